This is an optimization exercise on Yosys and OpenROAD, whose aim is small area, not a production implementation.
Where RTL was checked, it was by simulation tests only, not by an equivalence proof against the original.
Runs are listed by start time; runs that overlapped did not see each other's results, and the first one shown may already differ from the original design.
Some runs may be left out. An edit can pass the tests and still lose a function that they never use.
No functional check of the RTL was part of runs 1, 3, 9, 15 and 18.
The flow treats the clock pin as an ideal source, which a real chip does not have.
No activity file was given, so power comes from the tool's default toggle rates.

==> flow/design.v <==
module GoodButFixBallMotion(
		input        CLOCK_50,
		input        resetn,
		input  [3:0] KEY,
		output [7:0] x,
		output [6:0] y,
		output [2:0] colour,
		output       plot
	);
	localparam [2:0] M_UPD   = 3'b000;
	localparam [2:0] M_RESET = 3'b001;
	localparam [2:0] M_PAUSE = 3'b010;
	localparam [2:0] M_D0    = 3'b011;    
	localparam [2:0] M_DRAW  = 3'b101;
	localparam [2:0] M_ERASE = 3'b111;
	reg  [2:0] mode;
	reg  [7:0] X;
	reg  [6:0] Y;
	reg        C;
	reg  [6:0] P1, P2;      
	reg  [6:0] BX;          
	reg  [6:0] BY;          
	reg        VXN;         
	reg  [2:0] VY;          
	assign plot = mode[0];
	wire y120  = (Y == 7'd120);
	wire x160  = (X == 8'd160);
	wire x159  = (X == 8'd159);
	wire dup   = x160 & ~y120;
	wire [7:0] xo = dup ? 8'd159 : X;
	assign x = xo;
	assign y = Y;
	assign colour = {2'b00, C};
	wire [7:0] bx = {BX, 1'b0};
	wire in_p1 = (xo == 8'd3 || xo == 8'd4) && (P1 >= 7'd6) && ({1'b0,Y} + 8'd5 >= {1'b0,P1}) && ({1'b0,Y} <= {1'b0,P1} + 8'd5);
	wire in_p2 = (xo == 8'd155 || xo == 8'd156) && (P2 >= 7'd6) && ({1'b0,Y} + 8'd5 >= {1'b0,P2}) && ({1'b0,Y} <= {1'b0,P2} + 8'd5);
	wire in_b  = (BX != 7'd0) && ({1'b0,xo} + 9'd1 >= {1'b0,bx}) && ({1'b0,xo} <= {1'b0,bx} + 9'd1) &&
	             (BY >= 7'd2) && ({1'b0,Y} + 8'd1 >= {1'b0,BY}) && ({1'b0,Y} <= {1'b0,BY} + 8'd1);
	wire f = in_p1 | in_p2 | in_b;
	wire       rp = BX[6];                   
	wire [6:0] P  = rp ? P2 : P1;
	wire [7:0] D  = {1'b0,BY} - {1'b0,P};   
	wire signed [7:0] Ds = D;
	wire face1 = (bx == 8'd6)   && (P1 >= 7'd6) && (Ds >= -8'sd6) && (Ds <= 8'sd6);
	wire face2 = (bx == 8'd152) && (P2 >= 7'd7) && (Ds >= -8'sd7) && (Ds <= 8'sd7);
	wire side  = ((bx == 8'd4) && (P1 >= 7'd6) || (bx == 8'd154) && (P2 >= 7'd6)) && (Ds >= -8'sd6) && (Ds <= 8'sd6);
	wire wall  = ((BY == 7'd2) || (BY == 7'd117)) && (bx > 8'd2) && (bx < 8'd157);
	wire face  = face1 | face2;
	wire up    = face1 ? (Ds <= -8'sd2) : (Ds <= 8'sd3);
	wire mid   = face1 & (Ds >= -8'sd1) & (Ds <= 8'sd1);
	reg  [2:0] nVY;
	always @(*) begin
		if (wall | side)  nVY = -VY;
		else if (!face)   nVY = VY;
		else if (mid)     nVY = 3'd0;
		else if (up)      nVY = VY - 3'd1;
		else              nVY = VY + 3'd1;
	end
	always @(posedge CLOCK_50) begin
		if (!resetn) begin
			mode <= M_RESET;
			X <= 8'd156;
			Y <= 7'd0;
			C <= 1'b0;
			P1 <= 7'd59;
			P2 <= 7'd59;
			BX <= 7'd40;
			BY <= 7'd59;
			VXN <= 1'b0;
			VY <= 3'd0;
		end else begin
			case (mode)
				M_RESET: mode <= M_UPD;
				M_UPD: begin
					mode <= X[5] ? M_DRAW : M_D0;
					if (!KEY[2] && P1 >= 7'd4) P1 <= P1 - 7'd1;
					else if (!KEY[3] && P1 <= 7'd115) P1 <= P1 + 7'd1;
					if (!KEY[0] && P2 >= 7'd4) P2 <= P2 - 7'd1;
					else if (!KEY[1] && P2 <= 7'd115) P2 <= P2 + 7'd1;
					VXN <= VXN ^ (face & ~wall);
					VY <= nVY;
					BX <= VXN ? BX - 7'd1 : BX + 7'd1;
					BY <= BY + {{4{VY[2]}}, VY};
				end
				default: begin
					if (mode == M_D0 || (x160 && y120 && mode != M_PAUSE)) begin
						X <= 8'd0;
						Y <= 7'd0;
					end else if (x160 && y120) begin
						X <= 8'd28;
						Y <= 7'd82;
					end else if (x160) begin
						X <= 8'd0;
						Y <= Y + 7'd1;
					end else
						X <= X + 8'd1;
					if (x159 && y120) begin
						case (mode)
							M_DRAW:  mode <= M_PAUSE;
							M_PAUSE: mode <= M_ERASE;
							default: mode <= M_UPD;
						endcase
					end else if (mode == M_D0)
						mode <= M_DRAW;
					if (mode == M_ERASE)
						C <= 1'b0;
					else if (mode != M_PAUSE && !(x159 && !y120))
						C <= f;
				end
			endcase
		end
	end
endmodule
==> flow/run.sh <==
#!/bin/bash
# synth_recipe.tcl (not shown) runs the flow's synth.tcl, then flattens the netlist and writes it again
# the make line also repeats each setting of config.mk as NAME=value (left out here)
make -C /OpenROAD-flow-scripts/flow DESIGN_CONFIG=/design/flow/config.mk WORK_HOME=/design/flow/orfs CLKGATE_MAP_FILE= SYNTH_SCRIPT=/design/flow/synth_recipe.tcl finish
==> flow/config.mk <==
export PLATFORM = sky130hd
export DESIGN_NAME = GoodButFixBallMotion
export DESIGN_NICKNAME = GoodButFixBallMotion
export VERILOG_FILES = /design/flow/design.v
export SDC_FILE = /design/flow/constraint.sdc
export NUM_CORES = 4
export LEC_CHECK = 0
export CAP_MARGIN = 20
export CORE_MARGIN = 2
export CORE_UTILIZATION = 40
export SLEW_MARGIN = 20
==> flow/constraint.sdc <==
create_clock -name core_clock -period 10.0 [get_ports {CLOCK_50}]
set_input_delay 2.0000 -clock core_clock [delete_from_list [all_inputs] [get_ports {CLOCK_50}]]
set_output_delay 2.0000 -clock core_clock [all_outputs]
set_load 0.01 [all_outputs]
==> results of run 1 <==
[cell type report]
class	count	share of cell area
multi-input cells	592	0.701
flip-flops and latches	51	0.163
repair buffers	26	0.0400
well taps	180	0.0360
inverters	58	0.0348
clock buffers	6	0.0222
clock inverters	2	0.00260
[synth_stat cells, types with 6 or more instances]
cell       number
a21o_1         12
a21oi_1        63
buf_4           8
clkbuf_1       24
dfxtp_1        51
ha_1           96
inv_1          57
mux2i_1         8
nand2_1        45
nand2b_1        8
nand3_1        23
nand4_1         8
nor2_1         57
nor2b_1        14
nor3_1         14
nor4_1         11
o2111ai_1       8
o211ai_1       16
o21a_1          7
o21ai_0        45
o21bai_1        9
or2_2           6
or3_1           7
xnor2_1        43
xor2_1         14
[state kept, by name, summed over array words and instances (netlist names)]
name and cells:
VY 3, Y 7, mode 3, X 8, C 1, VXN 1, BY 7, P1 7
P2 7, BX 7
[critical path: cells and delay by family (launching register included)]
kind	cells	cell delay [ps]
fa+ha+maj	1	240
buf+inv	2	730
flops	1	550
simple gates	4	910
[worst max path at each step]
stage          endpoint  slack [ps]  cells after the start
2_1_floorplan     P1[6]        6050                     11
3_3_place_gp      P2[6]        5440                     12
3_5_place_dp      P2[6]        5320                     12
4_1_cts            x[4]        5250                      7
5_1_grt            x[2]        5110                      7
6_report           x[4]        5270                      7
[power breakdown]
group	internal [W]	switching (W)
Clock	0.000101	0.0000899
Combinational	0.000300	0.000385
Sequential	0.000236	0.0000828
[cells by family (layout without fill, tap and decap cells)]
logic type                 after synthesis  after routing  synth area share
adders and majority gates              101            101             0.225
other                                    1              2          0.000648
DFF                                     51             51             0.176
AOI/OAI and AO/OA                      205            205             0.236
xor gates and xnor gates                57             57            0.0863
buffers and inverters                   92             92            0.0651
muxes                                    8              8            0.0138
and+or+nand+nor                        219            219             0.197
[through the flow]
step	area, um2	total power [W]	utilization
after global placement	6110	0.000979	0.436
after detailed placement	6110	0.00100	0.436
after global routing	6260	0.00130	0.448
after floorplan	5790	0.000839	-
after CTS	6260	0.00120	0.448
final	6260	0.00119	0.448
[layer usage]
| metal | wire length [um] | up-vias | track usage |
|---|---|---|---|
| met2 | 6970 | 102 | 0.328 |
| met5 | 0 | - | 0 |
| met1 | 7510 | 2479 | 0.268 |
| li1 | - | 2651 | - |
| met3 | 541 | 26 | 0.0322 |
| met4 | 379 | 0 | 0.0720 |
==> qor.yml, run 1 <==
cells_and_area:
  instances_no_fill: 915
  multi_input_area_um2: 4390
  final_net_count: 841
  mostFrequentLayoutCell: "ha_1"
  syn_to_final_growth_pct: 8.22
  seqCellArea_um2: 1020
  n_antenna_cell: 0
  drive_above_1_share: 0.0435
  final_cell_mix: "96 x ha_1, 63 x a21oi_1, 57 x inv_1, 57 x nor2_1, 51 x dfxtp_1"
  fillCellCount: 1431
timing:
  fin_crit_ps: 4730
  hold_violations: 0
  worst_slew_pin_slew_ps: 968
  skew_ps: 7.50
  setup_viol: 0
  setup_tns_ps: 0
  maxSlewViolCount: 0
  rsz0062_at_grt: "no"
  setup_ws_ps: 5270
  fin_hold_ws_ps: 538
  fmax_mhz: 211
  slew-limit-headroom: 0.351
  period_share: 0.473
worst_setup_path:
  cp_cell_sequence: "inv_1 -> ha_1 -> and4b_1 -> nand3_1 -> and2_1 -> or2_2 -> clkdlybuf4s50_1"
  worst_r2r_endpoint: "VY[2]"
  crit_arrival_ps: 2730
  start_kind: "flop"
  crit_start: "Y[0]"
  critPathKind: "flop to output port"
  critPathMaxFanout: 10
  cp-end-kind: "output port"
  slowest_stage: "dfxtp_1"
  reg2reg_depth: 15
  cp.required_ps: 8000
  reg2reg_from: "BX[6]"
  rrSetupSlack_ps: 5850
  slowest_delay_ps: 550
floorplanning:
  initial_core_util: 0.414
  fp.dieArea_um2: 15400
  rows: 43
  pin_count: 25
  floorplan.die.width_um: 124
  core_um2: 14000
  die_h_um: 124
clocking:
  post_cts_buffers: 0
  cts_resized: 0
  cts.clk_slew.worst_paths_ps: 70
  cts-root-buf: "clkbuf_16"
  h-tree-depth: 2
  clock_sinks: 51
  ctsHoldBuffers: 0
  worstSkewPairLatency_ps: 310
  cts_buffers: 5
  cts_buffer_depth: 2
  cts_tree: "built"
route:
  antenna_left: 0
  routed_via_density: 5.75
  drt-wirelength-per-cell_um: 16.8
  drc: 0
  vias: 5258
  routed_wl_mm: 15.4
  drt_iter0_markers: 326
  drt_pass1_iterations: 5
yosys:
  synthTopCellsByArea: "ha_1 21%, dfxtp_1 18%, xnor2_1 6.5%, a21oi_1 5.4%, o21ai_0 3.9%"
  synth_ff_type: "dfxtp_1"
  yosysTopAreaCellShare: 0.208
  yosysSeqAreaShare: 0.176
  synth_cell_types: 68
  syn_avg_cell_area_um2: 7.88
  syn_inst: 734
  synthesis.area_um2: 5790
  synthArstFlopShare: 0
  synth-edff-count: 0
  synth_seq_cells: 51
  yosys_warnings: 1
  yosys.area.top_type: "ha_1"
global_routing:
  grt_pass1_vias: 5224
  grt_max_degree: 28
  antenna_found_initial: 0
  grt_pass1_wl_mm: 25.8
  grt.overflow.total: 0
  grt_use_total: 0.201
min_path:
  hold-path-cell-count: 2
  hp-start: "BY[6]"
  min_path_type: "flop to flop"
  hold_end: "BY[6]"
run_status:
  status: "finished clean"
pwr:
  pwr_density_cell_nw_per_um2: 191
  vdd_drop_max_mv: 0.0895
  power_leakage_nw: 2.67
place:
  routabilityCongestion: 0.878
  dp_slack_ps: 5320
  dpl.cell_count: 907
  dp_hpwl_mm: 11.7
  port_buffers: 22
flow_run:
  cap_violations: 0
==> run 2, diff against run 1 <==
==> flow/design.v (replaced) <==
module GoodButFixBallMotion(
		input        CLOCK_50,
		input        resetn,
		input  [3:0] KEY,
		output [7:0] x,
		output [6:0] y,
		output [2:0] colour,
		output       plot
	);
	localparam [2:0] M_UPD   = 3'b000;
	localparam [2:0] M_RESET = 3'b001;
	localparam [2:0] M_PAUSE = 3'b010;
	localparam [2:0] M_D0    = 3'b011;    
	localparam [2:0] M_DRAW  = 3'b101;
	localparam [2:0] M_ERASE = 3'b111;
	reg  [2:0] mode;
	reg  [7:0] X;
	reg  [6:0] Y;
	reg        C;
	reg  [6:0] P1, P2;      
	reg  [6:0] BX;          
	reg  [6:0] BY;          
	reg        VXN;         
	reg  [2:0] VY;          
	assign plot = mode[0];
	wire y120  = (Y == 7'd120);
	wire x160  = (X == 8'd160);
	wire x159  = (X == 8'd159);
	wire dup   = x160 & ~y120;
	wire [7:0] xo = dup ? 8'd159 : X;
	assign x = xo;
	assign y = Y;
	assign colour = {2'b00, C};
	wire f;
	wire [6:0] nP1, nP2, nBX, nBY;
	wire       nVXN;
	wire [2:0] nVY;
	pong_pix pix(xo, Y, P1, P2, BX, BY, f);
	pong_upd upd(KEY, P1, P2, BX, BY, VXN, VY, nP1, nP2, nBX, nBY, nVXN, nVY);
	always @(posedge CLOCK_50) begin
		if (!resetn) begin
			mode <= M_RESET;
			X <= 8'd156;
			Y <= 7'd0;
			C <= 1'b0;
			P1 <= 7'd59;
			P2 <= 7'd59;
			BX <= 7'd40;
			BY <= 7'd59;
			VXN <= 1'b0;
			VY <= 3'd0;
		end else begin
			case (mode)
				M_RESET: mode <= M_UPD;
				M_UPD: begin
					mode <= X[5] ? M_DRAW : M_D0;
					P1 <= nP1;
					P2 <= nP2;
					BX <= nBX;
					BY <= nBY;
					VXN <= nVXN;
					VY <= nVY;
				end
				default: begin
					if (mode == M_D0 || (x160 && y120 && mode != M_PAUSE)) begin
						X <= 8'd0;
						Y <= 7'd0;
					end else if (x160 && y120) begin
						X <= 8'd28;
						Y <= 7'd82;
					end else if (x160) begin
						X <= 8'd0;
						Y <= Y + 7'd1;
					end else
						X <= X + 8'd1;
					if (x159 && y120) begin
						case (mode)
							M_DRAW:  mode <= M_PAUSE;
							M_PAUSE: mode <= M_ERASE;
							default: mode <= M_UPD;
						endcase
					end else if (mode == M_D0)
						mode <= M_DRAW;
					if (mode == M_ERASE)
						C <= 1'b0;
					else if (mode != M_PAUSE && !(x159 && !y120))
						C <= f;
				end
			endcase
		end
	end
endmodule
module pong_pix(input [7:0] xo, input [6:0] Y, P1, P2, BX, BY, output f);
	wire [7:0] bx = {BX, 1'b0};
	wire in_p1 = (xo == 8'd3 || xo == 8'd4) && (P1 >= 7'd6) && ({1'b0,Y} + 8'd5 >= {1'b0,P1}) && ({1'b0,Y} <= {1'b0,P1} + 8'd5);
	wire in_p2 = (xo == 8'd155 || xo == 8'd156) && (P2 >= 7'd6) && ({1'b0,Y} + 8'd5 >= {1'b0,P2}) && ({1'b0,Y} <= {1'b0,P2} + 8'd5);
	wire in_b  = (BX != 7'd0) && ({1'b0,xo} + 9'd1 >= {1'b0,bx}) && ({1'b0,xo} <= {1'b0,bx} + 9'd1) &&
	             (BY >= 7'd2) && ({1'b0,Y} + 8'd1 >= {1'b0,BY}) && ({1'b0,Y} <= {1'b0,BY} + 8'd1);
	assign f = in_p1 | in_p2 | in_b;
endmodule
module pong_upd(input [3:0] KEY, input [6:0] P1, P2, BX, BY, input VXN, input [2:0] VY,
		output [6:0] nP1, nP2, nBX, nBY, output nVXN, output [2:0] nVY);
	wire [7:0] bx = {BX, 1'b0};
	reg  [2:0] nVY_r;
	wire       rp = BX[6];                   
	wire [6:0] P  = rp ? P2 : P1;
	wire [7:0] D  = {1'b0,BY} - {1'b0,P};   
	wire signed [7:0] Ds = D;
	wire face1 = (bx == 8'd6)   && (P1 >= 7'd6) && (Ds >= -8'sd6) && (Ds <= 8'sd6);
	wire face2 = (bx == 8'd152) && (P2 >= 7'd7) && (Ds >= -8'sd7) && (Ds <= 8'sd7);
	wire side  = ((bx == 8'd4) && (P1 >= 7'd6) || (bx == 8'd154) && (P2 >= 7'd6)) && (Ds >= -8'sd6) && (Ds <= 8'sd6);
	wire wall  = ((BY == 7'd2) || (BY == 7'd117)) && (bx > 8'd2) && (bx < 8'd157);
	wire face  = face1 | face2;
	wire up    = face1 ? (Ds <= -8'sd2) : (Ds <= 8'sd3);
	wire mid   = face1 & (Ds >= -8'sd1) & (Ds <= 8'sd1);
	always @(*) begin
		if (wall | side)  nVY_r = -VY;
		else if (!face)   nVY_r = VY;
		else if (mid)     nVY_r = 3'd0;
		else if (up)      nVY_r = VY - 3'd1;
		else              nVY_r = VY + 3'd1;
	end
	assign nVY  = nVY_r;
	assign nVXN = VXN ^ (face & ~wall);
	assign nBX  = VXN ? BX - 7'd1 : BX + 7'd1;
	assign nBY  = BY + {{4{VY[2]}}, VY};
	assign nP1  = (!KEY[2] && P1 >= 7'd4) ? P1 - 7'd1 : (!KEY[3] && P1 <= 7'd115) ? P1 + 7'd1 : P1;
	assign nP2  = (!KEY[0] && P2 >= 7'd4) ? P2 - 7'd1 : (!KEY[1] && P2 <= 7'd115) ? P2 + 7'd1 : P2;
endmodule
==> run 2 against run 1 <==
Total power is 16% lower. Clock power is essentially flat. Via count grew 2.8%. Global-route usage up 0.17 points. Non-clock buffer count fell by 1. First-iteration DRC count is 18% higher. Critical path depth shrank 2. Flip-flop and latch count did not move. Largest power group unchanged. Maximum frequency decreased by 0.44%. Setup slack worse by 21 ps. Register-to-register slack better by 150 ps. Worst hold slack better by 29 ps.
==> qor.yml, run 2 <==
clocking:
  cts_resized: 0
  cts_buffers: 5
  cts_tree: "built"
  cts_buffer_depth: 2
  ctsHoldBuffers: 0
  cts.clk_slew.worst_paths_ps: 70
  cts-root-buf: "clkbuf_16"
  clock_sinks: 51
  post_cts_buffers: 0
  h-tree-depth: 2
  worstSkewPairLatency_ps: 300
floorplanning:
  core_um2: 14500
  fp.dieArea_um2: 15700
  pin_count: 25
  rows: 44
  floorplan.die.width_um: 125
  die_h_um: 125
  initial_core_util: 0.407
yosys:
  syn_inst: 755
  synthMuxAreaShare: 0.0121
  synthArstFlopShare: 0
  syn_avg_cell_area_um2: 7.80
  yosysTopAreaCellShare: 0.204
  synth_xor_area_frac: 0.0833
  synth-simple-area-share: 0.210
  synth_cell_types: 70
  synthTopCellsByArea: "ha_1 20%, dfxtp_1 17%, xnor2_1 6.2%, a21oi_1 4.7%, nor2_1 3.7%"
  yosys.area.top_type: "ha_1"
  synth_seq_cells: 51
  synth_top_family_by_area: "compound AO/OA/AOI/OAI gates"
  synthesis.area_um2: 5890
  synthTopCellsByCount: "96 x ha_1, 58 x nor2_1, 55 x a21oi_1"
  yosys_warnings: 2
  synth_ff_type: "dfxtp_1"
  synth_compound_area_frac: 0.237
  yosysSeqAreaShare: 0.173
  synth_most_common_cell: "ha_1"
  synth-edff-count: 0
  synthAdderAreaFrac: 0.221
worst_setup_path:
  path_delay_family: "simple AND/OR/NAND/NOR gates"
  cp-end-kind: "output port"
  worst-path-buf-inv: 1
  slowest_stage: "dfxtp_1"
  cp_cell_sequence: "nand4_1 -> or3b_1 -> and2_1 -> or2_2 -> clkdlybuf4s50_1"
  critPathMaxFanout: 13
  critPathKind: "flop to output port"
  crit_arrival_ps: 2750
  cp.required_ps: 8000
  slowest_delay_ps: 600
  start_kind: "flop"
global_routing:
  antenna_found_initial: 0
  grt_max_degree: 30
  grt_use_total: 0.202
  grt_pass1_vias: 5258
  grt.overflow.total: 0
  grt_pass1_wl_mm: 26.6
cells_and_area:
  fin_area_um2: 6350
  n_antenna_cell: 0
  fillCellCount: 1443
  syn_to_final_growth_pct: 7.80
  largest_register_ffs: 8
  final_net_count: 856
  top_register: "X"
  drive_above_1_share: 0.0453
  final_cell_mix: "96 x ha_1, 58 x nor2_1, 55 x a21oi_1"
  mostFrequentLayoutCell: "ha_1"
place:
  placed_area_um2: 6200
  port_buffers: 22
  routabilityCongestion: 0.876
  dp_slack_ps: 5420
  dp_hpwl_mm: 12.1
route:
  drt-wirelength-per-cell_um: 16.9
  routed_wl_mm: 15.8
  drt_pass1_iterations: 5
  drt_iter0_markers: 384
  drc: 0
  antenna_left: 0
  vias: 5407
  routed_via_density: 5.79
run_status:
  status: "finished clean"
timing:
  slew-limit-headroom: 0.461
  fmax_mhz: 210
  skew_ps: 8.27
  fin_crit_ps: 4750
  setup_viol: 0
  rsz0062_at_grt: "no"
  setup_tns_ps: 0
  maxSlewViolCount: 0
  setup_ws_ps: 5250
  hold_violations: 0
  worst_slew_pin_slew_ps: 804
  period_share: 0.475
pwr:
  vdd_drop_max_mv: 0.0854
  finalPower_w: 0.000999
  power_leakage_nw: 2.74
  pwr_density_cell_nw_per_um2: 157
flow_run:
  cap_violations: 0
min_path:
  min_path_type: "flop to flop"
==> run 2: changes by cell type after synthesis, sizes merged, moves of 5 or more <==
cell	change
buf	+5
nor4	-7
nand2b	+8
nand3	-7
a21oi	-5
nand2	+7
==> run 2: worst paths after layout <==
path,depth (start not counted),from,slack (ps),to
max,5,Y[3],5250,x[4]
min,2,C,570,C
max reg2reg,15,BX[6],6000,VY[2]
min reg2reg,2,C,570,C
==> run 2: cells by family after synthesis <==
family,Yosys count
mux,7
xor+xnor,56
buf+inv,92
other cells,1
compound gates,207
flops,51
fa+ha+maj,101
simple gates,240
==> run 2: worst register-to-register path, cell delays in order (launching register included) <==
cell	delay [ps]
dfxtp_1	730
nand2_1	100
o21ai_0	130
ha_1	220
inv_1	80
fa_1	440
xor2_1	270
nor2_1	120
a211oi_1	380
and3_1	240
a22o_1	160
a21oi_2	80
fa_1	420
xnor2_1	150
a221oi_1	290
o21ai_1	80
==> run 2: per-layer routing <==
| layer | wire length, um | GRT usage | part of all wire |
|---|---|---|---|
| met1 | 7640 | 0.272 | 0.48 |
| met2 | 7310 | 0.339 | 0.46 |
| met3 | 540 | 0.0308 | 0.034 |
| met4 | 322 | 0.0536 | 0.020 |
| met5 | 0 | 0 | 0 |
==> run 2: stage by stage <==
stage                     cells  hold WS, ps   util
after floorplan             756          496      -
after global placement      926          549  0.428
after detailed placement    926          556  0.428
after CTS                   934          566  0.439
after global routing        934          599  0.439
final                       934          567  0.439
==> run 2: area by class of cell <==
cell class / instances / area, um2 / share of cell area
Timing Repair Buffer: 25 / 243 / 0.0382
Clock inverter: 2 / 13.8 / 0.00217
Clock buffer: 6 / 139 / 0.0219
Inverter: 53 / 199 / 0.0313
Multi-Input combinational cell: 613 / 4500 / 0.709
Sequential cell: 51 / 1020 / 0.161
Tap cell: 184 / 230 / 0.0363
==> run 2: where the power goes <==
| part | leakage [nW] | internal (W) | switching [W] |
|---|---|---|---|
| registers | 0.416 | 0.000225 | 0.0000525 |
| logic | 2.25 | 0.000233 | 0.000299 |
| clock network | 0.0772 | 0.000101 | 0.0000877 |
| total | 2.74 | 0.000559 | 0.000439 |
==> run 3, diff against run 2 <==
==> flow/design.v (replaced) <==
module GoodButFixBallMotion(
		input        CLOCK_50,
		input        resetn,
		input  [3:0] KEY,
		output [7:0] x,
		output [6:0] y,
		output [2:0] colour,
		output       plot
	);
	reg  [2:0] mode;
	reg  [7:0] X;
	reg  [6:0] Y;
	reg        C;
	reg  [6:0] P1, P2;      
	reg  [6:0] BX;          
	reg  [6:0] BY;          
	reg        VXN;         
	reg  [2:0] VY;          
	wire [2:0] mode_d;
	wire [7:0] X_d;
	wire [6:0] Y_d, P1_d, P2_d, BX_d, BY_d;
	wire       C_d, VXN_d;
	wire [2:0] VY_d;
	pong_next nx(resetn, KEY, mode, X, Y, C, P1, P2, BX, BY, VXN, VY,
		mode_d, X_d, Y_d, C_d, P1_d, P2_d, BX_d, BY_d, VXN_d, VY_d, x, y, colour, plot);
	always @(posedge CLOCK_50) begin
		mode <= mode_d;
		X    <= X_d;
		Y    <= Y_d;
		C    <= C_d;
		P1   <= P1_d;
		P2   <= P2_d;
		BX   <= BX_d;
		BY   <= BY_d;
		VXN  <= VXN_d;
		VY   <= VY_d;
	end
endmodule
module pong_next(
		input            resetn,
		input      [3:0] KEY,
		input      [2:0] mode,
		input      [7:0] X,
		input      [6:0] Y,
		input            C,
		input      [6:0] P1, P2, BX, BY,
		input            VXN,
		input      [2:0] VY,
		output reg [2:0] mode_d,
		output reg [7:0] X_d,
		output reg [6:0] Y_d,
		output reg       C_d,
		output reg [6:0] P1_d, P2_d, BX_d, BY_d,
		output reg       VXN_d,
		output reg [2:0] VY_d,
		output     [7:0] x,
		output     [6:0] y,
		output     [2:0] colour,
		output           plot
	);
	function ge8(input [7:0] a, input [7:0] k);
		integer i;
		begin
			ge8 = 1'b1;
			for (i = 0; i < 8; i = i + 1)
				ge8 = k[i] ? (a[i] & ge8) : (a[i] | ge8);
		end
	endfunction
	function le8(input [7:0] a, input [7:0] k);
		integer i;
		begin
			le8 = 1'b1;
			for (i = 0; i < 8; i = i + 1)
				le8 = k[i] ? (~a[i] | le8) : (~a[i] & le8);
		end
	endfunction
	function [7:0] diff7(input [6:0] a, input [6:0] b);
		integer i;
		reg c;
		begin
			c = 1'b0;
			for (i = 0; i < 7; i = i + 1) begin
				diff7[i] = a[i] ^ ~b[i] ^ c;
				c = (a[i] & ~b[i]) | (c & (a[i] ^ ~b[i]));
			end
			diff7[7] = c;
		end
	endfunction
	function [6:0] incdec7(input [6:0] a, input en, input dn);
		integer i;
		reg t;
		begin
			t = en;
			for (i = 0; i < 7; i = i + 1) begin
				incdec7[i] = a[i] ^ t;
				t = t & (a[i] ^ dn);
			end
		end
	endfunction
	localparam [2:0] M_UPD   = 3'b000;
	localparam [2:0] M_RESET = 3'b001;
	localparam [2:0] M_D0    = 3'b011;    
	localparam [2:0] M_PAUSE = 3'b100;
	localparam [2:0] M_DRAW  = 3'b101;
	localparam [2:0] M_ERASE = 3'b111;
	wire upd   = (mode == M_UPD);
	wire y120  = &Y[6:3];               
	wire x160  = X[7] & X[5];           
	wire x159  = X[7] & (&X[4:0]);
	wire dup   = x160 & ~y120;
	wire [7:0] xo = {X[7:6], X[5] & ~dup, X[4:0] | {5{dup}}};
	assign plot   = mode[0];
	assign x      = xo;
	assign y      = Y;
	assign colour = {2'b00, C};
	wire [7:0] xinc = X + 8'd1;
	wire [6:0] yinc = Y + 7'd1;
	wire       psel = upd ? BX[6] : xo[7];
	wire [6:0] Pm   = psel ? P2 : P1;
	wire [6:0] Am   = upd ? BY : Y;
	wire [7:0] S    = diff7(Am, Pm);        
	wire       pm6  = (Pm[6:3] != 4'd0) | (Pm[2] & Pm[1]);    
	wire       pm7  = (Pm[6:3] != 4'd0) | (&Pm[2:0]);         
	wire [6:0] u    = xo[7:1];
	wire in_bx = (BX != 7'd0) & ((u == BX) | (xo[0] & (xinc[7:1] == BX)));
	wire [7:0] SB   = diff7(Y, BY);         
	wire in_by = (BY[6:1] != 6'd0) & ge8(SB, 8'd126) & le8(SB, 8'd128);
	wire in_p  = pm6 & ge8(S, 8'd122) & le8(S, 8'd132) &
	             (xo == 8'd3 || xo == 8'd4 || xo == 8'd155 || xo == 8'd156);
	wire f = in_p | (in_bx & in_by);
	wire near6 = ge8(S, 8'd121) & le8(S, 8'd133) & pm6;   
	wire face1 = (BX == 7'd3)  & near6;
	wire face2 = (BX == 7'd76) & ge8(S, 8'd120) & le8(S, 8'd134) & pm7;
	wire side  = ((BX == 7'd2) | (BX == 7'd77)) & near6;
	wire wall  = ((BY == 7'd2) | (BY == 7'd117)) & (BX[6:1] != 6'd0) &
	             ~(BX[6] & (BX[5] | BX[4] | (&BX[3:0])));    
	wire face  = face1 | face2;
	wire up    = face1 ? le8(S, 8'd125) : le8(S, 8'd130);
	wire mid   = face1 & ge8(S, 8'd126) & le8(S, 8'd128);
	reg  [2:0] nVY;
	always @(*) begin
		if (wall | side)  nVY = -VY;
		else if (!face)   nVY = VY;
		else if (mid)     nVY = 3'd0;
		else if (up)      nVY = VY - 3'd1;
		else              nVY = VY + 3'd1;
	end
	wire p1dn = ~KEY[2] & (P1[6:2] != 5'd0);                        
	wire p1up = ~KEY[3] & ~(&P1[6:4] & (P1[3] | P1[2]));            
	wire p2dn = ~KEY[0] & (P2[6:2] != 5'd0);
	wire p2up = ~KEY[1] & ~(&P2[6:4] & (P2[3] | P2[2]));
	always @(*) begin
		mode_d = mode; X_d = X; Y_d = Y; C_d = C; P1_d = P1; P2_d = P2;
		BX_d = BX; BY_d = BY; VXN_d = VXN; VY_d = VY;
		if (!resetn) begin
			mode_d = M_RESET;
			X_d = 8'd156;
			Y_d = 7'd0;
			C_d = 1'b0;
			P1_d = 7'd59;
			P2_d = 7'd59;
			BX_d = 7'd40;
			BY_d = 7'd59;
			VXN_d = 1'b0;
			VY_d = 3'd0;
		end else begin
			P1_d = incdec7(P1, upd & (p1dn | p1up), p1dn);
			P2_d = incdec7(P2, upd & (p2dn | p2up), p2dn);
			BX_d = incdec7(BX, upd, VXN);
			VXN_d = VXN ^ (upd & face & ~wall);
			if (upd) begin
				VY_d = nVY;
				BY_d = BY + {{4{VY[2]}}, VY};
			end
			case (mode)
				M_RESET: mode_d = M_UPD;
				M_UPD:   mode_d = X[5] ? M_DRAW : M_D0;
				default: begin
					if (mode == M_D0) begin
						X_d = 8'd0;
						Y_d = 7'd0;
					end else if (x160) begin
						X_d = (y120 && mode == M_PAUSE) ? 8'd28 : 8'd0;
						Y_d = y120 ? ((mode == M_PAUSE) ? 7'd82 : 7'd0) : yinc;
					end else
						X_d = xinc;
					if (x159 && y120) begin
						case (mode)
							M_DRAW:  mode_d = M_PAUSE;
							M_PAUSE: mode_d = M_ERASE;
							default: mode_d = M_UPD;
						endcase
					end else if (mode == M_D0)
						mode_d = M_DRAW;
					if (mode == M_ERASE)
						C_d = 1'b0;
					else if (mode != M_PAUSE && !(x159 && !y120))
						C_d = f;
				end
			endcase
		end
	end
endmodule
==> run 3 against run 2 <==
Non-clock buffer count down 2. Sequential power down 6%. Setup slack worse by 2000 ps. Synthesized cell count down 30%. First-iteration DRC count is 44% lower. Sequential share of layout area up 7.0 points. Worst hold slack got worse by 38 ps.
==> qor.yml, run 3 <==
pwr:
  power_leakage_nw: 1.56
  pwr_density_cell_nw_per_um2: 139
  combPwrFrac: 0.333
  power.switching_w: 0.000233
  swShare: 0.378
  p_seq_frac: 0.424
  finalPower_w: 0.000615
  p_int_w: 0.000383
  vdd_drop_max_mv: 0.0573
  p_clk_frac: 0.243
clocking:
  cts-root-buf: "clkbuf_8"
  cts_resized: 0
  h-tree-depth: 2
  worstSkewPairLatency_ps: 320
  cts.clk_slew.worst_paths_ps: 110
  ctsHoldBuffers: 0
  cts_buffer_depth: 2
  cts_tree: "built"
  cts_buffers: 5
  clock_sinks: 51
  post_cts_buffers: 0
route:
  drc: 0
  antenna_left: 0
  routed-wl-met3_um: 371
  routed_via_density: 5.45
  vias: 3598
  routed_wl_mm: 9.75
  top_layer: "met4"
  drt-wirelength-per-cell_um: 14.8
  drt_iter0_markers: 215
  wl_met1_mm: 4.65
  wl_met2_mm: 4.65
  drt_pass1_iterations: 4
min_path:
  hold_end: "BY[2]"
  hp-start: "BY[2]"
  hold-path-cell-count: 2
  min_path_type: "flop to flop"
global_routing:
  grt.overflow.total: 0
  grt_use_total: 0.185
  grt_pass1_vias: 3545
  grt_max_degree: 29
  grt_pass1_wl_mm: 17.0
  antenna_found_initial: 0
yosys:
  synthArstFlopShare: 0
  synthTopCellsByCount: "66 x nand2_1, 51 x dfxtp_1, 44 x a21oi_1, 44 x nor2_1, 40 x o21ai_0"
  synth_ff_type: "dfxtp_1"
  yosys_warnings: 2
  yosysSeqAreaShare: 0.250
  syn_avg_cell_area_um2: 7.73
  synthTopCellsByArea: "dfxtp_1 25%, fa_1 6.9%, nand2_1 6.1%, a21oi_1 5.4%, xnor2_1 4.9%"
  synth_most_common_cell: "nand2_1"
  yosys.area.top_type: "dfxtp_1"
  synth_cell_types: 67
  synthesis.area_um2: 4080
  yosysTopAreaCellShare: 0.250
  syn_inst: 528
  synth-edff-count: 0
  synth_seq_cells: 51
timing:
  slew-limit-headroom: 0.354
  worst_slew_pin_slew_ps: 963
  maxSlewViolCount: 0
  setup_tns_ps: 0
  hold_violations: 0
  fin_crit_ps: 6770
  setup_viol: 0
  rsz0062_at_grt: "no"
  fmax_mhz: 148
  setup_ws_ps: 3230
  fin_hold_ws_ps: 530
  skew_ps: 13.8
  period_share: 0.677
cells_and_area:
  final_net_count: 558
  largest_register_ffs: 8
  n_antenna_cell: 0
  syn_to_final_growth_pct: 8.58
  final_cell_mix: "66 x nand2_1, 51 x dfxtp_1, 44 x a21oi_1, 44 x nor2_1, 40 x o21ai_0"
  drive_above_1_share: 0.0569
  mostFrequentLayoutCell: "nand2_1"
  top_register: "X"
worst_setup_path:
  slowest_delay_ps: 680
  reg2reg_depth: 23
  rrSetupSlack_ps: 3230
  slowest_stage: "nor3_4"
  crit_arrival_ps: 6990
  critPathKind: "flop to flop"
  start_kind: "flop"
  path_common_cell: "fa_1"
  critPathMaxFanout: 14
  worst_r2r_endpoint: "VY[2]"
  worst-path-buf-inv: 3
  path_delay_family: "adder cells"
  cp.required_ps: 10230
  reg2reg_from: "mode[2]"
  cp_cell_sequence: "nor3_4 -> mux2i_4 -> mux2i_1 -> ha_1 -> fa_1 -> fa_1 -> inv_1 -> fa_1 -> fa_1 -> inv_1 -> fa_1 -> inv_1 -> fa_1 -> nor4b_1 -> nand3_1 -> a211o_1 -> nor3_2 -> nor2_1 -> fa_1 -> xnor2_1 -> nor3b_1 -> o221ai_2 -> a21oi_2"
  cp-end-kind: "flop"
floorplanning:
  fp.dieArea_um2: 11000
  pin_count: 25
  rows: 36
  die_h_um: 105
  floorplan.die.width_um: 105
  initial_core_util: 0.416
  core_um2: 9820
run_status:
  status: "finished clean"
place:
  port_buffers: 22
  dp_hpwl_mm: 7.23
  dp_slack_ps: 3240
  routabilityCongestion: 0.836
flow_run:
  cap_violations: 0
[run 3: cell count changes in the layout (fill, tap and decap cells not counted), sizes merged, moves of 11 or more]
cell / delta
a21oi: -11
nor2: -14
ha: -84
xnor2: -19
o211ai: -11
inv: -28
nor2b: -13
nand2: +14
a21o: -11
[run 3: metrics by stage]
| step | area, um2 | std cells | utilization |
|---|---|---|---|
| 6_report | 4430 | 660 | 0.451 |
| 5_1_grt | 4430 | 660 | 0.451 |
| 4_1_cts | 4430 | 660 | 0.451 |
| 3_5_place_dp | 4320 | 652 | 0.440 |
| 3_3_place_gp | 4320 | 652 | 0.440 |
| 2_1_floorplan | 4090 | 529 | - |
[run 3: layout make-up]
| cell class | count | area (um2) |
|---|---|---|
| tap | 133 | 166 |
| clock buffer | 5 | 68.8 |
| timing repair buffer | 23 | 228 |
| clock inverter | 3 | 43.8 |
| inverter | 27 | 101 |
| multi-input combinational | 418 | 2800 |
| sequential | 51 | 1020 |
| fill | 1037 | 5390 |
[run 3: cells by family (layout without fill, tap and decap cells)]
group	after synthesis	in the layout	share of synthesized area
simple gates	202	202	0.252
compound gates	131	131	0.196
buf+inv	60	58	0.0640
flops	51	51	0.250
xor+xnor	41	41	0.0880
fa+ha+maj	26	26	0.105
mux	16	16	0.0444
other cells	1	2	0.000919
[run 3: tightest hold or removal path: stages (launching register included)]
cell	delay, ps
dfxtp_1	370
nand2_1	70
a21oi_1	50
[run 3: worst max-delay path by stage]
stage          depth (start not counted)  slack (ps)    start     to
4_1_cts                               23        3230  mode[2]  VY[2]
2_1_floorplan                         26        4120  mode[0]  VY[2]
3_5_place_dp                          23        3240  mode[2]  VY[2]
6_report                              23        3230  mode[2]  VY[2]
5_1_grt                               23        2650  mode[2]  VY[2]
3_3_place_gp                          23        3510  mode[2]  VY[2]
[run 3: layer usage]
| layer | vias to the layer above | global-route usage |
|---|---|---|
| li1 | 1842 | - |
| met1 | 1692 | 0.249 |
| met2 | 58 | 0.313 |
| met3 | 6 | 0.0274 |
| met4 | 0 | 0.0438 |
| met5 | - | 0 |
[run 3: power groups by stage]
stage | logic [W] | clock network, W | registers [W]
after global routing | 0.000233 | 0.000162 | 0.000266
after CTS | 0.000205 | 0.000156 | 0.000261
after global placement | 0.000200 | 0 | 0.000264
final | 0.000205 | 0.000150 | 0.000261
after floorplan | 0.000175 | 0 | 0.000242
after detailed placement | 0.000204 | 0 | 0.000266
==> run 4, diff against run 3 <==
--- a/flow/design.v
+++ b/flow/design.v
@@ -86,6 +86,29 @@
 			diff7[7] = c;
 		end
 	endfunction
+	function [6:0] adds7(input [6:0] a, input [2:0] b);
+		integer i;
+		reg c, bi;
+		begin
+			c = 1'b0;
+			for (i = 0; i < 7; i = i + 1) begin
+				bi = b[(i < 2) ? i : 2];
+				adds7[i] = a[i] ^ bi ^ c;
+				c = (a[i] & bi) | (c & (a[i] ^ bi));
+			end
+		end
+	endfunction
+	function [7:0] inc8(input [7:0] a);
+		integer i;
+		reg t;
+		begin
+			t = 1'b1;
+			for (i = 0; i < 8; i = i + 1) begin
+				inc8[i] = a[i] ^ t;
+				t = t & a[i];
+			end
+		end
+	endfunction
 	function [6:0] incdec7(input [6:0] a, input en, input dn);
 		integer i;
 		reg t;
@@ -113,8 +136,9 @@
 	assign x      = xo;
 	assign y      = Y;
 	assign colour = {2'b00, C};
-	wire [7:0] xinc = X + 8'd1;
-	wire [6:0] yinc = Y + 7'd1;
+	wire [7:0] xinc = inc8(X);
+	wire [7:0] yinc8 = inc8({1'b0, Y});
+	wire [6:0] yinc = yinc8[6:0];
 	wire       psel = upd ? BX[6] : xo[7];
 	wire [6:0] Pm   = psel ? P2 : P1;
 	wire [6:0] Am   = upd ? BY : Y;
@@ -137,13 +161,15 @@
 	wire face  = face1 | face2;
 	wire up    = face1 ? le8(S, 8'd125) : le8(S, 8'd130);
 	wire mid   = face1 & ge8(S, 8'd126) & le8(S, 8'd128);
+	wire [2:0] vym = {VY[2] ^ ~(VY[1] | VY[0]), VY[1] ^ ~VY[0], ~VY[0]};   
+	wire [2:0] vyp = {VY[2] ^ (VY[1] & VY[0]), VY[1] ^ VY[0], ~VY[0]};      
 	reg  [2:0] nVY;
 	always @(*) begin
-		if (wall | side)  nVY = -VY;
+		if (wall | side)  nVY = ~vym;           
 		else if (!face)   nVY = VY;
 		else if (mid)     nVY = 3'd0;
-		else if (up)      nVY = VY - 3'd1;
-		else              nVY = VY + 3'd1;
+		else if (up)      nVY = vym;
+		else              nVY = vyp;
 	end
 	wire p1dn = ~KEY[2] & (P1[6:2] != 5'd0);                        
 	wire p1up = ~KEY[3] & ~(&P1[6:4] & (P1[3] | P1[2]));            
@@ -170,7 +196,7 @@
 			VXN_d = VXN ^ (upd & face & ~wall);
 			if (upd) begin
 				VY_d = nVY;
-				BY_d = BY + {{4{VY[2]}}, VY};
+				BY_d = adds7(BY, VY);
 			end
 			case (mode)
 				M_RESET: mode_d = M_UPD;
--- a/flow/config.mk
+++ b/flow/config.mk
@@ -5,6 +5,7 @@
 export SDC_FILE = /design/flow/constraint.sdc
 export NUM_CORES = 4
 export LEC_CHECK = 0
+export ABC_AREA = 1
 export CAP_MARGIN = 20
 export CORE_MARGIN = 2
 export CORE_UTILIZATION = 40
==> run 4 against run 3 <==
First-iteration DRC count down 38%. Sequential share of layout area up 0.60 points. Flip-flop and latch count stayed put. Synthesized cell count increased by 5.3%. Core utilization decreased by 0.53 points. Count of clock-buffer cells in the layout is 2 higher. Routed wire length rose by 0.41%. Largest power group is now combinational logic. Cell area shrank 2.5%. Total power grew 60%. Largest cell class unchanged.
==> qor.yml, run 4 <==
route:
  routed_via_density: 5.13
  routed_wl_mm: 9.79
  drt_pass1_iterations: 4
  drc: 0
  vias: 3594
  drt-wirelength-per-cell_um: 14.0
  drt_iter0_markers: 134
  antenna_left: 0
pwr:
  vdd_drop_max_mv: 0.0872
  pwr_density_cell_nw_per_um2: 228
  power_leakage_nw: 1.89
floorplanning:
  die_h_um: 103
  rows: 36
  pin_count: 25
  core_um2: 9680
  floorplan.die.width_um: 103
  initial_core_util: 0.408
  fp.dieArea_um2: 10700
clocking:
  cts_buffers: 5
  cts_tree: "built"
  worstSkewPairLatency_ps: 300
  cts_buffer_depth: 2
  cts-root-buf: "clkbuf_8"
  cts_resized: 0
  h-tree-depth: 2
  post_cts_buffers: 0
  cts.clk_slew.worst_paths_ps: 100
  clock_sinks: 51
  ctsHoldBuffers: 0
timing:
  setup_tns_ps: 0
  setup_viol: 0
  fin_crit_ps: 5070
  rsz0062_at_grt: "no"
  fin_hold_ws_ps: 500
  fmax_mhz: 197
  skew_ps: 7.40
  slew-limit-headroom: 0.569
  setup_ws_ps: 4930
  maxSlewViolCount: 0
  hold_violations: 0
  period_share: 0.507
  worst_slew_pin_slew_ps: 645
flow_run:
  cap_violations: 0
place:
  dp_slack_ps: 4960
  routabilityCongestion: 0.854
  dp_hpwl_mm: 7.62
  placed_area_um2: 4240
  port_buffers: 22
global_routing:
  grt_pass1_wl_mm: 16.4
  grt_pass1_vias: 3537
  grt.overflow.total: 0
  grt_use_total: 0.196
  antenna_found_initial: 0
  grt_max_degree: 39
yosys:
  yosys.area.top_type: "dfxtp_1"
  syn_avg_cell_area_um2: 7.10
  syn_inst: 556
  synthTopCellsByCount: "101 x nand2_1, 76 x inv_1, 51 x dfxtp_1"
  synthTopCellsByArea: "dfxtp_1 26%, nand2_1 9.6%, fa_1 8.6%, inv_1 7.2%, o21ai_0 6.3%"
  synthArstFlopShare: 0
  yosysTopAreaCellShare: 0.259
  yosys_warnings: 2
  synth-edff-count: 0
  synth_ff_type: "dfxtp_1"
  yosysSeqAreaShare: 0.259
  synth_seq_cells: 51
  synth_most_common_cell: "nand2_1"
  synth_cell_types: 51
  synthesis.area_um2: 3950
worst_setup_path:
  crit_arrival_ps: 5320
  cp.required_ps: 10240
  cp-end-kind: "flop"
  start_kind: "flop"
  critPathKind: "flop to flop"
  critPathMaxFanout: 25
min_path:
  min_path_type: "flop to flop"
cells_and_area:
  final_cell_mix: "101 x nand2_1, 76 x inv_1, 51 x dfxtp_1"
  fillCellCount: 977
  top_register: "X"
  drive_above_1_share: 0.0792
  final_net_count: 606
  n_antenna_cell: 0
  mostFrequentLayoutCell: "nand2_1"
  largest_register_ffs: 8
  fin_area_um2: 4320
  syn_to_final_growth_pct: 9.45
run_status:
  status: "finished clean"
==> run 4: cell types whose count changed after synthesis, moves of 9 or more <==
cell      previous run  this run
a21oi_1             44        35
clkbuf_1            20         9
inv_1               26        76
mux2i_1             10         0
nand2_1             66       101
nand2_2              0        16
nand3_1             17        40
nor2_1              44        33
o21ai_0             40        50
or3_1               13         1
xnor2_1             23         3
==> run 4: power by group <==
| part | internal, W | switching, W |
|---|---|---|
| Combinational | 0.000191 | 0.000376 |
| Sequential | 0.000244 | 0.0000536 |
| Clock | 0.0000495 | 0.0000723 |
==> run 4: final cells by class <==
class                   count  area (um2)  area share
clock buffers               7        76.3      0.0177
clock inverters             1        5.00     0.00116
inverters                  80         300      0.0695
multi-input cells         406        2520       0.584
flip-flops and latches     51        1020       0.236
well taps                 133         166      0.0385
repair buffers             23         228      0.0527
==> run 4: per-stage QoR <==
stage | total power [W] | std cells | util
floorplan | 0.000730 | 557 | -
global placement | 0.000853 | 693 | 0.438
detailed placement | 0.000866 | 693 | 0.438
CTS | 0.000992 | 701 | 0.446
global route | 0.00108 | 701 | 0.446
finish | 0.000986 | 701 | 0.446
==> run 4: routing by layer <==
layer / vias up / global-route usage / part of all wire
met5: - / 0 / 0
met4: 0 / 0.0506 / 0.013
met3: 10 / 0.0276 / 0.038
met2: 68 / 0.341 / 0.48
met1: 1658 / 0.256 / 0.46
li1: 1858 / - / -
==> run 4: path summary, 6_finish.rpt <==
kind	slack, ps	from	cells after the start	endpoint
setup / recovery	4930	mode[2]	21	C
hold / removal	500	P2[0]	2	P2[0]
setup reg to reg	4930	mode[2]	21	C
hold reg to reg	500	P2[0]	2	P2[0]
==> run 4: cells by family (layout without fill, tap and decap cells) <==
| kind of cell | after synthesis | after routing | share of synthesized area |
|---|---|---|---|
| adders and majority gates | 33 | 33 | 0.137 |
| buffers and inverters | 100 | 111 | 0.103 |
| and+or+nand+nor | 230 | 230 | 0.282 |
| other | 1 | 2 | 0.000950 |
| DFF | 51 | 51 | 0.259 |
| xor gates and xnor gates | 20 | 20 | 0.0444 |
| AOI/OAI and AO/OA | 121 | 121 | 0.174 |
==> run 4: worst max-delay path: stages, from the launching register on <==
cell and delay, ps:
dfxtp_1 390, nor2_4 340, nand2_4 240, nand2_2 150
nand2_2 90, o21ai_2 160, ha_1 190, fa_1 180
fa_1 160, inv_1 50, fa_1 380, fa_1 390
fa_1 380, inv_1 80, fa_1 440, nor4_2 450
o21ai_0 150, o21ai_0 310, nand3_1 110, nor2_1 130
a21oi_1 80, a21oi_1 130
==> run 5, diff against run 4 <==
==> flow/flow/run.sh (new file) <==
#!/bin/bash
# Own layout flow: the standard synthesis, then an area re-mapping of its
# combinational logic (flip-flops untouched, checked equivalent with ABC's cec),
# then the standard layout with the port buffers made of buf_1 cells.
set -euo pipefail
WORK=$(pwd)
FLOWDIR=$WORK/flow
R=$WORK/orfs/results/$FLOW_PLATFORM/GoodButFixBallMotion/base
LIB=$FLOW_HOME/platforms/$FLOW_PLATFORM/lib/sky130_fd_sc_hd__tt_025C_1v80.lib

export BUFFER_PORTS_ARGS="-buffer_cell sky130_fd_sc_hd__buf_1"

bash standard.sh synth > $WORK/synth.log 2>&1

cp $R/1_2_yosys.v $WORK/std_netlist.v
DU=""
for c in $(cat $FLOWDIR/dont_use.txt); do DU="$DU -dont_use $c"; done
best=""
for t in 1 2 3; do
  sed -e "s#@LIB@#$LIB#g" -e "s#@IN@#$WORK/std_netlist.v#" -e "s#@TOP@#$FLOW_TOP#g" \
      -e "s#@DONTUSE@#$DU#" -e "s#@OUT@#$WORK/reopt_$t.v#" \
      -e "s#@SCRIPT@#strash;\&get,-n;\&deepsyn,-T,40,-S,$t;\&put;dch;amap;topo#" \
      $FLOWDIR/reopt.ys.in > $WORK/reopt_$t.ys
  yosys -l $WORK/reopt_$t.log -q $WORK/reopt_$t.ys > /dev/null 2>&1 &
done
wait
# equivalence of each candidate with the standard netlist (flip-flops matched by name)
for f in std_netlist reopt_1 reopt_2 reopt_3; do
  [[ -f $WORK/$f.v ]] || continue
  yosys -q -l $WORK/blif_$f.log -p "read_liberty -ignore_miss_func $LIB; read_verilog $WORK/$f.v; hierarchy -top $FLOW_TOP; flatten; opt_clean; techmap; opt_clean; write_blif -gates $WORK/$f.blif" > /dev/null 2>&1 || true
done
for t in 1 2 3; do
  [[ -f $WORK/reopt_$t.blif ]] || continue
  yosys-abc -c "cec -n $WORK/std_netlist.blif $WORK/reopt_$t.blif" > $WORK/cec_$t.log 2>&1 || true
  if grep -q "Networks are equivalent" $WORK/cec_$t.log; then
    a=$(grep "Chip area" $WORK/reopt_$t.log | tail -1 | awk '{print $NF}')
    echo "candidate $t area $a" >> $WORK/reopt_choice.log
    if [[ -z "$best" ]] || awk "BEGIN{exit !($a < $besta)}"; then best=$t; besta=$a; fi
  fi
done
if [[ -n "$best" ]]; then
  echo "using candidate $best" >> $WORK/reopt_choice.log
  cp $WORK/reopt_$best.v $R/1_2_yosys.v
  touch $R/1_2_yosys.v
else
  echo "no equivalent candidate, keeping the standard netlist" >> $WORK/reopt_choice.log
fi

bash standard.sh > $WORK/layout.log 2>&1
==> flow/flow/dont_use.txt (new file) <==
sky130_fd_sc_hd__probe_p_8 sky130_fd_sc_hd__probec_p_8 sky130_fd_sc_hd__lpflow_bleeder_1 sky130_fd_sc_hd__lpflow_clkbufkapwr_1 sky130_fd_sc_hd__lpflow_clkbufkapwr_16 sky130_fd_sc_hd__lpflow_clkbufkapwr_2 sky130_fd_sc_hd__lpflow_clkbufkapwr_4 sky130_fd_sc_hd__lpflow_clkbufkapwr_8 sky130_fd_sc_hd__lpflow_clkinvkapwr_1 sky130_fd_sc_hd__lpflow_clkinvkapwr_16 sky130_fd_sc_hd__lpflow_clkinvkapwr_2 sky130_fd_sc_hd__lpflow_clkinvkapwr_4 sky130_fd_sc_hd__lpflow_clkinvkapwr_8 sky130_fd_sc_hd__lpflow_decapkapwr_12 sky130_fd_sc_hd__lpflow_decapkapwr_3 sky130_fd_sc_hd__lpflow_decapkapwr_4 sky130_fd_sc_hd__lpflow_decapkapwr_6 sky130_fd_sc_hd__lpflow_decapkapwr_8 sky130_fd_sc_hd__lpflow_inputiso0n_1 sky130_fd_sc_hd__lpflow_inputiso0p_1 sky130_fd_sc_hd__lpflow_inputiso1n_1 sky130_fd_sc_hd__lpflow_inputiso1p_1 sky130_fd_sc_hd__lpflow_inputisolatch_1 sky130_fd_sc_hd__lpflow_isobufsrc_1 sky130_fd_sc_hd__lpflow_isobufsrc_16 sky130_fd_sc_hd__lpflow_isobufsrc_2 sky130_fd_sc_hd__lpflow_isobufsrc_4 sky130_fd_sc_hd__lpflow_isobufsrc_8 sky130_fd_sc_hd__lpflow_isobufsrckapwr_16 sky130_fd_sc_hd__lpflow_lsbuf_lh_hl_isowell_tap_1 sky130_fd_sc_hd__lpflow_lsbuf_lh_hl_isowell_tap_2 sky130_fd_sc_hd__lpflow_lsbuf_lh_hl_isowell_tap_4 sky130_fd_sc_hd__lpflow_lsbuf_lh_isowell_4 sky130_fd_sc_hd__lpflow_lsbuf_lh_isowell_tap_1 sky130_fd_sc_hd__lpflow_lsbuf_lh_isowell_tap_2 sky130_fd_sc_hd__lpflow_lsbuf_lh_isowell_tap_4 
==> flow/flow/reopt.ys.in (new file) <==
# Re-map the combinational logic of the standard synthesis netlist for area.
# The flip-flops are kept as they are (same instances, names and cells).
read_liberty -ignore_miss_func @LIB@
read_verilog @IN@
hierarchy -top @TOP@
setattr -mod -set keep_hierarchy 1 sky130_fd_sc_hd__dfxtp_1
flatten
opt_clean -purge
abc -liberty @LIB@ @DONTUSE@ -script +@SCRIPT@
opt_clean -purge
hilomap -singleton -hicell sky130_fd_sc_hd__conb_1 HI -locell sky130_fd_sc_hd__conb_1 LO
splitnets
opt_clean -purge
insbuf -buf sky130_fd_sc_hd__buf_4 A X
stat -liberty @LIB@
select @TOP@
write_verilog -noattr -noexpr -nohex -nodec -selected @OUT@
==> flow/standard.sh (new file) <==
#!/bin/bash
# synth_recipe.tcl (not shown) runs the flow's synth.tcl, then flattens the netlist and writes it again
# the make line also repeats each setting of config.mk as NAME=value (left out here)
make -C /OpenROAD-flow-scripts/flow DESIGN_CONFIG=/design/flow/config.mk WORK_HOME=/design/flow/orfs CLKGATE_MAP_FILE= SYNTH_SCRIPT=/design/flow/synth_recipe.tcl "${@:-finish}"
removed: flow/run.sh
==> run 5 against run 4 <==
Largest cell class unchanged. Combinational power decreased by 16%. Critical endpoint is now VY[2]. Largest power group unchanged. Via count increased by 0.64%. Cell area decreased by 16%. Flip-flop and latch count unchanged. Still clean on timing, DRC and antenna.
==> qor.yml, run 5 <==
timing:
  fmax_mhz: 158
  worst_slew_pin_slew_ps: 680
  skew_ps: 11.1
  rsz0062_at_grt: "no"
  maxSlewViolCount: 0
  setup_ws_ps: 3680
  period_share: 0.632
  fin_crit_ps: 6320
  setup_viol: 0
  hold_violations: 0
  slew-limit-headroom: 0.543
  setup_tns_ps: 0
worst_setup_path:
  critPathMaxFanout: 17
  crit_arrival_ps: 6540
  slowest_delay_ps: 640
  start_kind: "flop"
  rrSetupSlack_ps: 3680
  cp-end-kind: "flop"
  slowest_stage: "o22ai_1"
  path_common_cell: "clkinv_1"
  critPathKind: "flop to flop"
  cp.required_ps: 10220
clocking:
  worstSkewPairLatency_ps: 320
  cts_resized: 0
  post_cts_buffers: 0
  cts-root-buf: "clkbuf_8"
  clock_sinks: 51
  h-tree-depth: 2
  cts_tree: "built"
  cts_buffers: 5
  cts.clk_slew.worst_paths_ps: 100
  cts_buffer_depth: 2
  ctsHoldBuffers: 0
route:
  routed_via_density: 5.66
  routed_wl_mm: 9.28
  drt-wirelength-per-cell_um: 14.5
  antenna_left: 0
  vias: 3617
  drt_iter0_markers: 151
  drc: 0
  drt_pass1_iterations: 5
flow_run:
  cap_violations: 0
cells_and_area:
  drive_above_1_share: 0.0169
  top_register: "X"
  mostFrequentLayoutCell: "clkinv_1"
  largest_register_ffs: 8
  syn_to_final_growth_pct: 7.70
  n_antenna_cell: 0
  final_cell_mix: "92 x clkinv_1, 88 x nor2_1, 51 x dfxtp_1"
  final_net_count: 540
global_routing:
  grt_pass1_wl_mm: 15.1
  grt_use_total: 0.209
  grt.overflow.total: 0
  use_met2: 0.322
  grt_max_degree: 24
  grtUsageMet3: 0.0258
  antenna_found_initial: 0
  top_usage_layer: "met2"
  grt_pass1_vias: 3140
  use_met1: 0.302
yosys:
  syn_avg_cell_area_um2: 6.60
  yosys_warnings: 2
  syn_inst: 512
  synthesis.area_um2: 3380
run_status:
  status: "finished clean"
place:
  dp_slack_ps: 3760
  port_buffers: 22
  routabilityCongestion: 0.863
  dp_hpwl_mm: 7.19
floorplanning:
  rows: 33
  die_h_um: 95.9
  core_um2: 8220
  pin_count: 25
  initial_core_util: 0.411
  fp.dieArea_um2: 9200
  floorplan.die.width_um: 95.9
min_path:
  min_path_type: "flop to flop"
pwr:
  power_leakage_nw: 1.12
  vdd_drop_max_mv: 0.103
  pwr_density_cell_nw_per_um2: 244
==> run 5: final cells by class <==
class | instances | area (um2)
inverters | 92 | 345
clock buffers | 6 | 72.6
flip-flops and latches | 51 | 1020
clock inverters | 1 | 30.0
well taps | 105 | 131
multi-input cells | 359 | 1940
fillers | 872 | 4580
repair buffers | 25 | 105
==> run 5: path summary, 6_finish.rpt <==
path	startpoint	endpoint	depth (start not counted)
min reg2reg	P2[5]	P2[5]	1
min	P2[5]	P2[5]	1
max	mode[1]	VY[2]	29
max reg2reg	mode[1]	VY[2]	29
==> run 5: worst max-delay path: cells and delay by family (launching register included) <==
family | cells | cell delay [ps]
compound gates | 13 | 2600
simple gates | 10 | 1980
buf+inv | 6 | 1290
flops | 1 | 340
==> run 5: power breakdown <==
part / total [W] / switching (W) / internal (W)
logic: 0.000475 / 0.000323 / 0.000153
registers: 0.000264 / 0.0000332 / 0.000230
clock network: 0.000148 / 0.0000741 / 0.0000736
total: 0.000887 / 0.000430 / 0.000456
==> run 5: metrics by stage <==
stage | area [um2] | hold WS (ps) | instances | total power (W) | utilization
global placement | 3540 | 496 | 632 | 0.000731 | 0.431
CTS | 3640 | 518 | 639 | 0.000886 | 0.443
floorplan | 3380 | 446 | 513 | 0.000636 | -
finish | 3640 | 515 | 639 | 0.000887 | 0.443
global route | 3640 | 539 | 639 | 0.000972 | 0.443
detailed placement | 3540 | 480 | 632 | 0.000739 | 0.431
==> run 5: metal layers <==
layer / wire [um] / share of wire
met5: 0 / 0
met4: 141 / 0.015
met3: 381 / 0.041
met2: 4080 / 0.44
met1: 4670 / 0.50
==> run 6, diff against run 5 <==
--- a/flow/design.v
+++ b/flow/design.v
@@ -148,7 +148,7 @@
 	wire [6:0] u    = xo[7:1];
 	wire in_bx = (BX != 7'd0) & ((u == BX) | (xo[0] & (xinc[7:1] == BX)));
 	wire [7:0] SB   = diff7(Y, BY);         
-	wire in_by = (BY[6:1] != 6'd0) & ge8(SB, 8'd126) & le8(SB, 8'd128);
+	wire in_by = (BY[6:1] != 6'd0) & ((Y == BY) | (yinc == BY) | ({1'b0, Y} == {1'b0, BY} + 8'd1));
 	wire in_p  = pm6 & ge8(S, 8'd122) & le8(S, 8'd132) &
 	             (xo == 8'd3 || xo == 8'd4 || xo == 8'd155 || xo == 8'd156);
 	wire f = in_p | (in_bx & in_by);
--- a/flow/flow/run.sh
+++ b/flow/flow/run.sh
@@ -9,6 +9,7 @@
 LIB=$FLOW_HOME/platforms/$FLOW_PLATFORM/lib/sky130_fd_sc_hd__tt_025C_1v80.lib
 
 export BUFFER_PORTS_ARGS="-buffer_cell sky130_fd_sc_hd__buf_1"
+export CTS_ARGS="-sink_clustering_enable -repair_clock_nets -dont_use_dummy_load"
 
 bash standard.sh synth > $WORK/synth.log 2>&1
 
@@ -16,20 +17,20 @@
 DU=""
 for c in $(cat $FLOWDIR/dont_use.txt); do DU="$DU -dont_use $c"; done
 best=""
-for t in 1 2 3; do
+for t in 1 2 3 4; do
   sed -e "s#@LIB@#$LIB#g" -e "s#@IN@#$WORK/std_netlist.v#" -e "s#@TOP@#$FLOW_TOP#g" \
       -e "s#@DONTUSE@#$DU#" -e "s#@OUT@#$WORK/reopt_$t.v#" \
-      -e "s#@SCRIPT@#strash;\&get,-n;\&deepsyn,-T,40,-S,$t;\&put;dch;amap;topo#" \
+      -e "s#@SCRIPT@#strash;\&get,-n;\&deepsyn,-T,40,-S,$t;\&put;dch;amap;strash;dch;amap;topo#" \
       $FLOWDIR/reopt.ys.in > $WORK/reopt_$t.ys
   yosys -l $WORK/reopt_$t.log -q $WORK/reopt_$t.ys > /dev/null 2>&1 &
 done
 wait
 # equivalence of each candidate with the standard netlist (flip-flops matched by name)
-for f in std_netlist reopt_1 reopt_2 reopt_3; do
+for f in std_netlist reopt_1 reopt_2 reopt_3 reopt_4; do
   [[ -f $WORK/$f.v ]] || continue
   yosys -q -l $WORK/blif_$f.log -p "read_liberty -ignore_miss_func $LIB; read_verilog $WORK/$f.v; hierarchy -top $FLOW_TOP; flatten; opt_clean; techmap; opt_clean; write_blif -gates $WORK/$f.blif" > /dev/null 2>&1 || true
 done
-for t in 1 2 3; do
+for t in 1 2 3 4; do
   [[ -f $WORK/reopt_$t.blif ]] || continue
   yosys-abc -c "cec -n $WORK/std_netlist.blif $WORK/reopt_$t.blif" > $WORK/cec_$t.log 2>&1 || true
   if grep -q "Networks are equivalent" $WORK/cec_$t.log; then
--- a/flow/flow/reopt.ys.in
+++ b/flow/flow/reopt.ys.in
@@ -3,7 +3,7 @@
 read_liberty -ignore_miss_func @LIB@
 read_verilog @IN@
 hierarchy -top @TOP@
-setattr -mod -set keep_hierarchy 1 sky130_fd_sc_hd__dfxtp_1
+setattr -mod -set keep_hierarchy 1 sky130_fd_sc_hd__*df* sky130_fd_sc_hd__*dl*
 flatten
 opt_clean -purge
 abc -liberty @LIB@ @DONTUSE@ -script +@SCRIPT@
==> run 6 against run 5 <==
Still clean on timing, DRC and antenna. Non-clock buffer count fell by 2. Combinational power rose by 17%. Count of clock-buffer cells in the layout fell by 1. Largest power group unchanged. Highest routed layer unchanged.
==> qor.yml, run 6 <==
yosys:
  yosys_warnings: 2
  syn_avg_cell_area_um2: 6.50
  syn_inst: 514
  synthesis.area_um2: 3340
route:
  routed_wl_mm: 9.02
  drt_iter0_markers: 194
  antenna_left: 0
  drt-wirelength-per-cell_um: 14.2
  routed_via_density: 5.68
  vias: 3616
  drt_pass1_iterations: 5
  drc: 0
pwr:
  power.switching_w: 0.000479
  swShare: 0.507
  p_clk_frac: 0.118
  p_int_w: 0.000467
  power_leakage_nw: 1.13
  pwr_density_cell_nw_per_um2: 266
  vdd_drop_max_mv: 0.163
  p_seq_frac: 0.297
  combPwrFrac: 0.585
worst_setup_path:
  reg2reg_from: "mode[2]"
  path_common_cell: "nor2_1"
  crit_arrival_ps: 8140
  start_kind: "flop"
  crit_start: "mode[2]"
  rrSetupSlack_ps: 2070
  critPathMaxFanout: 17
  cp.required_ps: 10200
  critPathKind: "flop to flop"
  slowest_delay_ps: 740
  slowest_stage: "nor2_1"
  cp-end-kind: "flop"
place:
  dp_hpwl_mm: 6.96
  port_buffers: 22
  dpl.cell_count: 632
  dp_slack_ps: 2280
  placed_area_um2: 3480
  routabilityCongestion: 0.845
clocking:
  worstSkewPairLatency_ps: 310
  cts_buffer_depth: 2
  cts_tree: "built"
  ctsHoldBuffers: 0
  cts.clk_slew.worst_paths_ps: 90
  cts_resized: 0
  h-tree-depth: 2
  cts_buffers: 5
  post_cts_buffers: 0
  clock_sinks: 51
  cts-root-buf: "clkbuf_8"
floorplanning:
  core_um2: 8180
  fp.dieArea_um2: 9100
  floorplan.die.width_um: 95.4
  pin_count: 25
  initial_core_util: 0.409
  rows: 33
  die_h_um: 95.4
cells_and_area:
  n_antenna_cell: 0
  fin_area_um2: 3550
  top_register: "X"
  instances_no_fill: 637
  largest_register_ffs: 8
  final_net_count: 540
  final_cell_mix: "126 x nor2_1, 72 x clkinv_1, 51 x dfxtp_1"
  fillCellCount: 889
  mostFrequentLayoutCell: "nor2_1"
  syn_to_final_growth_pct: 6.33
  seqCellArea_um2: 1020
  drive_above_1_share: 0.0113
  multi_input_area_um2: 1970
global_routing:
  grt_pass1_vias: 3195
  grt_pass1_wl_mm: 15.1
  grt.overflow.total: 0
  antenna_found_initial: 0
  grt_use_total: 0.209
  grt_max_degree: 26
timing:
  setup_ws_ps: 2070
  rsz0062_at_grt: "no"
  fin_crit_ps: 7930
  slew-limit-headroom: 0.372
  maxSlewViolCount: 0
  setup_tns_ps: 0
  setup_viol: 0
  period_share: 0.793
  hold_violations: 0
  fmax_mhz: 126
  worst_slew_pin_slew_ps: 938
  skew_ps: 22.8
min_path:
  min_path_type: "flop to flop"
  hp-start: "VXN"
run_status:
  status: "finished clean"
flow_run:
  cap_violations: 0
run 6: power groups by stage:
stage	Combinational [W]	Sequential [W]	Clock, W
detailed placement	0.000540	0.000285	0
global placement	0.000527	0.000285	0
finish	0.000554	0.000281	0.000111
CTS	0.000543	0.000280	0.000115
floorplan	0.000431	0.000274	0
global route	0.000624	0.000287	0.000123
run 6: worst max-delay path, delay by kind of cell, from the launching register on:
kind | cells | cell delay [ps]
AND/OR/NAND/NOR | 10 | 2710
AO/OA/AOI/OAI | 13 | 3320
buffers and inverters | 5 | 1440
flip-flops | 1 | 370
run 6: path summary, 6_finish.rpt:
path / to / depth (start not counted)
worst min-delay path: VXN / 1
worst max-delay path: VY[1] / 28
worst min register to register: VXN / 1
worst max register to register: VY[1] / 28
run 6: final cells by class:
class | instances | share of cell area
Multi-Input combinational cell | 381 | 0.555
Sequential cell | 51 | 0.287
Inverter | 72 | 0.0761
Tap cell | 105 | 0.0370
Timing Repair Buffer | 23 | 0.0254
Clock buffer | 5 | 0.0194
run 6: metal layers:
layer	vias up	wire length (um)	global-route usage
li1	1860	-	-
met1	1633	4490	0.298
met2	113	4010	0.336
met3	10	417	0.0285
met4	0	112	0.0500
met5	-	0	0
run 6: through the flow:
step | hold WS, ps | power, W | util
floorplan | 458 | 0.000705 | -
global placement | 506 | 0.000812 | 0.426
detailed placement | 503 | 0.000825 | 0.426
CTS | 515 | 0.000938 | 0.435
global route | 535 | 0.00103 | 0.435
finish | 505 | 0.000946 | 0.435
==> run 7, diff against run 6 <==
--- a/flow/config.mk
+++ b/flow/config.mk
@@ -9,4 +9,5 @@
 export CAP_MARGIN = 20
 export CORE_MARGIN = 2
 export CORE_UTILIZATION = 40
+export GPL_TIMING_DRIVEN = 0
 export SLEW_MARGIN = 20
==> run 7 against run 6 <==
Critical path depth rose by 6. Worst hold slack got worse by 17 ps. Sequential power shrank 4%. Maximum frequency fell by 11%. Core utilization grew 1.2 points. Setup slack worse by 940 ps. Routed wire length up 1.4%. Register-to-register slack lost 940 ps. Clock skew up 4.1 ps. Flip-flop and latch count is the same. Synthesized area up 0.60%. Sequential share of layout area down 0.77 points. Critical endpoint unchanged. Largest power group unchanged.
==> qor.yml, run 7 <==
pwr:
  pwr_density_cell_nw_per_um2: 253
  power_leakage_nw: 1.17
  finalPower_w: 0.000925
  vdd_drop_max_mv: 0.156
clocking:
  post_cts_buffers: 0
  cts_resized: 0
  cts_buffer_depth: 2
  clock_sinks: 51
  cts_buffers: 5
  ctsHoldBuffers: 0
  h-tree-depth: 2
  cts_tree: "built"
  cts-root-buf: "clkbuf_8"
  cts.clk_slew.worst_paths_ps: 100
  worstSkewPairLatency_ps: 310
min_path:
  hold_end: "P1[1]"
  min_path_type: "flop to flop"
  hp-start: "P1[1]"
  hold-path-cell-count: 1
timing:
  setup_ws_ps: 1130
  skew_ps: 26.9
  slew-limit-headroom: 0.419
  fin_crit_ps: 8870
  period_share: 0.887
  fmax_mhz: 113
  worst_slew_pin_slew_ps: 866
  hold_violations: 0
  rsz0062_at_grt: "no"
  setup_tns_ps: 0
  setup_viol: 0
  maxSlewViolCount: 0
yosys:
  synthesis.area_um2: 3360
  syn_inst: 523
  yosys_warnings: 2
  syn_avg_cell_area_um2: 6.43
cells_and_area:
  final_cell_mix: "106 x nor2_1, 79 x clkinv_1, 64 x o21ai_0"
  mostFrequentLayoutCell: "nor2_1"
  syn_to_final_growth_pct: 8.60
  n_antenna_cell: 0
  drive_above_1_share: 0.0309
  largest_register_ffs: 8
  final_net_count: 559
  postLayoutCoreUtil: 0.447
  top_register: "X"
worst_setup_path:
  reg2reg_from: "mode[2]"
  critPathMaxFanout: 17
  worst-path-buf-inv: 7
  path_common_cell: "clkinv_1"
  crit_arrival_ps: 9070
  cp.required_ps: 10210
  worst_r2r_endpoint: "VY[1]"
  critPathKind: "flop to flop"
  rrSetupSlack_ps: 1130
  slowest_delay_ps: 760
  slowest_stage: "o22ai_1"
  cp-end-kind: "flop"
  start_kind: "flop"
  path_delay_family: "compound AO/OA/AOI/OAI gates"
  reg2reg_depth: 34
  worst-path-stages: 34
global_routing:
  grt_max_degree: 26
  grt_pass1_vias: 3190
  grt_pass1_wl_mm: 15.1
  grt.overflow.total: 0
  grt_use_total: 0.207
  antenna_found_initial: 0
route:
  routed_wl_mm: 9.15
  drt_pass1_iterations: 5
  routed_via_density: 5.66
  drt-wirelength-per-cell_um: 14.0
  drt_iter0_markers: 198
  antenna_left: 0
  drc: 0
  vias: 3712
place:
  dp_hpwl_mm: 6.97
  port_buffers: 22
  routabilityCongestion: 0.927
  dp_slack_ps: 1300
floorplanning:
  fp.dieArea_um2: 9150
  core_um2: 8180
  initial_core_util: 0.411
  rows: 33
  pin_count: 25
  floorplan.die.width_um: 95.7
  die_h_um: 95.7
flow_run:
  cap_violations: 0
run_status:
  status: "finished clean"
[run 7: metal layers]
layer	track usage	share of wire	up-vias
met1	0.283	0.48	1703
met4	0.0464	0.0083	0
met5	0	0	-
li1	-	-	1925
met2	0.346	0.47	80
met3	0.0269	0.037	4
[run 7: per-stage QoR]
step	cells	area (um2)	hold slack [ps]
2_1_floorplan	524	3370	454
6_report	656	3650	487
3_5_place_dp	651	3580	478
4_1_cts	656	3650	493
3_3_place_gp	651	3580	474
5_1_grt	656	3650	509
[run 7: power breakdown]
| part | switching [W] | internal, W |
|---|---|---|
| registers | 0.0000337 | 0.000236 |
| clock network | 0.0000662 | 0.0000454 |
| logic | 0.000363 | 0.000181 |
[run 7: how the worst max path moves through the flow]
stage | end | start | slack [ps]
floorplan | VY[1] | mode[2] | 3210
global placement | VY[1] | mode[2] | 770
detailed placement | VY[1] | mode[2] | 1300
CTS | VY[1] | mode[2] | 1220
global route | VY[1] | mode[2] | 120
finish | VY[1] | mode[2] | 1130
[run 7: layout make-up]
class | instances | area (um2)
plain buffers | 11 | 82.6
clock buffers | 5 | 68.8
fillers | 893 | 4520
inverters | 79 | 297
multi-input cells | 383 | 1970
flip-flops and latches | 51 | 1020
well taps | 105 | 131
repair buffers | 22 | 82.6
==> run 8, diff against run 7 <==
==> flow/flow/run.sh (replaced) <==
#!/bin/bash
# Own layout flow: the standard synthesis, then an area re-mapping of its
# combinational logic (flip-flops untouched; each candidate is checked
# equivalent to the standard netlist with ABC's cec, and the smallest is kept),
# then the standard layout with buf_1 port buffers and no CTS dummy loads.
set -euo pipefail
WORK=$(pwd)
FLOWDIR=$WORK/flow
R=$WORK/orfs/results/$FLOW_PLATFORM/GoodButFixBallMotion/base
LIB=$FLOW_HOME/platforms/$FLOW_PLATFORM/lib/sky130_fd_sc_hd__tt_025C_1v80.lib

export BUFFER_PORTS_ARGS="-buffer_cell sky130_fd_sc_hd__buf_1"
export CTS_ARGS="-sink_clustering_enable -repair_clock_nets -dont_use_dummy_load"

bash standard.sh synth > $WORK/synth.log 2>&1

cp $R/1_2_yosys.v $WORK/std_netlist.v
yosys -q -l $WORK/blif_std_netlist.log -p "read_liberty -ignore_miss_func $LIB; read_verilog $WORK/std_netlist.v; hierarchy -top $FLOW_TOP; flatten; opt_clean; techmap; opt_clean; write_blif -gates $WORK/std_netlist.blif" > /dev/null 2>&1

DU=""
for c in $(cat $FLOWDIR/dont_use.txt); do DU="$DU -dont_use $c"; done
NC=${NUM_CORES:-4}
cands=""
for t in 1 2 3 4 5 6 7 8; do
  ROUND="strash;\&get,-n;\&deepsyn,-T,15,-S,$t;\&put;dch;amap"
  sed -e "s#@LIB@#$LIB#g" -e "s#@IN@#$WORK/std_netlist.v#" -e "s#@TOP@#$FLOW_TOP#g" \
      -e "s#@DONTUSE@#$DU#" -e "s#@OUT@#$WORK/reopt_$t.v#" \
      -e "s#@SCRIPT@#$ROUND;$ROUND;$ROUND;topo#" \
      $FLOWDIR/reopt.ys.in > $WORK/reopt_$t.ys
  ( yosys -l $WORK/reopt_$t.log -q $WORK/reopt_$t.ys > /dev/null 2>&1 &&
    yosys -q -l $WORK/blif_reopt_$t.log -p "read_liberty -ignore_miss_func $LIB; read_verilog $WORK/reopt_$t.v; hierarchy -top $FLOW_TOP; flatten; opt_clean; techmap; opt_clean; write_blif -gates $WORK/reopt_$t.blif" > /dev/null 2>&1 &&
    yosys-abc -c "cec -n $WORK/std_netlist.blif $WORK/reopt_$t.blif" > $WORK/cec_$t.log 2>&1 ) || true &
  cands="$cands $t"
  if (( t % NC == 0 )); then wait; fi
done
wait
best=""
for t in $cands; do
  if [[ -f $WORK/cec_$t.log ]] && grep -q "Networks are equivalent" $WORK/cec_$t.log; then
    a=$(grep "Chip area" $WORK/reopt_$t.log | tail -1 | awk '{print $NF}')
    echo "candidate $t area $a" >> $WORK/reopt_choice.log
    if [[ -z "$best" ]] || awk "BEGIN{exit !($a < $besta)}"; then best=$t; besta=$a; fi
  else
    echo "candidate $t not proven equivalent" >> $WORK/reopt_choice.log
  fi
done
if [[ -n "$best" ]]; then
  echo "using candidate $best" >> $WORK/reopt_choice.log
  cp $WORK/reopt_$best.v $R/1_2_yosys.v
  touch $R/1_2_yosys.v
else
  echo "no equivalent candidate, keeping the standard netlist" >> $WORK/reopt_choice.log
fi

bash standard.sh > $WORK/layout.log 2>&1
--- a/flow/flow/reopt.ys.in
+++ b/flow/flow/reopt.ys.in
@@ -8,10 +8,11 @@
 opt_clean -purge
 abc -liberty @LIB@ @DONTUSE@ -script +@SCRIPT@
 opt_clean -purge
-hilomap -singleton -hicell sky130_fd_sc_hd__conb_1 HI -locell sky130_fd_sc_hd__conb_1 LO
+hilomap -hicell sky130_fd_sc_hd__conb_1 HI -locell sky130_fd_sc_hd__conb_1 LO
 splitnets
+# internal net names private, so that output ports need no assign statements
+rename -hide w:* x:* %d
 opt_clean -purge
-insbuf -buf sky130_fd_sc_hd__buf_4 A X
 stat -liberty @LIB@
 select @TOP@
 write_verilog -noattr -noexpr -nohex -nodec -selected @OUT@
--- a/flow/config.mk
+++ b/flow/config.mk
@@ -9,5 +9,4 @@
 export CAP_MARGIN = 20
 export CORE_MARGIN = 2
 export CORE_UTILIZATION = 40
-export GPL_TIMING_DRIVEN = 0
 export SLEW_MARGIN = 20
==> run 8 against run 7 <==
Total power is 3.4% higher. Clock skew is 2.7 ps lower. Synthesized area is 3.3% lower. Flip-flop and latch count stayed put. Highest routed layer unchanged.
==> qor.yml, run 8 <==
cells_and_area:
  postLayoutCoreUtil: 0.453
  mostFrequentLayoutCell: "nor2_1"
  final_cell_mix: "97 x nor2_1, 74 x clkinv_1, 54 x o21ai_0"
  final_net_count: 531
  top_register: "X"
  seqCellArea_um2: 1020
  fillCellCount: 832
  multi_input_area_um2: 1950
  largest_register_ffs: 8
  n_antenna_cell: 0
  syn_to_final_growth_pct: 8.82
  drive_above_1_share: 0.0115
worst_setup_path:
  critPathKind: "flop to flop"
  slowest_stage: "o22ai_1"
  crit_arrival_ps: 7120
  start_kind: "flop"
  critPathMaxFanout: 17
  cp.required_ps: 10180
  cp-end-kind: "flop"
  slowest_delay_ps: 620
timing:
  skew_ps: 24.2
  hold_violations: 0
  fmax_mhz: 144
  rsz0062_at_grt: "no"
  maxSlewViolCount: 0
  setup_viol: 0
  slew-limit-headroom: 0.404
  worst_slew_pin_slew_ps: 886
  fin_crit_ps: 6950
  setup_ws_ps: 3050
  setup_tns_ps: 0
  period_share: 0.695
clocking:
  post_cts_buffers: 0
  cts_buffers: 5
  clock_sinks: 51
  cts-root-buf: "clkbuf_8"
  h-tree-depth: 2
  worstSkewPairLatency_ps: 310
  ctsHoldBuffers: 0
  cts_tree: "built"
  cts_resized: 0
  cts.clk_slew.worst_paths_ps: 90
  cts_buffer_depth: 2
place:
  dp_slack_ps: 3160
  routabilityCongestion: 1.01
  port_buffers: 22
  dp_hpwl_mm: 6.84
yosys:
  synthesis.area_um2: 3250
  yosys_warnings: 2
  syn_avg_cell_area_um2: 6.56
  syn_inst: 495
floorplanning:
  die_h_um: 94.1
  core_um2: 7810
  floorplan.die.width_um: 94.1
  initial_core_util: 0.416
  rows: 32
  fp.dieArea_um2: 8860
  pin_count: 25
min_path:
  min_path_type: "flop to flop"
route:
  routed_via_density: 5.61
  drt-wirelength-per-cell_um: 14.3
  vias: 3504
  routed_wl_mm: 8.94
  drt_pass1_iterations: 6
  drt_iter0_markers: 162
  antenna_left: 0
  drc: 0
pwr:
  vdd_drop_max_mv: 0.133
  finalPower_w: 0.000956
  pwr_density_cell_nw_per_um2: 270
  power_leakage_nw: 1.13
global_routing:
  grt_pass1_vias: 3219
  grt_max_degree: 26
  grt_pass1_wl_mm: 15.0
  grt_use_total: 0.211
  antenna_found_initial: 0
  grt.overflow.total: 0
run_status:
  status: "finished clean"
flow_run:
  cap_violations: 0
-- run 8: cell types whose count changed in the layout (fill, tap and decap cells not counted), sizes merged, moves of 5 or more --
cell / change
nor3: -7
nor2b: -5
buf: -10
clkinv: -5
nor2: -10
o21ai: -10
-- run 8: cell type report --
class	instances	share of cell area
Tap cell	102	0.0361
Timing Repair Buffer	23	0.0255
Sequential cell	51	0.289
Multi-Input combinational cell	370	0.552
Clock buffer	5	0.0195
Inverter	74	0.0786
-- run 8: layer usage --
metal / part of all wire / GRT usage / routed length [um] / up-vias
met5: 0 / 0 / 0 / -
met4: 0.016 / 0.0568 / 143 / 0
met3: 0.046 / 0.0289 / 408 / 15
met2: 0.45 / 0.364 / 4070 / 86
met1: 0.48 / 0.274 / 4320 / 1545
li1: - / - / - / 1858
-- run 8: path summary, 6_finish.rpt --
check,from,endpoint,slack [ps],cells after the start
min reg2reg,VXN,VXN,510,2
max,mode[2],VY[1],3050,31
min,VXN,VXN,510,2
max reg2reg,mode[2],VY[1],3050,31
-- run 8: where the power goes --
group | switching (W) | internal [W] | leakage [nW] | total [W]
combinational | 0.000374 | 0.000190 | 0.680 | 0.000564
clock | 0.0000629 | 0.0000453 | 0.0359 | 0.000108
sequential | 0.0000450 | 0.000239 | 0.415 | 0.000284
total | 0.000482 | 0.000474 | 1.13 | 0.000956
-- run 8: through the flow --
| step | instance area (um2) | std cells | hold WS, ps |
|---|---|---|---|
| after floorplan | 3250 | 495 | 463 |
| after global placement | 3470 | 620 | 486 |
| after detailed placement | 3470 | 620 | 490 |
| after CTS | 3540 | 625 | 511 |
| after global routing | 3540 | 625 | 539 |
| final | 3540 | 625 | 507 |
-- run 8: worst max-delay path, delay by kind of cell, from the launching register on --
| family | cells | cell delay [ps] |
|---|---|---|
| AOI/OAI and AO/OA | 16 | 3520 |
| and+or+nand+nor | 9 | 1510 |
| buffers and inverters | 6 | 1410 |
| DFF | 1 | 370 |
==> run 9, diff against run 8 <==
--- a/flow/design.v
+++ b/flow/design.v
@@ -16,13 +16,16 @@
 	reg  [6:0] BY;          
 	reg        VXN;         
 	reg  [2:0] VY;          
+	reg        K;           
 	wire [2:0] mode_d;
 	wire [7:0] X_d;
 	wire [6:0] Y_d, P1_d, P2_d, BX_d, BY_d;
 	wire       C_d, VXN_d;
 	wire [2:0] VY_d;
-	pong_next nx(resetn, KEY, mode, X, Y, C, P1, P2, BX, BY, VXN, VY,
-		mode_d, X_d, Y_d, C_d, P1_d, P2_d, BX_d, BY_d, VXN_d, VY_d, x, y, colour, plot);
+	wire       K_d;
+	pong_next nx(resetn, KEY, mode, X, Y, C, P1, P2, BX, BY, VXN, VY, K,
+		mode_d, X_d, Y_d, C_d, P1_d, P2_d, BX_d, BY_d, VXN_d, VY_d, K_d,
+		x, y, colour, plot);
 	always @(posedge CLOCK_50) begin
 		mode <= mode_d;
 		X    <= X_d;
@@ -34,6 +37,7 @@
 		BY   <= BY_d;
 		VXN  <= VXN_d;
 		VY   <= VY_d;
+		K    <= K_d;
 	end
 endmodule
 module pong_next(
@@ -46,6 +50,7 @@
 		input      [6:0] P1, P2, BX, BY,
 		input            VXN,
 		input      [2:0] VY,
+		input            K,
 		output reg [2:0] mode_d,
 		output reg [7:0] X_d,
 		output reg [6:0] Y_d,
@@ -53,6 +58,7 @@
 		output reg [6:0] P1_d, P2_d, BX_d, BY_d,
 		output reg       VXN_d,
 		output reg [2:0] VY_d,
+		output           K_d,
 		output     [7:0] x,
 		output     [6:0] y,
 		output     [2:0] colour,
@@ -145,8 +151,9 @@
 	wire [7:0] S    = diff7(Am, Pm);        
 	wire       pm6  = (Pm[6:3] != 4'd0) | (Pm[2] & Pm[1]);    
 	wire       pm7  = (Pm[6:3] != 4'd0) | (&Pm[2:0]);         
-	wire [6:0] u    = xo[7:1];
-	wire in_bx = (BX != 7'd0) & ((u == BX) | (xo[0] & (xinc[7:1] == BX)));
+	wire k     = (xinc[7:1] == BX);
+	assign K_d = k;
+	wire in_bx = (BX != 7'd0) & (k | (K & xo[0]) | (dup & (BX == 7'd79)));
 	wire [7:0] SB   = diff7(Y, BY);         
 	wire in_by = (BY[6:1] != 6'd0) & ((Y == BY) | (yinc == BY) | ({1'b0, Y} == {1'b0, BY} + 8'd1));
 	wire in_p  = pm6 & ge8(S, 8'd122) & le8(S, 8'd132) &
==> run 9 against run 8 <==
Sequential power down about 10%. Critical path depth rose by 6. Die area grew 0.63%. Clock power up 4%. Non-clock buffer count increased by 3. Flip-flop and latch count is 1 higher. First-iteration DRC count up 100%. Critical endpoint is now VY[2]. Largest cell class unchanged.
==> qor.yml, run 9 <==
floorplanning:
  floorplan.die.width_um: 94.4
  pin_count: 25
  initial_core_util: 0.419
  core_um2: 7810
  fp.dieArea_um2: 8920
  die_h_um: 94.4
  rows: 32
worst_setup_path:
  slowest_delay_ps: 590
  path_common_cell: "clkinv_1"
  worst_r2r_endpoint: "VY[2]"
  crit_start: "mode[2]"
  crit_path_end: "VY[2]"
  start_kind: "flop"
  path_delay_family: "compound AO/OA/AOI/OAI gates"
  critPathMaxFanout: 16
  reg2reg_depth: 37
  worst-path-stages: 37
  crit_arrival_ps: 7470
  cp-end-kind: "flop"
  critPathKind: "flop to flop"
  rrSetupSlack_ps: 2760
  slowest_stage: "o22ai_1"
  reg2reg_from: "mode[2]"
  cp.required_ps: 10230
  worst-path-buf-inv: 9
place:
  port_buffers: 22
  dp_hpwl_mm: 6.82
  routabilityCongestion: 0.909
  dp_slack_ps: 2880
cells_and_area:
  postLayoutCoreUtil: 0.458
  top_register: "X"
  syn_to_final_growth_pct: 9.45
  drive_above_1_share: 0.0171
  final_net_count: 534
  final_cell_mix: "105 x nor2_1, 77 x clkinv_1, 52 x dfxtp_1"
  largest_register_ffs: 8
  mostFrequentLayoutCell: "nor2_1"
  n_antenna_cell: 0
timing:
  maxSlewViolCount: 0
  setup_viol: 0
  skew_ps: 22.9
  worst_slew_pin_slew_ps: 586
  setup_tns_ps: 0
  fin_hold_ws_ps: 507
  fin_crit_ps: 7240
  period_share: 0.724
  hold_violations: 0
  fmax_mhz: 138
  slew-limit-headroom: 0.599
  rsz0062_at_grt: "no"
  setup_ws_ps: 2760
route:
  vias: 3579
  drt_pass1_iterations: 5
  drt_iter0_markers: 324
  routed_wl_mm: 8.96
  drt-wirelength-per-cell_um: 14.3
  antenna_left: 0
  drc: 0
  routed_via_density: 5.70
yosys:
  syn_avg_cell_area_um2: 6.61
  synthesis.area_um2: 3270
  yosys_warnings: 2
  syn_inst: 495
global_routing:
  grt_pass1_wl_mm: 15.1
  grt.overflow.total: 0
  grt_use_total: 0.211
  grt_max_degree: 24
  antenna_found_initial: 0
  grt_pass1_vias: 3197
clocking:
  post_cts_buffers: 0
  cts_buffer_depth: 2
  cts-root-buf: "clkbuf_8"
  h-tree-depth: 2
  worstSkewPairLatency_ps: 310
  cts_resized: 0
  cts.clk_slew.worst_paths_ps: 100
  cts_tree: "built"
  clock_sinks: 52
  cts_buffers: 5
  ctsHoldBuffers: 0
pwr:
  pwr_density_cell_nw_per_um2: 190
  vdd_drop_max_mv: 0.0700
  power_leakage_nw: 1.13
min_path:
  hold-path-cell-count: 2
  min_path_type: "flop to flop"
flow_run:
  cap_violations: 0
run_status:
  status: "finished clean"
-- run 9: cell type report --
| type | count | area, um2 |
|---|---|---|
| Timing Repair Buffer | 26 | 113 |
| Fill cell | 842 | 4230 |
| Tap cell | 102 | 128 |
| Multi-Input combinational cell | 366 | 1940 |
| Sequential cell | 52 | 1040 |
| Clock buffer | 5 | 68.8 |
| Inverter | 77 | 289 |
-- run 9: how the worst min path moves through the flow --
stage                     startpoint      end  slack, ps
after floorplan                 X[5]  mode[2]        460
after global placement         P2[6]    P2[6]        490
after detailed placement       P1[6]    P1[6]        500
after CTS                      P2[6]    P2[6]        510
after global routing           P2[5]    P2[5]        540
final                          P2[6]    P2[6]        510
-- run 9: layer usage --
layer	global-route usage	vias to the layer above	routed length (um)
met3	0.0351	15	413
met4	0.0688	0	170
li1	-	1859	-
met2	0.354	118	4100
met1	0.277	1587	4270
met5	0	-	0
-- run 9: tightest hold or removal path, stage by stage, from the launching register on --
cell and delay, ps:
dfxtp_1 300, clkinv_1 90, a211oi_1 70
-- run 9: report_power, final --
part	switching [W]	leakage, nW	internal, W
clock	0.0000667	0.0359	0.0000454
combinational	0.000206	0.673	0.000106
sequential	0.0000253	0.423	0.000230
-- run 9: through the flow --
| stage | cells | power, W | cell area [um2] |
|---|---|---|---|
| 6_report | 628 | 0.000679 | 3580 |
| 5_1_grt | 628 | 0.000740 | 3580 |
| 4_1_cts | 628 | 0.000681 | 3580 |
| 3_5_place_dp | 623 | 0.000568 | 3510 |
| 3_3_place_gp | 623 | 0.000562 | 3510 |
| 2_1_floorplan | 495 | 0.000488 | 3270 |
==> run 10, diff against run 9 <==
--- a/flow/design.v
+++ b/flow/design.v
@@ -16,16 +16,13 @@
 	reg  [6:0] BY;          
 	reg        VXN;         
 	reg  [2:0] VY;          
-	reg        K;           
 	wire [2:0] mode_d;
 	wire [7:0] X_d;
 	wire [6:0] Y_d, P1_d, P2_d, BX_d, BY_d;
 	wire       C_d, VXN_d;
 	wire [2:0] VY_d;
-	wire       K_d;
-	pong_next nx(resetn, KEY, mode, X, Y, C, P1, P2, BX, BY, VXN, VY, K,
-		mode_d, X_d, Y_d, C_d, P1_d, P2_d, BX_d, BY_d, VXN_d, VY_d, K_d,
-		x, y, colour, plot);
+	pong_next nx(resetn, KEY, mode, X, Y, C, P1, P2, BX, BY, VXN, VY,
+		mode_d, X_d, Y_d, C_d, P1_d, P2_d, BX_d, BY_d, VXN_d, VY_d, x, y, colour, plot);
 	always @(posedge CLOCK_50) begin
 		mode <= mode_d;
 		X    <= X_d;
@@ -37,7 +34,6 @@
 		BY   <= BY_d;
 		VXN  <= VXN_d;
 		VY   <= VY_d;
-		K    <= K_d;
 	end
 endmodule
 module pong_next(
@@ -50,7 +46,6 @@
 		input      [6:0] P1, P2, BX, BY,
 		input            VXN,
 		input      [2:0] VY,
-		input            K,
 		output reg [2:0] mode_d,
 		output reg [7:0] X_d,
 		output reg [6:0] Y_d,
@@ -58,7 +53,6 @@
 		output reg [6:0] P1_d, P2_d, BX_d, BY_d,
 		output reg       VXN_d,
 		output reg [2:0] VY_d,
-		output           K_d,
 		output     [7:0] x,
 		output     [6:0] y,
 		output     [2:0] colour,
@@ -151,9 +145,8 @@
 	wire [7:0] S    = diff7(Am, Pm);        
 	wire       pm6  = (Pm[6:3] != 4'd0) | (Pm[2] & Pm[1]);    
 	wire       pm7  = (Pm[6:3] != 4'd0) | (&Pm[2:0]);         
-	wire k     = (xinc[7:1] == BX);
-	assign K_d = k;
-	wire in_bx = (BX != 7'd0) & (k | (K & xo[0]) | (dup & (BX == 7'd79)));
+	wire [6:0] u    = xo[7:1];
+	wire in_bx = (BX != 7'd0) & ((u == BX) | (xo[0] & (xinc[7:1] == BX)));
 	wire [7:0] SB   = diff7(Y, BY);         
 	wire in_by = (BY[6:1] != 6'd0) & ((Y == BY) | (yinc == BY) | ({1'b0, Y} == {1'b0, BY} + 8'd1));
 	wire in_p  = pm6 & ge8(S, 8'd122) & le8(S, 8'd132) &
--- a/flow/config.mk
+++ b/flow/config.mk
@@ -9,4 +9,5 @@
 export CAP_MARGIN = 20
 export CORE_MARGIN = 2
 export CORE_UTILIZATION = 40
+export GPL_TIMING_DRIVEN = 0
 export SLEW_MARGIN = 20
==> run 10 against run 9 <==
Synthesized area grew 0.65%. Still clean. Critical endpoint is now VY[0]. Cell area about the same. Count of clock-buffer cells in the layout unchanged. Non-clock buffer count decreased by 4. Setup slack lost 180 ps. Final cell count up 1.4%.
==> qor.yml, run 10 <==
timing:
  fmax_mhz: 135
  period_share: 0.742
  maxSlewViolCount: 0
  skew_ps: 13.2
  slew-limit-headroom: 0.427
  fin_crit_ps: 7420
  setup_ws_ps: 2580
  hold_violations: 0
  setup_tns_ps: 0
  setup_viol: 0
  worst_slew_pin_slew_ps: 854
  rsz0062_at_grt: "no"
cells_and_area:
  n_antenna_cell: 0
  fillCellCount: 876
  mostFrequentLayoutCell: "nor2_1"
  seqCellArea_um2: 1020
  instances_no_fill: 637
  final_cell_mix: "115 x nor2_1, 75 x clkinv_1, 51 x dfxtp_1"
  top_register: "X"
  fin_area_um2: 3580
  drive_above_1_share: 0.0113
  syn_to_final_growth_pct: 8.78
  final_net_count: 540
  largest_register_ffs: 8
  postLayoutCoreUtil: 0.442
  multi_input_area_um2: 2000
worst_setup_path:
  path_common_cell: "clkinv_1"
  start_kind: "flop"
  critPathMaxFanout: 17
  cp-end-kind: "flop"
  worst-path-buf-inv: 6
  critPathKind: "flop to flop"
  crit_arrival_ps: 7590
  slowest_delay_ps: 620
  slowest_stage: "o22ai_1"
  path_delay_family: "compound AO/OA/AOI/OAI gates"
  cp.required_ps: 10160
clocking:
  worstSkewPairLatency_ps: 300
  h-tree-depth: 2
  cts_resized: 0
  cts_tree: "built"
  clock_sinks: 51
  post_cts_buffers: 0
  cts-root-buf: "clkbuf_8"
  cts_buffers: 5
  ctsHoldBuffers: 0
  cts_buffer_depth: 2
  cts.clk_slew.worst_paths_ps: 100
pwr:
  vdd_drop_max_mv: 0.0884
  power_leakage_nw: 1.11
  pwr_density_cell_nw_per_um2: 244
floorplanning:
  initial_core_util: 0.407
  pin_count: 25
  rows: 33
  core_um2: 8090
  fp.dieArea_um2: 8970
  die_h_um: 94.7
  floorplan.die.width_um: 94.7
global_routing:
  grt.overflow.total: 0
  grt_use_total: 0.209
  grt_pass1_wl_mm: 15.1
  grt_max_degree: 27
  antenna_found_initial: 0
  grt_pass1_vias: 3335
route:
  antenna_left: 0
  vias: 3608
  drt-wirelength-per-cell_um: 13.9
  drc: 0
  routed_wl_mm: 8.84
  drt_pass1_iterations: 4
  routed_via_density: 5.66
  drt_iter0_markers: 163
place:
  dp_slack_ps: 2680
  routabilityCongestion: 0.913
  dpl.cell_count: 632
  port_buffers: 22
  placed_area_um2: 3510
  dp_hpwl_mm: 6.85
min_path:
  min_path_type: "flop to flop"
run_status:
  status: "finished clean"
yosys:
  yosys_warnings: 2
  syn_avg_cell_area_um2: 6.52
  synthesis.area_um2: 3290
  syn_inst: 505
flow_run:
  cap_violations: 0
-- run 10: final cells by class --
type                    count  share of cell area
well taps                 105              0.0367
multi-input cells         379               0.557
flip-flops and latches     51               0.285
clock buffers               5              0.0192
repair buffers             22              0.0231
inverters                  75              0.0786
-- run 10: final timing paths --
check	startpoint	end	slack (ps)	cells past startpoint
worst max-delay path	mode[2]	VY[0]	2580	28
worst min-delay path	VY[1]	VY[1]	510	1
worst max register to register	mode[2]	VY[0]	2580	28
worst min register to register	VY[1]	VY[1]	510	1
-- run 10: metrics by stage --
stage	power (W)	hold WS, ps
final	0.000875	509
after global routing	0.000962	548
after CTS	0.000874	510
after detailed placement	0.000758	495
after global placement	0.000746	492
after floorplan	0.000646	466
-- run 10: worst register-to-register path, delay by kind of cell, from the launching register on --
kind | cells | cell delay, ps
compound gates | 14 | 3670
flops | 1 | 430
simple gates | 8 | 1660
buf+inv | 6 | 1490
-- run 10: metal layers --
layer  vias up  share of wire  GRT usage
li1       1870              -          -
met1      1625           0.48      0.279
met2        96           0.45      0.345
met3        17          0.045     0.0263
met4         0          0.021     0.0749
met5         -              0          0
-- run 10: where the power goes --
part / internal, W / switching [W] / leakage (nW) / total (W)
clock: 0.0000454 / 0.0000662 / 0.0359 / 0.000112
combinational: 0.000168 / 0.000326 / 0.657 / 0.000494
sequential: 0.000233 / 0.0000358 / 0.415 / 0.000269
total: 0.000447 / 0.000428 / 1.11 / 0.000875
==> run 11, diff against run 10 <==
--- a/flow/flow/run.sh
+++ b/flow/flow/run.sh
@@ -2,7 +2,8 @@
 # Own layout flow: the standard synthesis, then an area re-mapping of its
 # combinational logic (flip-flops untouched; each candidate is checked
 # equivalent to the standard netlist with ABC's cec, and the smallest is kept),
-# then the standard layout with buf_1 port buffers and no CTS dummy loads.
+# then the standard layout with buf_1 port buffers and a clock tree of two
+# clkbuf_16 buffers (the standard CTS, without dummy loads, as a fallback).
 set -euo pipefail
 WORK=$(pwd)
 FLOWDIR=$WORK/flow
@@ -52,4 +53,20 @@
   echo "no equivalent candidate, keeping the standard netlist" >> $WORK/reopt_choice.log
 fi
 
+# placement, then a clock tree of two strong buffers in place of CTS (the
+# standard CTS is kept if its clock slew estimate is too high)
+bash standard.sh place > $WORK/place.log 2>&1
+if LIB=$LIB IN_ODB=$R/3_place.odb IN_SDC=$R/3_place.sdc OUT_ODB=$WORK/clock.odb OUT_SDC=$WORK/clock.sdc \
+   NBUF=2 CLKBUF=sky130_fd_sc_hd__clkbuf_16 CLKNET=CLOCK_50 MAX_SLEW=0.115 \
+   openroad -no_init -exit $FLOWDIR/clock.tcl > $WORK/clock.log 2>&1 && [[ -f $WORK/clock.odb && -f $WORK/clock.sdc ]]; then
+  cp $WORK/clock.odb $R/4_1_cts.odb
+  sleep 1
+  cp $WORK/clock.odb $R/4_cts.odb
+  sleep 1
+  cp $WORK/clock.sdc $R/4_cts.sdc
+  echo "own clock tree" >> $WORK/reopt_choice.log
+else
+  echo "standard CTS" >> $WORK/reopt_choice.log
+fi
+
 bash standard.sh > $WORK/layout.log 2>&1
==> flow/flow/clock.tcl (new file) <==
# Clock tree of a few strong buffers: the flip-flops are split by position
# into NBUF groups of equal size, each driven by one buffer placed at the
# group's centre, all fed straight from the clock port. Writes the design
# with its SDC (clocks propagated) as the CTS step's results.
read_liberty $::env(LIB)
read_db $::env(IN_ODB)
read_sdc $::env(IN_SDC)
source $::env(FLOW_HOME)/platforms/$::env(FLOW_PLATFORM)/setRC.tcl
set dbu [[ord::get_db_tech] getDbUnitsPerMicron]
set sinks {}
foreach p [get_pins -hierarchical */CLK] {
  set bb [[[sta::sta_to_db_pin $p] getInst] getBBox]
  lappend sinks [list [expr ([$bb xMin] + [$bb xMax]) / 2] [expr ([$bb yMin] + [$bb yMax]) / 2] [get_full_name $p]]
}
set N $::env(NBUF)
set sinks [lsort -integer -index 0 $sinks]
set n [llength $sinks]
for {set g 0} {$g < $N} {incr g} {
  set grp [lrange $sinks [expr $g * $n / $N] [expr ($g + 1) * $n / $N - 1]]
  set sx 0; set sy 0; set pins {}
  foreach s $grp { set sx [expr $sx + [lindex $s 0]]; set sy [expr $sy + [lindex $s 1]]; lappend pins [get_pins [lindex $s 2]] }
  set cx [expr double($sx) / [llength $grp] / $dbu]
  set cy [expr double($sy) / [llength $grp] / $dbu]
  insert_buffer -buffer_cell $::env(CLKBUF) -net $::env(CLKNET) -load_pins $pins -location [list $cx $cy] \
    -buffer_name clkbuf_leaf_$g -net_name clknet_leaf_$g
  puts "group $g: [llength $grp] sinks, buffer at $cx $cy"
}
detailed_placement
check_placement -verbose
set_propagated_clock [all_clocks]
estimate_parasitics -placement
set worst 0
foreach p [get_pins -hierarchical */CLK] {
  foreach r {slew_max_rise slew_max_fall} { set v [get_property $p $r]; if {$v > $worst} {set worst $v} }
}
puts "worst flip-flop clock slew $worst"
report_clock_skew
report_checks -path_delay min
report_worst_slack -min
report_worst_slack -max
if {$worst > $::env(MAX_SLEW)} {
  puts "clock slew estimate too high"
  exit 1
}
write_db $::env(OUT_ODB)
write_sdc $::env(OUT_SDC)
==> run 11 against run 10 <==
Non-clock buffer count is the same. Synthesized cell count is 1.2% lower. Die area is 0.95% lower. Worst hold slack worse by 15 ps. Largest cell class unchanged. Critical endpoint is now VY[1]. Still clean on timing, DRC and antenna. Setup slack better by 71 ps. Total power decreased by 1.7%. Combinational power hardly changed.
==> qor.yml, run 11 <==
cells_and_area:
  mostFrequentLayoutCell: "nor2_1"
  drive_above_1_share: 0.00382
  largest_register_ffs: 8
  n_antenna_cell: 0
  syn_to_final_growth_pct: 7.98
  final_cell_mix: "118 x nor2_1, 69 x clkinv_1, 51 x dfxtp_1"
  final_net_count: 531
  top_register: "X"
timing:
  hold_violations: 0
  fmax_mhz: 136
  rsz0062_at_grt: "no"
  period_share: 0.735
  maxSlewViolCount: 0
  setup_tns_ps: 0
  worst_slew_pin_slew_ps: 990
  skew_ps: 10.8
  fin_crit_ps: 7350
  fin_hold_ws_ps: 494
  setup_viol: 0
  slew-limit-headroom: 0.338
yosys:
  syn_inst: 499
  synthesis.area_um2: 3260
  yosys_warnings: 2
  syn_avg_cell_area_um2: 6.53
global_routing:
  grt_pass1_wl_mm: 15.2
  grt_use_total: 0.206
  antenna_found_initial: 0
  grt_max_degree: 28
  grt_pass1_vias: 3233
  grt.overflow.total: 0
route:
  drt-wirelength-per-cell_um: 14.2
  routed_wl_mm: 8.88
  vias: 3609
  antenna_left: 0
  drt_pass1_iterations: 5
  routed_via_density: 5.77
  drt_iter0_markers: 223
  drc: 0
floorplanning:
  pin_count: 25
  rows: 32
  floorplan.die.width_um: 94.3
  fp.dieArea_um2: 8890
  core_um2: 7810
  initial_core_util: 0.417
  die_h_um: 94.3
pwr:
  power_leakage_nw: 1.13
  pwr_density_cell_nw_per_um2: 244
  vdd_drop_max_mv: 0.104
worst_setup_path:
  start_kind: "flop"
  crit_arrival_ps: 7450
  critPathMaxFanout: 15
  path_delay_family: "simple AND/OR/NAND/NOR gates"
  slowest_stage: "nor2_1"
  cp.required_ps: 10100
  rrSetupSlack_ps: 2650
  cp-end-kind: "flop"
  critPathKind: "flop to flop"
  slowest_delay_ps: 770
  path_common_cell: "nand2_1"
  worst-path-buf-inv: 4
place:
  port_buffers: 22
  dp_hpwl_mm: 6.87
  routabilityCongestion: 0.968
run_status:
  status: "finished clean"
clocking:
  cts.clk_slew.worst_paths_ps: 100
  worstSkewPairLatency_ps: 170
flow_run:
  cap_violations: 0
min_path:
  min_path_type: "flop to flop"
-- run 11: worst paths after layout --
check             endpoint    start  depth (start not counted)
hold / removal        Y[0]     Y[0]                          1
setup reg to reg     VY[1]  mode[1]                         30
setup / recovery     VY[1]  mode[1]                         30
hold reg to reg       Y[0]     Y[0]                          1
-- run 11: area by class of cell --
type                    instances  area (um2)
fillers                       821        4290
multi-input cells             379        1980
flip-flops and latches         51        1020
inverters                      69         259
well taps                     102         128
repair buffers                 22        82.6
clock buffers                   2        50.0
-- run 11: report_power, final --
group / leakage [nW] / internal [W] / switching [W]
clock: 0.0246 / 0.0000370 / 0.0000537
sequential: 0.415 / 0.000234 / 0.0000417
combinational: 0.687 / 0.000167 / 0.000326
total: 1.13 / 0.000438 / 0.000422
-- run 11: layer usage --
layer  global-route usage  part of all wire
met1                0.302              0.49
met3              0.00963             0.054
met2                0.338              0.44
met5                    0                 0
met4               0.0362             0.017
-- run 11: per-stage QoR --
stage | util | std cells | area, um2 | total power, W | setup WS (ps)
final | 0.451 | 625 | 3520 | 0.000860 | 2650
after global routing | 0.451 | 625 | 3520 | 0.000947 | 1640
after detailed placement | 0.444 | 623 | 3470 | 0.000765 | 2720
after global placement | 0.444 | 623 | 3470 | 0.000753 | 2800
after floorplan | - | 499 | 3260 | 0.000652 | 4250
-- run 11: worst reg2reg max path: cells and delay by family, from the launching register on --
| kind | cells | cell delay, ps |
|---|---|---|
| flops | 1 | 350 |
| buf+inv | 4 | 1430 |
| compound gates | 11 | 2230 |
| simple gates | 15 | 3280 |
==> run 12, diff against run 11 <==
--- a/flow/design.v
+++ b/flow/design.v
@@ -126,7 +126,10 @@
 	localparam [2:0] M_PAUSE = 3'b100;
 	localparam [2:0] M_DRAW  = 3'b101;
 	localparam [2:0] M_ERASE = 3'b111;
-	wire upd   = (mode == M_UPD);
+	wire upd   = ~mode[2] & ~mode[1] & ~mode[0];
+	wire m_d0  = ~mode[2] & mode[1];
+	wire m_ps  = mode[2] & ~mode[0];
+	wire m_er  = mode[2] & mode[1];
 	wire y120  = &Y[6:3];               
 	wire x160  = X[7] & X[5];           
 	wire x159  = X[7] & (&X[4:0]);
@@ -198,29 +201,25 @@
 				VY_d = nVY;
 				BY_d = adds7(BY, VY);
 			end
-			case (mode)
-				M_RESET: mode_d = M_UPD;
-				M_UPD:   mode_d = X[5] ? M_DRAW : M_D0;
+			case ({mode[2] | mode[1], mode[0]})
+				2'b01:   mode_d = M_UPD;                      
+				2'b00:   mode_d = X[5] ? M_DRAW : M_D0;       
 				default: begin
-					if (mode == M_D0) begin
+					if (m_d0) begin
 						X_d = 8'd0;
 						Y_d = 7'd0;
 					end else if (x160) begin
-						X_d = (y120 && mode == M_PAUSE) ? 8'd28 : 8'd0;
-						Y_d = y120 ? ((mode == M_PAUSE) ? 7'd82 : 7'd0) : yinc;
+						X_d = (y120 && m_ps) ? 8'd28 : 8'd0;
+						Y_d = y120 ? (m_ps ? 7'd82 : 7'd0) : yinc;
 					end else
 						X_d = xinc;
-					if (x159 && y120) begin
-						case (mode)
-							M_DRAW:  mode_d = M_PAUSE;
-							M_PAUSE: mode_d = M_ERASE;
-							default: mode_d = M_UPD;
-						endcase
-					end else if (mode == M_D0)
+					if (x159 && y120)
+						mode_d = m_er ? M_UPD : m_ps ? M_ERASE : M_PAUSE;
+					else if (m_d0)
 						mode_d = M_DRAW;
-					if (mode == M_ERASE)
+					if (m_er)
 						C_d = 1'b0;
-					else if (mode != M_PAUSE && !(x159 && !y120))
+					else if (!m_ps && !(x159 && !y120))
 						C_d = f;
 				end
 			endcase
--- a/flow/flow/run.sh
+++ b/flow/flow/run.sh
@@ -22,7 +22,7 @@
 for c in $(cat $FLOWDIR/dont_use.txt); do DU="$DU -dont_use $c"; done
 NC=${NUM_CORES:-4}
 cands=""
-for t in 1 2 3 4 5 6 7 8; do
+for t in $(seq 1 16); do
   ROUND="strash;\&get,-n;\&deepsyn,-T,15,-S,$t;\&put;dch;amap"
   sed -e "s#@LIB@#$LIB#g" -e "s#@IN@#$WORK/std_netlist.v#" -e "s#@TOP@#$FLOW_TOP#g" \
       -e "s#@DONTUSE@#$DU#" -e "s#@OUT@#$WORK/reopt_$t.v#" \
==> run 12 against run 11 <==
Total power is 20% lower. Highest routed layer unchanged. Sequential share of layout area is 0.17 points higher. Count of clock-buffer cells in the layout did not move. Global-route usage down 0.24 points. Maximum frequency fell by 8.0%. Register-to-register slack worse by 640 ps. Cell area is 0.57% lower. Die area fell by 1.5%. Flip-flop and latch count unchanged. Still clean on timing, DRC and antenna.
==> qor.yml, run 12 <==
timing:
  setup_tns_ps: 0
  worst_slew_pin_slew_ps: 1030
  setup_viol: 0
  slew-limit-headroom: 0.304
  skew_ps: 12.7
  period_share: 0.799
  fin_crit_ps: 7990
  maxSlewViolCount: 0
  hold_violations: 0
  rsz0062_at_grt: "no"
  fmax_mhz: 125
place:
  port_buffers: 22
  dp_hpwl_mm: 6.76
  dpl.cell_count: 599
  placed_area_um2: 3420
  routabilityCongestion: 0.892
worst_setup_path:
  slowest_stage: "o22ai_1"
  reg2reg_depth: 32
  crit_start: "mode[2]"
  slowest_delay_ps: 700
  critPathMaxFanout: 17
  critPathKind: "flop to flop"
  path_common_cell: "nand2_1"
  cp.required_ps: 10090
  start_kind: "flop"
  crit_arrival_ps: 8080
  reg2reg_from: "mode[2]"
  cp-end-kind: "flop"
min_path:
  min_path_type: "flop to flop"
  hp-start: "X[0]"
  hold-path-cell-count: 1
cells_and_area:
  final_cell_mix: "76 x clkinv_1, 75 x nor2_1, 58 x o21ai_0"
  syn_to_final_growth_pct: 9.04
  mostFrequentLayoutCell: "clkinv_1"
  drive_above_1_share: 0.00800
  instances_no_fill: 602
  seqCellArea_um2: 1020
  fin_area_um2: 3500
  fillCellCount: 825
  postLayoutCoreUtil: 0.451
  multi_input_area_um2: 1910
  top_register: "X"
  n_antenna_cell: 0
  final_net_count: 508
  largest_register_ffs: 8
flow_run:
  cap_violations: 0
global_routing:
  grt_use_total: 0.204
  grt.overflow.total: 0
  antenna_found_initial: 0
  grt_max_degree: 33
  grt_pass1_vias: 3192
  grt_pass1_wl_mm: 15.0
yosys:
  synthesis.area_um2: 3210
  syn_inst: 475
  syn_avg_cell_area_um2: 6.76
  yosys_warnings: 2
route:
  drt_iter0_markers: 249
  drt-wirelength-per-cell_um: 14.7
  drc: 0
  routed_via_density: 5.76
  routed_wl_mm: 8.87
  vias: 3466
  drt_pass1_iterations: 4
  antenna_left: 0
pwr:
  finalPower_w: 0.000686
  power_leakage_nw: 1.09
  pwr_density_cell_nw_per_um2: 196
  vdd_drop_max_mv: 0.124
clocking:
  cts.clk_slew.worst_paths_ps: 110
  worstSkewPairLatency_ps: 170
floorplanning:
  pin_count: 25
  rows: 32
  core_um2: 7770
  die_h_um: 93.6
  floorplan.die.width_um: 93.6
  fp.dieArea_um2: 8760
  initial_core_util: 0.413
run_status:
  status: "finished clean"
==> run 12: worst max-delay path, delay by kind of cell (launching register included) <==
kind                   cells  cell delay, ps
and+or+nand+nor           18            3550
AOI/OAI and AO/OA         10            2700
buffers and inverters      4            1330
DFF                        1             340
==> run 12: per-stage QoR <==
stage                     worst slack, ps  hold slack [ps]
after floorplan                      3840              452
after global placement               1680              479
after detailed placement             2140              487
after global routing                 1180              532
final                                2010              502
==> run 12: area by class of cell <==
class,count,share of cell area
inverter,76,0.0815
tap,102,0.0365
multi-input combinational,348,0.545
timing repair buffer,23,0.0315
sequential,51,0.292
clock buffer,2,0.0143
==> run 12: metal layers <==
layer / track usage / vias to the layer above / part of all wire
li1: - / 1815 / -
met1: 0.305 / 1560 / 0.51
met2: 0.335 / 84 / 0.45
met3: 0.0105 / 7 / 0.035
met4: 0.0205 / 0 / 0.0086
met5: 0 / - / 0
==> run 12: power by group <==
group | switching [W] | total (W) | leakage (nW) | internal, W
clock | 0.0000545 | 0.0000915 | 0.0246 | 0.0000370
combinational | 0.000227 | 0.000338 | 0.655 | 0.000111
sequential | 0.0000290 | 0.000257 | 0.414 | 0.000228
==> run 12: path summary, 6_finish.rpt <==
path | to | slack, ps
max | VY[1] | 2010
min | X[0] | 500
max reg2reg | VY[1] | 2010
min reg2reg | X[0] | 500
==> run 13, diff against run 12 <==
--- a/flow/design.v
+++ b/flow/design.v
@@ -126,10 +126,7 @@
 	localparam [2:0] M_PAUSE = 3'b100;
 	localparam [2:0] M_DRAW  = 3'b101;
 	localparam [2:0] M_ERASE = 3'b111;
-	wire upd   = ~mode[2] & ~mode[1] & ~mode[0];
-	wire m_d0  = ~mode[2] & mode[1];
-	wire m_ps  = mode[2] & ~mode[0];
-	wire m_er  = mode[2] & mode[1];
+	wire upd   = (mode == M_UPD);
 	wire y120  = &Y[6:3];               
 	wire x160  = X[7] & X[5];           
 	wire x159  = X[7] & (&X[4:0]);
@@ -201,25 +198,29 @@
 				VY_d = nVY;
 				BY_d = adds7(BY, VY);
 			end
-			case ({mode[2] | mode[1], mode[0]})
-				2'b01:   mode_d = M_UPD;                      
-				2'b00:   mode_d = X[5] ? M_DRAW : M_D0;       
+			case (mode)
+				M_RESET: mode_d = M_UPD;
+				M_UPD:   mode_d = X[5] ? M_DRAW : M_D0;
 				default: begin
-					if (m_d0) begin
+					if (mode == M_D0) begin
 						X_d = 8'd0;
 						Y_d = 7'd0;
 					end else if (x160) begin
-						X_d = (y120 && m_ps) ? 8'd28 : 8'd0;
-						Y_d = y120 ? (m_ps ? 7'd82 : 7'd0) : yinc;
+						X_d = (y120 && mode == M_PAUSE) ? 8'd28 : 8'd0;
+						Y_d = y120 ? ((mode == M_PAUSE) ? 7'd82 : 7'd0) : yinc;
 					end else
 						X_d = xinc;
-					if (x159 && y120)
-						mode_d = m_er ? M_UPD : m_ps ? M_ERASE : M_PAUSE;
-					else if (m_d0)
+					if (x159 && y120) begin
+						case (mode)
+							M_DRAW:  mode_d = M_PAUSE;
+							M_PAUSE: mode_d = M_ERASE;
+							default: mode_d = M_UPD;
+						endcase
+					end else if (mode == M_D0)
 						mode_d = M_DRAW;
-					if (m_er)
+					if (mode == M_ERASE)
 						C_d = 1'b0;
-					else if (!m_ps && !(x159 && !y120))
+					else if (mode != M_PAUSE && !(x159 && !y120))
 						C_d = f;
 				end
 			endcase
==> run 13 against run 12 <==
Register-to-register slack lost 30 ps. Clock power rose by 0.9%. Global-route usage fell by 0.077 points. Highest routed layer unchanged.
==> qor.yml, run 13 <==
run_status:
  status: "finished clean"
worst_setup_path:
  cp-end-kind: "flop"
  slowest_delay_ps: 680
  critPathMaxFanout: 17
  slowest_stage: "o22ai_1"
  start_kind: "flop"
  critPathKind: "flop to flop"
  path_common_cell: "clkinv_1"
  cp.required_ps: 10070
  crit_arrival_ps: 8090
yosys:
  syn_inst: 495
  synthesis.area_um2: 3250
  syn_avg_cell_area_um2: 6.56
  yosys_warnings: 2
timing:
  setup_tns_ps: 0
  fin_crit_ps: 8020
  setup_viol: 0
  rsz0062_at_grt: "no"
  period_share: 0.802
  skew_ps: 13.4
  fmax_mhz: 125
  slew-limit-headroom: 0.393
  fin_hold_ws_ps: 513
  maxSlewViolCount: 0
  hold_violations: 0
  worst_slew_pin_slew_ps: 910
route:
  vias: 3610
  drt_iter0_markers: 168
  routed_wl_mm: 8.96
  routed_via_density: 5.81
  drc: 0
  drt-wirelength-per-cell_um: 14.4
  antenna_left: 0
  drt_pass1_iterations: 5
place:
  dp_hpwl_mm: 6.81
  port_buffers: 22
  routabilityCongestion: 0.890
min_path:
  min_path_type: "flop to flop"
floorplanning:
  core_um2: 7810
  rows: 32
  pin_count: 25
  floorplan.die.width_um: 94.1
  fp.dieArea_um2: 8860
  die_h_um: 94.1
  initial_core_util: 0.416
global_routing:
  grt_pass1_wl_mm: 15.0
  grt_use_total: 0.203
  grt.overflow.total: 0
  grt_max_degree: 27
  grt_pass1_vias: 3243
  antenna_found_initial: 0
cells_and_area:
  largest_register_ffs: 8
  syn_to_final_growth_pct: 8.09
  top_register: "X"
  final_cell_mix: "96 x nor2_1, 74 x clkinv_1, 54 x o21ai_0"
  n_antenna_cell: 0
  final_net_count: 527
  multi_input_area_um2: 1950
  seqCellArea_um2: 1020
  fillCellCount: 870
  mostFrequentLayoutCell: "nor2_1"
  drive_above_1_share: 0.00578
clocking:
  cts.clk_slew.worst_paths_ps: 110
  worstSkewPairLatency_ps: 170
pwr:
  vdd_drop_max_mv: 0.143
  power_leakage_nw: 1.12
  pwr_density_cell_nw_per_um2: 272
flow_run:
  cap_violations: 0
run 13: cell count changes in the layout (fill, tap and decap cells not counted), sizes merged, moves of 4 or more:
| cell | delta |
|---|---|
| nor2 | +21 |
| nand2 | +5 |
| a31oi | +6 |
| a221oi | -9 |
| o221ai | -12 |
| or4 | +4 |
| o21ai | -4 |
run 13: through the flow:
step                cell area, um2   util  total power (W)  worst slack, ps  cells
floorplan                     3250      -         0.000712             3700    495
global placement              3460  0.443         0.000838             1690    619
detailed placement            3460  0.443         0.000856             1990    619
global route                  3510  0.450          0.00105             1060    621
finish                        3510  0.450         0.000956             1980    621
run 13: per-layer routing:
layer | up-vias | track usage | share of wire
li1 | 1857 | - | -
met1 | 1631 | 0.278 | 0.48
met5 | - | 0 | 0
met4 | 0 | 0.0435 | 0.024
met3 | 18 | 0.00963 | 0.047
met2 | 104 | 0.353 | 0.45
run 13: report_power, final:
group	leakage, nW	total, W	internal [W]	switching, W
clock	0.0246	0.0000923	0.0000370	0.0000552
combinational	0.675	0.000579	0.000187	0.000392
sequential	0.415	0.000284	0.000239	0.0000455
total	1.11	0.000956	0.000463	0.000493
run 13: worst max-delay path, delay by kind of cell (launching register included):
family                 cells  cell delay [ps]
AO/OA/AOI/OAI             16             4110
AND/OR/NAND/NOR            6             1750
buffers and inverters      6             1670
flip-flops                 1              380
run 13: cell type report:
type                    count  area share
multi-input cells         370       0.556
flip-flops and latches     51       0.291
inverters                  74      0.0791
well taps                 102      0.0363
repair buffers             22      0.0235
clock buffers               2      0.0143
run 13: final timing paths:
kind,from,to,slack [ps],depth (start not counted)
max reg2reg,mode[2],VY[2],1980,28
max,mode[2],VY[2],1980,28
min,VXN,VXN,510,2
min reg2reg,VXN,VXN,510,2
==> run 14, diff against run 13 <==
--- a/flow/design.v
+++ b/flow/design.v
@@ -126,7 +126,10 @@
 	localparam [2:0] M_PAUSE = 3'b100;
 	localparam [2:0] M_DRAW  = 3'b101;
 	localparam [2:0] M_ERASE = 3'b111;
-	wire upd   = (mode == M_UPD);
+	wire upd   = ~mode[2] & ~mode[1] & ~mode[0];
+	wire m_d0  = ~mode[2] & mode[1];
+	wire m_ps  = mode[2] & ~mode[0];
+	wire m_er  = mode[2] & mode[1];
 	wire y120  = &Y[6:3];               
 	wire x160  = X[7] & X[5];           
 	wire x159  = X[7] & (&X[4:0]);
@@ -198,29 +201,25 @@
 				VY_d = nVY;
 				BY_d = adds7(BY, VY);
 			end
-			case (mode)
-				M_RESET: mode_d = M_UPD;
-				M_UPD:   mode_d = X[5] ? M_DRAW : M_D0;
+			case ({mode[2] | mode[1], mode[0]})
+				2'b01:   mode_d = M_UPD;                      
+				2'b00:   mode_d = X[5] ? M_DRAW : M_D0;       
 				default: begin
-					if (mode == M_D0) begin
+					if (m_d0) begin
 						X_d = 8'd0;
 						Y_d = 7'd0;
 					end else if (x160) begin
-						X_d = (y120 && mode == M_PAUSE) ? 8'd28 : 8'd0;
-						Y_d = y120 ? ((mode == M_PAUSE) ? 7'd82 : 7'd0) : yinc;
+						X_d = (y120 && m_ps) ? 8'd28 : 8'd0;
+						Y_d = y120 ? (m_ps ? 7'd82 : 7'd0) : yinc;
 					end else
 						X_d = xinc;
-					if (x159 && y120) begin
-						case (mode)
-							M_DRAW:  mode_d = M_PAUSE;
-							M_PAUSE: mode_d = M_ERASE;
-							default: mode_d = M_UPD;
-						endcase
-					end else if (mode == M_D0)
+					if (x159 && y120)
+						mode_d = m_er ? M_UPD : m_ps ? M_ERASE : M_PAUSE;
+					else if (m_d0)
 						mode_d = M_DRAW;
-					if (mode == M_ERASE)
+					if (m_er)
 						C_d = 1'b0;
-					else if (mode != M_PAUSE && !(x159 && !y120))
+					else if (!m_ps && !(x159 && !y120))
 						C_d = f;
 				end
 			endcase
--- a/flow/flow/run.sh
+++ b/flow/flow/run.sh
@@ -47,7 +47,16 @@
 done
 if [[ -n "$best" ]]; then
   echo "using candidate $best" >> $WORK/reopt_choice.log
-  cp $WORK/reopt_$best.v $R/1_2_yosys.v
+  cp $WORK/reopt_$best.v $WORK/chosen.v
+  # stronger drivers for the nets of highest fanout (the reset), checked again
+  if python3 $FLOWDIR/upsize.py $LIB $WORK/reopt_$best.v $WORK/upsized.v 20 $FLOWDIR/dont_use.txt > $WORK/upsize.log 2>&1 &&
+     yosys -q -l $WORK/blif_upsized.log -p "read_liberty -ignore_miss_func $LIB; read_verilog $WORK/upsized.v; hierarchy -top $FLOW_TOP; flatten; opt_clean; techmap; opt_clean; write_blif -gates $WORK/upsized.blif" > /dev/null 2>&1 &&
+     yosys-abc -c "cec -n $WORK/std_netlist.blif $WORK/upsized.blif" > $WORK/cec_upsized.log 2>&1 &&
+     grep -q "Networks are equivalent" $WORK/cec_upsized.log; then
+    cp $WORK/upsized.v $WORK/chosen.v
+    echo "upsized high-fanout drivers" >> $WORK/reopt_choice.log
+  fi
+  cp $WORK/chosen.v $R/1_2_yosys.v
   touch $R/1_2_yosys.v
 else
   echo "no equivalent candidate, keeping the standard netlist" >> $WORK/reopt_choice.log
==> flow/flow/upsize.py (new file) <==
#!/usr/bin/env python3
"""Give the drivers of high-fanout nets a stronger cell of the same function
(size 1 -> size 4, else size 2), so that the layout's repairs need no buffers
for them.  usage: upsize.py LIB IN.v OUT.v MIN_FANOUT [DONT_USE_FILE]"""
import re, sys
lib, src, dst, minfo = sys.argv[1], sys.argv[2], sys.argv[3], int(sys.argv[4])
dont = set(open(sys.argv[5]).read().split()) if len(sys.argv) > 5 else set()
cells = set(re.findall(r'cell\s*\(\s*"?(sky130_fd_sc_hd__\w+)"?\s*\)', open(lib).read()))
net = open(src).read()
insts = list(re.finditer(r'(sky130_fd_sc_hd__\w+)(\s+)(\\?\S+)\s*\((.*?)\);', net, re.S))
drv, fo = {}, {}
for m in insts:
    for p, v in re.findall(r'\.(\w+)\(([^()]*?)\)', m.group(4)):
        v = v.strip()
        if p in ('X', 'Y'):
            drv[v] = m
        elif p not in ('Q', 'HI', 'LO', 'SUM', 'COUT'):
            fo[v] = fo.get(v, 0) + 1
swap = {}
for v, n in fo.items():
    m = drv.get(v)
    if n < minfo or m is None:
        continue
    t = m.group(1)
    if not t.endswith('_1'):
        continue
    for size in ('4', '2'):
        u = t[:-1] + size
        if u in cells and u not in dont:
            swap[m.start()] = (t, u)
            print(f"{m.group(3)}: {t} -> {u} (fanout {n} on {v})")
            break
out, last = [], 0
for pos in sorted(swap):
    t, u = swap[pos]
    out.append(net[last:pos]); out.append(u); last = pos + len(t)
out.append(net[last:])
open(dst, 'w').write(''.join(out))
==> run 14 against run 13 <==
Sequential power shrank 9.5%. Routed wire length shrank 2.1%. Combinational power is 42% lower. Count of clock-buffer cells in the layout is the same. Largest cell class unchanged. First-iteration DRC count up 47%.
==> qor.yml, run 14 <==
place:
  routabilityCongestion: 0.908
  dp_hpwl_mm: 6.62
  port_buffers: 22
worst_setup_path:
  reg2reg_depth: 32
  cp-end-kind: "flop"
  slowest_delay_ps: 690
  critPathKind: "flop to flop"
  crit_arrival_ps: 8120
  start_kind: "flop"
  worst-path-buf-inv: 4
  worst-path-stages: 32
  path_delay_family: "simple AND/OR/NAND/NOR gates"
  path_common_cell: "nand2_1"
  slowest_stage: "o22ai_1"
  cp.required_ps: 10100
  critPathMaxFanout: 17
route:
  routed_wl_mm: 8.77
  vias: 3453
  drt_pass1_iterations: 4
  drt_iter0_markers: 247
  drt-wirelength-per-cell_um: 14.6
  antenna_left: 0
  drc: 0
  routed_via_density: 5.75
pwr:
  pwr_density_cell_nw_per_um2: 198
  power.switching_w: 0.000314
  p_clk_frac: 0.136
  p_seq_frac: 0.373
  swShare: 0.455
  vdd_drop_max_mv: 0.121
  power_leakage_nw: 1.08
  p_int_w: 0.000375
  combPwrFrac: 0.490
floorplanning:
  die_h_um: 93.6
  fp.dieArea_um2: 8770
  rows: 32
  pin_count: 25
  core_um2: 7770
  floorplan.die.width_um: 93.6
  initial_core_util: 0.414
timing:
  maxSlewViolCount: 0
  period_share: 0.802
  fin_crit_ps: 8020
  slew-limit-headroom: 0.295
  setup_viol: 0
  rsz0062_at_grt: "no"
  setup_tns_ps: 0
  hold_violations: 0
  fmax_mhz: 125
  skew_ps: 12.9
  worst_slew_pin_slew_ps: 1050
cells_and_area:
  postLayoutCoreUtil: 0.448
  fillCellCount: 820
  final_cell_mix: "75 x clkinv_1, 75 x nor2_1, 58 x o21ai_0"
  drive_above_1_share: 0.00802
  final_net_count: 507
  n_antenna_cell: 0
  top_register: "X"
  syn_to_final_growth_pct: 8.17
  largest_register_ffs: 8
global_routing:
  antenna_found_initial: 0
  grt_pass1_vias: 3066
  grt_pass1_wl_mm: 14.7
  grt_max_degree: 33
  grt.overflow.total: 0
  grt_use_total: 0.201
yosys:
  synthesis.area_um2: 3210
  syn_avg_cell_area_um2: 6.77
  yosys_warnings: 2
  syn_inst: 475
run_status:
  status: "finished clean"
min_path:
  min_path_type: "flop to flop"
  hold-path-cell-count: 1
clocking:
  worstSkewPairLatency_ps: 170
  cts.clk_slew.worst_paths_ps: 110
flow_run:
  cap_violations: 0
-- run 14: cell count changes in the layout (fill, tap and decap cells not counted), sizes merged, moves of 3 or more --
| cell | change |
|---|---|
| nor2 | -21 |
| o221ai | +12 |
| a221oi | +9 |
| a31oi | -6 |
| nand2 | -5 |
| o21ai | +4 |
| or4 | -4 |
| nor2b | +3 |
| o22ai | +3 |
| or2 | -3 |
| or3 | -3 |
-- run 14: final cells by class --
| type | instances | area (um2) | area share |
|---|---|---|---|
| Multi-Input combinational cell | 348 | 1910 | 0.548 |
| Inverter | 76 | 290 | 0.0835 |
| Clock buffer | 2 | 50.0 | 0.0144 |
| Tap cell | 102 | 128 | 0.0367 |
| Timing Repair Buffer | 22 | 82.6 | 0.0237 |
| Sequential cell | 51 | 1020 | 0.294 |
-- run 14: per-stage QoR --
step                      power [W]  area (um2)  setup slack [ps]  hold slack, ps  instances
final                      0.000689        3480              1980             504        601
after global routing       0.000743        3480              1160             530        601
after detailed placement   0.000591        3430              2140             487        599
after global placement     0.000587        3420              1700             481        599
after floorplan            0.000509        3210              3860             452        475
-- run 14: power groups by stage --
stage	clock network [W]	logic, W	registers [W]
after floorplan	0	0.000253	0.000256
after global placement	0	0.000326	0.000260
after detailed placement	0	0.000330	0.000261
after global routing	0.000103	0.000379	0.000260
final	0.0000940	0.000338	0.000257
-- run 14: worst paths after layout --
check,from,slack (ps),end
setup / recovery,mode[2],1980,VY[1]
hold / removal,X[0],500,X[0]
setup reg to reg,mode[2],1980,VY[1]
hold reg to reg,X[0],500,X[0]
-- run 14: metal layers --
metal  up-vias  part of all wire  routed length (um)  global-route usage
li1       1807                 -                   -                   -
met4         0            0.0050                  44              0.0109
met1      1549              0.50                4410               0.301
met3         4             0.047                 409              0.0105
met5         -                 0                   0                   0
met2        93              0.44                3900               0.334
==> run 15, diff against run 14 <==
--- a/flow/design.v
+++ b/flow/design.v
@@ -16,13 +16,16 @@
 	reg  [6:0] BY;          
 	reg        VXN;         
 	reg  [2:0] VY;          
+	reg        K;           
 	wire [2:0] mode_d;
 	wire [7:0] X_d;
 	wire [6:0] Y_d, P1_d, P2_d, BX_d, BY_d;
 	wire       C_d, VXN_d;
 	wire [2:0] VY_d;
-	pong_next nx(resetn, KEY, mode, X, Y, C, P1, P2, BX, BY, VXN, VY,
-		mode_d, X_d, Y_d, C_d, P1_d, P2_d, BX_d, BY_d, VXN_d, VY_d, x, y, colour, plot);
+	wire       K_d;
+	pong_next nx(resetn, KEY, mode, X, Y, C, P1, P2, BX, BY, VXN, VY, K,
+		mode_d, X_d, Y_d, C_d, P1_d, P2_d, BX_d, BY_d, VXN_d, VY_d, K_d,
+		x, y, colour, plot);
 	always @(posedge CLOCK_50) begin
 		mode <= mode_d;
 		X    <= X_d;
@@ -34,6 +37,7 @@
 		BY   <= BY_d;
 		VXN  <= VXN_d;
 		VY   <= VY_d;
+		K    <= K_d;
 	end
 endmodule
 module pong_next(
@@ -46,6 +50,7 @@
 		input      [6:0] P1, P2, BX, BY,
 		input            VXN,
 		input      [2:0] VY,
+		input            K,
 		output reg [2:0] mode_d,
 		output reg [7:0] X_d,
 		output reg [6:0] Y_d,
@@ -53,6 +58,7 @@
 		output reg [6:0] P1_d, P2_d, BX_d, BY_d,
 		output reg       VXN_d,
 		output reg [2:0] VY_d,
+		output           K_d,
 		output     [7:0] x,
 		output     [6:0] y,
 		output     [2:0] colour,
@@ -148,8 +154,9 @@
 	wire [7:0] S    = diff7(Am, Pm);        
 	wire       pm6  = (Pm[6:3] != 4'd0) | (Pm[2] & Pm[1]);    
 	wire       pm7  = (Pm[6:3] != 4'd0) | (&Pm[2:0]);         
-	wire [6:0] u    = xo[7:1];
-	wire in_bx = (BX != 7'd0) & ((u == BX) | (xo[0] & (xinc[7:1] == BX)));
+	wire k     = (xinc[7:1] == BX);
+	assign K_d = k;
+	wire in_bx = (BX != 7'd0) & (k | (K & xo[0]) | (dup & (BX == 7'd79)));
 	wire [7:0] SB   = diff7(Y, BY);         
 	wire in_by = (BY[6:1] != 6'd0) & ((Y == BY) | (yinc == BY) | ({1'b0, Y} == {1'b0, BY} + 8'd1));
 	wire in_p  = pm6 & ge8(S, 8'd122) & le8(S, 8'd132) &
==> run 15 against run 14 <==
Register-to-register slack improved by 420 ps. Via count is 1.0% higher. Critical path type unchanged. Largest cell class unchanged. Clock skew fell by 6.3 ps. Worst hold slack worse by 21 ps. Setup slack better by 420 ps. Non-clock buffer count is the same. Critical endpoint is now VY[2]. Core utilization is 0.19 points higher. Largest power group unchanged. First-iteration DRC count is 20% lower. Count of clock-buffer cells in the layout is the same.
==> qor.yml, run 15 <==
timing:
  skew_ps: 6.67
  fmax_mhz: 132
  maxSlewViolCount: 0
  hold_violations: 0
  period_share: 0.759
  fin_crit_ps: 7590
  worst_slew_pin_slew_ps: 883
  slew-limit-headroom: 0.411
  setup_tns_ps: 0
  rsz0062_at_grt: "no"
  setup_viol: 0
cells_and_area:
  top_register: "X"
  fillCellCount: 843
  mostFrequentLayoutCell: "nor2_1"
  fin_area_um2: 3490
  n_antenna_cell: 0
  largest_register_ffs: 8
  final_cell_mix: "101 x nor2_1, 75 x clkinv_1, 52 x dfxtp_1"
  drive_above_1_share: 0.00783
  syn_to_final_growth_pct: 8.14
  final_net_count: 519
worst_setup_path:
  reg2reg_from: "mode[0]"
  critPathMaxFanout: 18
  crit_arrival_ps: 7700
  reg2reg_depth: 32
  start_kind: "flop"
  slowest_stage: "o22ai_1"
  slowest_delay_ps: 780
  path_common_cell: "o21ai_0"
  cp-end-kind: "flop"
  rrSetupSlack_ps: 2410
  critPathKind: "flop to flop"
  worst_r2r_endpoint: "VY[2]"
  cp.required_ps: 10110
floorplanning:
  fp.dieArea_um2: 8810
  rows: 32
  pin_count: 25
  core_um2: 7770
  die_h_um: 93.9
  floorplan.die.width_um: 93.9
  initial_core_util: 0.416
min_path:
  hp-start: "VXN"
  hold_end: "VXN"
  hold-path-cell-count: 1
  min_path_type: "flop to flop"
global_routing:
  grt.overflow.total: 0
  antenna_found_initial: 0
  grt_pass1_vias: 3173
  grt_max_degree: 31
  grt_use_total: 0.200
  grt_pass1_wl_mm: 14.8
pwr:
  p_seq_frac: 0.399
  combPwrFrac: 0.458
  vdd_drop_max_mv: 0.0812
  finalPower_w: 0.000644
  swShare: 0.435
  power.switching_w: 0.000280
  pwr_density_cell_nw_per_um2: 184
  p_clk_frac: 0.143
  power_leakage_nw: 1.11
  p_int_w: 0.000364
flow_run:
  cap_violations: 0
yosys:
  syn_inst: 487
  synthesis.area_um2: 3230
  syn_avg_cell_area_um2: 6.63
  yosys_warnings: 2
route:
  routed_via_density: 5.69
  routed_wl_mm: 8.68
  drc: 0
  drt-wirelength-per-cell_um: 14.2
  vias: 3488
  drt_pass1_iterations: 5
  drt_iter0_markers: 198
  antenna_left: 0
clocking:
  cts.clk_slew.worst_paths_ps: 100
  worstSkewPairLatency_ps: 160
place:
  port_buffers: 22
  routabilityCongestion: 0.894
  dp_hpwl_mm: 6.73
  placed_area_um2: 3440
run_status:
  status: "finished clean"
[run 15: worst max path at each step]
stage	slack (ps)	from	to	cells after the start
after floorplan	4160	mode[0]	VY[2]	32
after global placement	2040	mode[0]	VY[2]	32
after detailed placement	2610	mode[0]	VY[2]	32
after global routing	1510	mode[0]	VY[2]	32
final	2410	mode[0]	VY[2]	32
[run 15: area by class of cell]
type                       instances  area [um2]  share of cell area
inverter                          76         290              0.0831
timing repair buffer              22        82.6              0.0236
clock buffer                       2        50.0              0.0143
tap                              102         128              0.0365
multi-input combinational        359        1900               0.544
sequential                        52        1040               0.298
[run 15: layer usage]
layer,up-vias,global-route usage,share of wire
met5,-,0,0
met4,0,0.0217,0.010
met3,7,0.0112,0.046
met2,79,0.345,0.45
met1,1572,0.285,0.49
li1,1830,-,-
[run 15: critical path: cells and delay by family (launching register included)]
family | cells | cell delay [ps]
DFF | 1 | 340
AOI/OAI and AO/OA | 17 | 3860
and+or+nand+nor | 10 | 1800
buffers and inverters | 5 | 1520
[run 15: power groups by stage]
| stage | combinational, W | clock (W) | sequential, W |
|---|---|---|---|
| detailed placement | 0.000290 | 0 | 0.000261 |
| floorplan | 0.000222 | 0 | 0.000257 |
| global route | 0.000335 | 0.000103 | 0.000261 |
| global placement | 0.000287 | 0 | 0.000260 |
| finish | 0.000295 | 0.0000923 | 0.000256 |
[run 15: per-stage QoR]
stage / util / std cells / hold slack (ps) / setup slack (ps)
finish: 0.450 / 613 / 483 / 2410
global route: 0.450 / 613 / 526 / 1510
floorplan: - / 487 / 437 / 4160
detailed placement: 0.443 / 611 / 469 / 2610
global placement: 0.443 / 611 / 459 / 2040
==> run 16, diff against run 15 <==
--- a/flow/design.v
+++ b/flow/design.v
@@ -16,16 +16,13 @@
 	reg  [6:0] BY;          
 	reg        VXN;         
 	reg  [2:0] VY;          
-	reg        K;           
 	wire [2:0] mode_d;
 	wire [7:0] X_d;
 	wire [6:0] Y_d, P1_d, P2_d, BX_d, BY_d;
 	wire       C_d, VXN_d;
 	wire [2:0] VY_d;
-	wire       K_d;
-	pong_next nx(resetn, KEY, mode, X, Y, C, P1, P2, BX, BY, VXN, VY, K,
-		mode_d, X_d, Y_d, C_d, P1_d, P2_d, BX_d, BY_d, VXN_d, VY_d, K_d,
-		x, y, colour, plot);
+	pong_next nx(resetn, KEY, mode, X, Y, C, P1, P2, BX, BY, VXN, VY,
+		mode_d, X_d, Y_d, C_d, P1_d, P2_d, BX_d, BY_d, VXN_d, VY_d, x, y, colour, plot);
 	always @(posedge CLOCK_50) begin
 		mode <= mode_d;
 		X    <= X_d;
@@ -37,7 +34,6 @@
 		BY   <= BY_d;
 		VXN  <= VXN_d;
 		VY   <= VY_d;
-		K    <= K_d;
 	end
 endmodule
 module pong_next(
@@ -50,7 +46,6 @@
 		input      [6:0] P1, P2, BX, BY,
 		input            VXN,
 		input      [2:0] VY,
-		input            K,
 		output reg [2:0] mode_d,
 		output reg [7:0] X_d,
 		output reg [6:0] Y_d,
@@ -58,7 +53,6 @@
 		output reg [6:0] P1_d, P2_d, BX_d, BY_d,
 		output reg       VXN_d,
 		output reg [2:0] VY_d,
-		output           K_d,
 		output     [7:0] x,
 		output     [6:0] y,
 		output     [2:0] colour,
@@ -154,9 +148,8 @@
 	wire [7:0] S    = diff7(Am, Pm);        
 	wire       pm6  = (Pm[6:3] != 4'd0) | (Pm[2] & Pm[1]);    
 	wire       pm7  = (Pm[6:3] != 4'd0) | (&Pm[2:0]);         
-	wire k     = (xinc[7:1] == BX);
-	assign K_d = k;
-	wire in_bx = (BX != 7'd0) & (k | (K & xo[0]) | (dup & (BX == 7'd79)));
+	wire [6:0] u    = xo[7:1];
+	wire in_bx = (BX != 7'd0) & ((u == BX) | (xo[0] & (xinc[7:1] == BX)));
 	wire [7:0] SB   = diff7(Y, BY);         
 	wire in_by = (BY[6:1] != 6'd0) & ((Y == BY) | (yinc == BY) | ({1'b0, Y} == {1'b0, BY} + 8'd1));
 	wire in_p  = pm6 & ge8(S, 8'd122) & le8(S, 8'd132) &
--- a/flow/flow/run.sh
+++ b/flow/flow/run.sh
@@ -23,7 +23,7 @@
 NC=${NUM_CORES:-4}
 cands=""
 for t in $(seq 1 16); do
-  ROUND="strash;\&get,-n;\&deepsyn,-T,15,-S,$t;\&put;dch;amap"
+  ROUND="strash;\&get,-n;\&deepsyn,-T,25,-S,$t;\&put;dch;amap"
   sed -e "s#@LIB@#$LIB#g" -e "s#@IN@#$WORK/std_netlist.v#" -e "s#@TOP@#$FLOW_TOP#g" \
       -e "s#@DONTUSE@#$DU#" -e "s#@OUT@#$WORK/reopt_$t.v#" \
       -e "s#@SCRIPT@#$ROUND;$ROUND;$ROUND;topo#" \
==> run 16 against run 15 <==
Register-to-register slack better by 160 ps. Global-route usage is 1.5 points higher. First-iteration DRC count is 8.1% lower. Count of clock-buffer cells in the layout is 3 higher. Final cell count is 0.16% lower. Largest power group unchanged.
==> qor.yml, run 16 <==
clocking:
  clock_sinks: 51
  cts.clk_slew.worst_paths_ps: 110
  cts_resized: 0
  ctsHoldBuffers: 0
  cts_buffer_depth: 2
  cts_tree: "built"
  cts-root-buf: "clkbuf_8"
  h-tree-depth: 2
  worstSkewPairLatency_ps: 310
  post_cts_buffers: 0
  cts_buffers: 5
worst_setup_path:
  path_common_cell: "nor2_1"
  slowest_stage: "o22ai_1"
  cp-end-kind: "flop"
  critPathKind: "flop to flop"
  cp.required_ps: 10230
  crit_arrival_ps: 7650
  critPathMaxFanout: 15
  reg2reg_depth: 29
  start_kind: "flop"
  reg2reg_from: "mode[2]"
  slowest_delay_ps: 730
  crit_start: "mode[2]"
global_routing:
  grt_pass1_vias: 3272
  grt_max_degree: 29
  grt.overflow.total: 0
  grt_pass1_wl_mm: 15.4
  antenna_found_initial: 0
  grt_use_total: 0.215
cells_and_area:
  n_antenna_cell: 0
  top_register: "X"
  fin_area_um2: 3520
  drive_above_1_share: 0.0137
  fillCellCount: 825
  seqCellArea_um2: 1020
  syn_to_final_growth_pct: 8.69
  mostFrequentLayoutCell: "nor2_1"
  final_cell_mix: "97 x nor2_1, 69 x clkinv_1, 51 x dfxtp_1"
  instances_no_fill: 612
  largest_register_ffs: 8
  multi_input_area_um2: 1950
  final_net_count: 518
timing:
  rsz0062_at_grt: "no"
  hold_violations: 0
  setup_viol: 0
  maxSlewViolCount: 0
  worst_slew_pin_slew_ps: 907
  fmax_mhz: 135
  fin_crit_ps: 7430
  slew-limit-headroom: 0.396
  setup_tns_ps: 0
  skew_ps: 22.0
  period_share: 0.743
route:
  drt_pass1_iterations: 5
  drt_iter0_markers: 182
  routed_wl_mm: 8.97
  drc: 0
  antenna_left: 0
  drt-wirelength-per-cell_um: 14.7
  vias: 3556
  routed_via_density: 5.81
place:
  placed_area_um2: 3450
  dpl.cell_count: 607
  dp_hpwl_mm: 6.85
  port_buffers: 22
  routabilityCongestion: 0.910
floorplanning:
  core_um2: 7770
  die_h_um: 94.0
  floorplan.die.width_um: 94.0
  initial_core_util: 0.417
  pin_count: 25
  fp.dieArea_um2: 8830
  rows: 32
min_path:
  hp-start: "P2[6]"
  min_path_type: "flop to flop"
  hold-path-cell-count: 2
flow_run:
  cap_violations: 0
pwr:
  pwr_density_cell_nw_per_um2: 223
  power_leakage_nw: 1.07
  vdd_drop_max_mv: 0.107
  finalPower_w: 0.000784
run_status:
  status: "finished clean"
yosys:
  synthesis.area_um2: 3240
  yosys_warnings: 2
  syn_inst: 483
  syn_avg_cell_area_um2: 6.71
-- run 16: layout make-up --
type / instances / area share
Multi-Input combinational cell: 362 / 0.555
Sequential cell: 51 / 0.290
Inverter: 70 / 0.0760
Tap cell: 102 / 0.0362
Timing Repair Buffer: 22 / 0.0235
Clock buffer: 5 / 0.0195
-- run 16: metal layers --
metal	wire, um	part of all wire	global-route usage
met3	403	0.045	0.0297
met1	4320	0.48	0.300
met2	4170	0.46	0.351
met5	0	0	0
met4	81	0.0090	0.0531
-- run 16: worst max-delay path: cells and delay by family, from the launching register on --
kind            cells  cell delay, ps
simple gates       14            2810
flops               1             390
buf+inv             3            1260
compound gates     12            2860
-- run 16: path summary, 6_finish.rpt --
check	slack, ps	end
setup / recovery	2570	VY[2]
hold / removal	510	P2[6]
setup reg to reg	2570	VY[2]
hold reg to reg	510	P2[6]
-- run 16: report_power, final --
| group | leakage [nW] | internal (W) | switching (W) |
|---|---|---|---|
| Clock | 0.0359 | 0.0000454 | 0.0000669 |
| Combinational | 0.619 | 0.000135 | 0.000266 |
| Sequential | 0.415 | 0.000233 | 0.0000381 |
| Total | 1.07 | 0.000413 | 0.000371 |
-- run 16: metrics by stage --
| step | util | worst slack, ps | hold WS (ps) |
|---|---|---|---|
| global route | 0.453 | 1680 | 527 |
| detailed placement | 0.444 | 2370 | 496 |
| floorplan | - | 4040 | 462 |
| global placement | 0.444 | 2380 | 492 |
| finish | 0.453 | 2570 | 513 |
| CTS | 0.453 | 2260 | 511 |
==> run 17, diff against run 16 <==
--- a/flow/flow/run.sh
+++ b/flow/flow/run.sh
@@ -22,8 +22,8 @@
 for c in $(cat $FLOWDIR/dont_use.txt); do DU="$DU -dont_use $c"; done
 NC=${NUM_CORES:-4}
 cands=""
-for t in $(seq 1 16); do
-  ROUND="strash;\&get,-n;\&deepsyn,-T,25,-S,$t;\&put;dch;amap"
+for t in $(seq 1 32); do
+  ROUND="strash;\&get,-n;\&deepsyn,-T,15,-S,$t;\&put;dch;amap"
   sed -e "s#@LIB@#$LIB#g" -e "s#@IN@#$WORK/std_netlist.v#" -e "s#@TOP@#$FLOW_TOP#g" \
       -e "s#@DONTUSE@#$DU#" -e "s#@OUT@#$WORK/reopt_$t.v#" \
       -e "s#@SCRIPT@#$ROUND;$ROUND;$ROUND;topo#" \
==> run 17 against run 16 <==
Total power is 12% lower. Largest power group unchanged. Still clean on timing, DRC and antenna. Synthesized cell count is 1.7% lower. Maximum frequency is 7.3% lower. Critical path type unchanged. Non-clock buffer count stayed put. Final cell count is 1.8% lower. Via count is 2.9% lower. Combinational power is 16% lower. Cell area is 1.2% lower. Clock power is 16% lower. Count of clock-buffer cells in the layout is 3 lower.
==> qor.yml, run 17 <==
clocking:
  cts.clk_slew.worst_paths_ps: 110
  worstSkewPairLatency_ps: 170
timing:
  maxSlewViolCount: 0
  rsz0062_at_grt: "no"
  fmax_mhz: 125
  setup_ws_ps: 1980
  setup_viol: 0
  period_share: 0.802
  fin_crit_ps: 8020
  hold_violations: 0
  skew_ps: 12.9
  setup_tns_ps: 0
  slew-limit-headroom: 0.295
  worst_slew_pin_slew_ps: 1050
cells_and_area:
  instances_no_fill: 601
  final_net_count: 507
  syn_to_final_growth_pct: 8.17
  postLayoutCoreUtil: 0.448
  top_register: "X"
  drive_above_1_share: 0.00802
  n_antenna_cell: 0
  final_cell_mix: "75 x clkinv_1, 75 x nor2_1, 58 x o21ai_0"
  largest_register_ffs: 8
worst_setup_path:
  cp.required_ps: 10100
  reg2reg_depth: 32
  worst_r2r_endpoint: "VY[1]"
  reg2reg_from: "mode[2]"
  critPathKind: "flop to flop"
  cp-end-kind: "flop"
  critPathMaxFanout: 17
  path_delay_family: "simple AND/OR/NAND/NOR gates"
  worst-path-buf-inv: 4
  path_common_cell: "nand2_1"
  start_kind: "flop"
  slowest_stage: "o22ai_1"
  rrSetupSlack_ps: 1980
  crit_arrival_ps: 8120
  slowest_delay_ps: 690
floorplanning:
  fp.dieArea_um2: 8770
  die_h_um: 93.6
  pin_count: 25
  initial_core_util: 0.414
  rows: 32
  core_um2: 7770
  floorplan.die.width_um: 93.6
route:
  drt-wirelength-per-cell_um: 14.6
  top_layer: "met4"
  vias: 3453
  routed_via_density: 5.75
  routed_wl_mm: 8.77
  drt_pass1_iterations: 4
  drt_iter0_markers: 247
  wl_met1_mm: 4.41
  drc: 0
  wl_met2_mm: 3.90
  routed-wl-met3_um: 409
  antenna_left: 0
min_path:
  min_path_type: "flop to flop"
  hold_end: "X[0]"
  hold-path-cell-count: 1
  hp-start: "X[0]"
yosys:
  yosys_warnings: 2
  synthesis.area_um2: 3210
  syn_avg_cell_area_um2: 6.77
  syn_inst: 475
pwr:
  pwr_density_cell_nw_per_um2: 198
  power_leakage_nw: 1.08
  vdd_drop_max_mv: 0.121
place:
  dp_slack_ps: 2140
  dp_hpwl_mm: 6.62
  routabilityCongestion: 0.908
  dpl.cell_count: 599
  port_buffers: 22
global_routing:
  grt.overflow.total: 0
  grt_pass1_wl_mm: 14.7
  antenna_found_initial: 0
  grt_use_total: 0.201
  grt_max_degree: 33
  grt_pass1_vias: 3066
run_status:
  status: "finished clean"
flow_run:
  cap_violations: 0
[run 17: cell type report]
class | instances | area (um2)
multi-input cells | 348 | 1910
inverters | 76 | 290
fillers | 820 | 4290
clock buffers | 2 | 50.0
well taps | 102 | 128
flip-flops and latches | 51 | 1020
repair buffers | 22 | 82.6
[run 17: worst max path at each step]
| stage | cells after the start | end | start |
|---|---|---|---|
| finish | 32 | VY[1] | mode[2] |
| global route | 33 | VY[2] | mode[2] |
| detailed placement | 32 | VY[1] | mode[2] |
| global placement | 32 | VY[1] | mode[2] |
| floorplan | 32 | VY[1] | mode[2] |
[run 17: metrics by stage]
stage,cell area (um2),hold WS (ps),total power (W)
after floorplan,3210,452,0.000509
after global placement,3420,481,0.000587
after detailed placement,3430,487,0.000591
after global routing,3480,530,0.000743
final,3480,504,0.000689
[run 17: routing by layer]
metal	vias up	track usage
met3	4	0.0105
met5	-	0
li1	1807	-
met1	1549	0.301
met4	0	0.0109
met2	93	0.334
[run 17: worst register-to-register path: cells and delay by family, from the launching register on]
family,cells,cell delay (ps)
simple gates,18,3610
flops,1,350
buf+inv,4,1330
compound gates,10,2680
[run 17: power breakdown]
| part | internal (W) | switching (W) |
|---|---|---|
| logic | 0.000110 | 0.000228 |
| registers | 0.000228 | 0.0000294 |
| clock network | 0.0000371 | 0.0000568 |
| total | 0.000375 | 0.000314 |
==> run 18, diff against run 17 <==
--- a/flow/design.v
+++ b/flow/design.v
@@ -151,7 +151,8 @@
 	wire [6:0] u    = xo[7:1];
 	wire in_bx = (BX != 7'd0) & ((u == BX) | (xo[0] & (xinc[7:1] == BX)));
 	wire [7:0] SB   = diff7(Y, BY);         
-	wire in_by = (BY[6:1] != 6'd0) & ((Y == BY) | (yinc == BY) | ({1'b0, Y} == {1'b0, BY} + 8'd1));
+	wire [7:0] byp  = inc8({1'b0, BY});
+	wire in_by = (BY[6:1] != 6'd0) & ((Y[6:1] == BY[6:1]) | (yinc8[7:1] == byp[7:1]));
 	wire in_p  = pm6 & ge8(S, 8'd122) & le8(S, 8'd132) &
 	             (xo == 8'd3 || xo == 8'd4 || xo == 8'd155 || xo == 8'd156);
 	wire f = in_p | (in_bx & in_by);
--- a/flow/flow/run.sh
+++ b/flow/flow/run.sh
@@ -22,7 +22,7 @@
 for c in $(cat $FLOWDIR/dont_use.txt); do DU="$DU -dont_use $c"; done
 NC=${NUM_CORES:-4}
 cands=""
-for t in $(seq 1 32); do
+for t in $(seq 1 16); do
   ROUND="strash;\&get,-n;\&deepsyn,-T,15,-S,$t;\&put;dch;amap"
   sed -e "s#@LIB@#$LIB#g" -e "s#@IN@#$WORK/std_netlist.v#" -e "s#@TOP@#$FLOW_TOP#g" \
       -e "s#@DONTUSE@#$DU#" -e "s#@OUT@#$WORK/reopt_$t.v#" \
==> run 18 against run 17 <==
Synthesized area up 1.1%. Sequential share of layout area down 0.26 points. Count of clock-buffer cells in the layout unchanged. Synthesized cell count up 4.4%. Via count up 3.3%.
==> qor.yml, run 18 <==
timing:
  maxSlewViolCount: 0
  setup_ws_ps: 2990
  slew-limit-headroom: 0.396
  hold_violations: 0
  period_share: 0.701
  fin_crit_ps: 7010
  setup_viol: 0
  setup_tns_ps: 0
  fin_hold_ws_ps: 498
  worst_slew_pin_slew_ps: 907
  fmax_mhz: 143
  skew_ps: 15.6
  rsz0062_at_grt: "no"
yosys:
  yosys_warnings: 2
  synthesis.area_um2: 3250
  syn_inst: 496
  syn_avg_cell_area_um2: 6.55
cells_and_area:
  syn_to_final_growth_pct: 8.01
  top_register: "X"
  seqCellArea_um2: 1020
  n_antenna_cell: 0
  multi_input_area_um2: 1930
  mostFrequentLayoutCell: "nor2_1"
  final_cell_mix: "92 x nor2_1, 78 x clkinv_1, 51 x dfxtp_1"
  final_net_count: 528
  fillCellCount: 851
  drive_above_1_share: 0.00577
  largest_register_ffs: 8
floorplanning:
  floorplan.die.width_um: 94.1
  die_h_um: 94.1
  rows: 32
  fp.dieArea_um2: 8860
  core_um2: 7810
  initial_core_util: 0.416
  pin_count: 25
global_routing:
  grt_max_degree: 29
  grt_use_total: 0.209
  grt_pass1_wl_mm: 15.4
  antenna_found_initial: 0
  grt_pass1_vias: 3236
  grt.overflow.total: 0
place:
  port_buffers: 22
  dp_slack_ps: 3100
  dp_hpwl_mm: 6.92
  routabilityCongestion: 0.968
worst_setup_path:
  start_kind: "flop"
  critPathMaxFanout: 16
  crit_arrival_ps: 7070
  slowest_delay_ps: 740
  cp.required_ps: 10060
  slowest_stage: "o22ai_1"
  critPathKind: "flop to flop"
  path_common_cell: "nand2_1"
  cp-end-kind: "flop"
route:
  routed_via_density: 5.73
  drc: 0
  antenna_left: 0
  drt_pass1_iterations: 4
  drt-wirelength-per-cell_um: 14.6
  routed_wl_mm: 9.08
  drt_iter0_markers: 198
  vias: 3567
pwr:
  vdd_drop_max_mv: 0.116
  pwr_density_cell_nw_per_um2: 241
  power_leakage_nw: 1.12
run_status:
  status: "finished clean"
flow_run:
  cap_violations: 0
clocking:
  worstSkewPairLatency_ps: 170
  cts.clk_slew.worst_paths_ps: 110
min_path:
  min_path_type: "flop to flop"
run 18: report_power, final:
part | switching, W | total, W | internal (W)
combinational | 0.000329 | 0.000483 | 0.000154
clock | 0.0000566 | 0.0000937 | 0.0000371
sequential | 0.0000348 | 0.000269 | 0.000234
total | 0.000421 | 0.000846 | 0.000425
run 18: worst paths after layout:
kind	from	slack [ps]	to	cells after the start
max	mode[2]	2990	VY[2]	31
min	P1[5]	500	P1[5]	1
max reg2reg	mode[2]	2990	VY[2]	31
min reg2reg	P1[5]	500	P1[5]	1
run 18: metrics by stage:
step                       util  instance area, um2  instances  power [W]
after floorplan               -                3250        496   0.000638
after global placement    0.443                3460        620   0.000746
after detailed placement  0.443                3460        620   0.000752
after global routing      0.449                3510        622   0.000929
final                     0.449                3510        622   0.000846
run 18: routing by layer:
| metal | GRT usage | part of all wire | vias up | routed length (um) |
|---|---|---|---|---|
| met5 | 0 | 0 | - | 0 |
| met4 | 0.0229 | 0.011 | 0 | 96 |
| met3 | 0.0104 | 0.037 | 10 | 336 |
| met2 | 0.351 | 0.45 | 72 | 4080 |
| met1 | 0.303 | 0.50 | 1621 | 4570 |
| li1 | - | - | 1864 | - |
run 18: critical path: cells and delay by family, from the launching register on:
family	cells	cell delay (ps)
buffers and inverters	5	1400
AO/OA/AOI/OAI	15	3590
AND/OR/NAND/NOR	11	1440
flip-flops	1	470
run 18: layout make-up:
class,count,share of cell area
inverter,79,0.0859
timing repair buffer,22,0.0235
tap,102,0.0364
clock buffer,2,0.0143
sequential,51,0.291
multi-input combinational,366,0.549

## what the ideal ports hide
Ports are ideal in the flow. The routed layouts listed here were re-timed in OpenROAD. Step 1 (the two cells are an assumption about what drives the block):
set clk [get_ports {CLOCK_50}]
set_driving_cell -lib_cell sky130_fd_sc_hd__clkbuf_16 $clk
set_driving_cell -lib_cell sky130_fd_sc_hd__buf_2 [delete_from_list [all_inputs] $clk]
Step 2 times the ports against the registers' clock, not the clock port: input delays grow and output delays shrink by t, the midpoint of the rising clock arrivals with the driver on. a / b / c = no drivers / after step 1 / after step 2; a / b = the first two.
run	t, ns	setup slack, ns	worst setup path after step 2	slew at the worst register clock pin (ns)	cell pins on the clock port's net
run 1	0.346	5.268 / 5.230 / 5.257	input to register	0.08 / 0.08	1
run 2	0.340	5.247 / 5.206 / 5.364	input to register	0.08 / 0.08	1
run 3	0.343	3.235 / 3.235 / 3.235	register to register	0.11 / 0.11	1
run 4	0.334	4.927 / 4.927 / 4.927	register to register	0.10 / 0.10	1
run 5	0.347	3.681 / 3.681 / 3.681	register to register	0.10 / 0.10	1
run 6	0.333	2.067 / 2.067 / 2.067	register to register	0.10 / 0.10	1
run 7	0.329	1.131 / 1.131 / 1.131	register to register	0.10 / 0.10	1
run 8	0.328	3.055 / 3.055 / 3.055	register to register	0.10 / 0.10	1
run 9	0.334	2.757 / 2.757 / 2.757	register to register	0.10 / 0.10	1
run 10	0.330	2.580 / 2.580 / 2.580	register to register	0.10 / 0.10	1
run 11	0.210	2.651 / 2.651 / 2.651	register to register	0.10 / 0.10	2
run 12	0.210	2.008 / 2.008 / 2.008	register to register	0.11 / 0.11	2
run 13	0.211	1.978 / 1.978 / 1.978	register to register	0.11 / 0.11	2
run 14	0.212	1.984 / 1.983 / 1.983	register to register	0.11 / 0.11	2
run 15	0.215	2.407 / 2.407 / 2.407	register to register	0.10 / 0.10	2
run 16	0.334	2.572 / 2.572 / 2.572	register to register	0.11 / 0.11	1
run 17	0.212	1.984 / 1.983 / 1.983	register to register	0.11 / 0.11	2
run 18	0.213	2.990 / 2.990 / 2.990	register to register	0.11 / 0.11	2
After both steps setup and hold are still met in every run listed. The setup slack of run 1, which loses most, moves by -0.038 ns with the drivers and by -0.011 ns with both steps.
